Background: an optimization exercise with open tools, aiming at small area. Do not read the settings as production practice.
RTL that was checked went through simulation tests only; none was proved equivalent to the original.
The runs stand in the order in which they began. Some may have run side by side, so a run need not build on the results above it, and the first need not be the original design.
Some runs may be left out. An edit can pass the tests and still lose a function that they never use.
Function not checked in runs 4 and 5: the RTL went through the layout flow alone.
Power figures rest on the tool's default switching activity, not on a simulated workload.

### design/flow/config.mk
export PLATFORM = sky130hd
export DESIGN_NAME = lookahead_router
export DESIGN_NICKNAME = lookahead_router
export VERILOG_FILES = /design/flow/design.v
export SDC_FILE = /design/flow/constraint.sdc
export NUM_CORES = 4
export LEC_CHECK = 0
export CAP_MARGIN = 20
export CORE_MARGIN = 2
export CORE_UTILIZATION = 40
export PLACE_DENSITY = 0.6
export SETUP_SLACK_MARGIN = 0.25
export SLEW_MARGIN = 20
### design/flow/constraint.sdc
create_clock -name core_clock -period 5.5 [get_ports {clk}]
set_input_delay 1.1000 -clock core_clock [delete_from_list [all_inputs] [get_ports {clk}]]
set_output_delay 1.1000 -clock core_clock [all_outputs]
set_load 0.01 [all_outputs]
### design/flow/design.v
package noc;
  parameter int unsigned PortQueueDepth = 4;
  parameter int unsigned xMax = 16;
  parameter int unsigned yMax = 16;
  parameter int unsigned messageTypeWidth = 5;
  parameter bit [4:0] AllPorts               = 5'b11111;
  parameter bit [4:0] TopLeftRouterPorts     = 5'b11010;
  parameter bit [4:0] TopRightRouterPorts    = 5'b10110;
  parameter bit [4:0] BottomLeftRouterPorts  = 5'b11001;
  parameter bit [4:0] BottomRightRouterPorts = 5'b10101;
  typedef enum logic [2:0] {
    kNorthPort = 3'd0,
    kSouthPort = 3'd1,
    kWestPort  = 3'd2,
    kEastPort  = 3'd3,
    kLocalPort = 3'd4
  } noc_port_t;
  typedef struct packed {
    logic        go_local;
    logic        go_east;
    logic        go_west;
    logic        go_south;
    logic        go_north;
  } direction_t;
  parameter direction_t goNorth = 5'b00001;
  parameter direction_t goSouth = 5'b00010;
  parameter direction_t goWest = 5'b00100;
  parameter direction_t goEast = 5'b01000;
  parameter direction_t goLocal = 5'b10000;
  parameter int unsigned xWidth = $clog2(xMax);
  parameter int unsigned yWidth = $clog2(xMax);
  typedef struct packed {
    logic [yWidth-1:0] y;
    logic [xWidth-1:0] x;
  } xy_t;
  typedef enum logic {
    kFlowControlAckNack = 1'b0,
    kFlowControlCreditBased = 1'b1
  } noc_flow_control_t;
  parameter int unsigned CreditsWidth = $clog2(PortQueueDepth + 1);
  typedef logic [4:0][CreditsWidth-1:0] credits_t;
  typedef logic [messageTypeWidth-1:0] message_t;
  typedef struct packed {
    logic head;
    logic tail;
  } preamble_t;
endpackage
module router_fifo
  #(
    parameter bit BypassEnable = 1'b1,
    parameter int unsigned Depth = 4,
    parameter int unsigned Width = 66
    )
  (
   input logic clk,
   input logic rst,
   input logic rdreq,
   input logic wrreq,
   input logic [Width-1:0] data_in,
   output logic empty,
   output logic full,
   output logic [Width-1:0] data_out
   );
  logic [Depth-1:0][Width-1:0] mem;
  logic [$clog2(Depth+1)-1:0] head;  
  logic [$clog2(Depth+1)-1:0] head_next;  
  logic [Depth-1:0] tail;
  logic [Depth:0] used;
  logic valid_read;
  logic valid_write;
  logic [Width-1:0] data_out_nobypass;
  genvar g_i;
  assign valid_read = rdreq & ~empty;
  assign valid_write = BypassEnable & empty ? wrreq & ~rdreq : wrreq & ~full;
  assign data_out = BypassEnable & empty ? data_in : data_out_nobypass;
  assign head_next = head == (Depth - 1'b1) ? '0 : head + 1'b1;
  always_ff @(posedge clk) begin
    if (rst) begin
      head <= '0;
    end else if (valid_read) begin
      head <= head_next;
    end
  end
  always_ff @(posedge clk) begin
    if (rst) begin
      tail[Depth-1:1] <= '0;
      tail[0] <= 1'b1;
    end else if (valid_write) begin
      tail[Depth-1:1] <= tail[Depth-2:0];
      tail[0] <= tail[Depth-1];
    end
  end
  always_ff @(posedge clk) begin
    if (rst) begin
      used[Depth:1] <= '0;
      used[0] <= 1'b1;
    end else begin
      if (valid_write & ~valid_read) begin
        used[Depth:1] <= used[Depth-1:0];
        used[0] <= 1'b0;
      end else if (~valid_write & valid_read) begin
        used[Depth-1:0] <= used[Depth:1];
        used[Depth] <= 1'b0;
      end
    end
  end
  assign empty = used[0];
  assign full = used[Depth];
  for (g_i = 0; g_i < Depth; g_i++) begin : gen_fifo_write
    always_ff @(posedge clk) begin
      if (rst) begin
        mem[g_i] <= '0;
      end else if (valid_write & tail[g_i]) begin
        mem[g_i] <= data_in;
      end
    end
  end
  assign data_out_nobypass = mem[head];   
endmodule
module lookahead_routing
  (
   input logic clk,
   input logic [7:0] position,         
   input logic [7:0] destination,      
   input logic [4:0] current_routing,  
   output logic [4:0] next_routing
   );
  function automatic logic [4:0] routing(
    input logic [7:0] next_position,
    input logic [7:0] destination);
    logic [4:0] west, east, north, south;
    west = next_position[3:0] > destination[3:0] ?
           noc::goWest : ~noc::goWest;
    east = next_position[3:0] < destination[3:0] ?
           noc::goEast : ~noc::goEast;
    north = next_position[7:4] > destination[7:4] ?
            noc::goNorth | noc::goWest | noc::goEast : ~noc::goNorth;
    south = next_position[7:4] < destination[7:4] ?
            noc::goSouth | noc::goWest | noc::goEast : ~noc::goSouth;
    routing = west & east & north & south;
  endfunction
  logic [7:0] next_position_d_n, next_position_d_s, next_position_d_w, next_position_d_e;
  logic [7:0] next_position_q_n, next_position_q_s, next_position_q_w, next_position_q_e;
  assign next_position_d_n = {position[7:4] - 4'd1, position[3:0]};
  assign next_position_d_s = {position[7:4] + 4'd1, position[3:0]};
  assign next_position_d_w = {position[7:4], position[3:0] - 4'd1};
  assign next_position_d_e = {position[7:4], position[3:0] + 4'd1};
  always_ff @(posedge clk) begin
    next_position_q_n <= next_position_d_n;
    next_position_q_s <= next_position_d_s;
    next_position_q_w <= next_position_d_w;
    next_position_q_e <= next_position_d_e;
  end
  always_comb begin
    case (current_routing)
      noc::goNorth : next_routing = routing(next_position_q_n, destination);
      noc::goSouth : next_routing = routing(next_position_q_s, destination);
      noc::goWest  : next_routing = routing(next_position_q_w, destination);
      noc::goEast  : next_routing = routing(next_position_q_e, destination);
      default : next_routing = current_routing;
    endcase
  end
endmodule
module router_arbiter
  (
   input  logic clk,
   input  logic rst,
   input  logic [3:0] request,
   input  logic forwarding_head,
   input  logic forwarding_tail,
   output logic [3:0] grant,
   output logic grant_valid
   );
  logic grant_locked;
  always_ff @(posedge clk) begin
    if (rst) begin
      grant_locked <= 1'b0;
    end else begin
      if (forwarding_tail) begin
        grant_locked <= 1'b0;
      end else if (forwarding_head) begin
        grant_locked <= 1'b1;
      end
    end
  end
  assign grant_valid = |request & ~grant_locked;
  logic [15:0] priority_mask, priority_mask_next;
  logic [15:0] grant_stage1;
  logic [7:0] grant_stage2;
  localparam logic [15:0] InitialPriority = { 4'b0000,    
                                              4'b1000,    
                                              4'b1100,    
                                              4'b1110 };  
  always_ff @(posedge clk) begin
    if (rst) begin
      priority_mask <= InitialPriority;
    end else if (forwarding_head) begin
      priority_mask <= priority_mask_next;
    end
  end
  always_comb begin
    priority_mask_next = priority_mask;
    case (grant)
      4'b0001 : begin
        priority_mask_next[3:0] = 4'b0000;
        priority_mask_next[4] = 1'b1;
        priority_mask_next[8] = 1'b1;
        priority_mask_next[12] = 1'b1;
      end
      4'b0010 : begin
        priority_mask_next[7:4] = 4'b0000;
        priority_mask_next[1] = 1'b1;
        priority_mask_next[9] = 1'b1;
        priority_mask_next[13] = 1'b1;
      end
      4'b0100 : begin
        priority_mask_next[11:8] = 4'b0000;
        priority_mask_next[2] = 1'b1;
        priority_mask_next[6] = 1'b1;
        priority_mask_next[14] = 1'b1;
      end
      4'b1000 : begin
        priority_mask_next[15:12] = 4'b0000;
        priority_mask_next[3] = 1'b1;
        priority_mask_next[7] = 1'b1;
        priority_mask_next[11] = 1'b1;
      end
      default begin
      end
    endcase
  end
  genvar g_i, g_j;
  for (g_i = 0; g_i < 4; g_i++) begin : gen_grant
    for (g_j = 0; g_j < 4; g_j++) begin : gen_grant_stage1
      assign grant_stage1[4*g_i + g_j] = request[g_j] & priority_mask[4*g_j + g_i];
    end
    for (g_j = 0; g_j < 2; g_j++) begin : gen_grant_stage2
      assign grant_stage2[2*g_i + g_j] = ~(grant_stage1[4*g_i + 2*g_j] | grant_stage1[4*g_i + 2*g_j + 1]);
    end
    assign grant[g_i] = grant_stage2[2*g_i] & grant_stage2[2*g_i + 1] & request[g_i];
  end   
endmodule
module lookahead_router
  #(
    parameter bit FlowControl = 1'b0,   
    parameter int unsigned DataWidth = 32,
    parameter int unsigned PortWidth = DataWidth + 2,
    parameter bit [4:0] Ports = 5'b11111
    )
  (
   input  logic clk,
   input  logic rst,
   input  logic [7:0] position,
   input  logic [PortWidth-1:0] data_n_in,
   input  logic [PortWidth-1:0] data_s_in,
   input  logic [PortWidth-1:0] data_w_in,
   input  logic [PortWidth-1:0] data_e_in,
   input  logic [PortWidth-1:0] data_p_in,
   input  logic [4:0] data_void_in,
   output logic [4:0] stop_out,
   output logic [PortWidth-1:0] data_n_out,
   output logic [PortWidth-1:0] data_s_out,
   output logic [PortWidth-1:0] data_w_out,
   output logic [PortWidth-1:0] data_e_out,
   output logic [PortWidth-1:0] data_p_out,
   output logic [4:0] data_void_out,
   input  logic [4:0] stop_in
   );
  localparam bit FifoBypassEnable = FlowControl == 1'b0;
  localparam int unsigned HeadBit = PortWidth - 1;
  localparam int unsigned TailBit = PortWidth - 2;
  localparam int unsigned DstLsb = 16;
  localparam int unsigned CreditsWidth = $clog2(noc::PortQueueDepth + 1);
  logic [4:0] state;      
  logic [4:0] new_state;
  logic [4:0][PortWidth-1:0] data_in;
  logic [4:0][PortWidth-1:0] fifo_head;
  logic [4:0][PortWidth-1:0] data_out_crossbar;
  logic [4:0][PortWidth-1:0] last_flit;
  logic [4:0][4:0] saved_routing_request;
  logic [4:0][4:0] final_routing_request;
  logic [4:0][4:0] next_hop_routing;
  logic [4:0][3:0] transp_final_routing_request;
  logic [4:0][4:0] enhanc_routing_configuration;
  logic [4:0][3:0] routing_configuration;
  logic [4:0][3:0] saved_routing_configuration;
  logic [4:0][3:0] grant;
  logic [4:0] grant_valid;
  logic [4:0][4:0] rd_fifo;
  logic [4:0] no_backpressure;
  logic [4:0] rd_fifo_or;
  logic [4:0] in_unvalid_flit;
  logic [4:0] out_unvalid_flit;
  logic [4:0] in_valid_head;
  logic [4:0] full;
  logic [4:0] empty;
  logic [4:0] wr_fifo;
  logic [4:0][CreditsWidth-1:0] credits;
  logic [4:0] forwarding_tail;
  logic [4:0] forwarding_head;
  logic [4:0] forwarding_in_progress;
  logic [4:0] insert_lookahead_routing;
  assign data_in[0] = data_n_in;
  assign data_in[1] = data_s_in;
  assign data_in[2] = data_w_in;
  assign data_in[3] = data_e_in;
  assign data_in[4] = data_p_in;
  assign data_n_out = FifoBypassEnable ? last_flit[0] : data_out_crossbar[0];
  assign data_s_out = FifoBypassEnable ? last_flit[1] : data_out_crossbar[1];
  assign data_w_out = FifoBypassEnable ? last_flit[2] : data_out_crossbar[2];
  assign data_e_out = FifoBypassEnable ? last_flit[3] : data_out_crossbar[3];
  assign data_p_out = FifoBypassEnable ? last_flit[4] : data_out_crossbar[4];
  genvar g_i;
  for (g_i = 0; g_i < 5; g_i++) begin : gen_input_fifo
    if (Ports[g_i]) begin : gen_input_port_enabled
      assign rd_fifo_or[g_i] = rd_fifo[0][g_i] | rd_fifo[1][g_i] | rd_fifo[2][g_i] |
                               rd_fifo[3][g_i] | rd_fifo[4][g_i];
      assign wr_fifo[g_i] = ~data_void_in[g_i];
      router_fifo
        #(
          .BypassEnable(FifoBypassEnable),
          .Depth(noc::PortQueueDepth),
          .Width(PortWidth)
          )
      input_queue (
            .clk(clk),
            .rst(rst),
            .rdreq(rd_fifo_or[g_i]),
            .wrreq(wr_fifo[g_i]),
            .data_in(data_in[g_i]),
            .empty(empty[g_i]),
            .full(full[g_i]),
            .data_out(fifo_head[g_i])
            );
      assign in_unvalid_flit[g_i] = FifoBypassEnable ? empty[g_i] & data_void_in[g_i] : empty[g_i];
      assign in_valid_head[g_i] = fifo_head[g_i][HeadBit] & ~in_unvalid_flit[g_i];
      always_ff @(posedge clk) begin
        if (rst) begin
          saved_routing_request[g_i] <= '0;
        end else begin
          if (fifo_head[g_i][TailBit]) begin
            saved_routing_request[g_i] <= '0;
          end else if (in_valid_head[g_i]) begin
            saved_routing_request[g_i] <= fifo_head[g_i][4:0];
          end
        end
      end
      assign final_routing_request[g_i] = in_valid_head[g_i] ? fifo_head[g_i][4:0] :
                                            saved_routing_request[g_i];
      assign stop_out[g_i] =  FifoBypassEnable ? full[g_i] :
                                ~(rd_fifo_or[g_i] & ~in_unvalid_flit[g_i]);
      lookahead_routing lookahead_routing_i
        (
         .clk(clk),
         .position(position),
         .destination(fifo_head[g_i][DstLsb+7:DstLsb]),
         .current_routing(fifo_head[g_i][4:0]),
         .next_routing(next_hop_routing[g_i])
         );
    end else begin : gen_input_port_disabled
      assign stop_out[g_i] = 1'b1;
      assign final_routing_request[g_i] = '0;
      assign saved_routing_request[g_i] = '0;
      assign in_unvalid_flit[g_i] = '1;
      assign fifo_head[g_i] = '0;
      assign empty[g_i] = 1'b1;
      assign full[g_i] = '0;
      assign next_hop_routing[g_i] = '0;
      assign rd_fifo_or[g_i] = '0;
      assign wr_fifo[g_i] = '0;
      assign in_valid_head[g_i] = 1'b0;
    end  
  end   
  for (g_i = 0; g_i < 5; g_i++) begin : gen_output_control
    if (Ports[g_i]) begin : gen_output_port_enabled
      genvar g_j;
      for (g_j = 0; g_j < 5; g_j++) begin : gen_transpose_routing
        if (g_j < g_i) begin : gen_transpose_routin_j_lt_i
          assign transp_final_routing_request[g_i][g_j] = final_routing_request[g_j][g_i];
          assign enhanc_routing_configuration[g_i][g_j] = routing_configuration[g_i][g_j];
        end else if (g_j > g_i) begin : gen_transpose_routin_j_gt_i
          assign transp_final_routing_request[g_i][g_j-1] = final_routing_request[g_j][g_i];
          assign enhanc_routing_configuration[g_i][g_j] = routing_configuration[g_i][g_j-1];
        end else begin : gen_transpose_routin_j_eq_i
          assign enhanc_routing_configuration[g_i][g_j] = 1'b0;
        end
      end  
      router_arbiter arbiter_i (
        .clk(clk),
        .rst(rst),
        .request(transp_final_routing_request[g_i]),
        .forwarding_head(forwarding_head[g_i]),
        .forwarding_tail(forwarding_tail[g_i]),
        .grant(grant[g_i]),
        .grant_valid(grant_valid[g_i])
      );
      always_ff @(posedge clk) begin
        if (forwarding_in_progress[g_i]) begin
          saved_routing_configuration[g_i] <= routing_configuration[g_i];
        end
      end
      always_ff @(posedge clk) begin
        if (rst) begin
          insert_lookahead_routing[g_i] <= 1'b1;
        end else begin
          if (forwarding_tail[g_i]) begin
            insert_lookahead_routing[g_i] <= 1'b1;
          end else if (forwarding_head[g_i]) begin
            insert_lookahead_routing[g_i] <= 1'b0;
          end
        end
      end
      always_comb begin
        data_out_crossbar[g_i] = '0;
        rd_fifo[g_i] = '0;
        out_unvalid_flit[g_i] = 1'b1;
        case (enhanc_routing_configuration[g_i])
          5'b00001 : begin
            data_out_crossbar[g_i] = ~insert_lookahead_routing[g_i] ? fifo_head[0] :
              {fifo_head[0][PortWidth-1:5], next_hop_routing[0]};
            rd_fifo[g_i][0] = no_backpressure[g_i];
            out_unvalid_flit[g_i] = in_unvalid_flit[0];
          end
          5'b00010 : begin
            data_out_crossbar[g_i] = ~insert_lookahead_routing[g_i] ? fifo_head[1] :
              {fifo_head[1][PortWidth-1:5], next_hop_routing[1]};
            rd_fifo[g_i][1] = no_backpressure[g_i];
            out_unvalid_flit[g_i] = in_unvalid_flit[1];
          end
          5'b00100 : begin
            data_out_crossbar[g_i] = ~insert_lookahead_routing[g_i] ? fifo_head[2] :
              {fifo_head[2][PortWidth-1:5], next_hop_routing[2]};
            rd_fifo[g_i][2] = no_backpressure[g_i];
            out_unvalid_flit[g_i] = in_unvalid_flit[2];
          end
          5'b01000 : begin
            data_out_crossbar[g_i] = ~insert_lookahead_routing[g_i] ? fifo_head[3] :
              {fifo_head[3][PortWidth-1:5], next_hop_routing[3]};
            rd_fifo[g_i][3] = no_backpressure[g_i];
            out_unvalid_flit[g_i] = in_unvalid_flit[3];
          end
          5'b10000 : begin
            data_out_crossbar[g_i] = ~insert_lookahead_routing[g_i] ? fifo_head[4] :
              {fifo_head[4][PortWidth-1:5], next_hop_routing[4]};
            rd_fifo[g_i][4] = no_backpressure[g_i];
            out_unvalid_flit[g_i] = in_unvalid_flit[4];
          end
          default : begin
          end
        endcase
      end
      always_ff @(posedge clk) begin
        if (rst) begin
          last_flit[g_i] <= '0;
        end else begin
          if (FifoBypassEnable) begin
            if (no_backpressure[g_i] & forwarding_in_progress[g_i] & ~out_unvalid_flit[g_i]) begin
              last_flit[g_i] <= data_out_crossbar[g_i];
            end
          end else begin
            if (~data_void_out[g_i]) begin
              last_flit[g_i] <= data_out_crossbar[g_i];
            end
          end
        end
      end
      assign no_backpressure[g_i] = FifoBypassEnable ? ~stop_in[g_i] : credits[g_i] != '0;
      assign forwarding_tail[g_i] = data_out_crossbar[g_i][TailBit] &
                                    ~out_unvalid_flit[g_i] & no_backpressure[g_i];
      assign forwarding_head[g_i] = data_out_crossbar[g_i][HeadBit] &
                                    ~out_unvalid_flit[g_i] & no_backpressure[g_i];
      always_comb begin : flow_control_fsm
        new_state[g_i] = state[g_i];
        routing_configuration[g_i] = '0;
        forwarding_in_progress[g_i] = 1'b0;
        case (state[g_i])
          1'b0 : begin
            if (grant_valid[g_i] & no_backpressure[g_i]) begin
              routing_configuration[g_i] = grant[g_i];
              forwarding_in_progress[g_i] = 1'b1;
              if (~data_out_crossbar[g_i][TailBit]) begin
                new_state[g_i] = 1'b1;
              end
            end
          end
          default : begin
            routing_configuration[g_i] = saved_routing_configuration[g_i];
            forwarding_in_progress[g_i] = 1'b1;
            if (forwarding_tail[g_i]) begin
                new_state[g_i] = 1'b0;
            end
          end
        endcase
      end
      always_ff @(posedge clk) begin
        if (rst) begin
          state[g_i] <= 1'b0;
        end else begin
          state[g_i] <= new_state[g_i];
        end
      end
      if (FifoBypassEnable) begin : gen_data_void_out_acknack
        always_ff @(posedge clk) begin
          if (rst) begin
            data_void_out[g_i] <= 1'b1;
          end else begin
            if (~forwarding_in_progress[g_i] && no_backpressure[g_i]) begin
              data_void_out[g_i] <= 1'b1;
            end else if (no_backpressure[g_i]) begin
              data_void_out[g_i] <= out_unvalid_flit[g_i];
            end
          end
        end
        assign credits[g_i] = '0;
      end else begin : gen_data_void_out_creditbased
        assign data_void_out[g_i] = forwarding_in_progress[g_i] & no_backpressure[g_i] ?
                                    out_unvalid_flit[g_i] : 1'b1;
        always_ff @(posedge clk) begin
          if (rst) begin
            credits[g_i] <= noc::PortQueueDepth;
          end else begin
            if (~data_void_out[g_i]) begin
              credits[g_i] <= credits[g_i] - stop_in[g_i];
            end else begin
              credits[g_i] <= credits[g_i] + ~stop_in[g_i];
            end
          end
        end
      end
    end  else begin : gen_input_port_disabled
      assign grant_valid[g_i] = '0;
      assign grant[g_i] = '0;
      assign data_void_out[g_i] = '1;
      assign out_unvalid_flit[g_i] = '1;
      assign data_out_crossbar[g_i] = '0;
      assign last_flit[g_i] = '0;
      assign routing_configuration[g_i] = '0;
      assign saved_routing_configuration[g_i] = '0;
      assign rd_fifo[g_i] = '0;
      assign no_backpressure[g_i] = '1;
      assign forwarding_tail[g_i] = '0;
      assign forwarding_head[g_i] = '0;
      assign forwarding_in_progress[g_i] = '0;
      assign insert_lookahead_routing[g_i] = '0;
      assign credits[g_i] = '0;
    end  
  end  
endmodule
### design/flow/run.sh
#!/bin/bash
# synth_recipe.tcl (not shown) runs the flow's synth.tcl, then flattens the netlist and writes it again
# the make line also repeats each setting of config.mk as NAME=value (left out here)
make -C /OpenROAD-flow-scripts/flow DESIGN_CONFIG=/design/flow/config.mk WORK_HOME=/design/flow/orfs CLKGATE_MAP_FILE= SYNTH_SCRIPT=/design/flow/synth_recipe.tcl finish
==> results of run 1 <==
[layout make-up]
| cell class | instances | area share [%] |
|---|---|---|
| multi-input combinational | 4285 | 45.8 |
| sequential | 1052 | 31.8 |
| timing repair buffer | 914 | 12.7 |
| clock buffer | 158 | 4.81 |
| tap | 1781 | 3.33 |
| clock inverter | 50 | 0.972 |
| inverter | 97 | 0.544 |
| antenna | 7 | 0.0262 |
[worst max path at each step]
stage	start	endpoint	slack, ns	cells after the start
floorplan	data_void_in[2]	register	0.67	16
global placement	data_void_in[2]	last_flit[2]$_SDFFE_PP0P_	-0.56	17
detailed placement	data_void_in[2]	last_flit[50]$_SDFFE_PP0P_	-0.46	17
CTS	register	last_flit[45]$_SDFFE_PP0P_	0.30	15
global route	register	last_flit[45]$_SDFFE_PP0P_	0.15	15
finish	register	last_flit[61]$_SDFFE_PP0P_	0.18	15
[metal layers]
layer,vias to the layer above,GRT usage [%],part of all wire [%]
li1,22900,-,-
met1,24900,44.4,42
met2,2436,49.6,43
met3,576,6.71,8.7
met4,22,17.2,5.8
met5,-,0,0.068
[what timing repair did]
action,4_1_cts,5_1_grt
pin swaps,0,1
gates resized for setup,1,3
setup endpoints to repair,1,8
[cells by family (layout without fill, tap and decap cells)]
kind of cell,Yosys count,count (layout)
compound gates,1460,1460
flops,1052,1052
other cells,0,7
mux,766,766
buf+inv,564,1219
fa+ha+maj,129,129
simple gates,1909,1909
xor+xnor,21,21
[sequential cells by signal, indices dropped and copies added, names as in the netlist, named ones only]
register,count
data_void_out,5
insert_lookahead_routing,5
last_flit,170
gen_input_fifo.gen_input_port_enabled.input_queue.tail,20
gen_input_fifo.gen_input_port_enabled.input_queue.mem,680
saved_routing_configuration,20
state,5
gen_input_fifo.gen_input_port_enabled.input_queue.head,15
gen_input_fifo.gen_input_port_enabled.input_queue.used,25
saved_routing_request,20
[power groups by stage]
stage / registers [uW] / logic [uW] / clock network (uW)
5_1_grt: 10400 / 20500 / 8350
6_report: 10200 / 19700 / 7920
3_3_place_gp: 10300 / 18900 / 0
2_1_floorplan: 10100 / 9840 / 0
4_1_cts: 10200 / 19100 / 8040
3_5_place_dp: 10400 / 19000 / 0
[worst min-delay path: cells and delay by family, from the launching register on]
kind	cells	cell delay, ns
AOI/OAI and AO/OA	1	0.05
buffers and inverters	1	0.05
DFF	1	0.31
[metrics by stage]
step,area [um^2],hold WS [ns]
floorplan,54200,0.422
global placement,63000,0.429
detailed placement,63000,0.441
CTS,66900,0.450
global route,66900,0.467
finish,66900,0.450
[cell usage in the layout (no fill, tap or decap), drive strengths merged, types with 25 or more instances in the layout]
master	Yosys	final
a22o	65	65
a211oi	192	192
nand2b	45	45
nand4	31	31
clkinv	0	27
o22ai	237	237
a21oi	282	282
nand3	41	41
inv	97	107
clkbuf	305	159
dfxtp	1032	1032
mux2i	586	586
o21ai	114	114
mux4	165	165
a221oi	70	70
o211ai	25	25
nor2b	52	52
clkdlybuf4s50	0	368
nor4	31	31
and2	32	32
nor3	117	117
nor2	1002	1002
a22oi	143	143
o21a	71	71
nand2	453	453
ha	129	129
buf	162	545
==> results.ini, run 1 <==
[floorplanning]
dieWidth_um = 372
row_count = 135
core_area_um2 = 135000
die-area_um2 = 139000
start_util_pct = 40.2
num_io_pins = 370
die_y_um = 372

[setup_path]
critPathMaxFanout = 28
cp_num_buf_inv = 4
cp_data_required_time_ns = 6.14
criticalPathCategory = register to register
ff2ff_path_depth = 15
cp_slowest_cell = a2111oi_0
timing.rr.end = last_flit[61]$_SDFFE_PP0P_
end_kind = register
cpPeakStageDelay_ns = 0.83
startpoint_type = register
critPathTopFamily = compound AO/OA/AOI/OAI gates
critPathArrivalTime_ns = 5.96
worstPathCellList = mux4_2 > a22oi_1 > nand2_1 > and2_1 > o41ai_4 > buf_4 > a21oi_2 > buf_4 > nor2_1 > a2bb2oi_1 > or3_1 > buf_12 > a2111oi_0 > buf_4 > nor3_1
crit_path_frequent_cell = buf_4
rrSetupSlack_ns = 0.18

[pwr]
pwr-share-comb_pct = 52.0
power_frac_seq_pct = 27.1
switchingPower_uw = 16500
p_sw_share_pct = 43.6
irDropWorstVdd_mv = 0.330
p_leak_uw = 0.0276
power_density_nw_per_um2 = 565
p_clk_share_pct = 20.9
power_uw = 37800
p_int_uw = 21300

[final_layout]
area_growth_pct = 23.4
final_layout_size_suffix_gt1_share_pct = 16.0
num-nets-final = 6780
multi_input_area_um2 = 30600
regArea_um2 = 21300
fillerInstances = 12600
instances_no_fill = 8344
final_util_pct = 49.6

[cts]
numClockSinks = 1052
post_cts_buffers = 0
postCtsHoldBufs = 0
cts_made_buffers = 111
clk_pin_slew_worst_paths_ns = 0.06
cts_tree = yes
insertion_delay_ns = 0.77
htree_num_levels = 3
cts_root_buf = clkbuf_16
clockBufferDepth = 3

[synthesis]
muxShareOfSynthArea_pct = 18.0
yosys-top-cells-area = dfxtp_1 38%, mux2i_1 11%, nor2_1 6.9%
synthAdderAreaFrac_pct = 2.98
synthCells = 5901
synth_commonest_cells = 1032 x dfxtp_1, 1002 x nor2_1, 585 x mux2i_1, 453 x nand2_1, 305 x clkbuf_1
synth_simple_gate_area_share_pct = 15.3
synth.net_count = 6220
async_reset_ff_share_pct = 0
synth_ff_type = dfxtp_1
ys_ff_latch = 1052
synth.avg_cell_area_um2 = 9.19
yosysWarnings = 4
synth-xor-area-share_pct = 0.339
synth_compound_area_share_pct = 19.4
post-synth-top-count-cell = dfxtp_1
syn_area_um2 = 54200
ys_seq_area_share_pct = 39.2
synth_top_area_cell = dfxtp_1
synth_cell_types = 110
netlist.area_leader.share_pct = 38.1
synth_top_family_by_area = compound AO/OA/AOI/OAI gates
synth_edf_count = 20

[route]
via_count = 50800
viasPerCell = 6.09
drtIter0Drc = 5564
drc = 0
detail-route-antenna-nets = 0
wl_per_cell_um = 28.1
routed_wl_um = 235000
drtPass1Iterations = 8

[sta]
period_needed_ns = 5.32
drv_slew = 0
finalCritPeriodShare_pct = 96.8
worst_pin_slew_ns = 1.35
hold_violations = 0
worst_slack_ns = 0.178
setup_viol = 0
fin_skew_ns = 0.0319
slew_headroom_pct = 10.2
rsz0062_at_grt = true
max_clock_freq_mhz = 188
finalSetupTns_ns = 0

[grt]
grt_max_degree = 213
grt_pass1_wl_um = 334000
grtUsageTotal_pct = 32.9
grt.overflow.total = 0
antenna_found_initial = 22
grt_pass1_vias = 47300

[placed_design]
dp.cells = 8127
preCtsSetupSlack_ns = -0.463
io_buffers = 369
dp_hpwl_um = 177000
gp_congestion = 1.06

[run]
cap_violations = 0

[outcome]
status = finished clean

[worst_hold_path]
hold_class = register to register
holdPathStages = 2

==> run 2, diff against run 1 <==
==> design/flow/design.v (replaced) <==
package noc;
  parameter int unsigned PortQueueDepth = 4;
  parameter int unsigned xMax = 16;
  parameter int unsigned yMax = 16;
  parameter int unsigned messageTypeWidth = 5;
  parameter bit [4:0] AllPorts               = 5'b11111;
  parameter bit [4:0] TopLeftRouterPorts     = 5'b11010;
  parameter bit [4:0] TopRightRouterPorts    = 5'b10110;
  parameter bit [4:0] BottomLeftRouterPorts  = 5'b11001;
  parameter bit [4:0] BottomRightRouterPorts = 5'b10101;
  typedef enum logic [2:0] {
    kNorthPort = 3'd0,
    kSouthPort = 3'd1,
    kWestPort  = 3'd2,
    kEastPort  = 3'd3,
    kLocalPort = 3'd4
  } noc_port_t;
  typedef struct packed {
    logic        go_local;
    logic        go_east;
    logic        go_west;
    logic        go_south;
    logic        go_north;
  } direction_t;
  parameter direction_t goNorth = 5'b00001;
  parameter direction_t goSouth = 5'b00010;
  parameter direction_t goWest = 5'b00100;
  parameter direction_t goEast = 5'b01000;
  parameter direction_t goLocal = 5'b10000;
  parameter int unsigned xWidth = $clog2(xMax);
  parameter int unsigned yWidth = $clog2(xMax);
  typedef struct packed {
    logic [yWidth-1:0] y;
    logic [xWidth-1:0] x;
  } xy_t;
  typedef enum logic {
    kFlowControlAckNack = 1'b0,
    kFlowControlCreditBased = 1'b1
  } noc_flow_control_t;
  parameter int unsigned CreditsWidth = $clog2(PortQueueDepth + 1);
  typedef logic [4:0][CreditsWidth-1:0] credits_t;
  typedef logic [messageTypeWidth-1:0] message_t;
  typedef struct packed {
    logic head;
    logic tail;
  } preamble_t;
endpackage
module router_fifo
  #(
    parameter int unsigned Width = 34
    )
  (
   input  logic clk,
   input  logic rst,
   input  logic rdreq,
   input  logic wrreq,
   input  logic [Width-1:0] data_in,
   output logic empty,
   output logic full,
   output logic [Width-1:0] data_out
   );
  logic [3:0][Width-1:0] mem;
  logic [1:0] rd_ptr, wr_ptr;
  logic [2:0] count;
  logic valid_read, valid_write;
  assign empty = count == 3'd0;
  assign full = count[2];
  assign valid_read = rdreq & ~empty;
  assign valid_write = empty ? wrreq & ~rdreq : wrreq & ~full;
  always_ff @(posedge clk) begin
    if (rst) begin
      rd_ptr <= '0;
      wr_ptr <= '0;
      count <= '0;
    end else begin
      if (valid_read) rd_ptr <= rd_ptr + 2'd1;
      if (valid_write) wr_ptr <= wr_ptr + 2'd1;
      if (valid_write & ~valid_read) count <= count + 3'd1;
      else if (~valid_write & valid_read) count <= count - 3'd1;
    end
  end
  for (genvar g_i = 0; g_i < 4; g_i++) begin : gen_mem
    always_ff @(posedge clk) begin
      if (valid_write && wr_ptr == g_i) mem[g_i] <= data_in;
    end
  end
  logic [3:0] rd_sel;
  always_comb begin
    data_out = {Width{empty}} & data_in;
    for (int k = 0; k < 4; k++) begin
      rd_sel[k] = ~empty & (rd_ptr == k);
      data_out = data_out | ({Width{rd_sel[k]}} & mem[k]);
    end
  end
endmodule
module lookahead_routing
  #(
    parameter int unsigned Dir = 0   
    )
  (
   input  logic [7:0] position,      
   input  logic [7:0] destination,   
   output logic [4:0] next_routing   
   );
  logic [3:0] px, py, dx, dy;
  assign {py, px} = position;
  assign {dy, dx} = destination;
  logic [4:0] y_route;
  assign y_route = dy > py ? noc::goSouth : dy < py ? noc::goNorth : noc::goLocal;
  if (Dir == 0) begin : gen_north
    assign next_routing = dy == py - 4'd1 ? noc::goLocal : noc::goNorth;
  end else if (Dir == 1) begin : gen_south
    assign next_routing = dy == py + 4'd1 ? noc::goLocal : noc::goSouth;
  end else if (Dir == 2) begin : gen_west
    assign next_routing = dx == px - 4'd1 ? y_route : noc::goWest;
  end else begin : gen_east
    assign next_routing = dx == px + 4'd1 ? y_route : noc::goEast;
  end
endmodule
module router_arbiter
  #(
    parameter bit [4:0] Allowed = 5'b11110
    )
  (
   input  logic clk,
   input  logic rst,
   input  logic [4:0] request,
   input  logic update,
   output logic [4:0] grant
   );
  logic [4:0][4:0] beats;   
  logic [24:0] pri_w;       
  for (genvar a = 0; a < 5; a++) begin : gen_a
    for (genvar b = 0; b < 5; b++) begin : gen_b
      if (a < b && Allowed[a] && Allowed[b]) begin : gen_pair
        logic pri;
        always_ff @(posedge clk) begin
          if (rst) begin
            pri <= 1'b1;
          end else if (update & grant[a]) begin
            pri <= 1'b0;
          end else if (update & grant[b]) begin
            pri <= 1'b1;
          end
        end
        assign pri_w[5*a+b] = pri;
        assign beats[a][b] = pri;
      end else if (a > b && Allowed[a] && Allowed[b]) begin : gen_pair_t
        assign pri_w[5*a+b] = 1'b0;
        assign beats[a][b] = ~pri_w[5*b+a];
      end else begin : gen_none
        assign pri_w[5*a+b] = 1'b0;
        assign beats[a][b] = 1'b0;
      end
    end
  end
  for (genvar b = 0; b < 5; b++) begin : gen_grant
    logic [4:0] blocked;
    for (genvar a = 0; a < 5; a++) begin : gen_block
      assign blocked[a] = request[a] & beats[a][b];
    end
    assign grant[b] = Allowed[b] & request[b] & ~|blocked;
  end
endmodule
module lookahead_router
  #(
    parameter bit FlowControl = 1'b0,   
    parameter int unsigned DataWidth = 32,
    parameter int unsigned PortWidth = DataWidth + 2,
    parameter bit [4:0] Ports = 5'b11111
    )
  (
   input  logic clk,
   input  logic rst,
   input  logic [7:0] position,
   input  logic [PortWidth-1:0] data_n_in,
   input  logic [PortWidth-1:0] data_s_in,
   input  logic [PortWidth-1:0] data_w_in,
   input  logic [PortWidth-1:0] data_e_in,
   input  logic [PortWidth-1:0] data_p_in,
   input  logic [4:0] data_void_in,
   output logic [4:0] stop_out,
   output logic [PortWidth-1:0] data_n_out,
   output logic [PortWidth-1:0] data_s_out,
   output logic [PortWidth-1:0] data_w_out,
   output logic [PortWidth-1:0] data_e_out,
   output logic [PortWidth-1:0] data_p_out,
   output logic [4:0] data_void_out,
   input  logic [4:0] stop_in
   );
  localparam int unsigned HeadBit = PortWidth - 1;
  localparam int unsigned TailBit = PortWidth - 2;
  localparam int unsigned DstLsb = 16;
  localparam bit [24:0] Allowed = {5'b01111,    
                                       5'b10100,    
                                       5'b11000,    
                                       5'b11101,    
                                       5'b11110};   
  logic [4:0][PortWidth-1:0] data_in;
  logic [4:0][PortWidth-1:0] fifo_head;
  logic [4:0][PortWidth-1:0] last_flit;
  logic [4:0] empty, full, in_valid, in_valid_head, rd_fifo;
  logic [4:0][4:0] request;    
  logic [4:0][4:0] grant;      
  logic [4:0][4:0] select;     
  logic [4:0][4:0] saved_select;
  logic [4:0] state;           
  assign data_in[0] = data_n_in;
  assign data_in[1] = data_s_in;
  assign data_in[2] = data_w_in;
  assign data_in[3] = data_e_in;
  assign data_in[4] = data_p_in;
  assign data_n_out = last_flit[0];
  assign data_s_out = last_flit[1];
  assign data_w_out = last_flit[2];
  assign data_e_out = last_flit[3];
  assign data_p_out = last_flit[4];
  for (genvar g_i = 0; g_i < 5; g_i++) begin : gen_input
    always_comb begin
      rd_fifo[g_i] = 1'b0;
      for (int o = 0; o < 5; o++) rd_fifo[g_i] = rd_fifo[g_i] | (select[o][g_i] & ~stop_in[o]);
    end
    router_fifo #(.Width(PortWidth)) input_queue (
      .clk(clk),
      .rst(rst),
      .rdreq(rd_fifo[g_i]),
      .wrreq(~data_void_in[g_i]),
      .data_in(data_in[g_i]),
      .empty(empty[g_i]),
      .full(full[g_i]),
      .data_out(fifo_head[g_i])
    );
    assign in_valid[g_i] = ~(empty[g_i] & data_void_in[g_i]);
    assign in_valid_head[g_i] = in_valid[g_i] & fifo_head[g_i][HeadBit];
    assign stop_out[g_i] = full[g_i];
  end
  for (genvar g_o = 0; g_o < 5; g_o++) begin : gen_output
    logic [PortWidth-1:0] crossbar;
    logic [PortWidth-1:0] next_flit;
    logic out_valid, forwarding;
    for (genvar g_i = 0; g_i < 5; g_i++) begin : gen_request
      assign request[g_o][g_i] = Allowed[5*g_o+g_i] & in_valid_head[g_i] & fifo_head[g_i][g_o];
    end
    router_arbiter #(.Allowed(Allowed[5*g_o +: 5])) arbiter_i (
      .clk(clk),
      .rst(rst),
      .request(request[g_o]),
      .update(forwarding & crossbar[HeadBit]),
      .grant(grant[g_o])
    );
    always_ff @(posedge clk) begin
      if (~state[g_o]) saved_select[g_o] <= grant[g_o];
    end
    assign select[g_o] = (state[g_o] ? saved_select[g_o] : grant[g_o]) & Allowed[5*g_o +: 5];
    always_comb begin
      crossbar = '0;
      out_valid = 1'b0;
      for (int i = 0; i < 5; i++) begin
        if (Allowed[5*g_o+i]) begin
          crossbar = crossbar | ({PortWidth{select[g_o][i]}} & fifo_head[i]);
          out_valid = out_valid | (select[g_o][i] & in_valid[i]);
        end
      end
    end
    assign forwarding = ~stop_in[g_o] & out_valid;
    always_ff @(posedge clk) begin
      if (rst) begin
        state[g_o] <= 1'b0;
      end else if (forwarding & crossbar[TailBit]) begin
        state[g_o] <= 1'b0;
      end else if (forwarding & crossbar[HeadBit]) begin
        state[g_o] <= 1'b1;
      end
    end
    if (g_o < 4) begin : gen_lookahead
      logic [4:0] next_routing;
      lookahead_routing #(.Dir(g_o)) lookahead_routing_i (
        .position(position),
        .destination(crossbar[DstLsb+7:DstLsb]),
        .next_routing(next_routing)
      );
      assign next_flit = {crossbar[PortWidth-1:5], state[g_o] ? crossbar[4:0] : next_routing};
    end else begin : gen_local
      assign next_flit = crossbar;
    end
    always_ff @(posedge clk) begin
      if (~stop_in[g_o]) last_flit[g_o] <= next_flit;
    end
    always_ff @(posedge clk) begin
      if (rst) begin
        data_void_out[g_o] <= 1'b1;
      end else if (~stop_in[g_o]) begin
        data_void_out[g_o] <= ~out_valid;
      end
    end
  end
endmodule
==> results.ini, run 2 <==
[outcome]
status = finished clean

[setup_path]
crit_path_end = gen_input[0].input_queue.count[2]$_SDFFE_PP0P_
cp_slowest_cell = a31oi_1
criticalPathCategory = register to register
startpoint_type = register
critPathMaxFanout = 14  ; -50%
cp-startpoint = gen_input[4].input_queue.rd_ptr[0]$_SDFFE_PP0P_
ff2ff_path_depth = 16  ; +1
timing.rr.end = gen_input[0].input_queue.count[2]$_SDFFE_PP0P_
cpPeakStageDelay_ns = 0.67  ; -0.16 ns
rrSetupSlack_ns = 0.71  ; +0.53 ns
cp_data_required_time_ns = 6.10  ; -0.04 ns
end_kind = register
r2r_start = gen_input[4].input_queue.rd_ptr[0]$_SDFFE_PP0P_
worstPathCellList = inv_1 > ha_1 > a22oi_1 > a31oi_1 > nand3_1 > buf_4 > o2111ai_1 > o21a_1 > o22ai_1 > a211oi_4 > ha_1 > inv_1 > fa_1 > xor2_1 > or3_1 > a21oi_1
critPathArrivalTime_ns = 5.39  ; -0.57 ns

[cts]
htree_num_levels = 3  ; unchanged
cts_root_buf = clkbuf_16
clockBufferDepth = 3  ; unchanged
cts_made_buffers = 98  ; -12%
insertion_delay_ns = 0.69  ; -0.08 ns
ctsResizeCount = 0  ; -1
post_cts_buffers = 0  ; unchanged
clk_pin_slew_worst_paths_ns = 0.06  ; about the same
postCtsHoldBufs = 0  ; unchanged
numClockSinks = 931  ; -12%
cts_tree = yes

[floorplanning]
start_util_pct = 40.2  ; +0.045 points
row_count = 114  ; -16%
die_y_um = 315  ; -15%
core_area_um2 = 96300  ; -29%
dieWidth_um = 315  ; -15%
die-area_um2 = 99300  ; -28%
num_io_pins = 370  ; unchanged

[final_layout]
instances_no_fill = 4612  ; -45%
final_util_pct = 49.9  ; +0.35 points
design_area_um2 = 48100  ; -28%
final_layout_size_suffix_gt1_share_pct = 11.2  ; -4.8 points
final_common_cell = edfxtp_1
fillerInstances = 8110  ; -36%
regMostFlops = gen_input.input_queue.mem
mostFrequentLayoutCells = 850 x edfxtp_1, 368 x clkdlybuf4s50_1, 265 x nand2_1
num-nets-final = 3497  ; -48%
largestRegisters = gen_input.input_queue.mem: 680 flops, last_flit: 170 flops, gen_output.arbiter_i.gen_a.gen_b.gen_pair.pri: 20 flops
largest_reg_flops = 680  ; unchanged
area_growth_pct = 24.1

[sta]
hold_violations = 0  ; unchanged
worst_pin_slew_ns = 1.28  ; -0.0615 ns
finalSetupTns_ns = 0  ; unchanged
period_needed_ns = 4.79  ; -0.528 ns
slew_headroom_pct = 13.9  ; +3.7 points
max_clock_freq_mhz = 209  ; +11%
rsz0062_at_grt = false
fin_skew_ns = 0.0325  ; +0.000540 ns
finalCritPeriodShare_pct = 87.2  ; -9.6 points
setup_viol = 0  ; unchanged
drv_slew = 0  ; unchanged

[grt]
antenna_found_initial = 16  ; -27%
grt.overflow.total = 0  ; unchanged
grtUsageTotal_pct = 27.9  ; -5.0 points
grt_pass1_vias = 27100  ; -43%
grt_pass1_wl_um = 198000  ; -41%
grt_max_degree = 37  ; -83%

[synthesis]
post-synth-top-count-cell = edfxtp_1
synth_top_area_cell = edfxtp_1
synth_simple_gate_area_share_pct = 7.88  ; -7.4 points
synth_top_family_by_area = compound AO/OA/AOI/OAI gates
ys_seq_area_share_pct = 70.1  ; +31 points
yosys-top-cells-area = edfxtp_1 66%, a22oi_1 4.8%, dfxtp_1 4.2%
synth.avg_cell_area_um2 = 13.9  ; +51%
synth_commonest_cells = 850 x edfxtp_1, 265 x nand2_1, 247 x a22oi_1, 185 x nor2_1, 131 x clkbuf_1
yosysWarnings = 7  ; +3
ys_ff_latch = 931  ; -12%
synth_compound_area_share_pct = 15.9  ; -3.4 points
async_reset_ff_share_pct = 0  ; unchanged
netlist.area_leader.share_pct = 65.9  ; +28 points
synth_ff_type = edfxtp_1
synthAdderAreaFrac_pct = 2.10  ; -0.88 points
muxShareOfSynthArea_pct = 0.472  ; -18 points
synth_cell_types = 87  ; -21%
synth-xor-area-share_pct = 0.791  ; +0.45 points
syn_area_um2 = 38700  ; -29%
synthCells = 2789  ; -53%
synth.net_count = 3041  ; -51%
synth_edf_count = 850  ; +4200%

[placed_design]
dp_hpwl_um = 100000  ; -43%
place_area_um2 = 44700  ; -29%
io_buffers = 369  ; unchanged
gp_congestion = 0.986  ; -6.9%
dp.cells = 4414  ; -46%

[route]
viasPerCell = 6.08  ; -0.20%
via_count = 28000  ; -45%
drc = 0  ; unchanged
detail-route-antenna-nets = 0  ; unchanged
wl_per_cell_um = 30.8  ; +9.5%
drtIter0Drc = 3616  ; -35%
routed_wl_um = 142000  ; -39%
drtPass1Iterations = 6  ; -2

[pwr]
irDropWorstVdd_mv = 0.375  ; +14%
power_density_nw_per_um2 = 693  ; +23%
p_leak_uw = 0.0166  ; -40%

[worst_hold_path]
hold_class = register to register

[run]
cap_violations = 0  ; unchanged

## run 2: cell types whose count changed after synthesis, sizes merged, moves of 185 or more
cell	before	now
dfxtp	1032	81
edfxtp	20	850
nor2	1002	185
mux2i	586	16
a21oi	282	67
nand2	453	265
a211oi	192	7
## run 2: worst min path at each step
stage	startpoint	cells after the start	to	slack (ns)
after floorplan	gen_input[1].input_queue.rd_ptr[1]$_SDFFE_PP0P_	2	gen_input[1].input_queue.rd_ptr[1]$_SDFFE_PP0P_	0.47
after global placement	gen_input[1].input_queue.rd_ptr[1]$_SDFFE_PP0P_	2	gen_input[1].input_queue.rd_ptr[1]$_SDFFE_PP0P_	0.49
after detailed placement	gen_input[1].input_queue.rd_ptr[1]$_SDFFE_PP0P_	2	gen_input[1].input_queue.rd_ptr[1]$_SDFFE_PP0P_	0.50
after CTS	gen_input[1].input_queue.rd_ptr[1]$_SDFFE_PP0P_	2	gen_input[1].input_queue.rd_ptr[1]$_SDFFE_PP0P_	0.51
after global routing	gen_input[1].input_queue.rd_ptr[1]$_SDFFE_PP0P_	2	gen_input[1].input_queue.rd_ptr[1]$_SDFFE_PP0P_	0.54
final	gen_input[1].input_queue.rd_ptr[1]$_SDFFE_PP0P_	2	gen_input[1].input_queue.rd_ptr[1]$_SDFFE_PP0P_	0.51
## run 2: area by class of cell
class	count	area [um^2]	area share, %
diodes	9	22.5	0.0468
clock inverters	72	850	1.77
repair buffers	535	5080	10.6
inverters	80	305	0.635
well taps	1276	1600	3.32
flip-flops and latches	931	27100	56.5
multi-input cells	1599	10600	22.0
clock buffers	110	2510	5.22
## run 2: metal layers
metal	share of wire, %	vias up	global-route usage (%)
li1	-	12000	-
met1	40	14100	37.6
met2	43	1706	40.8
met3	10	287	7.64
met4	6.0	14	15.6
met5	0.056	-	0
## run 2: critical path, delay by kind of cell (launching register included)
kind	cells	cell delay, ns
compound gates	7	2.05
fa+ha+maj	3	1.20
simple gates	2	0.57
buf+inv	3	0.37
flops	1	0.35
xor+xnor	1	0.15
## run 2: logic make-up after synthesis
family                   after synthesis
flip-flops                           931
AO/OA/AOI/OAI                        826
AND/OR/NAND/NOR                      658
buffers and inverters                259
adder cells (fa/ha/maj)               62
XOR/XNOR                              35
multiplexers                          18
## run 2: where the power goes
group	total (uW)	internal, uW	switching [uW]
sequential	11000	10100	928
clock	6930	4130	2810
combinational	15300	5220	10100
## run 2: stage by stage
| stage | setup slack [ns] | total power, uW | hold WS (ns) |
|---|---|---|---|
| 2_1_floorplan | 1.28 | 18300 | 0.469 |
| 4_1_cts | 0.843 | 33000 | 0.508 |
| 3_5_place_dp | 0.345 | 26000 | 0.499 |
| 6_report | 0.706 | 33300 | 0.509 |
| 3_3_place_gp | 0.373 | 25800 | 0.485 |
| 5_1_grt | 0.577 | 34400 | 0.538 |
==> run 3, diff against run 2 <==
==> design/flow/flow/run.sh (new file) <==
#!/bin/bash
# Standard ORFS layout, with the smallest buffer on the ports.
set -euo pipefail
export BUFFER_PORTS_ARGS="-buffer_cell sky130_fd_sc_hd__buf_1"
bash standard.sh finish > standard_flow.log 2>&1
==> design/flow/standard.sh (new file) <==
#!/bin/bash
# synth_recipe.tcl (not shown) runs the flow's synth.tcl, then flattens the netlist and writes it again
# the make line also repeats each setting of config.mk as NAME=value (left out here)
make -C /OpenROAD-flow-scripts/flow DESIGN_CONFIG=/design/flow/config.mk WORK_HOME=/design/flow/orfs CLKGATE_MAP_FILE= SYNTH_SCRIPT=/design/flow/synth_recipe.tcl "${@:-finish}"
--- a/design/flow/config.mk
+++ b/design/flow/config.mk
@@ -8,6 +8,7 @@
 export CAP_MARGIN = 20
 export CORE_MARGIN = 2
 export CORE_UTILIZATION = 40
+export CTS_BUF_LIST = sky130_fd_sc_hd__clkbuf_4 sky130_fd_sc_hd__clkbuf_8
 export PLACE_DENSITY = 0.6
-export SETUP_SLACK_MARGIN = 0.25
+export SETUP_SLACK_MARGIN = 0.0
 export SLEW_MARGIN = 20
removed: design/flow/run.sh
==> results.ini, run 3 <==
[sta]
finalCritPeriodShare_pct = 88.6  ; +1.4 points
hold_violations = 0  ; unchanged
period_needed_ns = 4.87  ; +0.0789 ns
setup_viol = 0  ; unchanged
slew_headroom_pct = 16.5  ; +2.5 points
rsz0062_at_grt = false
fin_skew_ns = 0.0528  ; +0.0203 ns
drv_slew = 0  ; unchanged
finalSetupTns_ns = 0  ; unchanged
worst_pin_slew_ns = 1.25  ; -0.0376 ns
max_clock_freq_mhz = 205  ; -1.6%

[route]
wl_per_cell_um = 29.5  ; -4.3%
drtPass1Iterations = 9  ; +3
drtIter0Drc = 3786  ; +4.7%
via_count = 27900  ; -0.34%
routed_wl_um = 138000  ; -2.9%
detail-route-antenna-nets = 0  ; unchanged
drc = 0  ; unchanged
viasPerCell = 5.97  ; -1.8%

[setup_path]
cp_data_required_time_ns = 5.97  ; -0.13 ns
r2r_start = gen_input[4].input_queue.rd_ptr[0]$_SDFFE_PP0P_
startpoint_type = register
cp-startpoint = gen_input[4].input_queue.rd_ptr[0]$_SDFFE_PP0P_
crit_path_end = gen_input[2].input_queue.mem[92]$_DFFE_PP_
critPathMaxFanout = 23  ; +9
timing.rr.end = gen_input[2].input_queue.mem[92]$_DFFE_PP_
criticalPathCategory = register to register
end_kind = register
rrSetupSlack_ns = 0.63  ; -0.08 ns
ff2ff_path_depth = 12  ; -4
critPathArrivalTime_ns = 5.34  ; -0.05 ns

[final_layout]
num-nets-final = 3519  ; +0.63%
regArea_um2 = 27100  ; unchanged
area_growth_pct = 16.4
largestRegisters = gen_input.input_queue.mem: 680 flops, last_flit: 170 flops, gen_output.arbiter_i.gen_a.gen_b.gen_pair.pri: 20 flops
mostFrequentLayoutCells = 850 x edfxtp_1, 368 x buf_1, 265 x nand2_1
multi_input_area_um2 = 10600  ; about the same
regMostFlops = gen_input.input_queue.mem
final_util_pct = 46.8  ; -3.1 points
final_layout_size_suffix_gt1_share_pct = 13.0  ; +1.8 points
fillerInstances = 8629  ; +6.4%
largest_reg_flops = 680  ; unchanged
final_common_cell = edfxtp_1

[floorplanning]
start_util_pct = 40.2  ; unchanged
die_y_um = 315  ; unchanged
core_area_um2 = 96300  ; unchanged
dieWidth_um = 315  ; unchanged
num_io_pins = 370  ; unchanged
row_count = 114  ; unchanged
die-area_um2 = 99300  ; unchanged

[grt]
grt_pass1_wl_um = 192000  ; -3.2%
antenna_found_initial = 20  ; +4
grt_pass1_vias = 26200  ; -3.3%
grtUsageTotal_pct = 27.1  ; -0.78 points
grt.overflow.total = 0  ; unchanged
grt_max_degree = 45  ; +22%

[cts]
insertion_delay_ns = 0.85  ; +0.16 ns
ctsResizeCount = 0  ; unchanged
clockBufferDepth = 3  ; unchanged
cts_root_buf = clkbuf_8
post_cts_buffers = 0  ; unchanged
clk_pin_slew_worst_paths_ns = 0.06  ; about the same
htree_num_levels = 4  ; +1
cts_tree = yes
postCtsHoldBufs = 0  ; unchanged
cts_made_buffers = 151  ; +54%
numClockSinks = 931  ; unchanged

[synthesis]
post-synth-top-count-cell = edfxtp_1
synth_top_area_cell = edfxtp_1
synth.net_count = 3041  ; unchanged
synth_cell_types = 87  ; unchanged
async_reset_ff_share_pct = 0  ; unchanged
synth_edf_count = 850  ; unchanged
yosys-top-cells-area = edfxtp_1 66%, a22oi_1 4.8%, dfxtp_1 4.2%
synth_ff_type = edfxtp_1
ys_seq_area_share_pct = 70.1  ; unchanged
synth_commonest_cells = 850 x edfxtp_1, 265 x nand2_1, 247 x a22oi_1, 185 x nor2_1, 131 x clkbuf_1
synthCells = 2789  ; unchanged
synth.avg_cell_area_um2 = 13.9  ; unchanged
syn_area_um2 = 38700  ; unchanged
netlist.area_leader.share_pct = 65.9  ; unchanged
yosysWarnings = 7  ; unchanged
ys_ff_latch = 931  ; unchanged

[pwr]
irDropWorstVdd_mv = 0.368  ; -1.9%
p_leak_uw = 0.0154  ; -7.3%
power_density_nw_per_um2 = 689  ; -0.60%

[outcome]
status = finished clean

[worst_hold_path]
hold_class = register to register
hold_start = data_void_out[3]$_SDFFE_PP1N_

[placed_design]
gp_congestion = 0.992  ; +0.59%
dp_hpwl_um = 95000  ; -5.1%
io_buffers = 369  ; unchanged

[run]
cap_violations = 0  ; unchanged

[run 3: cell counts after synthesis]
No cell type changed its count.
[run 3: critical path: stages, from the launching register on]
cell and delay, ns:
dfxtp_1 0.35, inv_1 0.10, ha_1 0.61, a22oi_1 0.19, a31oi_1 0.42, nand3_1 0.30, o2111ai_1 0.44, o21a_1 0.48
o22ai_2 0.18, nor3_1 0.19, o31a_2 0.24, and2_1 0.56, buf_4 0.45
[run 3: logic make-up after synthesis]
| group | synth area share [%] |
|---|---|
| flip-flops | 70.1 |
| AO/OA/AOI/OAI | 15.9 |
| AND/OR/NAND/NOR | 7.88 |
| buffers and inverters | 2.73 |
| adder cells (fa/ha/maj) | 2.10 |
| XOR/XNOR | 0.791 |
| multiplexers | 0.472 |
[run 3: routing by layer]
metal	wire, um	up-vias	share of wire [%]	global-route usage (%)
met5	89	-	0.065	0
met4	6280	14	4.6	12.6
met3	15600	248	11	8.10
met2	61400	1763	45	39.8
met1	54600	13900	40	37.0
li1	-	12000	-	-
[run 3: worst min path at each step]
stage	end	slack, ns	cells after the start
2_1_floorplan	gen_input[1].input_queue.rd_ptr[1]$_SDFFE_PP0P_	0.47	2
3_3_place_gp	data_void_out[0]$_SDFFE_PP1N_	0.48	2
3_5_place_dp	data_void_out[3]$_SDFFE_PP1N_	0.49	2
4_1_cts	gen_input[4].input_queue.mem[72]$_DFFE_PP_	0.49	1
5_1_grt	data_void_out[3]$_SDFFE_PP1N_	0.51	2
6_report	data_void_out[3]$_SDFFE_PP1N_	0.50	2
[run 3: layout make-up]
| type | count | share of cell area (%) |
|---|---|---|
| antenna | 15 | 0.0832 |
| timing repair buffer | 504 | 5.34 |
| clock buffer | 208 | 5.60 |
| inverter | 80 | 0.677 |
| multi-input combinational | 1599 | 23.5 |
| clock inverter | 66 | 1.11 |
| sequential | 931 | 60.2 |
| tap | 1276 | 3.54 |
[run 3: report_power, final]
part	internal [uW]	switching, uW
clock network	3200	2840
registers	10100	972
logic	4170	9760
total	17500	13600
[run 3: metrics by stage]
| stage | total power [uW] | instances | setup slack [ns] | hold WS [ns] | cell area, um^2 |
|---|---|---|---|---|---|
| floorplan | 18300 | 2789 | 1.28 | 0.469 | 38700 |
| global placement | 24600 | 4385 | 0.658 | 0.480 | 42000 |
| detailed placement | 24600 | 4386 | 0.599 | 0.485 | 42000 |
| CTS | 30700 | 4660 | 0.763 | 0.489 | 45000 |
| global route | 32100 | 4676 | 0.407 | 0.505 | 45100 |
| finish | 31100 | 4679 | 0.627 | 0.496 | 45100 |
==> run 4, diff against run 3 <==
--- a/design/flow/design.v
+++ b/design/flow/design.v
@@ -61,22 +61,24 @@
    );
   logic [3:0][Width-1:0] mem;
   logic [1:0] rd_ptr, wr_ptr;
-  logic [2:0] count;
+  logic last_write;
+  logic ptr_equal;
   logic valid_read, valid_write;
-  assign empty = count == 3'd0;
-  assign full = count[2];
+  assign ptr_equal = rd_ptr == wr_ptr;
+  assign empty = ptr_equal & ~last_write;
+  assign full = ptr_equal & last_write;
   assign valid_read = rdreq & ~empty;
   assign valid_write = empty ? wrreq & ~rdreq : wrreq & ~full;
   always_ff @(posedge clk) begin
     if (rst) begin
       rd_ptr <= '0;
       wr_ptr <= '0;
-      count <= '0;
+      last_write <= 1'b0;
     end else begin
-      if (valid_read) rd_ptr <= rd_ptr + 2'd1;
-      if (valid_write) wr_ptr <= wr_ptr + 2'd1;
-      if (valid_write & ~valid_read) count <= count + 3'd1;
-      else if (~valid_write & valid_read) count <= count - 3'd1;
+      if (valid_read) rd_ptr <= {rd_ptr[0], ~rd_ptr[1]};
+      if (valid_write) wr_ptr <= {wr_ptr[0], ~wr_ptr[1]};
+      if (valid_write & ~valid_read) last_write <= 1'b1;
+      else if (~valid_write & valid_read) last_write <= 1'b0;
     end
   end
   for (genvar g_i = 0; g_i < 4; g_i++) begin : gen_mem
@@ -126,7 +128,8 @@
    input  logic rst,
    input  logic [4:0] request,
    input  logic update,
-   output logic [4:0] grant
+   output logic [4:0] grant,
+   output logic [4:0] last
    );
   logic [4:0][4:0] beats;   
   logic [24:0] pri_w;       
@@ -161,6 +164,13 @@
     end
     assign grant[b] = Allowed[b] & request[b] & ~|blocked;
   end
+  for (genvar b = 0; b < 5; b++) begin : gen_last
+    logic [4:0] above;
+    for (genvar a = 0; a < 5; a++) begin : gen_above
+      assign above[a] = ~Allowed[a] | (a == b) | beats[a][b];
+    end
+    assign last[b] = Allowed[b] & &above;
+  end
 endmodule
 module lookahead_router
   #(
@@ -199,6 +209,7 @@
   logic [4:0][PortWidth-1:0] data_in;
   logic [4:0][PortWidth-1:0] fifo_head;
   logic [4:0][PortWidth-1:0] last_flit;
+  logic [4:0][PortWidth-1:0] data_out;
   logic [4:0] empty, full, in_valid, in_valid_head, rd_fifo;
   logic [4:0][4:0] request;    
   logic [4:0][4:0] grant;      
@@ -210,11 +221,11 @@
   assign data_in[2] = data_w_in;
   assign data_in[3] = data_e_in;
   assign data_in[4] = data_p_in;
-  assign data_n_out = last_flit[0];
-  assign data_s_out = last_flit[1];
-  assign data_w_out = last_flit[2];
-  assign data_e_out = last_flit[3];
-  assign data_p_out = last_flit[4];
+  assign data_n_out = data_out[0];
+  assign data_s_out = data_out[1];
+  assign data_w_out = data_out[2];
+  assign data_e_out = data_out[3];
+  assign data_p_out = data_out[4];
   for (genvar g_i = 0; g_i < 5; g_i++) begin : gen_input
     always_comb begin
       rd_fifo[g_i] = 1'b0;
@@ -236,7 +247,6 @@
   end
   for (genvar g_o = 0; g_o < 5; g_o++) begin : gen_output
     logic [PortWidth-1:0] crossbar;
-    logic [PortWidth-1:0] next_flit;
     logic out_valid, forwarding;
     for (genvar g_i = 0; g_i < 5; g_i++) begin : gen_request
       assign request[g_o][g_i] = Allowed[5*g_o+g_i] & in_valid_head[g_i] & fifo_head[g_i][g_o];
@@ -246,11 +256,9 @@
       .rst(rst),
       .request(request[g_o]),
       .update(forwarding & crossbar[HeadBit]),
-      .grant(grant[g_o])
+      .grant(grant[g_o]),
+      .last(saved_select[g_o])
     );
-    always_ff @(posedge clk) begin
-      if (~state[g_o]) saved_select[g_o] <= grant[g_o];
-    end
     assign select[g_o] = (state[g_o] ? saved_select[g_o] : grant[g_o]) & Allowed[5*g_o +: 5];
     always_comb begin
       crossbar = '0;
@@ -272,19 +280,20 @@
         state[g_o] <= 1'b1;
       end
     end
+    always_ff @(posedge clk) begin
+      if (~stop_in[g_o]) last_flit[g_o] <= crossbar;
+    end
     if (g_o < 4) begin : gen_lookahead
       logic [4:0] next_routing;
       lookahead_routing #(.Dir(g_o)) lookahead_routing_i (
         .position(position),
-        .destination(crossbar[DstLsb+7:DstLsb]),
+        .destination(last_flit[g_o][DstLsb+7:DstLsb]),
         .next_routing(next_routing)
       );
-      assign next_flit = {crossbar[PortWidth-1:5], state[g_o] ? crossbar[4:0] : next_routing};
+      assign data_out[g_o] = {last_flit[g_o][PortWidth-1:5],
+                              last_flit[g_o][HeadBit] ? next_routing : last_flit[g_o][4:0]};
     end else begin : gen_local
-      assign next_flit = crossbar;
-    end
-    always_ff @(posedge clk) begin
-      if (~stop_in[g_o]) last_flit[g_o] <= next_flit;
+      assign data_out[g_o] = last_flit[g_o];
     end
     always_ff @(posedge clk) begin
       if (rst) begin
==> design/flow/flow/run.sh (replaced) <==
#!/bin/bash
# Layout flow: the standard ORFS flow (standard.sh) with two changes:
#  - synthesis is the standard one (synth_recipe.tcl, same passes, same registers), except that the
#    final ABC technology mapping uses an area-oriented script (flow/area.abc);
#  - ports are buffered with the smallest buffer (sky130_fd_sc_hd__buf_1).
# Each tool's full output goes to the ORFS logs under orfs/logs/; make's output to flow_make.log.
set -euo pipefail
here=$(pwd)
export MY_ABC_SCRIPT="$here/flow/area.abc"
export BUFFER_PORTS_ARGS="-buffer_cell sky130_fd_sc_hd__buf_1"
# Synthesis script: the standard flow's, with abc's -script argument pointing at flow/area.abc
{
  echo 'proc abc {args} {'
  echo '  set i [lsearch $args -script]'
  echo '  if { $i >= 0 } { lset args [expr {$i + 1}] $::env(MY_ABC_SCRIPT) }'
  echo '  yosys abc {*}$args'
  echo '}'
  cat synth_recipe.tcl
} > "$here/area_synth.tcl"
sed "s#SYNTH_SCRIPT=[^ ]*#SYNTH_SCRIPT=$here/area_synth.tcl#" standard.sh > "$here/area_standard.sh"
grep -q "SYNTH_SCRIPT=$here/area_synth.tcl" "$here/area_standard.sh"
bash "$here/area_standard.sh" finish > flow_make.log 2>&1
==> design/flow/flow/area.abc (new file) <==
strash
&get -n
&st
&dch
&nf -a -p -F 6 -A 6
&put
topo
==> design/flow/config.mk (replaced) <==
export PLATFORM = sky130hd
export DESIGN_NAME = lookahead_router
export DESIGN_NICKNAME = lookahead_router
export VERILOG_FILES = /design/flow/design.v
export SDC_FILE = /design/flow/constraint.sdc
export NUM_CORES = 4
export LEC_CHECK = 0
export CAP_MARGIN = 5
export CORE_MARGIN = 2
export CORE_UTILIZATION = 55
export CTS_CLUSTER_DIAMETER = 60
export CTS_CLUSTER_SIZE = 30
export PLACE_DENSITY = 0.7
export SETUP_SLACK_MARGIN = 0.0
export SLEW_MARGIN = 5
==> results.ini, run 4 <==
[setup_path]
critPathArrivalTime_ns = 5.80  ; +0.46 ns
timing.rr.end = gen_input[4].input_queue.last_write$_SDFFE_PP0P_
cp_num_buf_inv = 4  ; +2
cp_data_required_time_ns = 6.06  ; +0.09 ns
worstPathCellList = clkinv_1 > o311a_1 > buf_4 > nand2_1 > and3_1 > buf_4 > nor3b_1 > o41a_1 > o32ai_1 > o31ai_1 > nand2_1 > clkinv_1 > ha_1 > nor2_1 > a211oi_1
critPathTopFamily = compound AO/OA/AOI/OAI gates
critPathMaxFanout = 22  ; -4.3%
r2r_start = gen_input[2].input_queue.wr_ptr[1]$_SDFFE_PP0P_
rrSetupSlack_ns = 0.26  ; -0.36 ns
ff2ff_path_depth = 15  ; +3
cp.depth = 15  ; +3
cpPeakStageDelay_ns = 0.65  ; +0.04 ns
criticalPathCategory = register to register
cp_slowest_cell = o311a_1
startpoint_type = register
end_kind = register

[sta]
max_clock_freq_mhz = 191  ; -7.0%
finalCritPeriodShare_pct = 95.2  ; +6.6 points
fin_skew_ns = 0.0788  ; +0.0260 ns
slew_headroom_pct = 28.6  ; +12 points
drv_slew = 0  ; unchanged
finalSetupTns_ns = 0  ; unchanged
hold_violations = 0  ; unchanged
worst_pin_slew_ns = 1.06  ; -0.185 ns
setup_viol = 0  ; unchanged
period_needed_ns = 5.24  ; +0.365 ns
rsz0062_at_grt = false

[final_layout]
num-nets-final = 3277  ; -6.9%
largest_reg_flops = 680  ; unchanged
mostFrequentLayoutCells = 850 x edfxtp_1, 368 x buf_1, 346 x nand2_1
largestRegisters = gen_input.input_queue.mem: 680 flops, last_flit: 170 flops, gen_output.arbiter_i.gen_a.gen_b.gen_pair.pri: 20 flops
final_common_cell = edfxtp_1
area_growth_pct = 12.7
final_layout_size_suffix_gt1_share_pct = 8.39  ; -4.6 points
regMostFlops = gen_input.input_queue.mem

[synthesis]
synth_edf_count = 850  ; unchanged
syn_area_um2 = 37200  ; -3.9%
yosys-top-cells-area = edfxtp_1 69%, a222oi_1 4.4%, nand2_1 3.5%
yosysWarnings = 7  ; unchanged
synth.net_count = 2904  ; -4.5%
netlist.area_leader.share_pct = 68.6  ; +2.7 points
synth_ff_type = edfxtp_1
synthCells = 2697  ; -3.3%
async_reset_ff_share_pct = 0  ; unchanged
synth_top_area_cell = edfxtp_1
synth.avg_cell_area_um2 = 13.8  ; -0.67%
post-synth-top-count-cell = edfxtp_1
ys_seq_area_share_pct = 71.6  ; +1.5 points
synth_cell_types = 60  ; -31%
ys_ff_latch = 905  ; -2.8%
synth_commonest_cells = 850 x edfxtp_1, 346 x nand2_1, 216 x nor2_1, 169 x o22ai_1, 165 x a222oi_1

[placed_design]
gp_congestion = 1.04  ; +4.9%
io_buffers = 369  ; unchanged
dp_hpwl_um = 83100  ; -13%

[pwr]
p_leak_uw = 0.0135  ; -12%
irDropWorstVdd_mv = 0.321  ; -13%
power_density_nw_per_um2 = 683  ; -0.78%
power_uw = 28700  ; -7.7%

[worst_hold_path]
hold_class = register to register
min_to = data_void_out[3]$_SDFFE_PP1N_
holdPathStages = 2  ; unchanged
hold_start = data_void_out[3]$_SDFFE_PP1N_

[route]
drc = 0  ; unchanged
routed_wl_um = 121000  ; -12%
wl_per_cell_um = 30.3  ; +2.6%
via_count = 27100  ; -3.2%
drtIter0Drc = 5083  ; +34%
viasPerCell = 6.77  ; +13%
drtPass1Iterations = 14  ; +5
detail-route-antenna-nets = 0  ; unchanged

[grt]
grt.overflow.total = 0  ; unchanged
grt_max_degree = 44  ; -2.2%
grtUsageTotal_pct = 34.0  ; +6.9 points
grt_pass1_vias = 25500  ; -2.3%
antenna_found_initial = 31  ; +55%
grt_pass1_wl_um = 174000  ; -9.3%

[cts]
post_cts_buffers = 0  ; unchanged
cts_root_buf = clkbuf_16
insertion_delay_ns = 0.69  ; -0.16 ns
numClockSinks = 905  ; -2.8%
htree_num_levels = 2  ; -2
cts_made_buffers = 51  ; -66%
ctsResizeCount = 0  ; unchanged
postCtsHoldBufs = 0  ; unchanged
clockBufferDepth = 3  ; unchanged
cts_tree = yes
clk_pin_slew_worst_paths_ns = 0.11  ; +0.05 ns

[floorplanning]
die_y_um = 264  ; -16%
core_area_um2 = 67000  ; -30%
num_io_pins = 370  ; unchanged
dieWidth_um = 264  ; -16%
start_util_pct = 55.5  ; +15 points
row_count = 95  ; -17%
die-area_um2 = 69700  ; -30%

[outcome]
status = finished clean

[run]
cap_violations = 0  ; unchanged

run 4: changes by cell type after synthesis, moves of 77 or more:
cell      change
clkbuf_1    -131
buf_4       +150
o22ai_1      +77
a222oi_1    +162
a21oi_1      +99
nand2_1      +81
a22oi_1     -239
a221oi_1    -116
run 4: how the worst max path moves through the flow:
stage	slack, ns	start	endpoint
floorplan	-0.20	gen_input[0].input_queue.wr_ptr[0]$_SDFFE_PP0P_	gen_input[1].input_queue.mem[100]$_DFFE_PP_
global placement	0.56	data_void_in[2]	gen_input[3].input_queue.mem[98]$_DFFE_PP_
detailed placement	0.40	gen_input[4].input_queue.wr_ptr[1]$_SDFFE_PP0P_	gen_input[2].input_queue.mem[102]$_DFFE_PP_
CTS	0.37	gen_input[4].input_queue.wr_ptr[1]$_SDFFE_PP0P_	gen_input[2].input_queue.mem[107]$_DFFE_PP_
global route	0.06	gen_input[2].input_queue.wr_ptr[1]$_SDFFE_PP0P_	gen_input[2].input_queue.mem[107]$_DFFE_PP_
finish	0.26	gen_input[2].input_queue.wr_ptr[1]$_SDFFE_PP0P_	gen_input[4].input_queue.last_write$_SDFFE_PP0P_
run 4: metrics by stage:
stage               util [%]  area [um^2]  cells  hold WS, ns  setup WS [ns]
detailed placement      59.6        40000   3890        0.490          0.399
global placement        59.6        40000   3890        0.475          0.558
CTS                     62.5        41900   3984        0.512          0.369
floorplan                  -        37800   2697        0.483         -0.203
global route            62.5        41900   3992        0.537         0.0611
finish                  62.6        41900   3998        0.512          0.262
run 4: report_power, final:
group | switching, uW | internal [uW]
Sequential | 854 | 9940
Combinational | 9600 | 3710
Clock | 2550 | 1990
run 4: logic make-up (layout without fill, tap and decap cells):
kind of cell,after synthesis,in the layout,synth area share [%]
buffers and inverters,221,635,3.79
AOI/OAI and AO/OA,783,783,14.9
other,0,14,0
xor gates and xnor gates,34,34,0.800
and+or+nand+nor,736,736,8.38
adders and majority gates,17,17,0.572
DFF,905,905,71.6
muxes,1,1,0.0269
run 4: metal layers:
layer  track usage (%)  part of all wire, %
met5                 0                 0.13
met4              17.2                  5.4
met3              6.59                   11
met2              52.8                   47
met1              46.3                   37
run 4: worst reg2reg max path: cells and delay by family (launching register included):
family,cells,cell delay (ns)
AO/OA/AOI/OAI,5,2.18
buffers and inverters,4,1.15
flip-flops,1,0.59
adder cells (fa/ha/maj),1,0.33
AND/OR/NAND/NOR,5,0.86
run 4: layout make-up:
| class | instances | area, um^2 |
|---|---|---|
| diodes | 14 | 35.0 |
| well taps | 873 | 1090 |
| clock buffers | 51 | 1280 |
| fillers | 5052 | 25100 |
| repair buffers | 475 | 2210 |
| flip-flops and latches | 905 | 26600 |
| clock inverters | 43 | 643 |
| multi-input cells | 1571 | 9810 |
| inverters | 66 | 250 |
==> run 5, diff against run 4 <==
==> design/flow/config.mk (replaced) <==
export PLATFORM = sky130hd
export DESIGN_NAME = lookahead_router
export DESIGN_NICKNAME = lookahead_router
export VERILOG_FILES = /design/flow/design.v
export SDC_FILE = /design/flow/constraint.sdc
export NUM_CORES = 4
export LEC_CHECK = 0
export CAP_MARGIN = 20
export CORE_MARGIN = 2
export CORE_UTILIZATION = 55
export CTS_CLUSTER_DIAMETER = 100
export CTS_CLUSTER_SIZE = 25
export PLACE_DENSITY = 0.7
export SETUP_SLACK_MARGIN = 0.0
export SLEW_MARGIN = 20
==> results.ini, run 5 <==
[cts]
numClockSinks = 905  ; unchanged
ctsResizeCount = 0  ; unchanged
cts_made_buffers = 42  ; -18%
postCtsHoldBufs = 0  ; unchanged
cts_tree = yes
clockBufferDepth = 3  ; unchanged
clk_pin_slew_worst_paths_ns = 0.10  ; about the same
cts_root_buf = clkbuf_16
htree_num_levels = 2  ; unchanged
insertion_delay_ns = 0.64  ; -0.05 ns
post_cts_buffers = 0  ; unchanged

[floorplanning]
die_y_um = 264  ; unchanged
core_area_um2 = 67000  ; unchanged
num_io_pins = 370  ; unchanged
dieWidth_um = 264  ; unchanged
row_count = 95  ; unchanged
die-area_um2 = 69700  ; unchanged
start_util_pct = 55.5  ; unchanged

[grt]
grt_max_degree = 44  ; unchanged
grt_pass1_vias = 25600  ; +0.24%
grt_pass1_wl_um = 174000  ; about the same
grtUsageTotal_pct = 34.0  ; -0.046 points
antenna_found_initial = 30  ; -3.2%
grt.overflow.total = 0  ; unchanged

[synthesis]
synth_compound_area_share_pct = 14.9  ; unchanged
post-synth-top-count-cell = edfxtp_1
synth_ff_type = edfxtp_1
synth_commonest_cells = 850 x edfxtp_1, 346 x nand2_1, 216 x nor2_1, 169 x o22ai_1, 165 x a222oi_1
async_reset_ff_share_pct = 0  ; unchanged
netlist.area_leader.share_pct = 68.6  ; unchanged
yosys-top-cells-area = edfxtp_1 69%, a222oi_1 4.4%, nand2_1 3.5%
synth_top_family_by_area = compound AO/OA/AOI/OAI gates
synth_simple_gate_area_share_pct = 8.38  ; unchanged
muxShareOfSynthArea_pct = 0.0269  ; unchanged
ys_seq_area_share_pct = 71.6  ; unchanged
synth_edf_count = 850  ; unchanged
synthCells = 2697  ; unchanged
syn_area_um2 = 37200  ; unchanged
synth-xor-area-share_pct = 0.800  ; unchanged
synth.avg_cell_area_um2 = 13.8  ; unchanged
synthAdderAreaFrac_pct = 0.572  ; unchanged
synth.net_count = 2904  ; unchanged
ys_ff_latch = 905  ; unchanged
synth_cell_types = 60  ; unchanged
yosysWarnings = 7  ; unchanged
synth_top_area_cell = edfxtp_1

[worst_hold_path]
hold_class = register to register
holdPathStages = 2  ; unchanged
hold_start = data_void_out[3]$_SDFFE_PP1N_

[setup_path]
critPathTopFamily = compound AO/OA/AOI/OAI gates
cp_slowest_cell = o311a_1
cpPeakStageDelay_ns = 0.65  ; about the same
critPathMaxFanout = 22  ; unchanged
critPathArrivalTime_ns = 5.74  ; -0.06 ns
end_kind = register
criticalPathCategory = register to register
startpoint_type = register
cp-startpoint = gen_input[2].input_queue.wr_ptr[1]$_SDFFE_PP0P_
cp_data_required_time_ns = 6.02  ; -0.04 ns
ff2ff_path_depth = 15  ; unchanged
cp.depth = 15  ; unchanged
cp_num_buf_inv = 4  ; unchanged
worstPathCellList = clkinv_1 > o311a_1 > buf_4 > nand2_1 > and3_1 > buf_4 > nor3b_1 > o41a_1 > o32ai_1 > o31ai_1 > nand2_1 > clkinv_1 > ha_1 > nor2_1 > a211oi_1
r2r_start = gen_input[2].input_queue.wr_ptr[1]$_SDFFE_PP0P_

[final_layout]
instances_no_fill = 3977  ; -0.53%
fillerInstances = 5109  ; +1.1%
regMostFlops = gen_input.input_queue.mem
final_layout_size_suffix_gt1_share_pct = 7.00  ; -1.4 points
final_common_cell = edfxtp_1
mostFrequentLayoutCells = 850 x edfxtp_1, 368 x buf_1, 346 x nand2_1
largestRegisters = gen_input.input_queue.mem: 680 flops, last_flit: 170 flops, gen_output.arbiter_i.gen_a.gen_b.gen_pair.pri: 20 flops
largest_reg_flops = 680  ; unchanged
num-nets-final = 3268  ; -0.27%
final_util_pct = 61.6  ; -0.99 points
area_growth_pct = 11.0

[route]
drtIter0Drc = 4624  ; -9.0%
routed_wl_um = 121000  ; about the same
detail-route-antenna-nets = 0  ; unchanged
wl_per_cell_um = 30.4  ; +0.45%
drtPass1Iterations = 13  ; -1
via_count = 26900  ; -0.58%
drc = 0  ; unchanged
viasPerCell = 6.77  ; about the same

[sta]
period_needed_ns = 5.22  ; -0.0178 ns
hold_violations = 0  ; unchanged
slew_headroom_pct = 29.9  ; +1.2 points
setup_viol = 0  ; unchanged
fin_skew_ns = 0.0364  ; -0.0424 ns
finalCritPeriodShare_pct = 94.9  ; -0.32 points
drv_slew = 0  ; unchanged
rsz0062_at_grt = false
worst_pin_slew_ns = 1.05  ; -0.0105 ns
max_clock_freq_mhz = 192  ; +0.34%

[placed_design]
dp_hpwl_um = 83100  ; unchanged
dp.cells = 3890  ; unchanged
gp_congestion = 1.04  ; unchanged
io_buffers = 369  ; unchanged

[outcome]
status = finished clean

[run]
cap_violations = 0  ; unchanged

[pwr]
p_leak_uw = 0.0132  ; -2.3%
power_density_nw_per_um2 = 672  ; -1.6%
irDropWorstVdd_mv = 0.336  ; +4.6%

-- run 5: cell counts after synthesis --
No cell type changed its count.
-- run 5: cell families (layout without fill, tap and decap cells) --
logic type / count (synthesis) / count (layout)
flops: 905 / 905
compound gates: 783 / 783
simple gates: 736 / 736
buf+inv: 221 / 610
xor+xnor: 34 / 34
fa+ha+maj: 17 / 17
mux: 1 / 1
other cells: 0 / 18
-- run 5: stage by stage --
stage / hold WS [ns] / setup TNS, ns / cell area (um^2) / setup WS (ns) / total power (uW)
3_5_place_dp: 0.490 / 0 / 40000 / 0.399 / 23700
5_1_grt: 0.539 / 0 / 41200 / 0.0674 / 28700
4_1_cts: 0.513 / 0 / 41200 / 0.389 / 27300
2_1_floorplan: 0.483 / -27.67 / 37800 / -0.203 / 18400
3_3_place_gp: 0.475 / 0 / 40000 / 0.558 / 23500
6_report: 0.516 / 0 / 41300 / 0.280 / 27700
-- run 5: path summary, 6_finish.rpt --
kind,endpoint,slack (ns)
worst max-delay path,gen_input[4].input_queue.last_write$_SDFFE_PP0P_,0.28
worst min-delay path,data_void_out[3]$_SDFFE_PP1N_,0.52
worst max register to register,gen_input[4].input_queue.last_write$_SDFFE_PP0P_,0.28
worst min register to register,data_void_out[3]$_SDFFE_PP1N_,0.52
-- run 5: cell type report --
type	count	area, um^2	area share (%)
Inverter	66	250	0.606
Timing Repair Buffer	475	2210	5.35
Tap cell	873	1090	2.65
Clock inverter	5	105	0.255
Antenna cell	18	45.0	0.109
Clock buffer	64	1140	2.77
Sequential cell	905	26600	64.5
Multi-Input combinational cell	1571	9810	23.8
-- run 5: worst reg2reg max path, delay by kind of cell (launching register included) --
kind | cells | cell delay (ns)
simple gates | 5 | 0.86
compound gates | 5 | 2.13
flops | 1 | 0.60
fa+ha+maj | 1 | 0.33
buf+inv | 4 | 1.16
-- run 5: power breakdown --
group | internal [uW] | switching, uW
clock | 1530 | 2100
sequential | 9940 | 856
combinational | 3710 | 9600
total | 15200 | 12600
-- run 5: layer usage --
layer	track usage, %	share of wire [%]	vias up
met5	0	0.083	-
met4	17.3	5.7	18
met3	6.85	11	285
met2	52.4	46	1927
met1	46.3	37	13200
li1	-	-	11400
==> run 6, diff against run 5 <==
--- a/design/flow/design.v
+++ b/design/flow/design.v
@@ -60,25 +60,28 @@
    output logic [Width-1:0] data_out
    );
   logic [3:0][Width-1:0] mem;
-  logic [1:0] rd_ptr, wr_ptr;
-  logic last_write;
-  logic ptr_equal;
+  logic [1:0] rd_ptr, wr_ptr, rd_ptr_next, wr_ptr_next;
   logic valid_read, valid_write;
-  assign ptr_equal = rd_ptr == wr_ptr;
-  assign empty = ptr_equal & ~last_write;
-  assign full = ptr_equal & last_write;
   assign valid_read = rdreq & ~empty;
   assign valid_write = empty ? wrreq & ~rdreq : wrreq & ~full;
+  assign rd_ptr_next = {rd_ptr[0], ~rd_ptr[1]};
+  assign wr_ptr_next = {wr_ptr[0], ~wr_ptr[1]};
   always_ff @(posedge clk) begin
     if (rst) begin
       rd_ptr <= '0;
       wr_ptr <= '0;
-      last_write <= 1'b0;
+      empty <= 1'b1;
+      full <= 1'b0;
     end else begin
-      if (valid_read) rd_ptr <= {rd_ptr[0], ~rd_ptr[1]};
-      if (valid_write) wr_ptr <= {wr_ptr[0], ~wr_ptr[1]};
-      if (valid_write & ~valid_read) last_write <= 1'b1;
-      else if (~valid_write & valid_read) last_write <= 1'b0;
+      if (valid_read) rd_ptr <= rd_ptr_next;
+      if (valid_write) wr_ptr <= wr_ptr_next;
+      if (valid_write & ~valid_read) begin
+        empty <= 1'b0;
+        full <= wr_ptr_next == rd_ptr;
+      end else if (~valid_write & valid_read) begin
+        empty <= rd_ptr_next == wr_ptr;
+        full <= 1'b0;
+      end
     end
   end
   for (genvar g_i = 0; g_i < 4; g_i++) begin : gen_mem
==> results.ini, run 6 <==
[sta]
worst_slack_ns = 0.402  ; +0.122 ns
slew_headroom_pct = 16.0  ; -14 points
fin_skew_ns = 0.0224  ; -0.0139 ns
hold_violations = 0  ; unchanged
hold_ws_ns = 0.507  ; -0.00833 ns
period_needed_ns = 5.10  ; -0.122 ns
max_clock_freq_mhz = 196  ; +2.4%
finalCritPeriodShare_pct = 92.7  ; -2.2 points
rsz0062_at_grt = false
worst_pin_slew_ns = 1.26  ; +0.209 ns
setup_viol = 0  ; unchanged
drv_slew = 0  ; unchanged

[cts]
postCtsHoldBufs = 0  ; unchanged
numClockSinks = 910  ; +0.55%
htree_num_levels = 2  ; unchanged
ctsResizeCount = 0  ; unchanged
cts_made_buffers = 43  ; +2.4%
cts_root_buf = clkbuf_16
post_cts_buffers = 0  ; unchanged
cts_tree = yes
clockBufferDepth = 3  ; unchanged
clk_pin_slew_worst_paths_ns = 0.11  ; about the same
insertion_delay_ns = 0.62  ; -0.02 ns

[final_layout]
mostFrequentLayoutCells = 850 x edfxtp_1, 368 x buf_1, 299 x nand2_1
num-nets-final = 3131  ; -4.2%
final_common_cell = edfxtp_1
area_growth_pct = 10.6
final_layout_size_suffix_gt1_share_pct = 6.90  ; -0.10 points
regMostFlops = gen_input.input_queue.mem
design_area_um2 = 41100  ; -0.44%
largestRegisters = gen_input.input_queue.mem: 680 flops, last_flit: 170 flops, gen_output.arbiter_i.gen_a.gen_b.gen_pair.pri: 20 flops
largest_reg_flops = 680  ; unchanged

[floorplanning]
row_count = 95  ; unchanged
start_util_pct = 55.4  ; -0.090 points
num_io_pins = 370  ; unchanged
die_y_um = 264  ; about the same
core_area_um2 = 67000  ; unchanged
die-area_um2 = 69600  ; -0.16%
dieWidth_um = 264  ; about the same

[route]
via_count = 26500  ; -1.5%
drtPass1Iterations = 13  ; unchanged
wl_per_cell_um = 31.6  ; +3.8%
routed_wl_um = 121000  ; +0.32%
viasPerCell = 6.90  ; +2.0%
detail-route-antenna-nets = 0  ; unchanged
drc = 0  ; unchanged
drtIter0Drc = 5079  ; +9.8%

[setup_path]
cp_data_required_time_ns = 6.04  ; +0.02 ns
criticalPathCategory = register to register
critPathMaxFanout = 15  ; -32%
critPathArrivalTime_ns = 5.64  ; -0.10 ns
startpoint_type = register
end_kind = register

[placed_design]
io_buffers = 369  ; unchanged
preCtsSetupSlack_ns = 0.403  ; +0.00436 ns
place_area_um2 = 39800  ; -0.58%
gp_congestion = 0.971  ; -6.6%
dp_hpwl_um = 85500  ; +3.0%

[grt]
grt_pass1_vias = 25000  ; -2.5%
grt.overflow.total = 0  ; unchanged
grt_max_degree = 49  ; +11%
grt_pass1_wl_um = 172000  ; -0.85%
antenna_found_initial = 14  ; -53%
grtUsageTotal_pct = 34.1  ; +0.11 points

[pwr]
p_leak_uw = 0.0131  ; -0.93%
power_density_nw_per_um2 = 498  ; -26%
irDropWorstVdd_mv = 0.246  ; -27%

[synthesis]
netlist.area_leader.share_pct = 68.7  ; +0.11 points
ys_ff_latch = 910  ; +0.55%
synth.avg_cell_area_um2 = 14.5  ; +5.4%
synth_edf_count = 850  ; unchanged
yosys-top-cells-area = edfxtp_1 69%, a222oi_1 5.9%, dfxtp_1 3.2%
synth_top_area_cell = edfxtp_1
syn_area_um2 = 37100  ; -0.16%
async_reset_ff_share_pct = 0  ; unchanged
yosysWarnings = 7  ; unchanged
synth_ff_type = edfxtp_1
synthCells = 2554  ; -5.3%
synth.net_count = 2761  ; -4.9%
synth_cell_types = 60  ; unchanged
post-synth-top-count-cell = edfxtp_1
synth_commonest_cells = 850 x edfxtp_1, 299 x nand2_1, 219 x a222oi_1, 155 x buf_4, 112 x a21oi_1
ys_seq_area_share_pct = 72.0  ; +0.39 points

[worst_hold_path]
hold_class = register to register

[outcome]
status = finished clean

[run]
cap_violations = 0  ; unchanged

==> run 6: where the power goes <==
group / internal (uW) / switching [uW] / leakage, uW
Sequential: 9080 / 640 / 0.00845
Clock: 1620 / 2110 / 0.000626
Combinational: 1950 / 5060 / 0.00403
==> run 6: stage by stage <==
stage | utilization, % | instances | power (uW) | setup TNS (ns)
after floorplan | - | 2554 | 13700 | -38.37
after global placement | 59.3 | 3752 | 16500 | 0
after detailed placement | 59.3 | 3752 | 16600 | 0
after CTS | 61.3 | 3830 | 20200 | 0
after global routing | 61.3 | 3841 | 21100 | 0
final | 61.3 | 3842 | 20500 | 0
==> run 6: critical path, stage by stage (launching register included) <==
cell	delay [ns]
dfxtp_1	0.77
and3b_1	0.27
buf_4	0.18
a222oi_1	0.62
a21oi_1	0.47
and3_1	0.32
o41ai_1	0.51
nand2_1	0.17
o22ai_1	0.33
a211o_1	0.47
clkinv_1	0.13
ha_1	0.35
nor4_1	0.27
a21oi_1	0.07
nand2_1	0.08
==> run 6: layout make-up <==
| type | count | area [um^2] |
|---|---|---|
| Timing Repair Buffer | 480 | 2280 |
| Multi-Input combinational cell | 1413 | 9370 |
| Sequential cell | 910 | 26700 |
| Antenna cell | 12 | 30.0 |
| Tap cell | 873 | 1090 |
| Fill cell | 5175 | 25900 |
| Clock inverter | 4 | 36.3 |
| Inverter | 76 | 285 |
| Clock buffer | 74 | 1280 |
==> run 6: worst paths after layout <==
kind | depth (start not counted) | from | slack, ns | to
worst max-delay path | 14 | gen_input[2].input_queue.empty$_SDFFE_PP1P_ | 0.40 | gen_input[1].input_queue.empty$_SDFFE_PP1P_
worst max register to register | 14 | gen_input[2].input_queue.empty$_SDFFE_PP1P_ | 0.40 | gen_input[1].input_queue.empty$_SDFFE_PP1P_
worst min register to register | 2 | register | 0.51 | register
worst min-delay path | 2 | register | 0.51 | register
==> run 6: logic make-up (layout without fill, tap and decap cells) <==
family / after synthesis / after routing / share of synthesized area (%)
compound gates: 766 / 766 / 15.5
xor+xnor: 34 / 34 / 0.802
fa+ha+maj: 17 / 17 / 0.573
buf+inv: 231 / 634 / 3.90
flops: 910 / 910 / 72.0
mux: 2 / 2 / 0.0539
other cells: 0 / 12 / 0
simple gates: 594 / 594 / 7.25
==> run 6: routing by layer <==
layer	track usage (%)	share of wire [%]	up-vias
met3	9.00	13	271
met4	17.7	5.8	4
met2	50.4	45	1966
met5	0	0.017	-
met1	46.8	36	13100
li1	-	-	11200
==> run 7, diff against run 6 <==
--- a/design/flow/flow/run.sh
+++ b/design/flow/flow/run.sh
@@ -8,6 +8,7 @@
 here=$(pwd)
 export MY_ABC_SCRIPT="$here/flow/area.abc"
 export BUFFER_PORTS_ARGS="-buffer_cell sky130_fd_sc_hd__buf_1"
+export SYNTH_INSBUF=0
 # Synthesis script: the standard flow's, with abc's -script argument pointing at flow/area.abc
 {
   echo 'proc abc {args} {'
--- a/design/flow/config.mk
+++ b/design/flow/config.mk
@@ -10,6 +10,7 @@
 export CORE_UTILIZATION = 55
 export CTS_CLUSTER_DIAMETER = 100
 export CTS_CLUSTER_SIZE = 25
+export GPL_TIMING_DRIVEN = 0
 export PLACE_DENSITY = 0.7
 export SETUP_SLACK_MARGIN = 0.0
 export SLEW_MARGIN = 20
==> results.ini, run 7 <==
[route]
drtIter0Drc = 5374  ; +5.8%
wl_per_cell_um = 32.6  ; +3.3%
viasPerCell = 7.04  ; +1.9%
via_count = 27000  ; +1.7%
drtPass1Iterations = 10  ; -3
routed_wl_um = 125000  ; +3.1%
detail-route-antenna-nets = 0  ; unchanged
drc = 0  ; unchanged

[final_layout]
final_common_cell = edfxtp_1
design_area_um2 = 42100  ; +2.4%
num-nets-final = 3135  ; +0.13%
largest_reg_flops = 680  ; unchanged
regMostFlops = gen_input.input_queue.mem
mostFrequentLayoutCells = 850 x edfxtp_1, 368 x buf_1, 297 x nand2_1
largestRegisters = gen_input.input_queue.mem: 680 flops, last_flit: 170 flops, gen_output.arbiter_i.gen_a.gen_b.gen_pair.pri: 20 flops
final_layout_size_suffix_gt1_share_pct = 8.34  ; +1.4 points
area_growth_pct = 17.0

[synthesis]
ys_seq_area_share_pct = 74.3  ; +2.3 points
synth_edf_count = 850  ; unchanged
synthCells = 2399  ; -6.1%
post-synth-top-count-cell = edfxtp_1
synth.net_count = 2606  ; -5.6%
async_reset_ff_share_pct = 0  ; unchanged
synth_cell_types = 59  ; -1.7%
synth_top_area_cell = edfxtp_1
synth_commonest_cells = 850 x edfxtp_1, 299 x nand2_1, 219 x a222oi_1, 112 x a21oi_1, 106 x o21ai_0
yosys-top-cells-area = edfxtp_1 71%, a222oi_1 6.1%, dfxtp_1 3.3%
ys_ff_latch = 910  ; unchanged
synth_ff_type = edfxtp_1
syn_area_um2 = 36000  ; -3.1%
synth.avg_cell_area_um2 = 15.0  ; +3.1%
yosysWarnings = 7  ; unchanged
netlist.area_leader.share_pct = 70.9  ; +2.2 points

[sta]
hold_violations = 0  ; unchanged
setup_viol = 0  ; unchanged
finalSetupTns_ns = 0  ; unchanged
max_clock_freq_mhz = 187  ; -4.7%
drv_slew = 0  ; unchanged
worst_pin_slew_ns = 1.23  ; -0.0302 ns
period_needed_ns = 5.35  ; +0.252 ns
worst_slack_ns = 0.150  ; -0.252 ns
rsz0062_at_grt = false
fin_skew_ns = 0.0377  ; +0.0153 ns
slew_headroom_pct = 18.0  ; +2.0 points
finalCritPeriodShare_pct = 97.3  ; +4.6 points

[setup_path]
cpPeakStageDelay_ns = 0.75  ; -0.02 ns
worstPathCellList = nor3_4 > buf_8 > a222oi_1 > a31o_2 > o311a_1 > nor4bb_2 > nor2_2 > buf_8 > o22ai_4 > a211o_1 > nor3_4 > buf_6 > buf_6
cp.depth = 13  ; -1
rrSetupSlack_ns = 0.15  ; -0.25 ns
criticalPathCategory = register to register
timing.rr.end = gen_input[1].input_queue.mem[56]$_DFFE_PP_
critPathArrivalTime_ns = 5.67  ; +0.03 ns
critPathMaxFanout = 18  ; +3
r2r_start = gen_input[3].input_queue.empty$_SDFFE_PP1P_
cp_data_required_time_ns = 5.82  ; -0.22 ns
end_kind = register
startpoint_type = register
cp_slowest_cell = nor3_4
crit_path_end = gen_input[1].input_queue.mem[56]$_DFFE_PP_
cp_num_buf_inv = 4  ; +2
ff2ff_path_depth = 13  ; -1
cp-startpoint = gen_input[3].input_queue.empty$_SDFFE_PP1P_
critPathTopFamily = simple AND/OR/NAND/NOR gates

[cts]
cts_made_buffers = 42  ; -2.3%
postCtsHoldBufs = 0  ; unchanged
insertion_delay_ns = 0.63  ; about the same
clockBufferDepth = 3  ; unchanged
numClockSinks = 910  ; unchanged
cts_tree = yes
cts_root_buf = clkbuf_16
clk_pin_slew_worst_paths_ns = 0.11  ; about the same
htree_num_levels = 2  ; unchanged

[floorplanning]
start_util_pct = 55.7  ; +0.31 points
die-area_um2 = 67500  ; -3.1%
die_y_um = 260  ; -1.6%
num_io_pins = 370  ; unchanged
row_count = 93  ; -2.1%
core_area_um2 = 64600  ; -3.7%
dieWidth_um = 260  ; -1.6%

[placed_design]
gp_congestion = 0.933  ; -3.9%
dp_hpwl_um = 90400  ; +5.7%
preCtsSetupSlack_ns = -0.758  ; -1.16 ns
place_area_um2 = 40600  ; +2.1%
io_buffers = 369  ; unchanged

[pwr]
switchingPower_uw = 7950  ; +1.8%
p_sw_share_pct = 38.2  ; about the same
irDropWorstVdd_mv = 0.322  ; +31%
power_density_nw_per_um2 = 495  ; -0.58%
p_int_uw = 12900  ; +1.9%
p_leak_uw = 0.0134  ; +2.4%
power_frac_seq_pct = 46.8  ; -0.7 points
p_clk_share_pct = 17.3  ; -0.9 points
pwr-share-comb_pct = 35.8  ; +1.5 points

[grt]
antenna_found_initial = 19  ; +5
grt_pass1_wl_um = 175000  ; +1.3%
grt_pass1_vias = 25100  ; +0.33%
grt.overflow.total = 0  ; unchanged
grt_max_degree = 35  ; -29%
grtUsageTotal_pct = 36.1  ; +2.0 points

[outcome]
status = finished clean

[worst_hold_path]
hold_class = register to register

[run]
cap_violations = 0  ; unchanged

[run 7: layout make-up]
type	count	area [um^2]
multi-input combinational	1413	9520
sequential	910	26700
timing repair buffer	485	3200
tap	855	1070
inverter	76	292
antenna	19	47.5
fill	4681	22500
clock buffer	74	1210
clock inverter	2	25.0
[run 7: logic make-up after synthesis]
| family | after synthesis | share of synthesized area, % |
|---|---|---|
| adders and majority gates | 17 | 0.591 |
| AOI/OAI and AO/OA | 766 | 16.0 |
| and+or+nand+nor | 594 | 7.48 |
| DFF | 910 | 74.3 |
| xor gates and xnor gates | 34 | 0.828 |
| muxes | 2 | 0.0556 |
| buffers and inverters | 76 | 0.793 |
[run 7: tightest hold or removal path, cell delays in order (launching register included)]
cell,delay (ns)
dfxtp_1,0.34
nand2_1,0.06
o211ai_1,0.08
[run 7: power groups by stage]
stage	logic, uW	clock network [uW]	registers, uW
floorplan	3280	0	9910
global placement	6200	0	9980
detailed placement	7090	0	9880
CTS	7180	3630	9730
global route	7730	3840	9830
finish	7470	3610	9760
[run 7: worst min-delay path by stage]
| stage | slack (ns) | from | to | cells past startpoint |
|---|---|---|---|---|
| detailed placement | 0.48 | data_void_out[3]$_SDFFE_PP1N_ | data_void_out[3]$_SDFFE_PP1N_ | 2 |
| floorplan | 0.46 | register | register | 2 |
| finish | 0.51 | data_void_out[3]$_SDFFE_PP1N_ | data_void_out[3]$_SDFFE_PP1N_ | 2 |
| CTS | 0.50 | data_void_out[3]$_SDFFE_PP1N_ | data_void_out[3]$_SDFFE_PP1N_ | 2 |
| global placement | 0.47 | register | register | 2 |
| global route | 0.53 | data_void_out[3]$_SDFFE_PP1N_ | data_void_out[3]$_SDFFE_PP1N_ | 2 |
[run 7: per-layer routing]
metal	up-vias	GRT usage (%)	share of wire, %
li1	11200	-	-
met1	13300	48.8	36
met2	2163	55.4	46
met3	328	8.81	13
met4	10	17.3	5.6
met5	-	0	0.051
[run 7: what timing repair did]
item / 4_1_cts / 5_1_grt
pin swaps: 4 / 4
gates resized for setup: 16 / 6
buffers inserted: 4 / 8
endpoints found under the setup margin: 481 / 275
[run 7: stage by stage]
stage,total power [uW],hold slack [ns],utilization (%),cells
6_report,20800,0.507,65.2,3834
3_5_place_dp,17000,0.480,62.9,3727
3_3_place_gp,16200,0.467,60.0,3623
5_1_grt,21400,0.533,65.2,3826
2_1_floorplan,13200,0.457,-,2399
4_1_cts,20500,0.504,65.0,3807
==> run 8, diff against run 7 <==
--- a/design/flow/design.v
+++ b/design/flow/design.v
@@ -86,7 +86,7 @@
   end
   for (genvar g_i = 0; g_i < 4; g_i++) begin : gen_mem
     always_ff @(posedge clk) begin
-      if (valid_write && wr_ptr == g_i) mem[g_i] <= data_in;
+      if (wr_ptr == g_i && !full) mem[g_i] <= data_in;
     end
   end
   logic [3:0] rd_sel;
--- a/design/flow/flow/run.sh
+++ b/design/flow/flow/run.sh
@@ -8,7 +8,6 @@
 here=$(pwd)
 export MY_ABC_SCRIPT="$here/flow/area.abc"
 export BUFFER_PORTS_ARGS="-buffer_cell sky130_fd_sc_hd__buf_1"
-export SYNTH_INSBUF=0
 # Synthesis script: the standard flow's, with abc's -script argument pointing at flow/area.abc
 {
   echo 'proc abc {args} {'
--- a/design/flow/config.mk
+++ b/design/flow/config.mk
@@ -10,7 +10,6 @@
 export CORE_UTILIZATION = 55
 export CTS_CLUSTER_DIAMETER = 100
 export CTS_CLUSTER_SIZE = 25
-export GPL_TIMING_DRIVEN = 0
 export PLACE_DENSITY = 0.7
 export SETUP_SLACK_MARGIN = 0.0
 export SLEW_MARGIN = 20
==> results.ini, run 8 <==
[outcome]
status = finished clean

[placed_design]
gp_congestion = 0.961  ; +3.0%
dp_hpwl_um = 84200  ; -6.9%
io_buffers = 369  ; unchanged

[final_layout]
largest_reg_flops = 680  ; unchanged
area_growth_pct = 9.84
regMostFlops = gen_input.input_queue.mem
num-nets-final = 3068  ; -2.1%
final_common_cell = edfxtp_1
final_layout_size_suffix_gt1_share_pct = 6.50  ; -1.8 points
largestRegisters = gen_input.input_queue.mem: 680 flops, last_flit: 170 flops, gen_output.arbiter_i.gen_a.gen_b.gen_pair.pri: 20 flops
mostFrequentLayoutCells = 850 x edfxtp_1, 368 x buf_1, 262 x nand2_1

[sta]
finalSetupTns_ns = 0  ; unchanged
period_needed_ns = 4.89  ; -0.456 ns
hold_violations = 0  ; unchanged
setup_viol = 0  ; unchanged
max_clock_freq_mhz = 204  ; +9.3%
drv_slew = 0  ; unchanged
rsz0062_at_grt = false
finalCritPeriodShare_pct = 89.0  ; -8.3 points
fin_skew_ns = 0.0267  ; -0.0110 ns
slew_headroom_pct = 17.8  ; -0.14 points
worst_pin_slew_ns = 1.23  ; -0.000831 ns

[synthesis]
synth.net_count = 2721  ; +4.4%
synth_top_area_cell = edfxtp_1
synth_edf_count = 850  ; unchanged
synthCells = 2514  ; +4.8%
yosysWarnings = 7  ; unchanged
synth.avg_cell_area_um2 = 14.8  ; -1.5%
netlist.area_leader.share_pct = 68.7  ; -2.2 points
ys_seq_area_share_pct = 72.0  ; -2.3 points
ys_ff_latch = 910  ; unchanged
yosys-top-cells-area = edfxtp_1 69%, a222oi_1 6.7%, dfxtp_1 3.2%
post-synth-top-count-cell = edfxtp_1
synth_commonest_cells = 850 x edfxtp_1, 262 x nand2_1, 248 x a222oi_1, 155 x buf_4, 119 x o21ai_0
synth_cell_types = 57  ; -3.4%
syn_area_um2 = 37100  ; +3.2%
synth_ff_type = edfxtp_1
async_reset_ff_share_pct = 0  ; unchanged

[route]
routed_wl_um = 123000  ; -1.4%
wl_per_cell_um = 32.6  ; about the same
detail-route-antenna-nets = 0  ; unchanged
drc = 0  ; unchanged
viasPerCell = 6.97  ; -0.99%
via_count = 26400  ; -2.3%
drtPass1Iterations = 10  ; unchanged
drtIter0Drc = 5177  ; -3.7%

[cts]
postCtsHoldBufs = 0  ; unchanged
clockBufferDepth = 3  ; unchanged
ctsResizeCount = 0  ; -16
insertion_delay_ns = 0.62  ; about the same
cts_made_buffers = 42  ; unchanged
htree_num_levels = 2  ; unchanged
cts_root_buf = clkbuf_16
post_cts_buffers = 0  ; -4
numClockSinks = 910  ; unchanged
cts_tree = yes
clk_pin_slew_worst_paths_ns = 0.10  ; about the same

[floorplanning]
dieWidth_um = 264  ; +1.6%
die_y_um = 264  ; +1.6%
core_area_um2 = 67000  ; +3.8%
die-area_um2 = 69600  ; +3.2%
num_io_pins = 370  ; unchanged
row_count = 95  ; +2.2%
start_util_pct = 55.4  ; -0.32 points

[pwr]
p_leak_uw = 0.0132  ; -2.1%
power_uw = 21500  ; +3.4%
power_density_nw_per_um2 = 528  ; +6.7%
irDropWorstVdd_mv = 0.353  ; +9.4%

[grt]
antenna_found_initial = 21  ; +2
grt.overflow.total = 0  ; unchanged
grt_max_degree = 46  ; +31%
grt_pass1_wl_um = 174000  ; -0.49%
grt_pass1_vias = 24900  ; -0.51%
grtUsageTotal_pct = 34.6  ; -1.5 points

[setup_path]
worstPathCellList = and3b_1 > nand2_1 > a41oi_1 > o311ai_0 > a2111oi_0 > buf_4 > o21ai_0 > a31o_1 > and2_0 > ha_1 > nor4_1 > a21oi_1 > nand2_1
critPathArrivalTime_ns = 5.43  ; -0.24 ns
rrSetupSlack_ns = 0.61  ; +0.46 ns
cp_data_required_time_ns = 6.03  ; +0.21 ns
startpoint_type = register
end_kind = register
crit_path_frequent_cell = nand2_1
cpPeakStageDelay_ns = 0.88  ; +0.13 ns
criticalPathCategory = register to register
critPathMaxFanout = 10  ; -8
cp_slowest_cell = a41oi_1

[worst_hold_path]
hold_class = register to register

[run]
cap_violations = 0  ; unchanged

==> run 8: worst max-delay path: cells and delay by family (launching register included) <==
family | cells | cell delay [ns]
AOI/OAI and AO/OA | 6 | 2.42
adders and majority gates | 1 | 0.36
buffers and inverters | 1 | 0.20
DFF | 1 | 0.57
and+or+nand+nor | 5 | 1.25
==> run 8: kinds of logic after synthesis <==
logic type	share of synthesized area, %
AO/OA/AOI/OAI	15.8
buffers and inverters	4.25
AND/OR/NAND/NOR	6.54
XOR/XNOR	0.802
flip-flops	72.0
multiplexers	0.0539
adder cells (fa/ha/maj)	0.573
==> run 8: where the power goes <==
part / total, uW / internal (uW) / switching (uW)
Combinational: 7410 / 2010 / 5400
Clock: 3590 / 1500 / 2090
Sequential: 10500 / 9700 / 842
==> run 8: worst paths after layout <==
path,to,start,depth (start not counted)
max,gen_input[1].input_queue.empty$_SDFFE_PP1P_,gen_input[1].input_queue.rd_ptr[0]$_SDFFE_PP0P_,13
min,data_void_out[0]$_SDFFE_PP1N_,data_void_out[0]$_SDFFE_PP1N_,2
max reg2reg,gen_input[1].input_queue.empty$_SDFFE_PP1P_,gen_input[1].input_queue.rd_ptr[0]$_SDFFE_PP0P_,13
min reg2reg,data_void_out[0]$_SDFFE_PP1N_,data_void_out[0]$_SDFFE_PP1N_,2
==> run 8: per-stage QoR <==
step | cells | hold WS [ns] | utilization [%] | setup WS, ns | cell area, um^2
final | 3783 | 0.516 | 60.8 | 0.606 | 40800
after global routing | 3780 | 0.555 | 60.8 | 0.317 | 40800
after CTS | 3767 | 0.509 | 60.8 | 0.686 | 40700
after detailed placement | 3690 | 0.494 | 59.0 | 0.401 | 39500
after global placement | 3688 | 0.493 | 58.9 | 0.379 | 39500
after floorplan | 2514 | 0.481 | - | 0.0322 | 37200
==> run 8: area by class of cell <==
cell class | count | area, um^2
inverter | 110 | 413
clock buffer | 73 | 1190
clock inverter | 4 | 28.8
sequential | 910 | 26700
timing repair buffer | 458 | 2120
antenna | 16 | 40.0
tap | 873 | 1090
multi-input combinational | 1339 | 9180
fill | 5134 | 26300
==> run 8: routing by layer <==
layer	track usage, %	up-vias	wire (um)	share of wire (%)
li1	-	11000	-	-
met1	48.0	13100	46000	37
met2	53.5	1936	56700	46
met3	7.56	276	14500	12
met4	14.2	12	5930	4.8
met5	0	-	71	0.058
==> run 9, diff against run 8 <==
--- a/design/flow/config.mk
+++ b/design/flow/config.mk
@@ -7,9 +7,9 @@
 export LEC_CHECK = 0
 export CAP_MARGIN = 20
 export CORE_MARGIN = 2
-export CORE_UTILIZATION = 55
+export CORE_UTILIZATION = 65
 export CTS_CLUSTER_DIAMETER = 100
 export CTS_CLUSTER_SIZE = 25
-export PLACE_DENSITY = 0.7
+export PLACE_DENSITY = 0.8
 export SETUP_SLACK_MARGIN = 0.0
 export SLEW_MARGIN = 20
==> results.ini, run 9 <==
[setup_path]
cpPeakStageDelay_ns = 0.86  ; -0.02 ns
end_kind = register
critPathMaxFanout = 20  ; +10
startpoint_type = register
worstPathCellList = and3b_1 > a222oi_1 > a31o_1 > o311ai_0 > a2111oi_0 > buf_4 > o21ai_0 > a31o_1 > and2_0 > ha_1 > nor4_1 > a21oi_1 > nand2_1
crit_path_frequent_cell = a31o_1
criticalPathCategory = register to register
cp_slowest_cell = and3b_1
critPathArrivalTime_ns = 5.47  ; +0.04 ns
cp_data_required_time_ns = 6.08  ; +0.05 ns

[floorplanning]
die_y_um = 243  ; -7.9%
num_io_pins = 370  ; unchanged
core_area_um2 = 56400  ; -16%
row_count = 87  ; -8.4%
dieWidth_um = 243  ; -7.9%
start_util_pct = 65.9  ; +10 points
die-area_um2 = 59100  ; -15%

[synthesis]
ys_seq_area_share_pct = 72.0  ; unchanged
ys_ff_latch = 910  ; unchanged
yosysWarnings = 7  ; unchanged
synth_commonest_cells = 850 x edfxtp_1, 262 x nand2_1, 248 x a222oi_1, 155 x buf_4, 119 x o21ai_0
post-synth-top-count-cell = edfxtp_1
async_reset_ff_share_pct = 0  ; unchanged
synth_cell_types = 57  ; unchanged
synthCells = 2514  ; unchanged
netlist.area_leader.share_pct = 68.7  ; unchanged
synth.net_count = 2721  ; unchanged
synth_top_area_cell = edfxtp_1
synth_ff_type = edfxtp_1
syn_area_um2 = 37100  ; unchanged
synth_edf_count = 850  ; unchanged
yosys-top-cells-area = edfxtp_1 69%, a222oi_1 6.7%, dfxtp_1 3.2%
synth.avg_cell_area_um2 = 14.8  ; unchanged

[final_layout]
final_common_cell = edfxtp_1
largestRegisters = gen_input.input_queue.mem: 680 flops, last_flit: 170 flops, gen_output.arbiter_i.gen_a.gen_b.gen_pair.pri: 20 flops
regMostFlops = gen_input.input_queue.mem
final_util_pct = 72.3  ; +11 points
instances_no_fill = 3676  ; -2.8%
num-nets-final = 3082  ; +0.46%
largest_reg_flops = 680  ; unchanged
area_growth_pct = 9.79  ; about the same
final_layout_size_suffix_gt1_share_pct = 6.91  ; +0.41 points
mostFrequentLayoutCells = 850 x edfxtp_1, 368 x buf_1, 262 x nand2_1

[placed_design]
io_buffers = 369  ; unchanged
gp_congestion = 0.972  ; +1.2%
dp_hpwl_um = 82400  ; -2.1%
dp.cells = 3583  ; -2.9%

[sta]
finalSetupTns_ns = 0  ; unchanged
drv_slew = 0  ; unchanged
finalCritPeriodShare_pct = 88.9  ; -0.097 points
max_clock_freq_mhz = 205  ; +0.11%
hold_violations = 0  ; unchanged
period_needed_ns = 4.89  ; -0.00532 ns
setup_viol = 0  ; unchanged
worst_pin_slew_ns = 1.20  ; -0.0292 ns
slew_headroom_pct = 20.0  ; +2.1 points
fin_skew_ns = 0.0451  ; +0.0183 ns
rsz0062_at_grt = false

[cts]
post_cts_buffers = 0  ; unchanged
cts_tree = yes
insertion_delay_ns = 0.66  ; +0.04 ns
cts_root_buf = clkbuf_16
clk_pin_slew_worst_paths_ns = 0.11  ; about the same
cts_made_buffers = 43  ; +2.4%
htree_num_levels = 2  ; unchanged
numClockSinks = 910  ; unchanged
clockBufferDepth = 3  ; unchanged
postCtsHoldBufs = 0  ; unchanged
ctsResizeCount = 0  ; unchanged

[grt]
grtUsageTotal_pct = 39.2  ; +4.7 points
grt_pass1_wl_um = 169000  ; -2.7%
grt_max_degree = 45  ; -2.2%
grt.overflow.total = 0  ; unchanged
antenna_found_initial = 16  ; -24%
grt_pass1_vias = 25400  ; +2.1%

[route]
routed_wl_um = 118000  ; -4.1%
drtPass1Iterations = 14  ; +4
drc = 0  ; unchanged
via_count = 26700  ; +1.4%
detail-route-antenna-nets = 0  ; unchanged
drtIter0Drc = 5264  ; +1.7%
wl_per_cell_um = 32.1  ; -1.3%
viasPerCell = 7.27  ; +4.4%

[outcome]
status = finished clean

[run]
cap_violations = 0  ; unchanged

[worst_hold_path]
hold_class = register to register

[pwr]
irDropWorstVdd_mv = 0.380  ; +7.7%
power_density_nw_per_um2 = 530  ; +0.43%
p_leak_uw = 0.0132  ; +0.74%

-- run 9: cell types whose count changed in the layout (fill, tap and decap cells not counted), moves of 2 or more --
cell / delta
buf_4: +13
diode_2: -6
inv_16: +3
clkinv_1: -2
nor2_1: +2
nor2_4: -2
-- run 9: cells by family after synthesis --
logic type | count (synthesis) | share of synthesized area [%]
XOR/XNOR | 34 | 0.802
multiplexers | 2 | 0.0539
buffers and inverters | 265 | 4.25
AO/OA/AOI/OAI | 764 | 15.8
adder cells (fa/ha/maj) | 17 | 0.573
flip-flops | 910 | 72.0
AND/OR/NAND/NOR | 522 | 6.54
-- run 9: area by class of cell --
class | instances | area, um^2
clock buffers | 74 | 1190
clock inverters | 6 | 96.3
well taps | 756 | 946
multi-input cells | 1339 | 9160
inverters | 110 | 413
flip-flops and latches | 910 | 26700
repair buffers | 471 | 2210
fillers | 3661 | 15600
diodes | 10 | 25.0
-- run 9: worst max-delay path, delay by kind of cell, from the launching register on --
| family | cells | cell delay (ns) |
|---|---|---|
| AOI/OAI and AO/OA | 7 | 2.30 |
| adders and majority gates | 1 | 0.30 |
| buffers and inverters | 1 | 0.18 |
| and+or+nand+nor | 4 | 1.46 |
| DFF | 1 | 0.55 |
-- run 9: metal layers --
| metal | routed length, um | global-route usage, % | vias up |
|---|---|---|---|
| met5 | 68 | 0 | - |
| met4 | 7130 | 19.4 | 10 |
| met3 | 17400 | 10.8 | 388 |
| met2 | 53500 | 59.6 | 2428 |
| met1 | 39900 | 52.8 | 12900 |
| li1 | - | - | 11000 |
-- run 9: path summary, 6_finish.rpt --
check / startpoint / to / slack, ns / depth (start not counted)
min: data_void_out[2]$_SDFFE_PP1N_ / data_void_out[2]$_SDFFE_PP1N_ / 0.54 / 2
min reg2reg: data_void_out[2]$_SDFFE_PP1N_ / data_void_out[2]$_SDFFE_PP1N_ / 0.54 / 2
max: gen_input[3].input_queue.rd_ptr[1]$_SDFFE_PP0P_ / gen_input[1].input_queue.empty$_SDFFE_PP1P_ / 0.61 / 13
max reg2reg: gen_input[3].input_queue.rd_ptr[1]$_SDFFE_PP0P_ / gen_input[1].input_queue.empty$_SDFFE_PP1P_ / 0.61 / 13
-- run 9: stage by stage --
stage / hold slack [ns] / instance area [um^2] / worst slack (ns) / total power, uW
finish: 0.538 / 40800 / 0.611 / 21600
global route: 0.561 / 40800 / 0.255 / 22200
CTS: 0.540 / 40700 / 0.726 / 21200
detailed placement: 0.524 / 39400 / 0.781 / 17700
global placement: 0.497 / 39400 / 0.949 / 17500
floorplan: 0.481 / 37200 / 0.0322 / 14700
-- run 9: power breakdown --
part	total [uW]	leakage [uW]	switching, uW	internal (uW)
combinational	7420	0.00403	5360	2060
clock	3650	0.000613	2120	1530
sequential	10600	0.00861	852	9700
==> run 10, diff against run 9 <==
==> design/flow/flow/area.abc (replaced) <==
strash
&get -n
&st
&dch
&nf -a -p -F 6 -A 6
&put
strash
&get -n
&st
&dch -f
&nf -a -p -F 6 -A 6
&put
strash
&get -n
&st
&dch
&nf -a -p -F 10 -A 10 -C 24
&put
topo
--- a/design/flow/config.mk
+++ b/design/flow/config.mk
@@ -7,9 +7,9 @@
 export LEC_CHECK = 0
 export CAP_MARGIN = 20
 export CORE_MARGIN = 2
-export CORE_UTILIZATION = 65
+export CORE_UTILIZATION = 55
 export CTS_CLUSTER_DIAMETER = 100
 export CTS_CLUSTER_SIZE = 25
-export PLACE_DENSITY = 0.8
+export PLACE_DENSITY = 0.7
 export SETUP_SLACK_MARGIN = 0.0
 export SLEW_MARGIN = 20
==> results.ini, run 10 <==
[synthesis]
yosys-top-cells-area = edfxtp_1 69%, a222oi_1 6.5%, dfxtp_1 3.3%
synth_top_area_cell = edfxtp_1
ys_ff_latch = 910  ; unchanged
syn_area_um2 = 37000  ; -0.48%
synth_edf_count = 850  ; unchanged
synth_top_family_by_area = compound AO/OA/AOI/OAI gates
synth.avg_cell_area_um2 = 15.0  ; +1.6%
synth_compound_area_share_pct = 15.8  ; about the same
post-synth-top-count-cell = edfxtp_1
async_reset_ff_share_pct = 0  ; unchanged
synth_cell_types = 65  ; +14%
synth_commonest_cells = 850 x edfxtp_1, 260 x nand2_1, 240 x a222oi_1, 155 x buf_4, 129 x a22oi_1
ys_seq_area_share_pct = 72.3  ; +0.35 points
synthAdderAreaFrac_pct = 0.576  ; +0.0028 points
netlist.area_leader.share_pct = 69.1  ; +0.33 points
synthCells = 2462  ; -2.1%
muxShareOfSynthArea_pct = 0.0813  ; +0.027 points
synth-xor-area-share_pct = 0.711  ; -0.091 points
synth.net_count = 2669  ; -1.9%
yosysWarnings = 7  ; unchanged
synth_ff_type = edfxtp_1
synth_simple_gate_area_share_pct = 6.30  ; -0.24 points

[grt]
antenna_found_initial = 13  ; -3
grt_max_degree = 44  ; -2.2%
grtUsageTotal_pct = 33.8  ; -5.4 points
grt_pass1_vias = 24300  ; -4.5%
grt_pass1_wl_um = 170000  ; +0.50%
grt.overflow.total = 0  ; unchanged

[placed_design]
io_buffers = 369  ; unchanged
gp_congestion = 1.03  ; +6.2%
dp_hpwl_um = 82700  ; +0.38%

[setup_path]
end_kind = register
cp_slowest_cell = o31a_2
startpoint_type = register
worstPathCellList = nor3b_4 > buf_4 > nand2_1 > a31oi_1 > and3_1 > o31a_2 > o22ai_1 > o31ai_1 > and2_0 > ha_1 > o41ai_1
critPathMaxFanout = 36  ; +80%
ff2ff_path_depth = 11  ; -2
cp_data_required_time_ns = 5.99  ; -0.09 ns
cpPeakStageDelay_ns = 0.88  ; +0.02 ns
criticalPathCategory = register to register
critPathArrivalTime_ns = 5.33  ; -0.14 ns

[sta]
finalSetupTns_ns = 0  ; unchanged
drv_slew = 0  ; unchanged
max_clock_freq_mhz = 207  ; +1.1%
period_needed_ns = 4.84  ; -0.0509 ns
hold_violations = 0  ; unchanged
worst_pin_slew_ns = 1.13  ; -0.0669 ns
finalCritPeriodShare_pct = 88.0  ; -0.93 points
fin_skew_ns = 0.0393  ; -0.00573 ns
setup_viol = 0  ; unchanged
hold_ws_ns = 0.533  ; -0.00526 ns
rsz0062_at_grt = false
slew_headroom_pct = 24.4  ; +4.5 points

[pwr]
power_density_nw_per_um2 = 430  ; -19%
switchingPower_uw = 5950  ; -29%
p_leak_uw = 0.0131  ; -1.2%
irDropWorstVdd_mv = 0.351  ; -7.5%
p_sw_share_pct = 34.1  ; -4.4 points
p_int_uw = 11500  ; -13%
p_clk_share_pct = 20.3  ; +3.4 points
power_frac_seq_pct = 53.4  ; +4.6 points
pwr-share-comb_pct = 26.3  ; -8.0 points

[floorplanning]
start_util_pct = 55.3  ; -11 points
die-area_um2 = 69300  ; +17%
num_io_pins = 370  ; unchanged
core_area_um2 = 66800  ; +18%
row_count = 95  ; +9.2%
dieWidth_um = 263  ; +8.3%
die_y_um = 263  ; +8.3%

[route]
via_count = 25900  ; -3.0%
routed_wl_um = 120000  ; +1.7%
drc = 0  ; unchanged
detail-route-antenna-nets = 0  ; unchanged
viasPerCell = 6.95  ; -4.4%
drtIter0Drc = 4895  ; -7.0%
drtPass1Iterations = 13  ; -1
wl_per_cell_um = 32.2  ; +0.29%

[cts]
htree_num_levels = 2  ; unchanged
insertion_delay_ns = 0.63  ; -0.03 ns
cts_made_buffers = 42  ; -2.3%
clk_pin_slew_worst_paths_ns = 0.10  ; about the same
postCtsHoldBufs = 0  ; unchanged
cts_root_buf = clkbuf_16
numClockSinks = 910  ; unchanged
ctsResizeCount = 0  ; unchanged
clockBufferDepth = 3  ; unchanged
cts_tree = yes
post_cts_buffers = 0  ; unchanged

[final_layout]
largestRegisters = gen_input.input_queue.mem: 680 flops, last_flit: 170 flops, gen_output.arbiter_i.gen_a.gen_b.gen_pair.pri: 20 flops
regMostFlops = gen_input.input_queue.mem
area_growth_pct = 9.90
largest_reg_flops = 680  ; unchanged
final_common_cell = edfxtp_1
final_layout_size_suffix_gt1_share_pct = 6.55  ; -0.36 points
num-nets-final = 3016  ; -2.1%
mostFrequentLayoutCells = 850 x edfxtp_1, 368 x buf_1, 260 x nand2_1

[worst_hold_path]
hold_class = register to register
holdPathStages = 2  ; unchanged

[run]
cap_violations = 0  ; unchanged

[outcome]
status = finished clean

[run 10: cell count changes after synthesis, moves of 11 or more]
| cell | delta |
|---|---|
| a21oi_1 | -13 |
| or2_0 | -12 |
| nor2_1 | -17 |
| and3_1 | +26 |
| o221ai_1 | +15 |
| nor3_1 | -15 |
| a22oi_1 | +11 |
| o21ai_0 | -13 |
[run 10: metal layers]
layer	GRT usage [%]	part of all wire, %	vias up
met2	50.2	45	1930
met5	0	0.011	-
li1	-	-	10900
met3	9.32	13	291
met4	18.7	6.4	2
met1	45.5	36	12800
[run 10: layout make-up]
cell class,instances,area [um^2]
antenna,16,40.0
fill,5119,26200
clock buffer,72,1180
clock inverter,3,30.0
timing repair buffer,458,2090
multi-input combinational,1292,9060
sequential,910,26700
inverter,105,394
tap,873,1090
[run 10: worst max-delay path, delay by kind of cell (launching register included)]
kind	cells	cell delay, ns
flops	1	0.55
fa+ha+maj	1	0.29
simple gates	4	0.95
buf+inv	1	0.42
compound gates	5	2.51
[run 10: kinds of logic (layout without fill, tap and decap cells)]
logic type	count (synthesis)	in the layout
buffers and inverters	260	638
adders and majority gates	17	17
AOI/OAI and AO/OA	751	751
other	0	16
muxes	3	3
and+or+nand+nor	491	491
DFF	910	910
xor gates and xnor gates	30	30
[run 10: worst paths after layout]
path                                              startpoint                                           to  slack (ns)
max          gen_input[3].input_queue.rd_ptr[1]$_SDFFE_PP0P_  gen_input[4].input_queue.empty$_SDFFE_PP1P_        0.66
min                            data_void_out[4]$_SDFFE_PP1N_                data_void_out[4]$_SDFFE_PP1N_        0.53
max reg2reg  gen_input[3].input_queue.rd_ptr[1]$_SDFFE_PP0P_  gen_input[4].input_queue.empty$_SDFFE_PP1P_        0.66
min reg2reg                    data_void_out[4]$_SDFFE_PP1N_                data_void_out[4]$_SDFFE_PP1N_        0.53
[run 10: stage by stage]
| step | setup slack, ns | std cells | total power (uW) | cell area, um^2 | utilization, % |
|---|---|---|---|---|---|
| 2_1_floorplan | 0.0369 | 2462 | 11900 | 37100 | - |
| 4_1_cts | 0.722 | 3713 | 17300 | 40600 | 60.7 |
| 5_1_grt | 0.436 | 3726 | 18000 | 40600 | 60.8 |
| 6_report | 0.662 | 3729 | 17500 | 40600 | 60.8 |
| 3_3_place_gp | 0.715 | 3635 | 13800 | 39300 | 58.8 |
| 3_5_place_dp | 0.651 | 3638 | 13900 | 39400 | 58.9 |
[run 10: power by group through the flow]
stage | registers [uW] | clock network, uW | logic (uW)
2_1_floorplan | 9280 | 0 | 2590
3_3_place_gp | 9420 | 0 | 4380
3_5_place_dp | 9460 | 0 | 4440
4_1_cts | 9300 | 3590 | 4460
5_1_grt | 9390 | 3790 | 4780
6_report | 9320 | 3550 | 4600
==> run 11, diff against run 10 <==
--- a/design/flow/config.mk
+++ b/design/flow/config.mk
@@ -8,8 +8,8 @@
 export CAP_MARGIN = 20
 export CORE_MARGIN = 2
 export CORE_UTILIZATION = 55
-export CTS_CLUSTER_DIAMETER = 100
-export CTS_CLUSTER_SIZE = 25
+export CTS_CLUSTER_DIAMETER = 80
+export CTS_CLUSTER_SIZE = 28
 export PLACE_DENSITY = 0.7
 export SETUP_SLACK_MARGIN = 0.0
 export SLEW_MARGIN = 20
==> results.ini, run 11 <==
[synthesis]
post-synth-top-count-cell = edfxtp_1
synth_top_area_cell = edfxtp_1
ys_ff_latch = 910  ; unchanged
yosys-top-cells-area = edfxtp_1 69%, a222oi_1 6.5%, dfxtp_1 3.3%
synth_edf_count = 850  ; unchanged
synth_cell_types = 65  ; unchanged
synth_commonest_cells = 850 x edfxtp_1, 260 x nand2_1, 240 x a222oi_1, 155 x buf_4, 129 x a22oi_1
synthCells = 2462  ; unchanged
ys_seq_area_share_pct = 72.3  ; unchanged
yosysWarnings = 7  ; unchanged
syn_area_um2 = 37000  ; unchanged
synth_ff_type = edfxtp_1
async_reset_ff_share_pct = 0  ; unchanged
synth.avg_cell_area_um2 = 15.0  ; unchanged
synth.net_count = 2669  ; unchanged
netlist.area_leader.share_pct = 69.1  ; unchanged

[sta]
period_needed_ns = 4.86  ; +0.0187 ns
rsz0062_at_grt = false
slew_headroom_pct = 20.9  ; -3.5 points
fin_skew_ns = 0.0552  ; +0.0158 ns
finalCritPeriodShare_pct = 88.3  ; +0.34 points
setup_viol = 0  ; unchanged
finalSetupTns_ns = 0  ; unchanged
worst_slack_ns = 0.644  ; -0.0187 ns
hold_violations = 0  ; unchanged
worst_pin_slew_ns = 1.18  ; +0.0510 ns
max_clock_freq_mhz = 206  ; -0.39%
hold_ws_ns = 0.532  ; -0.000910 ns
drv_slew = 0  ; unchanged

[route]
drtPass1Iterations = 12  ; -1
detail-route-antenna-nets = 0  ; unchanged
wl_per_cell_um = 32.2  ; -0.20%
routed_wl_um = 120000  ; -0.22%
drc = 0  ; unchanged
drtIter0Drc = 4880  ; -0.31%
viasPerCell = 6.98  ; +0.35%
via_count = 26000  ; +0.33%

[setup_path]
critPathArrivalTime_ns = 5.35  ; +0.02 ns
end_kind = register
startpoint_type = register
critPathMaxFanout = 36  ; unchanged
cp_data_required_time_ns = 5.99  ; about the same
criticalPathCategory = register to register

[cts]
cts_tree = yes
cts_made_buffers = 41  ; -2.4%
ctsResizeCount = 0  ; unchanged
numClockSinks = 910  ; unchanged
postCtsHoldBufs = 0  ; unchanged
clk_pin_slew_worst_paths_ns = 0.11  ; about the same
cts_root_buf = clkbuf_16
post_cts_buffers = 0  ; unchanged
htree_num_levels = 2  ; unchanged
clockBufferDepth = 3  ; unchanged
insertion_delay_ns = 0.64  ; about the same

[run]
cap_violations = 0  ; unchanged

[placed_design]
preCtsSetupSlack_ns = 0.651  ; unchanged
gp_congestion = 1.03  ; unchanged
io_buffers = 369  ; unchanged
dp_hpwl_um = 82700  ; unchanged
place_area_um2 = 39400  ; unchanged

[final_layout]
fillerInstances = 5123  ; +0.078%
num-nets-final = 3015  ; -0.033%
final_layout_size_suffix_gt1_share_pct = 6.83  ; +0.28 points
mostFrequentLayoutCells = 850 x edfxtp_1, 368 x buf_1, 260 x nand2_1
final_common_cell = edfxtp_1
area_growth_pct = 10.1
design_area_um2 = 40700  ; +0.21%
regArea_um2 = 26700  ; unchanged
largestRegisters = gen_input.input_queue.mem: 680 flops, last_flit: 170 flops, gen_output.arbiter_i.gen_a.gen_b.gen_pair.pri: 20 flops
largest_reg_flops = 680  ; unchanged
multi_input_area_um2 = 9060  ; unchanged
regMostFlops = gen_input.input_queue.mem

[outcome]
status = finished clean

[floorplanning]
dieWidth_um = 263  ; unchanged
row_count = 95  ; unchanged
num_io_pins = 370  ; unchanged
core_area_um2 = 66800  ; unchanged
die_y_um = 263  ; unchanged
die-area_um2 = 69300  ; unchanged
start_util_pct = 55.3  ; unchanged

[grt]
grt.overflow.total = 0  ; unchanged
grt_max_degree = 44  ; unchanged
grt_pass1_vias = 24300  ; +0.19%
grtUsageTotal_pct = 33.7  ; -0.11 points
antenna_found_initial = 15  ; +2
grt_pass1_wl_um = 170000  ; -0.11%

[pwr]
power_uw = 17600  ; +0.85%
p_leak_uw = 0.0131  ; +0.34%
power_density_nw_per_um2 = 433  ; +0.64%
irDropWorstVdd_mv = 0.331  ; -5.6%

[worst_hold_path]
hold_class = register to register

[run 11: final timing paths]
path                                                    from                                          end  slack (ns)  cells past startpoint
max          gen_input[3].input_queue.rd_ptr[1]$_SDFFE_PP0P_  gen_input[4].input_queue.empty$_SDFFE_PP1P_        0.64                     11
max reg2reg  gen_input[3].input_queue.rd_ptr[1]$_SDFFE_PP0P_  gen_input[4].input_queue.empty$_SDFFE_PP1P_        0.64                     11
min                                                 register                                     register        0.53                      2
min reg2reg                                         register                                     register        0.53                      2
[run 11: layer usage]
layer / global-route usage, % / up-vias / share of wire [%]
met5: 0 / - / 0.024
met4: 17.4 / 4 / 5.7
met3: 8.63 / 278 / 13
met2: 50.6 / 2011 / 45
met1: 45.9 / 12800 / 36
li1: - / 10900 / -
[run 11: where the power goes]
part / total, uW / switching [uW] / internal [uW]
registers: 9320 / 525 / 8790
logic: 4610 / 3380 / 1220
clock network: 3690 / 2140 / 1550
[run 11: through the flow]
step           util (%)  instances
6_report           60.9       3728
5_1_grt            60.9       3726
4_1_cts            60.9       3713
3_5_place_dp       58.9       3638
3_3_place_gp       58.8       3635
2_1_floorplan         -       2462
[run 11: cell type report]
cell class / instances / area share [%]
diodes: 15 / 0.0922
well taps: 873 / 2.68
flip-flops and latches: 910 / 65.7
repair buffers: 458 / 5.14
clock buffers: 63 / 2.80
clock inverters: 12 / 0.397
inverters: 105 / 0.968
multi-input cells: 1292 / 22.3
[run 11: critical path, cell delays in order (launching register included)]
cell     delay (ns)
dfxtp_1        0.56
nor3b_4        0.27
buf_4          0.43
nand2_1        0.16
a31oi_1        0.53
and3_1         0.25
o31a_2         0.89
o22ai_1        0.24
o31ai_1        0.46
and2_0         0.25
ha_1           0.29
o41ai_1        0.39
[run 11: cell families after synthesis]
group                      share of synthesized area [%]
DFF                                                 72.3
AOI/OAI and AO/OA                                   15.8
and+or+nand+nor                                     6.30
buffers and inverters                               4.22
xor gates and xnor gates                           0.711
adders and majority gates                          0.576
muxes                                             0.0813
==> run 12, diff against run 11 <==
--- a/design/flow/flow/run.sh
+++ b/design/flow/flow/run.sh
@@ -1,13 +1,16 @@
 #!/bin/bash
-# Layout flow: the standard ORFS flow (standard.sh) with two changes:
+# Layout flow: the standard ORFS flow (standard.sh) with these changes:
 #  - synthesis is the standard one (synth_recipe.tcl, same passes, same registers), except that the
 #    final ABC technology mapping uses an area-oriented script (flow/area.abc);
-#  - ports are buffered with the smallest buffer (sky130_fd_sc_hd__buf_1).
+#  - ports are buffered with the smallest buffer (sky130_fd_sc_hd__buf_1);
+#  - clock tree synthesis adds no dummy loads (CTS_ARGS repeats ORFS's arguments and
+#    config.mk's cluster settings, plus -dont_use_dummy_load).
 # Each tool's full output goes to the ORFS logs under orfs/logs/; make's output to flow_make.log.
 set -euo pipefail
 here=$(pwd)
 export MY_ABC_SCRIPT="$here/flow/area.abc"
 export BUFFER_PORTS_ARGS="-buffer_cell sky130_fd_sc_hd__buf_1"
+export CTS_ARGS="-sink_clustering_enable -repair_clock_nets -sink_clustering_size 25 -sink_clustering_max_diameter 100 -dont_use_dummy_load"
 # Synthesis script: the standard flow's, with abc's -script argument pointing at flow/area.abc
 {
   echo 'proc abc {args} {'
--- a/design/flow/config.mk
+++ b/design/flow/config.mk
@@ -8,8 +8,8 @@
 export CAP_MARGIN = 20
 export CORE_MARGIN = 2
 export CORE_UTILIZATION = 55
-export CTS_CLUSTER_DIAMETER = 80
-export CTS_CLUSTER_SIZE = 28
+export CTS_CLUSTER_DIAMETER = 100
+export CTS_CLUSTER_SIZE = 25
 export PLACE_DENSITY = 0.7
 export SETUP_SLACK_MARGIN = 0.0
 export SLEW_MARGIN = 20
==> results.ini, run 12 <==
[outcome]
status = finished clean

[pwr]
p_int_uw = 11400  ; -1.5%
p_sw_share_pct = 34.1  ; -0.22 points
pwr-share-comb_pct = 26.6  ; +0.4 points
p_leak_uw = 0.0130  ; -0.81%
irDropWorstVdd_mv = 0.348  ; +5.1%
power_frac_seq_pct = 53.9  ; +1.0 points
switchingPower_uw = 5900  ; -2.4%
power_density_nw_per_um2 = 428  ; -1.2%
power_uw = 17300  ; -1.8%
p_clk_share_pct = 19.5  ; -1.4 points

[sta]
slew_headroom_pct = 23.4  ; +2.5 points
fin_skew_ns = 0.0612  ; +0.00608 ns
max_clock_freq_mhz = 207  ; +0.31%
drv_slew = 0  ; unchanged
hold_violations = 0  ; unchanged
setup_viol = 0  ; unchanged
finalCritPeriodShare_pct = 88.0  ; -0.28 points
period_needed_ns = 4.84  ; -0.0152 ns
worst_pin_slew_ns = 1.15  ; -0.0373 ns
finalSetupTns_ns = 0  ; unchanged
rsz0062_at_grt = false

[route]
dr_wl_met2_um = 53600  ; -0.85%
drtPass1Iterations = 12  ; unchanged
wl_per_cell_um = 32.6  ; +1.2%
routed_wl_um = 120000  ; +0.30%
drc = 0  ; unchanged
met1_length_um = 43500  ; +1.1%
viasPerCell = 7.00  ; +0.30%
via_count = 25800  ; -0.64%
drtIter0Drc = 4785  ; -1.9%
detail-route-antenna-nets = 0  ; unchanged
top_layer = met5
met3WireLength_um = 15700  ; -1.1%

[synthesis]
syn_area_um2 = 37000  ; unchanged
post-synth-top-count-cell = edfxtp_1
ys_seq_area_share_pct = 72.3  ; unchanged
yosysWarnings = 7  ; unchanged
synth_edf_count = 850  ; unchanged
synth.avg_cell_area_um2 = 15.0  ; unchanged
synth_top_area_cell = edfxtp_1
ys_ff_latch = 910  ; unchanged
async_reset_ff_share_pct = 0  ; unchanged
netlist.area_leader.share_pct = 69.1  ; unchanged
synthCells = 2462  ; unchanged
synth_cell_types = 65  ; unchanged
synth_commonest_cells = 850 x edfxtp_1, 260 x nand2_1, 240 x a222oi_1, 155 x buf_4, 129 x a22oi_1
synth.net_count = 2669  ; unchanged
yosys-top-cells-area = edfxtp_1 69%, a222oi_1 6.5%, dfxtp_1 3.3%
synth_ff_type = edfxtp_1

[floorplanning]
start_util_pct = 55.3  ; unchanged
die_y_um = 263  ; unchanged
num_io_pins = 370  ; unchanged
core_area_um2 = 66800  ; unchanged
dieWidth_um = 263  ; unchanged
die-area_um2 = 69300  ; unchanged
row_count = 95  ; unchanged

[cts]
clockBufferDepth = 3  ; unchanged
numClockSinks = 910  ; unchanged
htree_num_levels = 2  ; unchanged
cts_tree = yes
insertion_delay_ns = 0.62  ; -0.02 ns
cts_made_buffers = 42  ; +2.4%
post_cts_buffers = 0  ; unchanged
cts_root_buf = clkbuf_16
clk_pin_slew_worst_paths_ns = 0.10  ; about the same
postCtsHoldBufs = 0  ; unchanged
ctsResizeCount = 0  ; unchanged

[placed_design]
io_buffers = 369  ; unchanged
gp_congestion = 1.03  ; unchanged
dp_hpwl_um = 82700  ; unchanged

[final_layout]
mostFrequentLayoutCells = 850 x edfxtp_1, 368 x buf_1, 260 x nand2_1
fillerInstances = 5121  ; -0.039%
largestRegisters = gen_input.input_queue.mem: 680 flops, last_flit: 170 flops, gen_output.arbiter_i.gen_a.gen_b.gen_pair.pri: 20 flops
final_layout_size_suffix_gt1_share_pct = 6.48  ; -0.35 points
num-nets-final = 3016  ; +0.033%
area_growth_pct = 9.44
final_util_pct = 60.5  ; -0.38 points
final_common_cell = edfxtp_1
largest_reg_flops = 680  ; unchanged
regMostFlops = gen_input.input_queue.mem

[setup_path]
cp_data_required_time_ns = 5.97  ; -0.02 ns
cpPeakStageDelay_ns = 0.89  ; about the same
worstPathCellList = nor3b_4 > buf_4 > nand2_1 > a31oi_1 > and3_1 > o31a_2 > o22ai_1 > o31ai_1 > and2_0 > ha_1 > o41ai_1
end_kind = register
ff2ff_path_depth = 11  ; unchanged
criticalPathCategory = register to register
cp_slowest_cell = o31a_2
startpoint_type = register
critPathArrivalTime_ns = 5.31  ; -0.04 ns
timing.rr.end = gen_input[4].input_queue.empty$_SDFFE_PP1P_
rrSetupSlack_ns = 0.66  ; +0.02 ns
r2r_start = gen_input[3].input_queue.rd_ptr[1]$_SDFFE_PP0P_
critPathMaxFanout = 36  ; unchanged

[worst_hold_path]
min_to = data_void_out[4]$_SDFFE_PP1N_
hold_start = data_void_out[4]$_SDFFE_PP1N_
holdPathStages = 2  ; unchanged
hold_class = register to register

[grt]
grt_pass1_vias = 24200  ; -0.39%
antenna_found_initial = 14  ; -1
grt_max_degree = 44  ; unchanged
grtUsageTotal_pct = 33.8  ; +0.071 points
grt.overflow.total = 0  ; unchanged
grt_pass1_wl_um = 170000  ; about the same

[run]
cap_violations = 0  ; unchanged

-- run 12: worst max path at each step --
stage / from / to / slack [ns] / cells past startpoint
2_1_floorplan: gen_input[3].input_queue.empty$_SDFFE_PP1P_ / register / 0.04 / 9
3_3_place_gp: data_e_in[33] / register / 0.72 / 10
3_5_place_dp: data_e_in[33] / register / 0.65 / 11
4_1_cts: gen_input[3].input_queue.rd_ptr[1]$_SDFFE_PP0P_ / gen_input[4].input_queue.empty$_SDFFE_PP1P_ / 0.72 / 11
5_1_grt: gen_input[3].input_queue.rd_ptr[1]$_SDFFE_PP0P_ / gen_input[4].input_queue.empty$_SDFFE_PP1P_ / 0.43 / 11
6_report: gen_input[3].input_queue.rd_ptr[1]$_SDFFE_PP0P_ / gen_input[4].input_queue.empty$_SDFFE_PP1P_ / 0.66 / 11
-- run 12: layout make-up --
type / instances / area [um^2] / area share, %
antenna: 13 / 32.5 / 0.0804
clock buffer: 42 / 1050 / 2.60
inverter: 105 / 394 / 0.974
multi-input combinational: 1292 / 9060 / 22.4
sequential: 910 / 26700 / 66.1
tap: 873 / 1090 / 2.70
timing repair buffer: 458 / 2090 / 5.17
-- run 12: power groups by stage --
stage	Clock, uW	Sequential, uW	Combinational, uW
finish	3370	9320	4610
global route	3590	9390	4780
CTS	3380	9300	4460
detailed placement	0	9460	4440
global placement	0	9420	4380
floorplan	0	9280	2590
-- run 12: per-layer routing --
metal  up-vias  track usage (%)
met5         -                0
met4         6             18.8
met3       301             9.43
met2      1976             50.2
met1     12700             45.3
li1      10800                -
-- run 12: worst max-delay path, delay by kind of cell (launching register included) --
kind            cells  cell delay (ns)
compound gates      5             2.52
simple gates        4             0.94
flops               1             0.56
buf+inv             1             0.41
fa+ha+maj           1             0.29
-- run 12: metrics by stage --
| stage | cells | hold slack, ns | instance area (um^2) | setup slack [ns] |
|---|---|---|---|---|
| 5_1_grt | 3692 | 0.554 | 40400 | 0.431 |
| 2_1_floorplan | 2462 | 0.460 | 37100 | 0.0369 |
| 3_3_place_gp | 3635 | 0.518 | 39300 | 0.715 |
| 4_1_cts | 3680 | 0.528 | 40400 | 0.722 |
| 3_5_place_dp | 3638 | 0.511 | 39400 | 0.651 |
| 6_report | 3693 | 0.526 | 40400 | 0.659 |
-- run 12: logic make-up after synthesis --
family,after synthesis,share of synthesized area (%)
DFF,910,72.3
and+or+nand+nor,491,6.30
adders and majority gates,17,0.576
AOI/OAI and AO/OA,751,15.8
buffers and inverters,260,4.22
xor gates and xnor gates,30,0.711
muxes,3,0.0813
==> run 13, diff against run 12 <==
--- a/design/flow/config.mk
+++ b/design/flow/config.mk
@@ -5,11 +5,11 @@
 export SDC_FILE = /design/flow/constraint.sdc
 export NUM_CORES = 4
 export LEC_CHECK = 0
-export CAP_MARGIN = 20
+export CAP_MARGIN = 10
 export CORE_MARGIN = 2
 export CORE_UTILIZATION = 55
 export CTS_CLUSTER_DIAMETER = 100
 export CTS_CLUSTER_SIZE = 25
 export PLACE_DENSITY = 0.7
 export SETUP_SLACK_MARGIN = 0.0
-export SLEW_MARGIN = 20
+export SLEW_MARGIN = 10
==> results.ini, run 13 <==
[outcome]
status = finished clean

[final_layout]
final_layout_size_suffix_gt1_share_pct = 6.42  ; -0.067 points
num-nets-final = 3014  ; -0.066%
largest_reg_flops = 680  ; unchanged
fillerInstances = 5111  ; -0.20%
design_area_um2 = 40400  ; about the same
area_growth_pct = 9.34  ; about the same
largestRegisters = gen_input.input_queue.mem: 680 flops, last_flit: 170 flops, gen_output.arbiter_i.gen_a.gen_b.gen_pair.pri: 20 flops
mostFrequentLayoutCells = 850 x edfxtp_1, 368 x buf_1, 260 x nand2_1
final_common_cell = edfxtp_1
regMostFlops = gen_input.input_queue.mem

[sta]
worst_pin_slew_ns = 1.18  ; +0.0298 ns
hold_violations = 0  ; unchanged
setup_viol = 0  ; unchanged
drv_slew = 0  ; unchanged
slew_headroom_pct = 21.3  ; -2.1 points
fin_skew_ns = 0.0769  ; +0.0157 ns
finalSetupTns_ns = 0  ; unchanged
period_needed_ns = 4.97  ; +0.131 ns
rsz0062_at_grt = false
max_clock_freq_mhz = 201  ; -2.6%
finalCritPeriodShare_pct = 90.4  ; +2.4 points
hold_ws_ns = 0.530  ; +0.00348 ns

[synthesis]
synth_commonest_cells = 850 x edfxtp_1, 260 x nand2_1, 240 x a222oi_1, 155 x buf_4, 129 x a22oi_1
synth_ff_type = edfxtp_1
ys_seq_area_share_pct = 72.3  ; unchanged
synth_edf_count = 850  ; unchanged
synth.avg_cell_area_um2 = 15.0  ; unchanged
synth.net_count = 2669  ; unchanged
yosysWarnings = 7  ; unchanged
netlist.area_leader.share_pct = 69.1  ; unchanged
ys_ff_latch = 910  ; unchanged
async_reset_ff_share_pct = 0  ; unchanged
synthCells = 2462  ; unchanged
post-synth-top-count-cell = edfxtp_1
synth_cell_types = 65  ; unchanged
syn_area_um2 = 37000  ; unchanged
yosys-top-cells-area = edfxtp_1 69%, a222oi_1 6.5%, dfxtp_1 3.3%
synth_top_area_cell = edfxtp_1

[floorplanning]
dieWidth_um = 263  ; unchanged
num_io_pins = 370  ; unchanged
start_util_pct = 55.3  ; unchanged
row_count = 95  ; unchanged
die-area_um2 = 69300  ; unchanged
die_y_um = 263  ; unchanged
core_area_um2 = 66800  ; unchanged

[pwr]
power_density_nw_per_um2 = 429  ; +0.23%
p_leak_uw = 0.0130  ; about the same
irDropWorstVdd_mv = 0.363  ; +4.3%

[cts]
clockBufferDepth = 3  ; unchanged
cts_made_buffers = 43  ; +2.4%
ctsResizeCount = 0  ; unchanged
insertion_delay_ns = 0.64  ; +0.02 ns
htree_num_levels = 2  ; unchanged
numClockSinks = 910  ; unchanged
cts_root_buf = clkbuf_16
post_cts_buffers = 0  ; unchanged
postCtsHoldBufs = 0  ; unchanged
clk_pin_slew_worst_paths_ns = 0.10  ; about the same
cts_tree = yes

[grt]
grt_max_degree = 44  ; unchanged
antenna_found_initial = 18  ; +4
grt.overflow.total = 0  ; unchanged
grt_pass1_vias = 24300  ; +0.078%
grt_pass1_wl_um = 169000  ; -0.10%
grtUsageTotal_pct = 33.7  ; -0.086 points

[setup_path]
critPathArrivalTime_ns = 5.38  ; +0.07 ns
ff2ff_path_depth = 11  ; unchanged
startpoint_type = register
timing.rr.end = last_flit[160]$_DFFE_PN_
criticalPathCategory = register to register
end_kind = register
rrSetupSlack_ns = 0.53  ; -0.13 ns
cp_data_required_time_ns = 5.91  ; -0.06 ns
r2r_start = gen_input[1].input_queue.empty$_SDFFE_PP1P_
crit_path_end = last_flit[160]$_DFFE_PN_
cp-startpoint = gen_input[1].input_queue.empty$_SDFFE_PP1P_
critPathMaxFanout = 26  ; -28%

[route]
drc = 0  ; unchanged
detail-route-antenna-nets = 0  ; unchanged
drtIter0Drc = 4884  ; +2.1%
drtPass1Iterations = 10  ; -2
wl_per_cell_um = 32.5  ; -0.31%
viasPerCell = 7.01  ; +0.13%
via_count = 25900  ; +0.050%
routed_wl_um = 120000  ; -0.39%

[placed_design]
dp_hpwl_um = 82400  ; -0.33%
gp_congestion = 1.03  ; unchanged
place_area_um2 = 39300  ; -0.15%
io_buffers = 369  ; unchanged

[worst_hold_path]
hold_class = register to register

[run]
cap_violations = 0  ; unchanged

-- run 13: cell counts after synthesis --
Identical to the previous run, type by type.
-- run 13: final cells by class --
cell class	count	area [um^2]	share of cell area [%]
timing repair buffer	455	2030	5.03
clock buffer	43	1080	2.66
antenna	12	30.0	0.0743
tap	873	1090	2.70
inverter	105	394	0.975
multi-input combinational	1292	9060	22.4
sequential	910	26700	66.1
-- run 13: layer usage --
metal	track usage, %	up-vias	share of wire [%]
li1	-	10800	-
met1	46.2	12800	37
met2	50.7	1932	45
met3	8.32	300	12
met4	16.9	12	5.9
met5	0	-	0.063
-- run 13: stage by stage --
step           worst slack [ns]  instances  power (uW)  util (%)
2_1_floorplan            0.0369       2462       11900         -
3_3_place_gp              0.715       3635       13800      58.8
3_5_place_dp              0.656       3635       13900      58.8
4_1_cts                   0.714       3678       17200      60.4
5_1_grt                   0.473       3689       17800      60.5
6_report                  0.528       3690       17300      60.5
-- run 13: kinds of logic after synthesis --
group / synth area share [%]
flops: 72.3
compound gates: 15.8
simple gates: 6.30
buf+inv: 4.22
xor+xnor: 0.711
fa+ha+maj: 0.576
mux: 0.0813
-- run 13: where the power goes --
group,switching (uW),internal [uW],total [uW]
clock,2000,1400,3400
combinational,3380,1220,4590
sequential,529,8800,9330
-- run 13: how the worst min path moves through the flow --
stage / endpoint / slack (ns) / startpoint / cells after the start
4_1_cts: data_void_out[4]$_SDFFE_PP1N_ / 0.53 / data_void_out[4]$_SDFFE_PP1N_ / 2
6_report: data_void_out[4]$_SDFFE_PP1N_ / 0.53 / data_void_out[4]$_SDFFE_PP1N_ / 2
5_1_grt: data_void_out[4]$_SDFFE_PP1N_ / 0.54 / data_void_out[4]$_SDFFE_PP1N_ / 2
3_3_place_gp: register / 0.52 / register / 2
3_5_place_dp: register / 0.52 / register / 2
2_1_floorplan: state[2]$_SDFFE_PP0N_ / 0.46 / state[2]$_SDFFE_PP0N_ / 2
-- run 13: worst max-delay path, stage by stage (launching register included) --
cell      delay, ns
dfxtp_1        0.73
buf_4          0.42
nor3_4         0.14
buf_4          0.27
a222oi_1       0.29
nand2_1        0.31
and3_1         0.33
o41ai_4        0.62
buf_4          0.43
clkinv_1       0.57
buf_4          0.40
o21ai_0        0.23
==> run 14, diff against run 13 <==
--- a/design/flow/config.mk
+++ b/design/flow/config.mk
@@ -7,9 +7,9 @@
 export LEC_CHECK = 0
 export CAP_MARGIN = 10
 export CORE_MARGIN = 2
-export CORE_UTILIZATION = 55
+export CORE_UTILIZATION = 45
 export CTS_CLUSTER_DIAMETER = 100
 export CTS_CLUSTER_SIZE = 25
-export PLACE_DENSITY = 0.7
+export PLACE_DENSITY = 0.6
 export SETUP_SLACK_MARGIN = 0.0
 export SLEW_MARGIN = 10
==> results.ini, run 14 <==
[synthesis]
synth_edf_count = 850  ; unchanged
synth_top_area_cell = edfxtp_1
synthCells = 2462  ; unchanged
yosysWarnings = 7  ; unchanged
synth_cell_types = 65  ; unchanged
post-synth-top-count-cell = edfxtp_1
synth_ff_type = edfxtp_1
synth_commonest_cells = 850 x edfxtp_1, 260 x nand2_1, 240 x a222oi_1, 155 x buf_4, 129 x a22oi_1
ys_seq_area_share_pct = 72.3  ; unchanged
netlist.area_leader.share_pct = 69.1  ; unchanged
syn_area_um2 = 37000  ; unchanged
synth.avg_cell_area_um2 = 15.0  ; unchanged
synth.net_count = 2669  ; unchanged
yosys-top-cells-area = edfxtp_1 69%, a222oi_1 6.5%, dfxtp_1 3.3%
ys_ff_latch = 910  ; unchanged
async_reset_ff_share_pct = 0  ; unchanged

[sta]
period_needed_ns = 4.75  ; -0.227 ns
slew_headroom_pct = 20.4  ; -0.92 points
hold_violations = 0  ; unchanged
fin_skew_ns = 0.0481  ; -0.0288 ns
setup_viol = 0  ; unchanged
finalSetupTns_ns = 0  ; unchanged
rsz0062_at_grt = false
worst_pin_slew_ns = 1.19  ; +0.0137 ns
max_clock_freq_mhz = 211  ; +4.8%
drv_slew = 0  ; unchanged
finalCritPeriodShare_pct = 86.3  ; -4.1 points

[cts]
postCtsHoldBufs = 0  ; unchanged
numClockSinks = 910  ; unchanged
post_cts_buffers = 0  ; unchanged
insertion_delay_ns = 0.63  ; about the same
htree_num_levels = 2  ; unchanged
clk_pin_slew_worst_paths_ns = 0.10  ; about the same
ctsResizeCount = 0  ; unchanged
cts_made_buffers = 42  ; -2.3%
cts_tree = yes
clockBufferDepth = 3  ; unchanged
cts_root_buf = clkbuf_16

[setup_path]
criticalPathCategory = register to register
r2r_start = gen_input[4].input_queue.empty$_SDFFE_PP1P_
critPathMaxFanout = 21  ; -19%
cp_data_required_time_ns = 5.98  ; +0.07 ns
critPathArrivalTime_ns = 5.23  ; -0.15 ns
startpoint_type = register
ff2ff_path_depth = 12  ; +1
cp-startpoint = gen_input[4].input_queue.empty$_SDFFE_PP1P_
end_kind = register
rrSetupSlack_ns = 0.75  ; +0.23 ns

[floorplanning]
dieWidth_um = 291  ; +10%
row_count = 105  ; +11%
num_io_pins = 370  ; unchanged
start_util_pct = 45.2  ; -10 points
die-area_um2 = 84400  ; +22%
die_y_um = 291  ; +10%
core_area_um2 = 81700  ; +22%

[grt]
grt_pass1_wl_um = 178000  ; +5.2%
antenna_found_initial = 11  ; -7
grt_pass1_vias = 24300  ; +0.34%
grt.overflow.total = 0  ; unchanged
grtUsageTotal_pct = 29.1  ; -4.6 points
grt_max_degree = 44  ; unchanged

[pwr]
irDropWorstVdd_mv = 0.259  ; -29%
power_density_nw_per_um2 = 428  ; -0.19%
p_leak_uw = 0.0130  ; about the same

[route]
routed_wl_um = 127000  ; +5.9%
top_layer = met5
met1_length_um = 49100  ; +11%
detail-route-antenna-nets = 0  ; unchanged
via_count = 25700  ; -0.60%
viasPerCell = 6.62  ; -5.5%
drtPass1Iterations = 15  ; +5
drc = 0  ; unchanged
wl_per_cell_um = 32.7  ; +0.67%
drtIter0Drc = 4992  ; +2.2%
dr_wl_met2_um = 57600  ; +7.2%
met3WireLength_um = 14400  ; -2.5%

[final_layout]
num-nets-final = 3014  ; unchanged
area_growth_pct = 9.93
final_common_cell = edfxtp_1
final_layout_size_suffix_gt1_share_pct = 6.42  ; unchanged
instances_no_fill = 3883  ; +5.2%
largestRegisters = gen_input.input_queue.mem: 680 flops, last_flit: 170 flops, gen_output.arbiter_i.gen_a.gen_b.gen_pair.pri: 20 flops
mostFrequentLayoutCells = 850 x edfxtp_1, 368 x buf_1, 260 x nand2_1
fillerInstances = 7017  ; +37%
regMostFlops = gen_input.input_queue.mem
largest_reg_flops = 680  ; unchanged

[placed_design]
io_buffers = 369  ; unchanged
dp_hpwl_um = 88600  ; +7.4%
dp.cells = 3833  ; +5.4%
gp_congestion = 0.946  ; -8.4%

[worst_hold_path]
hold_class = register to register

[outcome]
status = finished clean

[run]
cap_violations = 0  ; unchanged

[run 14: routing by layer]
| layer | GRT usage (%) | up-vias |
|---|---|---|
| met5 | 0 | - |
| met4 | 11.4 | 4 |
| met3 | 6.45 | 234 |
| met2 | 44.8 | 1754 |
| met1 | 40.4 | 12900 |
| li1 | - | 10800 |
[run 14: kinds of logic after synthesis]
| group | Yosys count | share of synthesized area (%) |
|---|---|---|
| compound gates | 751 | 15.8 |
| xor+xnor | 30 | 0.711 |
| fa+ha+maj | 17 | 0.576 |
| buf+inv | 260 | 4.22 |
| flops | 910 | 72.3 |
| mux | 3 | 0.0813 |
| simple gates | 491 | 6.30 |
[run 14: critical path: stages, from the launching register on]
cell	delay (ns)
dfxtp_2	0.73
and3b_1	0.37
a2111oi_0	0.60
buf_4	0.23
a21o_1	0.33
o32ai_1	0.22
o41ai_4	0.39
buf_4	0.32
nand2_1	0.11
a221oi_1	0.32
buf_4	0.21
or4b_1	0.51
a211o_1	0.31
[run 14: layout make-up]
type,instances,area [um^2],share of cell area (%)
clock buffers,42,1050,2.59
repair buffers,456,2040,5.02
well taps,1070,1340,3.30
diodes,8,20.0,0.0493
multi-input cells,1292,9050,22.3
inverters,105,394,0.970
flip-flops and latches,910,26700,65.8
[run 14: how the worst min path moves through the flow]
stage,to,cells after the start,startpoint
final,data_void_out[3]$_SDFFE_PP1N_,2,data_void_out[3]$_SDFFE_PP1N_
after global routing,data_void_out[4]$_SDFFE_PP1N_,2,data_void_out[4]$_SDFFE_PP1N_
after CTS,data_void_out[3]$_SDFFE_PP1N_,2,data_void_out[3]$_SDFFE_PP1N_
after detailed placement,data_void_out[3]$_SDFFE_PP1N_,2,data_void_out[3]$_SDFFE_PP1N_
after global placement,data_void_out[3]$_SDFFE_PP1N_,2,data_void_out[3]$_SDFFE_PP1N_
after floorplan,state[2]$_SDFFE_PP0N_,2,state[2]$_SDFFE_PP0N_
[run 14: per-stage QoR]
step                utilization [%]  total power (uW)  setup WS (ns)  instance area (um^2)  hold slack (ns)
floorplan                         -             11900         0.0369                 37100            0.460
global placement               48.4             14000          0.635                 39600            0.471
detailed placement             48.4             14000          0.514                 39600            0.467
CTS                            49.7             17300          0.700                 40600            0.491
global route                   49.7             17900          0.503                 40600            0.548
finish                         49.7             17400          0.755                 40600            0.503
[run 14: power breakdown]
group          internal, uW  total (uW)  switching, uW  leakage [uW]
Sequential             8800        9380            583       0.00861
Clock                  1370        3390           2020      0.000518
Combinational          1210        4600           3390       0.00388
Total                 11400       17400           5990        0.0130
==> run 15, diff against run 14 <==
--- a/design/flow/flow/run.sh
+++ b/design/flow/flow/run.sh
@@ -10,7 +10,7 @@
 here=$(pwd)
 export MY_ABC_SCRIPT="$here/flow/area.abc"
 export BUFFER_PORTS_ARGS="-buffer_cell sky130_fd_sc_hd__buf_1"
-export CTS_ARGS="-sink_clustering_enable -repair_clock_nets -sink_clustering_size 25 -sink_clustering_max_diameter 100 -dont_use_dummy_load"
+export CTS_ARGS="-sink_clustering_enable -repair_clock_nets -sink_clustering_size 28 -sink_clustering_max_diameter 100 -dont_use_dummy_load"
 # Synthesis script: the standard flow's, with abc's -script argument pointing at flow/area.abc
 {
   echo 'proc abc {args} {'
--- a/design/flow/config.mk
+++ b/design/flow/config.mk
@@ -9,7 +9,7 @@
 export CORE_MARGIN = 2
 export CORE_UTILIZATION = 45
 export CTS_CLUSTER_DIAMETER = 100
-export CTS_CLUSTER_SIZE = 25
+export CTS_CLUSTER_SIZE = 28
 export PLACE_DENSITY = 0.6
 export SETUP_SLACK_MARGIN = 0.0
 export SLEW_MARGIN = 10
==> results.ini, run 15 <==
[outcome]
status = finished clean

[sta]
period_needed_ns = 4.74  ; -0.00567 ns
max_clock_freq_mhz = 211  ; +0.12%
fin_skew_ns = 0.0937  ; +0.0456 ns
worst_pin_slew_ns = 1.18  ; -0.00926 ns
setup_viol = 0  ; unchanged
drv_slew = 0  ; unchanged
finalSetupTns_ns = 0  ; unchanged
rsz0062_at_grt = false
finalCritPeriodShare_pct = 86.2  ; -0.10 points
slew_headroom_pct = 21.0  ; +0.62 points
hold_violations = 0  ; unchanged

[final_layout]
area_growth_pct = 9.75
final_layout_size_suffix_gt1_share_pct = 6.32  ; -0.10 points
largest_reg_flops = 680  ; unchanged
mostFrequentLayoutCells = 850 x edfxtp_1, 368 x buf_1, 260 x nand2_1
design_area_um2 = 40600  ; -0.16%
instances_no_fill = 3884  ; +0.026%
regMostFlops = gen_input.input_queue.mem
final_util_pct = 49.6  ; -0.080 points
regArea_um2 = 26700  ; unchanged
multi_input_area_um2 = 9050  ; unchanged
fillerInstances = 7027  ; +0.14%
num-nets-final = 3011  ; -0.10%
final_common_cell = edfxtp_1
largestRegisters = gen_input.input_queue.mem: 680 flops, last_flit: 170 flops, gen_output.arbiter_i.gen_a.gen_b.gen_pair.pri: 20 flops

[synthesis]
ys_seq_area_share_pct = 72.3  ; unchanged
async_reset_ff_share_pct = 0  ; unchanged
synth.net_count = 2669  ; unchanged
synth_ff_type = edfxtp_1
synth.avg_cell_area_um2 = 15.0  ; unchanged
synth_compound_area_share_pct = 15.8  ; unchanged
yosys-top-cells-area = edfxtp_1 69%, a222oi_1 6.5%, dfxtp_1 3.3%
syn_area_um2 = 37000  ; unchanged
synthAdderAreaFrac_pct = 0.576  ; unchanged
synth_top_family_by_area = compound AO/OA/AOI/OAI gates
synth_top_area_cell = edfxtp_1
synth_simple_gate_area_share_pct = 6.30  ; unchanged
synth_cell_types = 65  ; unchanged
synthCells = 2462  ; unchanged
ys_ff_latch = 910  ; unchanged
synth_edf_count = 850  ; unchanged
post-synth-top-count-cell = edfxtp_1
netlist.area_leader.share_pct = 69.1  ; unchanged
yosysWarnings = 7  ; unchanged
muxShareOfSynthArea_pct = 0.0813  ; unchanged
synth-xor-area-share_pct = 0.711  ; unchanged
synth_commonest_cells = 850 x edfxtp_1, 260 x nand2_1, 240 x a222oi_1, 155 x buf_4, 129 x a22oi_1

[pwr]
p_clk_share_pct = 19.0  ; -0.5 points
switchingPower_uw = 5980  ; -0.27%
p_sw_share_pct = 34.6  ; +0.12 points
power_density_nw_per_um2 = 426  ; -0.46%
power_frac_seq_pct = 54.3  ; +0.3 points
power_uw = 17300  ; -0.62%
irDropWorstVdd_mv = 0.240  ; -7.2%
pwr-share-comb_pct = 26.7  ; +0.2 points
p_int_uw = 11300  ; -0.80%
p_leak_uw = 0.0130  ; -0.28%

[cts]
cts_made_buffers = 39  ; -7.1%
insertion_delay_ns = 0.63  ; about the same
clk_pin_slew_worst_paths_ns = 0.11  ; about the same
post_cts_buffers = 0  ; unchanged
cts_tree = yes
clockBufferDepth = 3  ; unchanged
cts_root_buf = clkbuf_16
postCtsHoldBufs = 0  ; unchanged
numClockSinks = 910  ; unchanged
htree_num_levels = 2  ; unchanged
ctsResizeCount = 0  ; unchanged

[setup_path]
crit_path_frequent_cell = buf_4
r2r_start = gen_input[4].input_queue.empty$_SDFFE_PP1P_
critPathMaxFanout = 21  ; unchanged
critPathArrivalTime_ns = 5.26  ; +0.03 ns
cp-startpoint = gen_input[4].input_queue.empty$_SDFFE_PP1P_
cpPeakStageDelay_ns = 0.72  ; about the same
cp_data_required_time_ns = 6.02  ; +0.04 ns
cp_slowest_cell = dfxtp_2
end_kind = register
critPathTopFamily = compound AO/OA/AOI/OAI gates
criticalPathCategory = register to register
worstPathCellList = and3b_1 > a2111oi_0 > buf_4 > a21o_1 > o32ai_1 > o41ai_4 > buf_4 > nand2_1 > a221oi_1 > buf_4 > or4b_1 > a211o_1
cp_num_buf_inv = 3  ; unchanged
startpoint_type = register

[placed_design]
dp_hpwl_um = 88600  ; unchanged
place_area_um2 = 39600  ; unchanged
io_buffers = 369  ; unchanged
dp.cells = 3833  ; unchanged
gp_congestion = 0.946  ; unchanged

[run]
cap_violations = 0  ; unchanged

[route]
via_count = 25700  ; -0.054%
detail-route-antenna-nets = 0  ; unchanged
wl_per_cell_um = 32.6  ; -0.14%
routed_wl_um = 127000  ; -0.11%
drtIter0Drc = 4951  ; -0.82%
drc = 0  ; unchanged
viasPerCell = 6.62  ; about the same
drtPass1Iterations = 9  ; -6

[grt]
grt_max_degree = 44  ; unchanged
grtUsageTotal_pct = 29.0  ; -0.075 points
grt.overflow.total = 0  ; unchanged
grt_pass1_vias = 24200  ; -0.44%
antenna_found_initial = 14  ; +3
grt_pass1_wl_um = 178000  ; -0.32%

[worst_hold_path]
hold_start = data_void_out[3]$_SDFFE_PP1N_
hold_class = register to register

[floorplanning]
die_y_um = 291  ; unchanged
row_count = 105  ; unchanged
core_area_um2 = 81700  ; unchanged
num_io_pins = 370  ; unchanged
die-area_um2 = 84400  ; unchanged
dieWidth_um = 291  ; unchanged
start_util_pct = 45.2  ; unchanged

run 15: cell counts after synthesis:
Identical to the previous run, type by type.
run 15: layout make-up:
class,count,share of cell area [%]
diodes,12,0.0740
clock buffers,39,2.41
inverters,105,0.972
multi-input cells,1292,22.3
flip-flops and latches,910,65.9
well taps,1070,3.30
repair buffers,456,5.03
run 15: metal layers:
metal	GRT usage, %	vias up	routed length, um
met5	0	-	52
met2	44.6	1774	57600
li1	-	10800	-
met3	5.87	243	13600
met1	40.6	12800	49700
met4	11.5	10	5830
run 15: worst min-delay path: cells and delay by family, from the launching register on:
family	cells	cell delay (ns)
AO/OA/AOI/OAI	1	0.07
flip-flops	1	0.34
AND/OR/NAND/NOR	1	0.06
run 15: power by group through the flow:
stage,clock network (uW),registers [uW],logic [uW]
finish,3280,9380,4610
detailed placement,0,9510,4500
floorplan,0,9280,2590
global placement,0,9480,4470
global route,3540,9440,4800
CTS,3330,9360,4520
run 15: worst paths after layout:
check                           slack, ns  cells past startpoint                            end
worst max-delay path                 0.76                     12                       register
worst min-delay path                 0.50                      2  data_void_out[3]$_SDFFE_PP1N_
worst max register to register       0.76                     12                       register
worst min register to register       0.50                      2  data_void_out[3]$_SDFFE_PP1N_
run 15: metrics by stage:
step | hold slack (ns) | worst slack [ns]
after floorplan | 0.460 | 0.0369
after global placement | 0.471 | 0.635
after detailed placement | 0.467 | 0.514
after CTS | 0.494 | 0.767
after global routing | 0.550 | 0.446
final | 0.498 | 0.760
run 15: cells by family after synthesis:
logic type	after synthesis
simple gates	491
compound gates	751
xor+xnor	30
mux	3
buf+inv	260
flops	910
fa+ha+maj	17
==> run 16, diff against run 15 <==
--- a/design/flow/config.mk
+++ b/design/flow/config.mk
@@ -7,9 +7,9 @@
 export LEC_CHECK = 0
 export CAP_MARGIN = 10
 export CORE_MARGIN = 2
-export CORE_UTILIZATION = 45
+export CORE_UTILIZATION = 55
 export CTS_CLUSTER_DIAMETER = 100
 export CTS_CLUSTER_SIZE = 28
-export PLACE_DENSITY = 0.6
+export PLACE_DENSITY = 0.7
 export SETUP_SLACK_MARGIN = 0.0
 export SLEW_MARGIN = 10
==> results.ini, run 16 <==
[floorplanning]
die_y_um = 263  ; -9.4%
die-area_um2 = 69300  ; -18%
core_area_um2 = 66800  ; -18%
num_io_pins = 370  ; unchanged
row_count = 95  ; -9.5%
dieWidth_um = 263  ; -9.4%
start_util_pct = 55.3  ; +10 points

[grt]
antenna_found_initial = 19  ; +5
grt_busiest_layer = met2
grt_pass1_wl_um = 169000  ; -4.7%
grt.overflow.total = 0  ; unchanged
grtUsageTotal_pct = 33.7  ; +4.7 points
grt_util_met3_pct = 8.59  ; +2.7 points
grt_max_degree = 44  ; unchanged
grt_use_met1_pct = 46.2  ; +5.6 points
grt_pass1_vias = 24200  ; -0.24%
met2_usage_pct = 50.8  ; +6.1 points

[final_layout]
instances_no_fill = 3685  ; -5.1%
largest_reg_flops = 680  ; unchanged
final_layout_size_suffix_gt1_share_pct = 6.25  ; -0.067 points
largestRegisters = gen_input.input_queue.mem: 680 flops, last_flit: 170 flops, gen_output.arbiter_i.gen_a.gen_b.gen_pair.pri: 20 flops
area_growth_pct = 9.00
final_common_cell = edfxtp_1
regMostFlops = gen_input.input_queue.mem
mostFrequentLayoutCells = 850 x edfxtp_1, 368 x buf_1, 260 x nand2_1
final_util_pct = 60.3  ; +11 points
fillerInstances = 5132  ; -27%
num-nets-final = 3009  ; -0.066%

[pwr]
power_density_nw_per_um2 = 425  ; -0.19%
p_leak_uw = 0.0130  ; -0.12%
irDropWorstVdd_mv = 0.219  ; -8.7%

[synthesis]
synth_cell_types = 65  ; unchanged
async_reset_ff_share_pct = 0  ; unchanged
yosysWarnings = 7  ; unchanged
synth.net_count = 2669  ; unchanged
post-synth-top-count-cell = edfxtp_1
synth_commonest_cells = 850 x edfxtp_1, 260 x nand2_1, 240 x a222oi_1, 155 x buf_4, 129 x a22oi_1
synth.avg_cell_area_um2 = 15.0  ; unchanged
syn_area_um2 = 37000  ; unchanged
synth_top_area_cell = edfxtp_1
synth_ff_type = edfxtp_1
ys_ff_latch = 910  ; unchanged
synth_edf_count = 850  ; unchanged
netlist.area_leader.share_pct = 69.1  ; unchanged
yosys-top-cells-area = edfxtp_1 69%, a222oi_1 6.5%, dfxtp_1 3.3%
ys_seq_area_share_pct = 72.3  ; unchanged
synthCells = 2462  ; unchanged

[setup_path]
ff2ff_path_depth = 11  ; -1
rrSetupSlack_ns = 0.64  ; -0.12 ns
timing.rr.end = last_flit[141]$_DFFE_PN_
criticalPathCategory = register to register
cp_data_required_time_ns = 5.92  ; -0.10 ns
end_kind = register
cp-startpoint = gen_input[1].input_queue.empty$_SDFFE_PP1P_
r2r_start = gen_input[1].input_queue.empty$_SDFFE_PP1P_
critPathArrivalTime_ns = 5.28  ; +0.02 ns
startpoint_type = register
critPathMaxFanout = 26  ; +24%

[sta]
rsz0062_at_grt = false
hold_ws_ns = 0.530  ; +0.0316 ns
hold_violations = 0  ; unchanged
drv_slew = 0  ; unchanged
slew_headroom_pct = 21.4  ; +0.31 points
worst_pin_slew_ns = 1.18  ; -0.00458 ns
setup_viol = 0  ; unchanged
worst_slack_ns = 0.641  ; -0.119 ns
finalCritPeriodShare_pct = 88.3  ; +2.2 points
max_clock_freq_mhz = 206  ; -2.5%
finalSetupTns_ns = 0  ; unchanged
fin_skew_ns = 0.0511  ; -0.0426 ns
period_needed_ns = 4.86  ; +0.119 ns

[route]
via_count = 25800  ; +0.46%
routed_wl_um = 119000  ; -5.8%
viasPerCell = 7.00  ; +5.9%
wl_per_cell_um = 32.4  ; -0.69%
drc = 0  ; unchanged
drtPass1Iterations = 14  ; +5
detail-route-antenna-nets = 0  ; unchanged
drtIter0Drc = 4959  ; +0.16%

[cts]
htree_num_levels = 2  ; unchanged
post_cts_buffers = 0  ; unchanged
clk_pin_slew_worst_paths_ns = 0.11  ; about the same
cts_root_buf = clkbuf_16
numClockSinks = 910  ; unchanged
ctsResizeCount = 0  ; unchanged
clockBufferDepth = 3  ; unchanged
postCtsHoldBufs = 0  ; unchanged
cts_tree = yes
insertion_delay_ns = 0.62  ; about the same
cts_made_buffers = 38  ; -2.6%

[placed_design]
io_buffers = 369  ; unchanged
dp_hpwl_um = 82400  ; -6.9%
preCtsSetupSlack_ns = 0.656  ; +0.142 ns
gp_congestion = 1.03  ; +9.2%
dp.cells = 3635  ; -5.2%

[outcome]
status = finished clean

[run]
cap_violations = 0  ; unchanged

[worst_hold_path]
min_to = data_void_out[4]$_SDFFE_PP1N_
hold_class = register to register
holdPathStages = 2  ; unchanged
hold_start = data_void_out[4]$_SDFFE_PP1N_

-- run 16: worst max-delay path by stage --
stage | end
after floorplan | register
after global routing | gen_input[4].input_queue.empty$_SDFFE_PP1P_
after CTS | gen_input[4].input_queue.empty$_SDFFE_PP1P_
after detailed placement | gen_input[4].input_queue.empty$_SDFFE_PP1P_
final | last_flit[141]$_DFFE_PN_
after global placement | register
-- run 16: layout make-up --
class / instances / area [um^2] / area share (%)
sequential: 910 / 26700 / 66.3
clock buffer: 38 / 951 / 2.36
timing repair buffer: 455 / 2030 / 5.04
multi-input combinational: 1292 / 9060 / 22.5
inverter: 105 / 394 / 0.978
tap: 873 / 1090 / 2.71
antenna: 12 / 30.0 / 0.0745
-- run 16: cells by family (layout without fill, tap and decap cells) --
family | count (synthesis) | count (layout) | synth area share, %
compound gates | 751 | 751 | 15.8
xor+xnor | 30 | 30 | 0.711
fa+ha+maj | 17 | 17 | 0.576
buf+inv | 260 | 598 | 4.22
flops | 910 | 910 | 72.3
mux | 3 | 3 | 0.0813
other cells | 0 | 12 | 0
simple gates | 491 | 491 | 6.30
-- run 16: critical path, cell delays in order (launching register included) --
cell      delay [ns]
dfxtp_1         0.73
buf_4           0.42
nor3_4          0.14
buf_4           0.27
a222oi_1        0.27
nand2_1         0.31
and3_1          0.33
o41ai_4         0.62
buf_4           0.42
clkinv_1        0.54
buf_4           0.38
o21ai_0         0.20
-- run 16: per-layer routing --
metal | part of all wire, % | vias to the layer above | wire (um)
li1 | - | 10800 | -
met1 | 36 | 12700 | 43200
met2 | 45 | 1993 | 53900
met3 | 13 | 295 | 15600
met4 | 5.6 | 12 | 6730
met5 | 0.058 | - | 69
-- run 16: power by group --
group	switching [uW]	internal, uW	leakage, uW
Sequential	525	8800	0.00861
Combinational	3370	1220	0.00388
Clock	1960	1250	0.000468
Total	5860	11300	0.0130
-- run 16: metrics by stage --
| step | power [uW] | cell area [um^2] |
|---|---|---|
| CTS | 17000 | 40300 |
| global route | 17600 | 40300 |
| finish | 17100 | 40300 |
| detailed placement | 13900 | 39300 |
| floorplan | 11900 | 37100 |
| global placement | 13800 | 39300 |

[static timing again, ports no longer ideal]
Ports are ideal in the flow. The routed layouts listed here were re-timed in OpenROAD. Step 1, drivers: a clkbuf_16 drives clk and a buf_2 each remaining input, both assumed. Step 2 adds t to the input delays and takes it off the output delays; t is the mean of the earliest and latest rising clock arrival at the registers after step 1. Input paths then give back, and output paths get back, about the clock's delay inside the block. a / b / c = ideal ports / drivers / drivers and shift; a / b = the first two.
run | t, ns | slack for setup (ns) | clock arrival spread, ns | slew at the worst register clock pin (ns) | worst slew at a driven data input, ns
run 1 | 0.840 | 0.178 / 0.178 / -0.469 | 0.032 / 0.032 | 0.07 / 0.07 | 0.22
run 2 | 0.744 | 0.706 / 0.706 / 0.280 | 0.034 / 0.034 | 0.07 / 0.07 | 0.12
run 3 | 0.895 | 0.627 / 0.627 / 0.417 | 0.055 / 0.055 | 0.07 / 0.07 | 0.13
run 4 | 0.719 | 0.262 / 0.262 / 0.262 | 0.079 / 0.079 | 0.11 / 0.11 | 0.18
run 5 | 0.685 | 0.280 / 0.280 / 0.280 | 0.036 / 0.036 | 0.11 / 0.11 | 0.17
run 6 | 0.671 | 0.402 / 0.402 / 0.309 | 0.023 / 0.023 | 0.11 / 0.11 | 0.12
run 7 | 0.673 | 0.150 / 0.150 / 0.124 | 0.038 / 0.038 | 0.11 / 0.11 | 0.12
run 8 | 0.672 | 0.606 / 0.606 / 0.391 | 0.027 / 0.028 | 0.10 / 0.10 | 0.12
run 9 | 0.702 | 0.611 / 0.611 / 0.611 | 0.047 / 0.047 | 0.11 / 0.11 | 0.12
run 10 | 0.674 | 0.662 / 0.662 / 0.526 | 0.040 / 0.040 | 0.11 / 0.11 | 0.12
run 11 | 0.677 | 0.644 / 0.644 / 0.534 | 0.056 / 0.056 | 0.12 / 0.12 | 0.11
run 12 | 0.653 | 0.659 / 0.659 / 0.534 | 0.062 / 0.062 | 0.10 / 0.10 | 0.12
run 13 | 0.665 | 0.528 / 0.528 / 0.438 | 0.081 / 0.081 | 0.11 / 0.11 | 0.13
run 14 | 0.669 | 0.755 / 0.755 / 0.519 | 0.048 / 0.048 | 0.10 / 0.10 | 0.12
run 15 | 0.651 | 0.760 / 0.760 / 0.500 | 0.094 / 0.094 | 0.12 / 0.12 | 0.11
run 16 | 0.659 | 0.641 / 0.641 / 0.533 | 0.051 / 0.051 | 0.12 / 0.12 | 0.11
With both steps, setup timing fails in run 1, where it was met with ideal ports. The setup slack of run 1, which loses most, moves by 0.000 ns with the drivers and by -0.647 ns with both steps.
